This design comes from an exercise in tuning for small area, a short achievable clock period and few clock cycles on the open sky130 flow, not from production work. Function was checked by simulation only, so behaviour that the tests miss may differ from the original. Order is by start time. A run may have started before the one above it ended, and the first run may already hold edits. Some runs may be left out. An edit can pass the tests and still lose a function that they never use. No activity file was given, so power comes from the tool's default toggle rates.

==> flow/design.v <==
module Replicacao (
    input  wire       clk,
    input  wire       rst,
    input  wire       enable,          
    input  wire [7:0] pixel_in,        
    input  wire [2:0] escala,          
    output reg  [7:0]  pixel_out,      
    output reg  [3:0]  offset_x,       
    output reg  [3:0]  offset_y,       
    output reg         done            
);
    reg [3:0] cont_x, cont_y;
    reg [7:0] pixel_hold;
    reg estado;   
    always @(posedge clk or posedge rst) begin
        if (rst) begin
            estado <= 0;
            cont_x <= 0;
            cont_y <= 0;
            pixel_out <= 0;
            pixel_hold <= 0;
            offset_x <= 0;
            offset_y <= 0;
            done <= 0;
        end else begin
            if (estado == 0) begin   
                done <= 0;
                if (enable) begin
                    pixel_hold <= pixel_in;
                    pixel_out <= pixel_in;
                    cont_x <= 0;
                    cont_y <= 0;
                    offset_x <= 0;
                    offset_y <= 0;
                    estado <= 1;
                end
            end else begin   
                pixel_out <= pixel_hold;
                offset_x <= cont_x;
                offset_y <= cont_y;
                if (cont_x == escala-1 && cont_y == escala-1) begin
                    done <= 1;
                    estado <= 0;
                end else begin
                    done <= 0;
                    if (cont_x < escala-1)
                        cont_x <= cont_x + 1;
                    else begin
                        cont_x <= 0;
                        cont_y <= cont_y + 1;
                    end
                end
            end
        end
    end
endmodule
module Decimacao (
    input  wire       clk,
    input  wire       rst,
    input  wire       enable,
    input  wire [7:0] pixel_in,
    input  wire [9:0] x_orig,          
    input  wire [9:0] y_orig,          
    input  wire [2:0] escala,
    output reg  [7:0] pixel_out,
    output reg        should_write,    
    output reg        ready
);
    wire amostravel = ((x_orig % escala) == 0) && ((y_orig % escala) == 0);
    always @(posedge clk or posedge rst) begin
        if (rst) begin
            pixel_out <= 0;
            should_write <= 0;
            ready <= 1;
        end else begin
            if (enable) begin
                pixel_out <= pixel_in;
                should_write <= amostravel;   
                ready <= 1;   
            end else begin
                should_write <= 0;
                ready <= 1;
            end
        end
    end
endmodule
module VizinhoMaisProximo #(
    parameter LARGURA_ORIG = 320   
)(
    input  wire       clk,
    input  wire       rst,
    input  wire       enable,
    input  wire [7:0] pixel_in,
    input  wire [9:0] x_dest,
    input  wire [9:0] y_dest,
    input  wire [2:0] escala,
    output reg  [7:0]  pixel_out,
    output wire [9:0]  x_orig,
    output wire [9:0]  y_orig,
    output wire [16:0] rom_addr_calc,   
    output reg         ready
);
    assign x_orig = x_dest / escala;
    assign y_orig = y_dest / escala;
    wire [21:0] y_mult = {12'b0, y_orig} * LARGURA_ORIG;   
    assign rom_addr_calc = y_mult + {12'b0, x_orig};       
    always @(posedge clk or posedge rst) begin
        if (rst) begin
            pixel_out <= 0;
            ready <= 1;
        end else begin
            if (enable) begin
                pixel_out <= pixel_in;
                ready <= 1;
            end else begin
                ready <= 1;
            end
        end
    end
endmodule
module MediaDeBlocos (
    input  wire       clk,
    input  wire       rst,
    input  wire       enable,          
    input  wire       new_block,       
    input  wire [7:0] pixel_in,
    input  wire [12:0] tamanho_bloco,  
    output reg  [7:0] pixel_out,       
    output reg        block_done       
);
    reg [18:0] acumulador;
    reg [12:0] contador;
    reg        processing;   
    always @(posedge clk or posedge rst) begin
        if (rst) begin
            acumulador <= 0;
            contador <= 0;
            pixel_out <= 0;
            block_done <= 0;
            processing <= 0;
        end else begin
            if (new_block) begin
                acumulador <= 0;
                contador <= 0;
                block_done <= 0;
                processing <= 1;   
            end 
            else if (enable && processing) begin
                acumulador <= acumulador + pixel_in;
                contador <= contador + 1;
                if (contador == tamanho_bloco - 1) begin
                    pixel_out <= (acumulador + pixel_in) / tamanho_bloco;
                    block_done <= 1;
                    processing <= 0;   
                end else begin
                    block_done <= 0;
                end
            end 
            else if (block_done && !new_block) begin
                block_done <= 1;   
            end
            else begin
                block_done <= 0;
            end
        end
    end
endmodule
module ControladorRedimensionamento #(
    parameter LARGURA_ORIG = 320,      
    parameter ALTURA_ORIG   = 240,
    parameter MAX_LARGURA   = 640,
    parameter MAX_ALTURA   = 480
)(
    input  wire        clk,
    input  wire        rst,
    input  wire        start,
    input  wire [1:0]  algoritmo,
    input  wire [1:0]  zoom_select,
    input  wire [7:0]  pixel_in, 
	 input wire [7:0]   red_pixel,
    input  wire [8:0]  janela_x_inicio,    
    input  wire [7:0]  janela_y_inicio,    
    input  wire [10:0]  janela_largura,     
    input  wire [9:0]  janela_altura,      
    output reg  [16:0] rom_addr,       
    output reg  [16:0] ram_addr, 
    output reg  [7:0]  pixel_out,
    output reg         wren,
    output reg         done
);
    localparam IDLE    = 3'b000;
    localparam LOAD    = 3'b001;
    localparam WAIT    = 3'b010;
    localparam PROCESS = 3'b011;
    localparam WRITE   = 3'b100;
    localparam FINAL   = 3'b101;
    reg [2:0] estado, prox_estado;
    reg [2:0] escala_reg;
    reg [1:0] wait_counter;
    reg [9:0] x_orig, y_orig;
    reg [9:0] x_dest, y_dest;
    reg [4:0] local_x, local_y;
    wire [10:0] largura_ampliada = janela_largura * escala_reg;
    wire [10:0] altura_ampliada = janela_altura * escala_reg;
    wire precisa_cortar_x = (largura_ampliada > MAX_LARGURA);
    wire precisa_cortar_y = (altura_ampliada > MAX_ALTURA);
    wire [9:0] offset_corte_x = precisa_cortar_x ? ((largura_ampliada - MAX_LARGURA) >> 1) : 10'd0;
    wire [9:0] offset_corte_y = precisa_cortar_y ? ((altura_ampliada - MAX_ALTURA) >> 1) : 10'd0;
    wire [9:0] largura_final = precisa_cortar_x ? MAX_LARGURA : largura_ampliada[9:0];
    wire [9:0] altura_final = precisa_cortar_y ? MAX_ALTURA : altura_ampliada[9:0];
    wire [10:0] largura_dest = (algoritmo == 2'b00 || algoritmo == 2'b10) ? 
                               {1'b0, largura_final} :
                               (janela_largura / escala_reg);
    wire [10:0] altura_dest = (algoritmo == 2'b00 || algoritmo == 2'b10) ? 
                              {1'b0, altura_final} :
                              (janela_altura / escala_reg);
    wire [12:0] tamanho_bloco = escala_reg * escala_reg;
    reg alg_enable, new_block;
    wire [9:0] x_absoluto = janela_x_inicio + x_orig;
    wire [9:0] y_absoluto = janela_y_inicio + y_orig;
    wire [16:0] rom_addr_absoluto = y_absoluto * LARGURA_ORIG + x_absoluto;
    wire [7:0] rep_pixel;
    wire [3:0] rep_offset_x, rep_offset_y;
    wire rep_done;
    Replicacao rep_inst (
        .clk(clk), 
        .rst(rst),
        .enable(alg_enable && algoritmo == 2'b00),
        .pixel_in(pixel_in),
        .escala(escala_reg),
        .pixel_out(rep_pixel),
        .offset_x(rep_offset_x),
        .offset_y(rep_offset_y),
        .done(rep_done)
    );
    wire [7:0] dcm_pixel;
    wire dcm_should_write, dcm_ready;
    Decimacao dcm_inst (
        .clk(clk), 
        .rst(rst),
        .enable(alg_enable && algoritmo == 2'b01),
        .pixel_in(red_pixel),
        .x_orig(x_orig),
        .y_orig(y_orig),
        .escala(escala_reg),
        .pixel_out(dcm_pixel),
        .should_write(dcm_should_write),
        .ready(dcm_ready)
    );
    wire [7:0] vmp_pixel;
    wire [9:0] vmp_x_orig, vmp_y_orig;
    wire [16:0] vmp_rom_calc_relativo;
    wire vmp_ready;
    VizinhoMaisProximo #(LARGURA_ORIG) vmp_inst (
        .clk(clk), 
        .rst(rst),
        .enable(alg_enable && algoritmo == 2'b10),
        .pixel_in(pixel_in),
        .x_dest(x_dest),
        .y_dest(y_dest),
        .escala(escala_reg),
        .pixel_out(vmp_pixel),
        .x_orig(vmp_x_orig),
        .y_orig(vmp_y_orig),
        .rom_addr_calc(vmp_rom_calc_relativo),
        .ready(vmp_ready)
    );
    wire [9:0] vmp_x_absoluto = janela_x_inicio + vmp_x_orig;
    wire [9:0] vmp_y_absoluto = janela_y_inicio + vmp_y_orig;
    wire [16:0] vmp_rom_addr_absoluto = vmp_y_absoluto * LARGURA_ORIG + vmp_x_absoluto;
    wire [7:0] mdb_pixel;
    wire mdb_block_done;
    MediaDeBlocos mdb_inst (
        .clk(clk),
        .rst(rst),
        .enable(alg_enable && algoritmo == 2'b11),
        .new_block(new_block),
        .pixel_in(red_pixel),
        .tamanho_bloco(tamanho_bloco),
        .pixel_out(mdb_pixel),
        .block_done(mdb_block_done)
    );
    reg [9:0] x_ampliada;
    reg [9:0] y_ampliada;
    reg [9:0] x_ram;
    reg [9:0] y_ram;
    reg dentro_janela_x;
    reg dentro_janela_y;                                    
    reg dentro_janela;
    reg [9:0] x_ampliada_vmp;
    reg [9:0] y_ampliada_vmp;
    reg dentro_janela_x_vmp;
    reg dentro_janela_y_vmp;
    reg dentro_janela_vmp;
    reg [9:0] x_ram_vmp;
    reg [9:0] y_ram_vmp;
    always @(posedge clk or posedge rst) begin
        if (rst)
            escala_reg <= 1;
        else if (start) begin
            case (zoom_select)
                2'b00: escala_reg <= 1;
                2'b01: escala_reg <= 2;
                2'b10: escala_reg <= 4;
                2'b11: escala_reg <= 8;
            endcase
        end
    end
    always @(posedge clk or posedge rst) begin
        if (rst) begin
            estado <= IDLE;
            prox_estado <= IDLE;
            x_orig <= 0;
            y_orig <= 0;
            x_dest <= 0;
            y_dest <= 0;
            local_x <= 0;
            local_y <= 0;
            rom_addr <= 0;
            ram_addr <= 0;
            pixel_out <= 0;
            wren <= 0;
            alg_enable <= 0;
            new_block <= 0;
            wait_counter <= 0;
            done <= 0;
            x_ampliada <= 0;
            y_ampliada <= 0;
            x_ram <= 0;
            y_ram <= 0;
            dentro_janela_x <= 0;
            dentro_janela_y <= 0;
            dentro_janela <= 0;
            x_ampliada_vmp <= 0;
            y_ampliada_vmp <= 0;
            dentro_janela_x_vmp <= 0;
            dentro_janela_y_vmp <= 0;
            dentro_janela_vmp <= 0;
            x_ram_vmp <= 0;
            y_ram_vmp <= 0;
        end else begin
            estado <= prox_estado;
            case (estado)
                IDLE: begin
                    alg_enable <= 0;
                    new_block <= 0;
                    wren <= 0;
                    done <= 0;
                    if (start) begin
                        x_orig <= 0;
                        y_orig <= 0;
                        x_dest <= 0;
                        y_dest <= 0;
                        local_x <= 0;
                        local_y <= 0;
                        prox_estado <= LOAD;
                    end else
                        prox_estado <= IDLE;
                end
               LOAD: begin
                    wren <= 0;
                    alg_enable <= 0;
                    wait_counter <= 0;
                    case (algoritmo)
                        2'b00: begin  
                           rom_addr <= rom_addr_absoluto;  
                        end
                        2'b01: begin  
                          rom_addr <= 17'b0;  
                            ram_addr <= {2'b00, y_orig} * {2'b00, largura_final} + {11'b0, x_orig};
                        end
                        2'b10: begin  
                            rom_addr <= vmp_rom_addr_absoluto;  
                        end
                        2'b11: begin  
                            rom_addr <= 17'b0;
                            ram_addr <= ({2'b00, y_dest} * escala_reg + {6'b0, local_y}) * {2'b00, largura_final} + 
                                        ({2'b00, x_dest} * escala_reg + {6'b0, local_x});
                            if (local_x == 0 && local_y == 0)
                                new_block <= 1;
                            else
                                new_block <= 0;
                        end
                    endcase
                    prox_estado <= WAIT;
                end
                WAIT: begin
                    new_block <= 0;
                    if (wait_counter < 2) begin
                        wait_counter <= wait_counter + 1;
                        prox_estado <= WAIT;
                    end else begin
                        wait_counter <= 0;
                        prox_estado <= PROCESS;
                    end
                end
                PROCESS: begin
                    alg_enable <= 1;
                    prox_estado <= WRITE;
                end
                WRITE: begin
                    alg_enable <= 0;
                    case (algoritmo)
                        2'b00: begin   
                            x_ampliada <= x_orig * escala_reg + rep_offset_x;
                            y_ampliada <= y_orig * escala_reg + rep_offset_y;
                            dentro_janela_x <= (x_ampliada >= offset_corte_x) && 
                                               (x_ampliada < offset_corte_x + largura_final);
                            dentro_janela_y <= (y_ampliada >= offset_corte_y) && 
                                               (y_ampliada < offset_corte_y + altura_final);
                            dentro_janela <= dentro_janela_x && dentro_janela_y;
                            if (dentro_janela) begin
                                x_ram <= x_ampliada - offset_corte_x;
                                y_ram <= y_ampliada - offset_corte_y;
                                ram_addr <= ({11'b0, y_ram} * largura_dest) + {11'b0, x_ram};
                                pixel_out <= rep_pixel;
                                wren <= 1;
                            end else begin
                                wren <= 0;
                            end
                            if (rep_done) begin
                                if (x_orig == janela_largura - 1) begin
                                    x_orig <= 0;
                                    if (y_orig == janela_altura - 1)
                                        prox_estado <= FINAL;
                                    else begin
                                        y_orig <= y_orig + 1;
                                        prox_estado <= LOAD;
                                    end
                                end else begin
                                    x_orig <= x_orig + 1;
                                    prox_estado <= LOAD;
                                end 
                            end else begin
                                prox_estado <= WRITE;
                            end    
                        end
                        2'b01: begin   
                            if (dcm_ready) begin
                                if (dcm_should_write) begin
                                    ram_addr <= ({12'b0, y_orig} / escala_reg) * largura_dest 
																	+ ({12'b0, x_orig} / escala_reg);
                                    pixel_out <= dcm_pixel;
                                    wren <= 1;
                                end else
                                    wren <= 0;
                                if (x_orig == janela_largura - 1) begin
                                    x_orig <= 0;
                                    if (y_orig == janela_altura - 1)
                                        prox_estado <= FINAL;
                                    else begin
                                        y_orig <= y_orig + 1;
                                        prox_estado <= LOAD;
                                    end
                                end else begin
                                    x_orig <= x_orig + 1;
                                    prox_estado <= LOAD;
                                end
                            end else
                                prox_estado <= WRITE;
                        end
                        2'b10: begin   
                            if (vmp_ready) begin
                                x_ampliada_vmp <= x_dest;
                                y_ampliada_vmp <= y_dest;
                                dentro_janela_x_vmp <= (x_ampliada_vmp >= offset_corte_x) && 
                                                       (x_ampliada_vmp < offset_corte_x + largura_final);
                                dentro_janela_y_vmp <= (y_ampliada_vmp >= offset_corte_y) && 
                                                       (y_ampliada_vmp < offset_corte_y + altura_final);
                                dentro_janela_vmp <= dentro_janela_x_vmp && dentro_janela_y_vmp;
                                if (dentro_janela_vmp) begin
                                    x_ram_vmp <= x_ampliada_vmp - offset_corte_x;
                                    y_ram_vmp <= y_ampliada_vmp - offset_corte_y;
                                    ram_addr <= ({12'b0, y_ram_vmp} * largura_dest) 
														+ {12'b0, x_ram_vmp};
                                    pixel_out <= vmp_pixel;
                                    wren <= 1;
                                end else begin
                                    wren <= 0;
                                end
                                if (x_dest == largura_ampliada[9:0] - 1) begin
                                    x_dest <= 0;
                                    if (y_dest == altura_ampliada[9:0] - 1)
                                        prox_estado <= FINAL;
                                    else begin
                                        y_dest <= y_dest + 1;
                                        prox_estado <= LOAD;
                                    end
                                end else begin
                                    x_dest <= x_dest + 1;
                                    prox_estado <= LOAD;
                                end
                            end else
                                prox_estado <= WRITE;
                        end
                        2'b11: begin   
                            if (mdb_block_done) begin
                                 ram_addr <= ({12'b0, y_dest} * largura_dest) + {12'b0, x_dest};
                                pixel_out <= mdb_pixel;
                                wren <= 1;
                                local_x <= 0;
                                local_y <= 0;
                                if (x_dest == largura_dest - 1) begin
                                    x_dest <= 0;
                                    if (y_dest == altura_dest - 1)
                                        prox_estado <= FINAL;
                                    else begin
                                        y_dest <= y_dest + 1;
                                        prox_estado <= LOAD;
                                    end
                                end else begin
                                    x_dest <= x_dest + 1;
                                    prox_estado <= LOAD;
                                end
                            end else begin
                                wren <= 0;
                                if (local_x < escala_reg - 1) begin
                                    local_x <= local_x + 1;
                                end else begin
                                    local_x <= 0;
                                    local_y <= local_y + 1;
                                end
                                prox_estado <= LOAD;
                            end
                        end
                    endcase
                end
                FINAL: begin
                    wren <= 0;
                    done <= 1;
                    prox_estado <= IDLE;
                end
                default: prox_estado <= IDLE;
            endcase
        end
    end
endmodule
==> flow/run.sh <==
#!/bin/bash
# synth_recipe.tcl (not shown) runs the flow's synth.tcl, then flattens the netlist and writes it again
# the make line also repeats each setting of config.mk as NAME=value (left out here)
make -C /OpenROAD-flow-scripts/flow DESIGN_CONFIG=/design/flow/config.mk WORK_HOME=/design/flow/orfs CLKGATE_MAP_FILE= SYNTH_SCRIPT=/design/flow/synth_recipe.tcl finish
==> flow/config.mk <==
export PLATFORM = sky130hd
export DESIGN_NAME = ControladorRedimensionamento
export DESIGN_NICKNAME = ControladorRedimensionamento
export VERILOG_FILES = /design/flow/design.v
export SDC_FILE = /design/flow/constraint.sdc
export NUM_CORES = 4
export LEC_CHECK = 0
export CAP_MARGIN = 20
export CORE_MARGIN = 2
export CORE_UTILIZATION = 40
export SLEW_MARGIN = 20
==> flow/constraint.sdc <==
create_clock -name core_clock -period 85.0 [get_ports {clk}]
set_input_delay 17.0000 -clock core_clock [delete_from_list [all_inputs] [get_ports {clk}]]
set_output_delay 17.0000 -clock core_clock [all_outputs]
set_load 0.01 [all_outputs]
==> results of run 1 <==
==> per-stage QoR <==
| step | cells | util (%) |
|---|---|---|
| 5_1_grt | 18900 | 42.7 |
| 4_1_cts | 18800 | 42.7 |
| 3_3_place_gp | 18800 | 42.1 |
| 2_1_floorplan | 15300 | - |
| 6_report | 18900 | 42.7 |
| 3_5_place_dp | 18800 | 42.1 |
==> layout make-up <==
class / count / area share (%)
Multi-Input combinational cell: 13300 / 82.7
Sequential cell: 286 / 6.08
Tap cell: 3705 / 3.93
Inverter: 1119 / 3.59
Timing Repair Buffer: 335 / 2.37
Clock buffer: 47 / 0.914
Clock inverter: 26 / 0.336
Antenna cell: 23 / 0.0488
==> cell families (layout without fill, tap and decap cells) <==
family | after synthesis | after routing | synth area share [%]
multiplexers | 307 | 307 | 3.19
adder cells (fa/ha/maj) | 1649 | 1649 | 22.4
flip-flops | 286 | 286 | 6.46
other | 1 | 89 | 0.00339
XOR/XNOR | 1089 | 1089 | 8.63
AND/OR/NAND/NOR | 6044 | 6044 | 27.5
buffers and inverters | 1695 | 1527 | 5.94
AO/OA/AOI/OAI | 4160 | 4160 | 25.9
==> placed cells by master, fill, tap and decap left out, types with 332 or more instances in the layout <==
| cell type | netlist | layout |
|---|---|---|
| nand2_1 | 1637 | 1636 |
| nor2_1 | 1320 | 1317 |
| inv_1 | 1106 | 1103 |
| ha_1 | 1069 | 1069 |
| a21oi_1 | 903 | 900 |
| o21ai_0 | 846 | 845 |
| xnor2_1 | 754 | 753 |
| fa_1 | 566 | 566 |
| nor3_1 | 509 | 501 |
| nand3_1 | 447 | 447 |
| and2_1 | 358 | 358 |
| xor2_1 | 333 | 332 |
==> final timing paths <==
check	startpoint	to	slack (ns)	cells after the start
max in group asynchronous	rst	escala_reg[1]	66.73	3
worst min-delay path	prox_estado[0]	estado[0]	0.35	0
worst min register to register	prox_estado[0]	estado[0]	0.35	0
worst max-delay path	escala_reg[1]	dcm_inst.should_write	11.04	257
worst max register to register	escala_reg[1]	dcm_inst.should_write	11.04	257
min in group asynchronous	rst	pixel_out[4]	16.85	2
==> layer usage <==
metal,global-route usage (%),share of wire (%),wire (um),up-vias
met1,39.9,46,189000,55200
met5,0,0.0022,9,-
met3,3.35,6.7,27300,508
li1,-,-,-,55100
met2,44.7,44,181000,3910
met4,8.00,3.1,12500,2
==> summary.txt, run 1 <==
Yosys
  – Most instantiated cells after synthesis: 1637 x nand2_1, 1320 x nor2_1, 1106 x inv_1
  – Top_reg_cell synth: dfrtp_1
  – Post-Syn Instances: 15200
  – Dominant cell type by area after synthesis: ha_1
  – Mapped Area: 0.111 mm^2
  – Syn avg cell area: 7.27 um^2
  – Synth top area share: 12.1%
  – Warnings, synthesis: 5
  – FF+latch count, synth: 286
  – Dominant cells by area after synthesis: ha_1 12%, fa_1 10%, dfrtp_1 6.4%, xnor2_1 6.0%, nand2_1 5.5%
  – Number of enable flip-flop cells after synthesis: 0
  – Seq/Total Area, Yosys: 6.46%
  – Synth cell types: 159
  – Async SR Flop Fraction: 100%
  – Top-count cell post-synth: nand2_1

Cells and area
  – Area grow syn2layout: 6.42%
  – Largest register FFs: 19
  – Regs by FF count: mdb_inst.acumulador (19), ram_addr (17), rom_addr (17)
  – Fillers: 28800
  – Area of the multi-input gates: 0.0975 mm^2
  – Share of layout cells above drive strength 1: 5.86%
  – Final instance area: 0.118 mm^2
  – Sequential cell area: 0.00717 mm^2
  – Largest Register: mdb_inst.acumulador
  – Final net count: 16800

Place
  – RD Place Congestion: 1.00
  – IO Port Bufs: 104
  – DP Area: 0.116 mm^2
  – DP Wirelength: 330000 um
  – Dpl ws: 12.76 ns

Clock tree
  – Clock Pin Slew Worst Setup and Hold Paths: 0.07 ns
  – H-tree Lvls: 2
  – CTS tree: done
  – Max clock buf depth: 3
  – Post-cts sizing count: 0
  – CTS buffer count: 40
  – CTS Hold Bufs: 0
  – Post-CTS Setup Bufs: 0
  – Clock root buffer: clkbuf_16
  – Clk Latency, worst-skew pair: 0.65 ns
  – Clock tree sinks: 286

Floorplanning
  – IO Pins: 105
  – Die ar.: 0.281 mm^2
  – Die Width: 530 um
  – Core Region: 0.276 mm^2
  – Site Rows: 193
  – Starting Density: 40.1%
  – Height of the chip: 530 um

Setup path
  – Crit-path most repeated cell: ha_1
  – Crit path buffers/inverters: 20
  – Slowest stage delay, CP: 0.87 ns
  – Data required time of the critical path: 85.54 ns
  – Crit Path Class: reg2reg
  – Crit-path slowest cell: nor2b_1
  – CP Capture Type: flip-flop
  – Critical Path Fanout Max: 35
  – CP delay by family, top: simple AND/OR/NAND/NOR gates
  – Signal arrival time at the worst endpoint: 74.50 ns
  – Startpoint Class: flip-flop

Global route
  – Global route overflow: 0
  – GRT Overall Usage: 28.2%
  – Largest net degree at the start of global routing: 150
  – Initial antenna violation count: 31
  – First-pass GRT wire length: 635000 um
  – Vias in the first global route: 107000

Timing
  – Slew Viols, Final: 0
  – Final setup fails: 0
  – Worst Max-Slew Pin Slew: 1.21 ns
  – Minimum clock period: 73.96 ns
  – Rel. slew slack: 18.8%
  – Setup_tns: 0 ns
  – Final WS setup: 11.04 ns
  – Fmax: 13.5 MHz
  – Final period utilization: 87.0%
  – RSZ-0062 raised after global routing: no
  – WHS: 0.349 ns
  – Worst clock skew: 0.0366 ns
  – Endpoints failing hold: 0

Status
  – Status: no timing/DRC/antenna violations

Hold path
  – Hold Crit Class: reg2reg

Drt
  – Final ANT Viol Nets: 0
  – DR vias: 115000
  – DR vias/cell: 6.08
  – WL/cell: 21.8 um
  – Initial drt markers: 10300
  – # DRC: 0
  – Routed WL: 410000 um
  – DR pass1 iterations: 8

Run
  – Max_cap viols: 0
Testbench counts, summed over its fixed seeds: cycles 3,155,936.
Power of run 1 is not shown: default switching activity piles up to over one toggle a cycle in this logic, so the estimate is an artifact.
==> run 2: changes to the inputs <==
==> flow/design.v (replaced) <==
module ControladorRedimensionamento #(
    parameter LARGURA_ORIG = 320,
    parameter ALTURA_ORIG  = 240,
    parameter MAX_LARGURA  = 640,
    parameter MAX_ALTURA   = 480
)(
    input  wire        clk,
    input  wire        rst,
    input  wire        start,
    input  wire [1:0]  algoritmo,
    input  wire [1:0]  zoom_select,
    input  wire [7:0]  pixel_in,
    input  wire [7:0]  red_pixel,
    input  wire [8:0]  janela_x_inicio,
    input  wire [7:0]  janela_y_inicio,
    input  wire [10:0] janela_largura,
    input  wire [9:0]  janela_altura,
    output reg  [16:0] rom_addr,
    output reg  [16:0] ram_addr,
    output reg  [7:0]  pixel_out,
    output reg         wren,
    output reg         done
);
    reg        st_r;
    reg [1:0]  p_alg, p_k;
    reg [8:0]  p_jx, p_w;
    reg [7:0]  p_jy, p_h;
    reg [7:0]  rp;
    always @(posedge clk) begin
        p_alg <= algoritmo;
        p_k   <= zoom_select;
        p_jx  <= janela_x_inicio;
        p_jy  <= janela_y_inicio;
        p_w   <= janela_largura[8:0];
        p_h   <= janela_altura[7:0];
        rp    <= red_pixel;
    end
    always @(posedge clk or posedge rst)
        if (rst) st_r <= 1'b0;
        else     st_r <= start;
    wire [1:0] k = p_k;
    wire [10:0] lax = {2'b00, p_w} << k;
    wire [9:0]  lay = {2'b00, p_h} << k;
    wire        cropx = lax > 11'd640;
    wire        cropy = lay > 10'd480;
    wire [10:0] lax_m = lax - 11'd640;
    wire [9:0]  lay_m = lay - 10'd480;
    wire [9:0]  offx = cropx ? lax_m[10:1] : 10'd0;
    wire [9:0]  offy = cropy ? {1'b0, lay_m[9:1]} : 10'd0;
    wire [9:0]  lfx  = cropx ? 10'd640 : lax[9:0];
    wire [9:0]  lfy  = cropy ? 10'd480 : lay;
    wire [9:0]  limx = offx + lfx;
    wire [9:0]  limy = offy + lfy;
    localparam S_IDLE = 2'd0, S_NR = 2'd1, S_DRAIN = 2'd2, S_DA = 2'd3;
    reg [1:0] estado;
    wire is_nr  = ~p_alg[0];           
    wire is_rep = ~p_alg[1];           
    wire is_avg = p_alg[1];            
    reg [9:0] r_xa, r_ya, r_xr, r_yr;
    reg       r_dx, r_dy, r_dj;
    reg [9:0] n_xa, n_ya, n_xr, n_yr;
    reg       n_dx, n_dy, n_dj;
    wire [9:0] c_xa = is_rep ? r_xa : n_xa;
    wire [9:0] c_ya = is_rep ? r_ya : n_ya;
    wire [9:0] c_xr = is_rep ? r_xr : n_xr;
    wire [9:0] c_yr = is_rep ? r_yr : n_yr;
    wire       c_dx = is_rep ? r_dx : n_dx;
    wire       c_dy = is_rep ? r_dy : n_dy;
    wire       c_dj = is_rep ? r_dj : n_dj;
    wire       s_dx = (c_xa >= offx) && (c_xa < limx);
    wire       s_dy = (c_ya >= offy) && (c_ya < limy);
    wire       s_dj = c_dx & c_dy;
    wire [9:0] s_xr = c_dj ? c_xa - offx : c_xr;
    wire [9:0] s_yr = c_dj ? c_ya - offy : c_yr;
    reg [9:0] gX, gY;
    reg [3:0] gJ;
    wire       j_last = is_rep ? (gJ == ((k == 2'd2) ? 4'd8 : 4'd2)) : 1'b1;
    wire [9:0] xlim   = is_rep ? {1'b0, p_w} - 10'd1 : lax[9:0] - 10'd1;
    wire [9:0] ylim   = is_rep ? {2'b00, p_h} - 10'd1 : lay - 10'd1;
    wire       x_last = (gX == xlim);
    wire       y_last = (gY == ylim);
    wire       g_last = j_last & x_last & y_last;
    wire [3:0] nJ = j_last ? 4'd0 : gJ + 4'd1;
    wire [9:0] nX = j_last ? (x_last ? 10'd0 : gX + 10'd1) : gX;
    wire [9:0] nY = (j_last & x_last) ? gY + 10'd1 : gY;
    reg [1:0] ox, oy;
    always @* begin
        if (k == 2'd2) begin
            ox = (gJ == 4'd0) ? 2'd0 : (gJ[0] ? 2'd1 : 2'd3);
            oy = (gJ == 4'd0) ? 2'd0 : ((gJ - 4'd1) >> 1);
        end else begin
            ox = (gJ == 4'd0) ? 2'd0 : 2'd1;
            oy = (gJ == 4'd2) ? 2'd1 : 2'd0;
        end
    end
    wire [9:0] ax = is_rep ? ((gX << k) | {8'd0, ox}) : gX;
    wire [9:0] ay = is_rep ? ((gY << k) | {8'd0, oy}) : gY;
    wire       g_init = (estado == S_IDLE);
    wire [9:0] nXs = g_init ? 10'd0 : nX;
    wire [9:0] nYs = g_init ? 10'd0 : nY;
    wire [9:0] sx  = is_rep ? nXs : (nXs >> k);
    wire [9:0] sy  = is_rep ? nYs : (nYs >> k);
    wire [9:0] xabs = {1'b0, p_jx} + sx;
    wire [9:0] yabs = {2'b00, p_jy} + sy;
    wire [16:0] rom_next = {yabs, 8'd0} + {yabs, 6'd0} + {7'd0, xabs};
    reg [7:0] bX, bY, wX, wY;
    reg [1:0] lX, lY;
    reg       rdone;
    reg       t1v, t1f, t1l, t2v, t2f, t2l, t3v, t3f, t3l;
    reg [11:0] acc;
    wire [1:0] smax   = (k == 2'd2) ? 2'd3 : 2'd1;
    wire       lx_last = ~is_avg | (lX == smax);
    wire       ly_last = ~is_avg | (lY == smax);
    wire [8:0] wsub = p_w - (is_avg ? ({7'd0, smax} + 9'd1) : 9'd1);
    wire [7:0] hsub = p_h - (is_avg ? ({6'd0, smax} + 8'd1) : 8'd1);
    wire [7:0] bxlim = wsub[8:0] >> k;
    wire [7:0] bylim = hsub >> k;
    wire       bx_last = (bX == bxlim);
    wire       by_last = (bY == bylim);
    wire       wx_last = (wX == bxlim);
    wire       r_first = (lX == 2'd0) && (lY == 2'd0);
    wire       r_lastb = lx_last & ly_last;
    wire       r_final = r_lastb & bx_last & by_last;
    wire [7:0] ldw  = p_w >> k;
    wire [9:0] yrow = ({2'b00, bY} << k) | {8'd0, lY};
    wire [9:0] xcol = ({2'b00, bX} << k) | {8'd0, lX};
    wire       slow   = p_h[7];
    wire       w_dec  = t3v & t3l;
    wire       r_ok   = ~rdone & ~(slow & (t1l | t2l));
    wire       w_lastop = rdone & ~t1v & ~t2v;
    wire [11:0] sum   = (t3f ? 12'd0 : acc) + {4'd0, rp};
    wire [7:0]  avg   = (k == 2'd2) ? sum[11:4] : sum[9:2];
    wire       da_w  = (estado == S_DA) & w_dec;
    wire [9:0] mul_a = (estado == S_DA) ? (w_dec ? {2'b00, wY} : yrow) : c_yr;
    wire [9:0] mul_b = da_w ? {2'b00, ldw} : lfx;
    wire [9:0] mul_c = (estado == S_DA) ? (w_dec ? {2'b00, wX} : xcol) : c_xr;
    wire [19:0] prod  = mul_a * mul_b;
    wire [16:0] maddr = prod[16:0] + {7'd0, mul_c};
    reg [16:0] dA;
    reg        dW;
    always @(posedge clk or posedge rst) begin
        if (rst) begin
            estado <= S_IDLE;
            done <= 1'b0;
            wren <= 1'b0;
            dW <= 1'b0;
            r_xa <= 0; r_ya <= 0; r_xr <= 0; r_yr <= 0;
            r_dx <= 0; r_dy <= 0; r_dj <= 0;
            n_xa <= 0; n_ya <= 0; n_xr <= 0; n_yr <= 0;
            n_dx <= 0; n_dy <= 0; n_dj <= 0;
            t1v <= 0; t2v <= 0; t3v <= 0;
            t1l <= 0; t2l <= 0; t3l <= 0;
        end else begin
            done <= 1'b0;
            case (estado)
                S_IDLE: begin
                    wren <= 1'b0;
                    dW <= 1'b0;
                    t1v <= 0; t2v <= 0; t3v <= 0;
                    t1l <= 0; t2l <= 0; t3l <= 0;
                    if (st_r) begin
                        if (is_nr) begin
                            estado <= S_NR;
                        end else if (k == 2'd0) begin
                            done <= 1'b1;           
                        end else begin
                            estado <= S_DA;
                        end
                    end
                end
                S_NR: begin
                    dW <= c_dj;
                    dA <= maddr;
                    if (is_rep) begin
                        r_xa <= ax; r_ya <= ay;
                        r_dx <= s_dx; r_dy <= s_dy; r_dj <= s_dj;
                        r_xr <= s_xr; r_yr <= s_yr;
                    end else begin
                        n_xa <= ax; n_ya <= ay;
                        n_dx <= s_dx; n_dy <= s_dy; n_dj <= s_dj;
                        n_xr <= s_xr; n_yr <= s_yr;
                    end
                    wren <= dW;
                    if (g_last) estado <= S_DRAIN;
                end
                S_DRAIN: begin
                    dW <= 1'b0;
                    wren <= dW;
                    done <= 1'b1;
                    estado <= S_IDLE;
                end
                S_DA: begin
                    t2v <= t1v; t2l <= t1l;
                    t3v <= t2v; t3l <= t2l;
                    if (w_dec) begin
                        wren <= 1'b1;
                        t1v <= 1'b0; t1l <= 1'b0;
                        if (w_lastop) begin
                            done <= 1'b1;
                            estado <= S_IDLE;
                        end
                    end else if (r_ok) begin
                        wren <= 1'b0;
                        t1v <= 1'b1; t1l <= r_lastb;
                    end else begin
                        wren <= 1'b0;
                        t1v <= 1'b0; t1l <= 1'b0;
                    end
                end
            endcase
        end
    end
    always @(posedge clk) begin
        case (estado)
            S_IDLE: begin
                gX <= 10'd0; gY <= 10'd0; gJ <= 4'd0;
                rom_addr <= rom_next;
                bX <= 0; bY <= 0; lX <= 0; lY <= 0;
                wX <= 0; wY <= 0;
                rdone <= 1'b0;
            end
            S_NR: begin
                gX <= nX; gY <= nY; gJ <= nJ;
                rom_addr <= rom_next;
                ram_addr <= dA;
                pixel_out <= pixel_in;
            end
            S_DRAIN: begin
                ram_addr <= dA;
                pixel_out <= pixel_in;
            end
            S_DA: begin
                t2f <= t1f; t3f <= t2f;
                if (t3v) acc <= sum;
                if (w_dec) begin
                    ram_addr <= maddr;
                    pixel_out <= is_avg ? avg : rp;
                    if (wx_last) begin wX <= 0; wY <= wY + 8'd1; end
                    else wX <= wX + 8'd1;
                end else if (r_ok) begin
                    ram_addr <= maddr;
                    t1f <= r_first;
                    if (r_final) rdone <= 1'b1;
                    if (!lx_last) lX <= lX + 2'd1;
                    else begin
                        lX <= 2'd0;
                        if (!ly_last) lY <= lY + 2'd1;
                        else begin
                            lY <= 2'd0;
                            if (bx_last) begin bX <= 0; bY <= bY + 8'd1; end
                            else bX <= bX + 8'd1;
                        end
                    end
                end
            end
        endcase
    end
endmodule
==> run 2 against run 1 <==
Core utilization grew 2.9 points. Die area shrank 79%. Final cell count shrank 82%.
==> summary.txt, run 2 <==
Status
  – Status: no timing/DRC/antenna violations

Yosys
  – Async SR Flop Fraction: 35.1%
  – Post-Syn Instances: 2490
  – Warnings, synthesis: 1
  – Dominant cells by area after synthesis: edfxtp_1 18%, dfrtp_1 11%, ha_1 8.9%, fa_1 7.1%, nand2_1 5.0%
  – Top-count cell post-synth: nand2_1
  – FF+latch count, synth: 279
  – Dominant cell type by area after synthesis: edfxtp_1
  – Seq/Total Area, Yosys: 32.3%
  – Synth cell types: 97
  – Most instantiated cells after synthesis: 307 x nand2_1, 192 x nor2_1, 181 x inv_1
  – Synth top area share: 17.6%
  – Mapped Area: 0.0230 mm^2
  – Syn avg cell area: 9.24 um^2
  – Number of enable flip-flop cells after synthesis: 135
  – Top_reg_cell synth: edfxtp_1

Timing
  – Worst Max-Slew Pin Slew: 1.01 ns
  – Rel. slew slack: 30.7%
  – Endpoints failing hold: 0
  – Minimum clock period: 18.42 ns
  – Final WS setup: 66.58 ns
  – Setup_tns: 0 ns
  – Fmax: 54.3 MHz
  – RSZ-0062 raised after global routing: no
  – Final setup fails: 0
  – Final period utilization: 21.7%
  – WHS: 0.419 ns
  – Worst clock skew: 0.0250 ns
  – Slew Viols, Final: 0

Hold path
  – Hold Crit Class: reg2reg

Setup path
  – Data required time of the critical path: 68.00 ns
  – Worst R2R Path Depth: 35
  – Reg2reg end: rom_addr[16]
  – Crit Path Class: reg2out
  – Setup crit end: rom_addr[0]
  – Reg2Reg Launch Point: p_k[1]
  – Worst R2R Setup Slack: 75.57 ns
  – Critical Path Fanout Max: 1
  – CP Capture Type: output port
  – Crit-path slowest cell: clkdlybuf4s50_1
  – WP depth: 1
  – Startpoint Class: flip-flop
  – Signal arrival time at the worst endpoint: 1.42 ns
  – Cells along the critical path: clkdlybuf4s50_1
  – CP delay by family, top: buffers and inverters
  – CP startpoint: rom_addr[0]
  – Slowest stage delay, CP: 0.53 ns
  – Crit path buffers/inverters: 1

Floorplanning
  – IO Pins: 105
  – Core Region: 0.0566 mm^2
  – Die ar.: 0.0595 mm^2
  – Height of the chip: 244 um
  – Site Rows: 87
  – Starting Density: 40.6%
  – Die Width: 244 um

Global route
  – Largest net degree at the start of global routing: 62
  – First-pass GRT wire length: 100000 um
  – Initial antenna violation count: 0
  – Vias in the first global route: 18200
  – GRT Overall Usage: 21.1%
  – Global route overflow: 0

Cells and area
  – Commonest non-fill, non-tap cell in the layout: nand2_1
  – Final net count: 2829
  – Final instance area: 0.0258 mm^2
  – Area of the multi-input gates: 0.0144 mm^2
  – Fillers: 5410
  – Sequential cell area: 0.00744 mm^2
  – Regs by FF count: dA (17), ram_addr (17), rom_addr (17)
  – Antenna cell count: 0
  – Area grow syn2layout: 12.2%
  – Share of layout cells above drive strength 1: 8.55%
  – Commonest non-fill, non-tap cells in the layout: 305 x nand2_1, 192 x nor2_1, 179 x inv_1

Clock tree
  – Post-CTS Setup Bufs: 0
  – Clock Pin Slew Worst Setup and Hold Paths: 0.06 ns
  – CTS Hold Bufs: 0
  – Max clock buf depth: 3
  – H-tree Lvls: 2
  – Clock root buffer: clkbuf_16
  – Clk Latency, worst-skew pair: 0.56 ns
  – Clock tree sinks: 279
  – CTS buffer count: 35
  – Post-cts sizing count: 0
  – CTS tree: done

Power and ir drop
  – Static leakage: 11.0 nW
  – Pwr/cell area: 36.8 mW/mm^2
  – Peak VDD IR: 48.3 uV

Place
  – RD Place Congestion: 0.880
  – DP Wirelength: 46500 um
  – DP Area: 0.0246 mm^2
  – Dpl ws: 66.26 ns
  – IO Port Bufs: 100

Drt
  – # DRC: 0
  – DR pass1 iterations: 5
  – WL/cell: 18.9 um
  – DR vias/cell: 5.52
  – Initial drt markers: 1195
  – DR vias: 18300
  – Routed WL: 62400 um
  – Final ANT Viol Nets: 0

Run
  – Max_cap viols: 0
run 2: worst min path at each step:
| stage | from | endpoint | slack (ns) | depth (start not counted) |
|---|---|---|---|---|
| 2_1_floorplan | t1f | t2f | 0.40 | 0 |
| 3_3_place_gp | t1f | t2f | 0.40 | 0 |
| 3_5_place_dp | t1f | t2f | 0.42 | 0 |
| 4_1_cts | t2f | t3f | 0.42 | 0 |
| 5_1_grt | t2f | t3f | 0.42 | 0 |
| 6_report | t2f | t3f | 0.42 | 0 |
run 2: per-layer routing:
metal | vias up | routed length (um) | track usage (%)
met1 | 8938 | 28500 | 28.6
li1 | 8757 | - | -
met3 | 90 | 3060 | 2.45
met5 | - | 0 | 0
met2 | 468 | 29400 | 35.5
met4 | 0 | 1530 | 6.01
run 2: cell type report:
| class | count | area share (%) |
|---|---|---|
| Sequential cell | 279 | 28.8 |
| Inverter | 183 | 2.67 |
| Clock buffer | 49 | 3.87 |
| Multi-Input combinational cell | 1896 | 55.7 |
| Timing Repair Buffer | 127 | 4.66 |
| Clock inverter | 15 | 0.616 |
| Tap cell | 756 | 3.66 |
run 2: kinds of logic (layout without fill, tap and decap cells):
family          after synthesis  count (layout)  synth area share, %
compound gates              514             514                 14.7
xor+xnor                    179             179                 6.93
fa+ha+maj                   246             246                 16.1
buf+inv                     315             374                 5.43
flops                       279             279                 32.3
mux                         163             163                 8.65
other cells                   2               2               0.0326
simple gates                792             792                 16.0
run 2: report_power, final:
part | switching [mW] | leakage (nW) | internal, mW
sequential | 0.0454 | 3.01 | 0.221
combinational | 0.307 | 7.44 | 0.226
clock | 0.0617 | 0.560 | 0.0891
total | 0.414 | 11.0 | 0.536
run 2: stage by stage:
stage / power [mW] / std cells / utilization, %
after floorplan: 0.650 / 2490 / -
final: 0.950 / 3305 / 45.6
after CTS: 0.955 / 3305 / 45.6
after global placement: 0.786 / 3241 / 43.5
after global routing: 1.03 / 3305 / 45.6
after detailed placement: 0.799 / 3241 / 43.5
Testbench counts for the RTL of run 2, summed over its fixed seeds: cycles 327,894.
==> run 3: changes to the inputs <==
==> flow/design.v (replaced) <==
module rc_add #(parameter N = 8) (
    input  wire [N-1:0] a,
    input  wire [N-1:0] b,
    input  wire         ci,
    output wire [N-1:0] s,
    output wire         co
);
    wire [N:0] c;
    assign c[0] = ci;
    genvar i;
    generate for (i = 0; i < N; i = i + 1) begin : g
        assign s[i]   = a[i] ^ b[i] ^ c[i];
        assign c[i+1] = (a[i] & b[i]) | (a[i] & c[i]) | (b[i] & c[i]);
    end endgenerate
    assign co = c[N];
endmodule
module rc_inc #(parameter N = 8) (
    input  wire [N-1:0] a,
    input  wire         ci,
    output wire [N-1:0] s,
    output wire         co
);
    wire [N:0] c;
    assign c[0] = ci;
    genvar i;
    generate for (i = 0; i < N; i = i + 1) begin : g
        assign s[i]   = a[i] ^ c[i];
        assign c[i+1] = a[i] & c[i];
    end endgenerate
    assign co = c[N];
endmodule
module rc_ge #(parameter N = 8) (
    input  wire [N-1:0] a,
    input  wire [N-1:0] b,
    output wire         ge
);
    wire [N:0] c;
    assign c[0] = 1'b1;
    genvar i;
    generate for (i = 0; i < N; i = i + 1) begin : g
        assign c[i+1] = (a[i] & ~b[i]) | (a[i] & c[i]) | (~b[i] & c[i]);
    end endgenerate
    assign ge = c[N];
endmodule
module mul_acc (
    input  wire [9:0]  a,
    input  wire [9:0]  b,
    input  wire [9:0]  c,
    output wire [16:0] y
);
    wire [16:0] acc [0:10];
    assign acc[0] = {7'd0, c};
    genvar i;
    generate for (i = 0; i < 10; i = i + 1) begin : row
        wire [16:0] pp = {7'd0, a & {10{b[i]}}} << i;
        wire        co;
        rc_add #(17) u_add (.a(acc[i]), .b(pp), .ci(1'b0), .s(acc[i+1]), .co(co));
    end endgenerate
    assign y = acc[10];
endmodule
module ControladorRedimensionamento #(
    parameter LARGURA_ORIG = 320,
    parameter ALTURA_ORIG  = 240,
    parameter MAX_LARGURA  = 640,
    parameter MAX_ALTURA   = 480
)(
    input  wire        clk,
    input  wire        rst,
    input  wire        start,
    input  wire [1:0]  algoritmo,
    input  wire [1:0]  zoom_select,
    input  wire [7:0]  pixel_in,
    input  wire [7:0]  red_pixel,
    input  wire [8:0]  janela_x_inicio,
    input  wire [7:0]  janela_y_inicio,
    input  wire [10:0] janela_largura,
    input  wire [9:0]  janela_altura,
    output reg  [16:0] rom_addr,
    output reg  [16:0] ram_addr,
    output reg  [7:0]  pixel_out,
    output reg         wren,
    output reg         done
);
    reg        st_r;
    reg [1:0]  p_alg, p_k;
    reg [8:0]  p_jx, p_w;
    reg [7:0]  p_jy, p_h;
    reg [7:0]  rp;
    always @(posedge clk) begin
        p_alg <= algoritmo;
        p_k   <= zoom_select;
        p_jx  <= janela_x_inicio;
        p_jy  <= janela_y_inicio;
        p_w   <= janela_largura[8:0];
        p_h   <= janela_altura[7:0];
        rp    <= red_pixel;
    end
    always @(posedge clk or posedge rst)
        if (rst) st_r <= 1'b0;
        else     st_r <= start;
    wire k2 = p_k[1];                  
    wire k1 = ~p_k[1] & p_k[0];        
    wire [10:0] lax = k2 ? {p_w, 2'b00} : k1 ? {1'b0, p_w, 1'b0} : {2'b00, p_w};
    wire [9:0]  lay = k2 ? {p_h, 2'b00} : k1 ? {1'b0, p_h, 1'b0} : {2'b00, p_h};
    wire        cropx = lax[10] | (lax[9] & (lax[8] | (lax[7] & (|lax[6:0]))));
    wire        cropy = lay[9] | ((&lay[8:5]) & (|lay[4:0]));
    wire [3:0]  uxm, uxp;
    wire [4:0]  uym;
    wire [5:0]  uyp;
    wire        nc0, nc1, nc2, nc3;
    rc_add #(4) u_uxm (.a(lax[10:7]), .b(4'b1011),  .ci(1'b0), .s(uxm), .co(nc0));
    rc_add #(4) u_uxp (.a(lax[10:7]), .b(4'b0101),  .ci(1'b0), .s(uxp), .co(nc1));
    rc_add #(5) u_uym (.a(lay[9:5]),  .b(5'b10001), .ci(1'b0), .s(uym), .co(nc2));
    rc_add #(6) u_uyp (.a({1'b0, lay[9:5]}), .b(6'b001111), .ci(1'b0), .s(uyp), .co(nc3));
    wire [9:0]  offx = cropx ? {uxm, lax[6:1]} : 10'd0;
    wire [9:0]  limx = cropx ? {uxp, lax[6:1]} : lax[9:0];
    wire [9:0]  lfx  = cropx ? 10'd640 : lax[9:0];
    wire [9:0]  offy = cropy ? {1'b0, uym, lay[4:1]} : 10'd0;
    wire [9:0]  limy = cropy ? {uyp, lay[4:1]} : lay;
    localparam S_IDLE = 2'd0, S_NR = 2'd1, S_DRAIN = 2'd2, S_DA = 2'd3;
    reg [1:0] estado;
    wire in_da = (estado == S_DA);
    wire is_nr  = ~p_alg[0];           
    wire is_rep = ~p_alg[1];           
    wire is_avg = p_alg[1];            
    reg [9:0] r_xa, r_ya, r_xr, r_yr;
    reg       r_dx, r_dy, r_dj;
    reg [9:0] n_xa, n_ya, n_xr, n_yr;
    reg       n_dx, n_dy, n_dj;
    wire [9:0] c_xa = is_rep ? r_xa : n_xa;
    wire [9:0] c_ya = is_rep ? r_ya : n_ya;
    wire [9:0] c_xr = is_rep ? r_xr : n_xr;
    wire [9:0] c_yr = is_rep ? r_yr : n_yr;
    wire       c_dx = is_rep ? r_dx : n_dx;
    wire       c_dy = is_rep ? r_dy : n_dy;
    wire       c_dj = is_rep ? r_dj : n_dj;
    wire [9:0] xa_off, ya_off;
    wire       ge_x, ge_y, lim_x, lim_y;
    rc_add #(10) u_xoff (.a(c_xa), .b(~offx), .ci(1'b1), .s(xa_off), .co(ge_x));
    rc_add #(10) u_yoff (.a(c_ya), .b(~offy), .ci(1'b1), .s(ya_off), .co(ge_y));
    rc_ge  #(10) u_xlim (.a(c_xa), .b(limx), .ge(lim_x));
    rc_ge  #(10) u_ylim (.a(c_ya), .b(limy), .ge(lim_y));
    wire       s_dx = ge_x & ~lim_x;
    wire       s_dy = ge_y & ~lim_y;
    wire       s_dj = c_dx & c_dy;
    wire [9:0] s_xr = c_dj ? xa_off : c_xr;
    wire [9:0] s_yr = c_dj ? ya_off : c_yr;
    reg [9:0] gX, gY;
    reg [3:0] gJ;
    wire [9:0] gX1, gY1;
    wire [3:0] gJ1;
    wire       nc4, nc5, nc6;
    rc_inc #(10) u_gx1 (.a(gX), .ci(1'b1), .s(gX1), .co(nc4));
    rc_inc #(10) u_gy1 (.a(gY), .ci(1'b1), .s(gY1), .co(nc5));
    rc_inc #(4)  u_gj1 (.a(gJ), .ci(1'b1), .s(gJ1), .co(nc6));
    wire       j_last = ~is_rep | (k2 ? (gJ == 4'd8) : (gJ == 4'd2));
    wire [9:0] xend   = is_rep ? {1'b0, p_w} : lax[9:0];
    wire [9:0] yend   = is_rep ? {2'b00, p_h} : lay;
    wire       x_last = (gX1 == xend);
    wire       y_last = (gY1 == yend);
    wire       g_last = j_last & x_last & y_last;
    wire [3:0] nJ = j_last ? 4'd0 : gJ1;
    wire [9:0] nX = j_last ? (x_last ? 10'd0 : gX1) : gX;
    wire [9:0] nY = (j_last & x_last) ? gY1 : gY;
    wire       j0 = (gJ == 4'd0);
    wire [1:0] ox = j0 ? 2'd0 : (k2 ? (gJ[0] ? 2'd1 : 2'd3) : 2'd1);
    wire [3:0] jm1 = gJ - 4'd1;
    wire [1:0] oy = j0 ? 2'd0 : (k2 ? jm1[2:1] : {1'b0, gJ[1]});
    wire [9:0] gXs = k2 ? {gX[7:0], 2'b00} : {gX[8:0], 1'b0};
    wire [9:0] gYs = k2 ? {gY[7:0], 2'b00} : {gY[8:0], 1'b0};
    wire [9:0] ax = is_rep ? {gXs[9:2], gXs[1:0] | ox} : gX;
    wire [9:0] ay = is_rep ? {gYs[9:2], gYs[1:0] | oy} : gY;
    wire       g_init = (estado == S_IDLE);
    wire [9:0] nXs = g_init ? 10'd0 : nX;
    wire [9:0] nYs = g_init ? 10'd0 : nY;
    wire [8:0] sx = is_rep ? nXs[8:0] : k2 ? {1'b0, nXs[9:2]} : k1 ? nXs[9:1] : nXs[8:0];
    wire [7:0] sy = is_rep ? nYs[7:0] : k2 ? nYs[9:2] : k1 ? nYs[8:1] : nYs[7:0];
    wire [8:0] xabs_l, yabs_l, tt_l, rh;
    wire       xabs_h, yabs_h, tt_h, nc7;
    rc_add #(9) u_xabs (.a(p_jx), .b(sx), .ci(1'b0), .s(xabs_l), .co(xabs_h));
    rc_add #(8) u_yabs (.a(p_jy), .b(sy), .ci(1'b0), .s(yabs_l[7:0]), .co(yabs_l[8]));
    wire [9:0] xabs = {xabs_h, xabs_l};
    wire [8:0] yabs = yabs_l;
    rc_add #(9) u_tt (.a(yabs), .b({5'd0, xabs[9:6]}), .ci(1'b0), .s(tt_l), .co(tt_h));
    rc_add #(9) u_rh (.a(yabs), .b({tt_h, tt_l[8:2]}), .ci(1'b0), .s(rh), .co(nc7));
    wire [16:0] rom_next = {rh, tt_l[1:0], xabs[5:0]};
    reg [16:0] dA;                     
    reg        dW;
    reg        rdone;
    reg        t1v, t1f, t1l, t2v, t2f, t2l, t3v, t3f, t3l;
    reg [11:0] acc;
    wire [7:0] wX = dA[7:0];
    wire [7:0] wY = dA[15:8];
    wire [1:0] lX = gJ[1:0];
    wire [1:0] lY = gJ[3:2];
    wire       lx_last = ~is_avg | (k2 ? (lX == 2'd3) : (lX == 2'd1));
    wire       ly_last = ~is_avg | (k2 ? (lY == 2'd3) : (lY == 2'd1));
    wire [1:0] rnd = is_avg ? 2'd0 : (k2 ? 2'd3 : 2'd1);
    wire [8:0] wr_l; wire wr_h;
    wire [7:0] hr_l; wire hr_h;
    rc_add #(9) u_wr (.a(p_w), .b({7'd0, rnd}), .ci(1'b0), .s(wr_l), .co(wr_h));
    rc_add #(8) u_hr (.a(p_h), .b({6'd0, rnd}), .ci(1'b0), .s(hr_l), .co(hr_h));
    wire [8:0] nbx = k2 ? {1'b0, wr_h, wr_l[8:2]} : {wr_h, wr_l[8:1]};
    wire [8:0] nby = k2 ? {2'b00, hr_h, hr_l[7:2]} : {1'b0, hr_h, hr_l[7:1]};
    wire       bx_last = (gX1[8:0] == nbx);
    wire       by_last = (gY1[8:0] == nby);
    wire [8:0] wX1; wire [7:0] wY1; wire nc8, nc9;
    rc_inc #(8) u_wx1 (.a(wX), .ci(1'b1), .s(wX1[7:0]), .co(wX1[8]));
    rc_inc #(8) u_wy1 (.a(wY), .ci(1'b1), .s(wY1), .co(nc9));
    wire       wx_last = (wX1 == nbx);
    wire       r_first = (gJ == 4'd0);
    wire       r_lastb = lx_last & ly_last;
    wire       r_final = r_lastb & bx_last & by_last;
    wire [7:0] ldw  = k2 ? {2'b00, p_w[8:2]} : {1'b0, p_w[8:1]};
    wire [9:0] yrow = k2 ? {gY[7:0], lY} : {gY[8:0], lY[0]};
    wire [9:0] xcol = k2 ? {gX[7:0], lX} : {gX[8:0], lX[0]};
    wire       slow   = p_h[7];
    wire       w_dec  = t3v & t3l;
    wire       r_ok   = ~rdone & ~(slow & (t1l | t2l));
    wire       w_lastop = rdone & ~t1v & ~t2v;
    wire [11:0] sum;
    wire        nc10;
    rc_add #(12) u_sum (.a(t3f ? 12'd0 : acc), .b({4'd0, rp}), .ci(1'b0), .s(sum), .co(nc10));
    wire [7:0]  avg = k2 ? sum[11:4] : sum[9:2];
    wire       da_w  = in_da & w_dec;
    wire [9:0] mul_a = in_da ? (w_dec ? {2'b00, wY} : yrow) : c_yr;
    wire [9:0] mul_b = da_w ? {2'b00, ldw} : lfx;
    wire [9:0] mul_c = in_da ? (w_dec ? {2'b00, wX} : xcol) : c_xr;
    wire [16:0] maddr;
    mul_acc u_mul (.a(mul_a), .b(mul_b), .c(mul_c), .y(maddr));
    always @(posedge clk or posedge rst) begin
        if (rst) begin
            estado <= S_IDLE;
            done <= 1'b0;
            wren <= 1'b0;
            r_xa <= 0; r_ya <= 0; r_xr <= 0; r_yr <= 0;
            r_dx <= 0; r_dy <= 0; r_dj <= 0;
            n_xa <= 0; n_ya <= 0; n_xr <= 0; n_yr <= 0;
            n_dx <= 0; n_dy <= 0; n_dj <= 0;
        end else begin
            done <= 1'b0;
            case (estado)
                S_IDLE: begin
                    wren <= 1'b0;
                    if (st_r) begin
                        if (is_nr)
                            estado <= S_NR;
                        else if (p_k == 2'd0)
                            done <= 1'b1;           
                        else
                            estado <= S_DA;
                    end
                end
                S_NR: begin
                    if (is_rep) begin
                        r_xa <= ax; r_ya <= ay;
                        r_dx <= s_dx; r_dy <= s_dy; r_dj <= s_dj;
                        r_xr <= s_xr; r_yr <= s_yr;
                    end else begin
                        n_xa <= ax; n_ya <= ay;
                        n_dx <= s_dx; n_dy <= s_dy; n_dj <= s_dj;
                        n_xr <= s_xr; n_yr <= s_yr;
                    end
                    wren <= dW;
                    if (g_last) estado <= S_DRAIN;
                end
                S_DRAIN: begin
                    wren <= dW;
                    done <= 1'b1;
                    estado <= S_IDLE;
                end
                S_DA: begin
                    wren <= w_dec;
                    if (w_dec & w_lastop) begin
                        done <= 1'b1;
                        estado <= S_IDLE;
                    end
                end
            endcase
        end
    end
    always @(posedge clk) begin
        rom_addr  <= rom_next;
        ram_addr  <= in_da ? maddr : dA;
        pixel_out <= in_da ? (is_avg ? avg : rp) : pixel_in;
        t2v <= t1v; t2l <= t1l; t2f <= t1f;
        t3v <= t2v; t3l <= t2l; t3f <= t2f;
        t1f <= r_first;
        t1v <= 1'b0; t1l <= 1'b0;
        dW  <= 1'b0;
        case (estado)
            S_IDLE: begin
                gX <= 10'd0; gY <= 10'd0; gJ <= 4'd0;
                dA <= 17'd0;
                rdone <= 1'b0;
                t2v <= 1'b0; t3v <= 1'b0;
            end
            S_NR: begin
                gX <= nX; gY <= nY; gJ <= nJ;
                dA <= maddr;
                dW <= c_dj;
            end
            S_DA: begin
                if (t3v) acc <= sum;
                if (w_dec) begin
                    if (wx_last) dA[15:0] <= {wY1, 8'd0};
                    else         dA[7:0]  <= wX1[7:0];
                end else if (r_ok) begin
                    t1v <= 1'b1; t1l <= r_lastb;
                    if (r_final) rdone <= 1'b1;
                    if (!lx_last) gJ[1:0] <= lX + 2'd1;
                    else begin
                        gJ[1:0] <= 2'd0;
                        if (!ly_last) gJ[3:2] <= lY + 2'd1;
                        else begin
                            gJ[3:2] <= 2'd0;
                            if (bx_last) begin gX <= 10'd0; gY <= gY1; end
                            else gX <= gX1;
                        end
                    end
                end
            end
            default: ;
        endcase
    end
endmodule
--- a/flow/config.mk
+++ b/flow/config.mk
@@ -5,6 +5,7 @@
 export SDC_FILE = /design/flow/constraint.sdc
 export NUM_CORES = 4
 export LEC_CHECK = 0
+export ABC_AREA = 1
 export CAP_MARGIN = 20
 export CORE_MARGIN = 2
 export CORE_UTILIZATION = 40
==> run 3 against run 2 <==
Register-to-register slack got worse by 5.8 ns. Worst setup slack worse by 0.11 ns. Wire length is 24% lower. Clock power shrank 14%. Final area is 25% lower. Global-route usage up 0.77 points. Core utilization rose by 0.81 points. Total power down 16%. Critical path type unchanged. Critical endpoint is now done. Largest power group unchanged.
==> summary.txt, run 3 <==
Yosys
  – Post-Syn Instances: 1992
  – Async SR Flop Fraction: 37.4%
  – Mapped Area: 0.0168 mm^2
  – Synth top area share: 16.0%
  – Number of enable flip-flop cells after synthesis: 54
  – Dominant cell type by area after synthesis: fa_1
  – Top_reg_cell synth: dfxtp_1
  – Warnings, synthesis: 3
  – Most instantiated cells after synthesis: 433 x nand2_1, 252 x inv_1, 190 x o21ai_0
  – Syn avg cell area: 8.46 um^2
  – Dominant cells by area after synthesis: fa_1 16%, dfrtp_1 14%, dfxtp_1 12%, nand2_1 9.6%, edfxtp_1 9.6%
  – Synth cell types: 53
  – Top-count cell post-synth: nand2_1
  – Seq/Total Area, Yosys: 34.8%
  – FF+latch count, synth: 243

Drt
  – DR vias: 13800
  – Final ANT Viol Nets: 0
  – Initial drt markers: 1076
  – Routed WL: 47500 um
  – DR vias/cell: 5.25
  – # DRC: 0
  – DR pass1 iterations: 6
  – WL/cell: 18.1 um

Setup path
  – CP delay by family, top: buffers and inverters
  – Worst R2R Setup Slack: 69.78 ns
  – Startpoint Class: flip-flop
  – Signal arrival time at the worst endpoint: 1.53 ns
  – Slowest stage delay, CP: 0.62 ns
  – Cells along the critical path: clkdlybuf4s50_1
  – Crit Path Class: reg2out
  – Crit path buffers/inverters: 1
  – Reg2reg end: dA[16]
  – Crit-path slowest cell: clkdlybuf4s50_1
  – CP Capture Type: output port
  – Reg2Reg Launch Point: p_k[1]
  – Worst R2R Path Depth: 43
  – Critical Path Fanout Max: 1
  – Data required time of the critical path: 68.00 ns

Cells and area
  – Commonest non-fill, non-tap cells in the layout: 432 x nand2_1, 250 x inv_1, 190 x o21ai_0
  – Fillers: 4043
  – Final instance area: 0.0194 mm^2
  – Area grow syn2layout: 15.0%
  – Regs by FF count: dA (17), ram_addr (17), rom_addr (17)
  – Post-route insts no fill: 2623
  – Final Util: 46.4%
  – Share of layout cells above drive strength 1: 6.58%
  – Commonest non-fill, non-tap cell in the layout: nand2_1
  – Final net count: 2344

Global route
  – Initial antenna violation count: 0
  – First-pass GRT wire length: 75100 um
  – GRT Overall Usage: 21.9%
  – Global route overflow: 0
  – Vias in the first global route: 13500
  – Largest net degree at the start of global routing: 72

Clock tree
  – CTS tree: done
  – Max clock buf depth: 3
  – CTS buffer count: 28
  – Post-cts sizing count: 0
  – Clock Pin Slew Worst Setup and Hold Paths: 0.07 ns
  – Clk Latency, worst-skew pair: 0.58 ns
  – Clock root buffer: clkbuf_16
  – Clock tree sinks: 243
  – Post-CTS Setup Bufs: 0
  – H-tree Lvls: 1
  – CTS Hold Bufs: 0

Hold path
  – Hold depth: 0
  – Hold Crit Start: t2f
  – Min-Delay Endpoint: t3f
  – Hold Crit Class: reg2reg

Timing
  – Worst Max-Slew Pin Slew: 1.09 ns
  – Final period utilization: 21.8%
  – Final WS setup: 66.47 ns
  – Minimum clock period: 18.53 ns
  – RSZ-0062 raised after global routing: no
  – Endpoints failing hold: 0
  – Fmax: 54.0 MHz
  – Final setup fails: 0
  – WHS: 0.339 ns
  – Worst clock skew: 0.0218 ns
  – Slew Viols, Final: 0
  – Rel. slew slack: 27.4%
  – Setup_tns: 0 ns

Place
  – IO Port Bufs: 100
  – DP Area: 0.0184 mm^2
  – RD Place Congestion: 0.886
  – DP Wirelength: 35800 um
  – Placed insts: 2570
  – Dpl ws: 66.23 ns

Floorplanning
  – Die ar.: 0.0438 mm^2
  – Starting Density: 40.4%
  – Core Region: 0.0418 mm^2
  – IO Pins: 105
  – Site Rows: 75
  – Height of the chip: 209 um
  – Die Width: 209 um

Power and ir drop
  – Register share of total power: 24.4%
  – Switch Pwr: 362 uW
  – Pwr/cell area: 41.2 mW/mm^2
  – P_int: 437 uW
  – Peak VDD IR: 25.4 uV
  – Share of total power in combinational logic: 59.3%
  – Tot Pwr: 800 uW
  – Clock share of power: 16.3%
  – Switching share of power: 45.3%
  – Static leakage: 9.30 nW

Run
  – Max_cap viols: 0

Status
  – Status: no timing/DRC/antenna violations
## run 3: power groups by stage
stage | registers [mW] | clock network, mW | logic [mW]
after floorplan | 0.192 | 0 | 0.332
after global placement | 0.196 | 0 | 0.470
after detailed placement | 0.197 | 0 | 0.479
after CTS | 0.195 | 0.133 | 0.481
after global routing | 0.199 | 0.137 | 0.545
final | 0.195 | 0.130 | 0.474
## run 3: logic make-up after synthesis
kind of cell	count (synthesis)	share of synthesized area, %
DFF	243	34.8
AOI/OAI and AO/OA	339	11.2
muxes	45	2.81
buffers and inverters	353	8.06
xor gates and xnor gates	52	2.70
adders and majority gates	222	22.5
and+or+nand+nor	738	17.9
## run 3: cell type report
class | count | area [um^2] | area share, %
well taps | 539 | 674 | 3.48
clock inverters | 17 | 181 | 0.936
inverters | 270 | 1010 | 5.24
diodes | 1 | 2.50 | 0.0129
multi-input cells | 1396 | 9650 | 49.8
repair buffers | 122 | 1170 | 6.02
clock buffers | 35 | 832 | 4.29
flip-flops and latches | 243 | 5870 | 30.3
## run 3: worst max-delay path by stage
stage          startpoint  cells past startpoint      end
6_report             done                      1     done
3_3_place_gp          rst                      3  n_xr[6]
3_5_place_dp          rst                      3  n_xr[5]
5_1_grt              done                      1     done
4_1_cts              done                      1     done
2_1_floorplan         rst                      1     done
## run 3: layer usage
layer	vias to the layer above	global-route usage (%)	share of wire (%)	routed length, um
met1	6686	29.7	44	21000
li1	6557	-	-	-
met4	0	7.86	3.7	1770
met5	-	0	0	0
met2	434	35.6	46	21800
met3	93	3.32	6.1	2880
Testbench counts for the RTL of run 3, summed over its fixed seeds: cycles 327,894.
==> run 4: changes to the inputs <==
--- a/flow/design.v
+++ b/flow/design.v
@@ -124,15 +124,14 @@
     wire is_rep = ~p_alg[1];           
     wire is_avg = p_alg[1];            
     reg [9:0] r_xa, r_ya, r_xr, r_yr;
-    reg       r_dx, r_dy, r_dj;
+    reg       r_dxy, r_dj;
     reg [9:0] n_xa, n_ya, n_xr, n_yr;
-    reg       n_dx, n_dy, n_dj;
+    reg       n_dxy, n_dj;
     wire [9:0] c_xa = is_rep ? r_xa : n_xa;
     wire [9:0] c_ya = is_rep ? r_ya : n_ya;
     wire [9:0] c_xr = is_rep ? r_xr : n_xr;
     wire [9:0] c_yr = is_rep ? r_yr : n_yr;
-    wire       c_dx = is_rep ? r_dx : n_dx;
-    wire       c_dy = is_rep ? r_dy : n_dy;
+    wire       c_dxy = is_rep ? r_dxy : n_dxy;
     wire       c_dj = is_rep ? r_dj : n_dj;
     wire [9:0] xa_off, ya_off;
     wire       ge_x, ge_y, lim_x, lim_y;
@@ -140,9 +139,8 @@
     rc_add #(10) u_yoff (.a(c_ya), .b(~offy), .ci(1'b1), .s(ya_off), .co(ge_y));
     rc_ge  #(10) u_xlim (.a(c_xa), .b(limx), .ge(lim_x));
     rc_ge  #(10) u_ylim (.a(c_ya), .b(limy), .ge(lim_y));
-    wire       s_dx = ge_x & ~lim_x;
-    wire       s_dy = ge_y & ~lim_y;
-    wire       s_dj = c_dx & c_dy;
+    wire       s_dxy = ge_x & ~lim_x & ge_y & ~lim_y;    
+    wire       s_dj  = c_dxy;
     wire [9:0] s_xr = c_dj ? xa_off : c_xr;
     wire [9:0] s_yr = c_dj ? ya_off : c_yr;
     reg [9:0] gX, gY;
@@ -153,7 +151,7 @@
     rc_inc #(10) u_gx1 (.a(gX), .ci(1'b1), .s(gX1), .co(nc4));
     rc_inc #(10) u_gy1 (.a(gY), .ci(1'b1), .s(gY1), .co(nc5));
     rc_inc #(4)  u_gj1 (.a(gJ), .ci(1'b1), .s(gJ1), .co(nc6));
-    wire       j_last = ~is_rep | (k2 ? (gJ == 4'd8) : (gJ == 4'd2));
+    wire       j_last = (estado != S_IDLE) & (~is_rep | (k2 ? (gJ == 4'd8) : (gJ == 4'd2)));
     wire [9:0] xend   = is_rep ? {1'b0, p_w} : lax[9:0];
     wire [9:0] yend   = is_rep ? {2'b00, p_h} : lay;
     wire       x_last = (gX1 == xend);
@@ -170,9 +168,8 @@
     wire [9:0] gYs = k2 ? {gY[7:0], 2'b00} : {gY[8:0], 1'b0};
     wire [9:0] ax = is_rep ? {gXs[9:2], gXs[1:0] | ox} : gX;
     wire [9:0] ay = is_rep ? {gYs[9:2], gYs[1:0] | oy} : gY;
-    wire       g_init = (estado == S_IDLE);
-    wire [9:0] nXs = g_init ? 10'd0 : nX;
-    wire [9:0] nYs = g_init ? 10'd0 : nY;
+    wire [9:0] nXs = nX;
+    wire [9:0] nYs = nY;
     wire [8:0] sx = is_rep ? nXs[8:0] : k2 ? {1'b0, nXs[9:2]} : k1 ? nXs[9:1] : nXs[8:0];
     wire [7:0] sy = is_rep ? nYs[7:0] : k2 ? nYs[9:2] : k1 ? nYs[8:1] : nYs[7:0];
     wire [8:0] xabs_l, yabs_l, tt_l, rh;
@@ -185,30 +182,32 @@
     rc_add #(9) u_rh (.a(yabs), .b({tt_h, tt_l[8:2]}), .ci(1'b0), .s(rh), .co(nc7));
     wire [16:0] rom_next = {rh, tt_l[1:0], xabs[5:0]};
     reg [16:0] dA;                     
-    reg        dW;
-    reg        rdone;
-    reg        t1v, t1f, t1l, t2v, t2f, t2l, t3v, t3f, t3l;
-    reg [11:0] acc;
+    reg        dW;                     
+    reg        t3l;
+    wire [11:0] acc   = rom_addr[11:0];
+    wire        rdone = rom_addr[12];
+    wire        t1v   = rom_addr[13];
+    wire        t1l   = rom_addr[14];
+    wire        t2v   = rom_addr[15];
+    wire        t2l   = rom_addr[16];
+    wire        t3v   = dW;
     wire [7:0] wX = dA[7:0];
     wire [7:0] wY = dA[15:8];
     wire [1:0] lX = gJ[1:0];
     wire [1:0] lY = gJ[3:2];
     wire       lx_last = ~is_avg | (k2 ? (lX == 2'd3) : (lX == 2'd1));
     wire       ly_last = ~is_avg | (k2 ? (lY == 2'd3) : (lY == 2'd1));
-    wire [1:0] rnd = is_avg ? 2'd0 : (k2 ? 2'd3 : 2'd1);
-    wire [8:0] wr_l; wire wr_h;
-    wire [7:0] hr_l; wire hr_h;
-    rc_add #(9) u_wr (.a(p_w), .b({7'd0, rnd}), .ci(1'b0), .s(wr_l), .co(wr_h));
-    rc_add #(8) u_hr (.a(p_h), .b({6'd0, rnd}), .ci(1'b0), .s(hr_l), .co(hr_h));
-    wire [8:0] nbx = k2 ? {1'b0, wr_h, wr_l[8:2]} : {wr_h, wr_l[8:1]};
-    wire [8:0] nby = k2 ? {2'b00, hr_h, hr_l[7:2]} : {1'b0, hr_h, hr_l[7:1]};
-    wire       bx_last = (gX1[8:0] == nbx);
-    wire       by_last = (gY1[8:0] == nby);
-    wire [8:0] wX1; wire [7:0] wY1; wire nc8, nc9;
+    wire [1:0]  sm  = is_avg ? (k2 ? 2'd3 : 2'd1) : 2'd0;
+    wire [10:0] qx  = k2 ? {gX1[8:0], sm} : {1'b0, gX1[8:0], sm[0]};
+    wire [10:0] qy  = k2 ? {gY1[8:0], sm} : {1'b0, gY1[8:0], sm[0]};
+    wire [8:0]  wX1; wire [7:0] wY1; wire nc9;
     rc_inc #(8) u_wx1 (.a(wX), .ci(1'b1), .s(wX1[7:0]), .co(wX1[8]));
     rc_inc #(8) u_wy1 (.a(wY), .ci(1'b1), .s(wY1), .co(nc9));
-    wire       wx_last = (wX1 == nbx);
-    wire       r_first = (gJ == 4'd0);
+    wire [10:0] qw  = k2 ? {wX1, sm} : {1'b0, wX1, sm[0]};
+    wire        bx_last, by_last, wx_last;
+    rc_ge #(11) u_bxl (.a(qx), .b({2'b00, p_w}), .ge(bx_last));
+    rc_ge #(11) u_byl (.a(qy), .b({3'b000, p_h}), .ge(by_last));
+    rc_ge #(11) u_wxl (.a(qw), .b({2'b00, p_w}), .ge(wx_last));
     wire       r_lastb = lx_last & ly_last;
     wire       r_final = r_lastb & bx_last & by_last;
     wire [7:0] ldw  = k2 ? {2'b00, p_w[8:2]} : {1'b0, p_w[8:1]};
@@ -220,7 +219,7 @@
     wire       w_lastop = rdone & ~t1v & ~t2v;
     wire [11:0] sum;
     wire        nc10;
-    rc_add #(12) u_sum (.a(t3f ? 12'd0 : acc), .b({4'd0, rp}), .ci(1'b0), .s(sum), .co(nc10));
+    rc_add #(12) u_sum (.a(acc), .b({4'd0, rp}), .ci(1'b0), .s(sum), .co(nc10));
     wire [7:0]  avg = k2 ? sum[11:4] : sum[9:2];
     wire       da_w  = in_da & w_dec;
     wire [9:0] mul_a = in_da ? (w_dec ? {2'b00, wY} : yrow) : c_yr;
@@ -234,9 +233,9 @@
             done <= 1'b0;
             wren <= 1'b0;
             r_xa <= 0; r_ya <= 0; r_xr <= 0; r_yr <= 0;
-            r_dx <= 0; r_dy <= 0; r_dj <= 0;
+            r_dxy <= 0; r_dj <= 0;
             n_xa <= 0; n_ya <= 0; n_xr <= 0; n_yr <= 0;
-            n_dx <= 0; n_dy <= 0; n_dj <= 0;
+            n_dxy <= 0; n_dj <= 0;
         end else begin
             done <= 1'b0;
             case (estado)
@@ -254,11 +253,11 @@
                 S_NR: begin
                     if (is_rep) begin
                         r_xa <= ax; r_ya <= ay;
-                        r_dx <= s_dx; r_dy <= s_dy; r_dj <= s_dj;
+                        r_dxy <= s_dxy; r_dj <= s_dj;
                         r_xr <= s_xr; r_yr <= s_yr;
                     end else begin
                         n_xa <= ax; n_ya <= ay;
-                        n_dx <= s_dx; n_dy <= s_dy; n_dj <= s_dj;
+                        n_dxy <= s_dxy; n_dj <= s_dj;
                         n_xr <= s_xr; n_yr <= s_yr;
                     end
                     wren <= dW;
@@ -279,21 +278,30 @@
             endcase
         end
     end
+    reg [11:0] acc_n;
+    reg        rdone_n, t1v_n, t1l_n;
+    always @* begin
+        acc_n   = t3v ? (t3l ? 12'd0 : sum) : acc;
+        rdone_n = rdone;
+        t1v_n   = 1'b0;
+        t1l_n   = 1'b0;
+        if (!w_dec && r_ok) begin
+            t1v_n = 1'b1;
+            t1l_n = r_lastb;
+            if (r_final) rdone_n = 1'b1;
+        end
+    end
     always @(posedge clk) begin
-        rom_addr  <= rom_next;
         ram_addr  <= in_da ? maddr : dA;
         pixel_out <= in_da ? (is_avg ? avg : rp) : pixel_in;
-        t2v <= t1v; t2l <= t1l; t2f <= t1f;
-        t3v <= t2v; t3l <= t2l; t3f <= t2f;
-        t1f <= r_first;
-        t1v <= 1'b0; t1l <= 1'b0;
         dW  <= 1'b0;
+        t3l <= 1'b0;
+        rom_addr <= rom_next;
         case (estado)
             S_IDLE: begin
                 gX <= 10'd0; gY <= 10'd0; gJ <= 4'd0;
                 dA <= 17'd0;
-                rdone <= 1'b0;
-                t2v <= 1'b0; t3v <= 1'b0;
+                if (!is_nr) rom_addr <= 17'd0;
             end
             S_NR: begin
                 gX <= nX; gY <= nY; gJ <= nJ;
@@ -301,13 +309,13 @@
                 dW <= c_dj;
             end
             S_DA: begin
-                if (t3v) acc <= sum;
+                rom_addr <= {t1l, t1v, t1l_n, t1v_n, rdone_n, acc_n};
+                dW  <= t2v;
+                t3l <= t2l;
                 if (w_dec) begin
                     if (wx_last) dA[15:0] <= {wY1, 8'd0};
                     else         dA[7:0]  <= wX1[7:0];
                 end else if (r_ok) begin
-                    t1v <= 1'b1; t1l <= r_lastb;
-                    if (r_final) rdone <= 1'b1;
                     if (!lx_last) gJ[1:0] <= lX + 2'd1;
                     else begin
                         gJ[1:0] <= 2'd0;
--- a/flow/config.mk
+++ b/flow/config.mk
@@ -9,4 +9,7 @@
 export CAP_MARGIN = 20
 export CORE_MARGIN = 2
 export CORE_UTILIZATION = 40
+export CTS_BUF_LIST = sky130_fd_sc_hd__clkbuf_16
+export CTS_CLUSTER_DIAMETER = 100
+export CTS_CLUSTER_SIZE = 20
 export SLEW_MARGIN = 20
==> run 4 against run 3 <==
Still clean. Sequential power down 6%. Final cell count down 4.0%. Wire length down 0.96%. Fmax up 0.20%. Combinational power down 6.8%. Clock-buffer cell count down 20. Critical path depth unchanged. Area after synthesis down 3.1%. First-iteration DRC count down 6.1%.
==> summary.txt, run 4 <==
Status
  – Status: no timing/DRC/antenna violations

Floorplanning
  – Height of the chip: 206 um
  – Die Width: 206 um
  – Starting Density: 40.8%
  – IO Pins: 105
  – Core Region: 0.0400 mm^2
  – Die ar.: 0.0424 mm^2
  – Site Rows: 73

Power and ir drop
  – Peak VDD IR: 32.2 uV
  – Clock share of power: 10.2%
  – Tot Pwr: 697 uW
  – Static leakage: 8.62 nW
  – Register share of total power: 26.3%
  – P_int: 359 uW
  – Switch Pwr: 338 uW
  – Share of total power in combinational logic: 63.5%
  – Pwr/cell area: 38.4 mW/mm^2
  – Switching share of power: 48.5%

Drt
  – Routed WL: 47000 um
  – # DRC: 0
  – DR vias/cell: 5.30
  – DR vias: 13300
  – Final ANT Viol Nets: 0
  – WL/cell: 18.7 um
  – DR pass1 iterations: 7
  – Initial drt markers: 1010

Hold path
  – Hold Crit Class: reg2reg
  – Hold Crit Start: dA[16]

Setup path
  – Critical Path Fanout Max: 2
  – Crit Path Class: reg2out
  – Crit-path slowest cell: clkdlybuf4s50_1
  – Cells along the critical path: clkdlybuf4s50_1
  – Data required time of the critical path: 68.00 ns
  – CP startpoint: rom_addr[6]
  – Reg2Reg Launch Point: estado[1]
  – CP Capture Type: output port
  – Slowest stage delay, CP: 0.60 ns
  – CP delay by family, top: buffers and inverters
  – Signal arrival time at the worst endpoint: 1.49 ns
  – Startpoint Class: flip-flop
  – Crit path buffers/inverters: 1

Timing
  – Final period utilization: 21.8%
  – Fmax: 54.1 MHz
  – Endpoints failing hold: 0
  – Rel. slew slack: 26.7%
  – Final setup fails: 0
  – Worst Max-Slew Pin Slew: 1.10 ns
  – RSZ-0062 raised after global routing: no
  – WHS: 0.469 ns
  – Worst clock skew: 0.0289 ns
  – Minimum clock period: 18.49 ns
  – Setup_tns: 0 ns
  – Slew Viols, Final: 0

Run
  – Max_cap viols: 0

Yosys
  – Syn avg cell area: 8.46 um^2
  – Top_reg_cell synth: dfrtp_1
  – Async SR Flop Fraction: 40.5%
  – Number of enable flip-flop cells after synthesis: 54
  – Seq/Total Area, Yosys: 33.0%
  – Dominant cell type by area after synthesis: fa_1
  – Dominant cells by area after synthesis: fa_1 16%, dfrtp_1 14%, edfxtp_1 9.9%, nand2_1 9.9%, dfxtp_1 9.4%
  – Top-count cell post-synth: nand2_1
  – Synth top area share: 16.3%
  – Post-Syn Instances: 1928
  – Most instantiated cells after synthesis: 430 x nand2_1, 237 x inv_1, 201 x o21ai_0
  – Warnings, synthesis: 3
  – Synth cell types: 62
  – FF+latch count, synth: 220
  – Mapped Area: 0.0163 mm^2

Clock tree
  – Post-cts sizing count: 0
  – Post-CTS Setup Bufs: 0
  – Clk Latency, worst-skew pair: 0.51 ns
  – H-tree Lvls: 1
  – CTS tree: done
  – CTS Hold Bufs: 0
  – Clock root buffer: clkbuf_16
  – Clock Pin Slew Worst Setup and Hold Paths: 0.08 ns
  – Clock tree sinks: 220
  – CTS buffer count: 15
  – Max clock buf depth: 3

Global route
  – Initial antenna violation count: 0
  – GRT Overall Usage: 23.1%
  – Vias in the first global route: 13300
  – First-pass GRT wire length: 75200 um
  – Largest net degree at the start of global routing: 75
  – Global route overflow: 0

Place
  – DP Area: 0.0177 mm^2
  – IO Port Bufs: 100
  – DP Wirelength: 36900 um
  – RD Place Congestion: 0.943

Cells and area
  – Commonest non-fill, non-tap cells in the layout: 429 x nand2_1, 242 x inv_1, 201 x o21ai_0
  – Share of layout cells above drive strength 1: 7.23%
  – Final instance area: 0.0181 mm^2
  – Area grow syn2layout: 11.1%
  – Final net count: 2252
  – Regs by FF count: dA (17), ram_addr (17), rom_addr (17)
  – Commonest non-fill, non-tap cell in the layout: nand2_1
  – Fillers: 3960
  – Antenna cell count: 0
-- run 4: metal layers --
layer / up-vias / GRT usage (%) / wire [um]
met3: 80 / 3.28 / 3040
li1: 6355 / - / -
met2: 462 / 38.1 / 21900
met1: 6440 / 30.9 / 20200
met5: - / 0 / 0
met4: 0 / 8.85 / 1900
-- run 4: per-stage QoR --
step,util [%],std cells,worst slack [ns]
2_1_floorplan,-,1928,65.69
3_3_place_gp,44.2,2492,66.37
3_5_place_dp,44.3,2492,66.36
4_1_cts,45.3,2517,66.48
5_1_grt,45.3,2517,66.46
6_report,45.3,2517,66.51
-- run 4: area by class of cell --
cell class | count | area (um^2) | share of cell area (%)
clock inverter | 10 | 53.8 | 0.297
clock buffer | 15 | 375 | 2.07
tap | 525 | 657 | 3.62
timing repair buffer | 117 | 1130 | 6.22
sequential | 220 | 5400 | 29.8
multi-input combinational | 1376 | 9560 | 52.7
inverter | 254 | 963 | 5.31
-- run 4: final timing paths --
kind	to	slack (ns)	depth (start not counted)
max	rom_addr[6]	66.51	1
min	ram_addr[16]	0.47	2
max reg2reg	dA[16]	69.88	39
min reg2reg	ram_addr[16]	0.47	2
max in group asynchronous	estado[0]	66.97	3
min in group asynchronous	r_yr[4]	16.82	2
-- run 4: logic make-up (layout without fill, tap and decap cells) --
kind of cell	after synthesis	after routing	synth area share (%)
buffers and inverters	332	396	8.47
flip-flops	220	220	33.0
XOR/XNOR	37	37	2.08
multiplexers	48	48	3.09
AND/OR/NAND/NOR	700	700	18.0
adder cells (fa/ha/maj)	207	207	22.0
AO/OA/AOI/OAI	384	384	13.3
-- run 4: power groups by stage --
| stage | sequential, mW | combinational, mW | clock, mW |
|---|---|---|---|
| 3_3_place_gp | 0.184 | 0.436 | 0 |
| 2_1_floorplan | 0.178 | 0.288 | 0 |
| 5_1_grt | 0.188 | 0.505 | 0.0768 |
| 3_5_place_dp | 0.185 | 0.443 | 0 |
| 6_report | 0.183 | 0.442 | 0.0708 |
| 4_1_cts | 0.183 | 0.446 | 0.0729 |
Testbench counts for the RTL of run 4, summed over its fixed seeds: cycles 327,894.
==> run 5: changes to the inputs <==
==> flow/flow/run.sh (new file) <==
#!/bin/bash
# Layout flow: the standard ORFS flow (standard.sh, all steps), except
# that the buffers buffer_ports puts on every input and output port are
# sky130_fd_sc_hd__buf_1 cells. The make output goes to standard_flow.log;
# ORFS keeps each step's own log under orfs/logs/.
set -euo pipefail
cd "$(dirname "${BASH_SOURCE[0]}")/.."
export BUFFER_PORTS_ARGS="-buffer_cell sky130_fd_sc_hd__buf_1"
bash standard.sh > standard_flow.log 2>&1
==> flow/standard.sh (new file) <==
#!/bin/bash
# synth_recipe.tcl (not shown) runs the flow's synth.tcl, then flattens the netlist and writes it again
# the make line also repeats each setting of config.mk as NAME=value (left out here)
make -C /OpenROAD-flow-scripts/flow DESIGN_CONFIG=/design/flow/config.mk WORK_HOME=/design/flow/orfs CLKGATE_MAP_FILE= SYNTH_SCRIPT=/design/flow/synth_recipe.tcl "${@:-finish}"
removed: flow/run.sh
==> run 5 against run 4 <==
Critical endpoint is now rom_addr[3]. Area after synthesis unchanged. Core utilization down 1.5 points. Critical path type unchanged. Critical path depth did not move. Non-clock buffer count increased by 2. Register-to-register slack gained 0.02 ns. Global-route usage is 0.51 points lower. Sequential share of layout area grew 1.0 points. Worst hold slack worse by 0.0040 ns.
==> summary.txt, run 5 <==
Timing
  – Endpoints failing hold: 0
  – Final period utilization: 21.3%
  – Worst Max-Slew Pin Slew: 1.10 ns
  – Rel. slew slack: 26.3%
  – Worst clock skew: 0.0290 ns
  – WHS: 0.465 ns
  – RSZ-0062 raised after global routing: no
  – Slew Viols, Final: 0
  – Fmax: 55.2 MHz
  – Minimum clock period: 18.12 ns
  – Setup_tns: 0 ns
  – Final setup fails: 0

Cells and area
  – Sequential cell area: 0.00540 mm^2
  – Fillers: 4089
  – Final net count: 2254
  – Commonest non-fill, non-tap cell in the layout: nand2_1
  – Area grow syn2layout: 7.37%
  – Commonest non-fill, non-tap cells in the layout: 429 x nand2_1, 243 x inv_1, 201 x o21ai_0
  – Antenna cell count: 0
  – Regs by FF count: dA (17), ram_addr (17), rom_addr (17)
  – Area of the multi-input gates: 0.00956 mm^2
  – Share of layout cells above drive strength 1: 7.27%

Setup path
  – Signal arrival time at the worst endpoint: 1.12 ns
  – Cells along the critical path: buf_1
  – CP delay by family, top: flip-flops
  – Crit-path slowest cell: edfxtp_1
  – Crit Path Class: reg2out
  – Startpoint Class: flip-flop
  – Crit path buffers/inverters: 1
  – Data required time of the critical path: 68.00 ns
  – CP Capture Type: output port
  – Slowest stage delay, CP: 0.46 ns
  – Critical Path Fanout Max: 2

Clock tree
  – Max clock buf depth: 3
  – Clock root buffer: clkbuf_16
  – Clock tree sinks: 220
  – Clk Latency, worst-skew pair: 0.51 ns
  – CTS buffer count: 15
  – Post-cts sizing count: 0
  – Post-CTS Setup Bufs: 0
  – CTS tree: done
  – H-tree Lvls: 1
  – CTS Hold Bufs: 0
  – Clock Pin Slew Worst Setup and Hold Paths: 0.09 ns

Global route
  – First-pass GRT wire length: 74200 um
  – Met3 Usage GRT: 2.16%
  – GRT Overall Usage: 22.6%
  – Met2 usage: 38.9%
  – Initial antenna violation count: 0
  – Met1 Resource Use GR: 30.1%
  – Vias in the first global route: 13200
  – Busiest grt layer: met2
  – Global route overflow: 0
  – Largest net degree at the start of global routing: 76

Yosys
  – Seq/Total Area, Yosys: 33.0%
  – Async SR Flop Fraction: 40.5%
  – Top_reg_cell synth: dfrtp_1
  – Mapped Area: 0.0163 mm^2
  – Most instantiated cells after synthesis: 430 x nand2_1, 237 x inv_1, 201 x o21ai_0
  – FF+latch count, synth: 220
  – Dominant cell type by area after synthesis: fa_1
  – Dominant cells by area after synthesis: fa_1 16%, dfrtp_1 14%, edfxtp_1 9.9%, nand2_1 9.9%, dfxtp_1 9.4%
  – Number of enable flip-flop cells after synthesis: 54
  – Post-Syn Instances: 1928
  – Synth top area share: 16.3%
  – Synth cell types: 62
  – Top-count cell post-synth: nand2_1
  – Syn avg cell area: 8.46 um^2
  – Warnings, synthesis: 3

Place
  – DP Wirelength: 36300 um
  – RD Place Congestion: 0.893
  – IO Port Bufs: 100

Status
  – Status: no timing/DRC/antenna violations

Drt
  – Routed WL: 46400 um
  – WL/cell: 18.4 um
  – Final ANT Viol Nets: 0
  – DR vias/cell: 5.24
  – DR vias: 13200
  – Initial drt markers: 1003
  – DR pass1 iterations: 7
  – # DRC: 0

Floorplanning
  – Die Width: 206 um
  – Height of the chip: 206 um
  – Site Rows: 73
  – Starting Density: 40.8%
  – Die ar.: 0.0424 mm^2
  – Core Region: 0.0400 mm^2
  – IO Pins: 105

Run
  – Max_cap viols: 0

Hold path
  – Hold Crit Class: reg2reg

Power and ir drop
  – Pwr/cell area: 39.0 mW/mm^2
  – Static leakage: 8.38 nW
  – Peak VDD IR: 36.4 uV
  – Tot Pwr: 683 uW
[run 5: cell count changes in the layout (fill, tap and decap cells not counted)]
cell / change
o221ai_2: -1
clkdlybuf4s50_1: -100
clkinvlp_4: -1
o221ai_1: +1
inv_6: +1
buf_4: +1
buf_1: +100
clkbuf_4: +1
clkinv_1: -1
inv_1: +1
[run 5: path summary, 6_finish.rpt]
| check | start | to | slack (ns) | cells past startpoint |
|---|---|---|---|---|
| min reg2reg | dA[16] | ram_addr[16] | 0.46 | 2 |
| min in group asynchronous | rst | r_yr[5] | 16.50 | 2 |
| max reg2reg | estado[1] | dA[16] | 69.90 | 38 |
| max | rom_addr[3] | rom_addr[3] | 66.88 | 1 |
| max in group asynchronous | rst | estado[0] | 67.33 | 3 |
| min | dA[16] | ram_addr[16] | 0.46 | 2 |
[run 5: cell type report]
cell class	instances	area share (%)
clock buffers	15	2.14
clock inverters	10	0.314
inverters	254	5.50
multi-input cells	1376	54.5
flip-flops and latches	220	30.8
well taps	525	3.75
repair buffers	119	2.96
[run 5: layer usage]
metal | vias up | part of all wire (%) | wire length (um)
met1 | 6425 | 44 | 20400
li1 | 6347 | - | -
met5 | - | 0 | 0
met4 | 0 | 3.1 | 1440
met3 | 69 | 4.6 | 2150
met2 | 352 | 48 | 22400
[run 5: report_power, final]
| group | total (mW) | internal [mW] | switching [mW] |
|---|---|---|---|
| Clock | 0.0710 | 0.0328 | 0.0382 |
| Combinational | 0.429 | 0.158 | 0.271 |
| Sequential | 0.183 | 0.156 | 0.0268 |
| Total | 0.683 | 0.347 | 0.336 |
[run 5: cell families (layout without fill, tap and decap cells)]
group,Yosys count,after routing,share of synthesized area (%)
simple gates,700,700,18.0
compound gates,384,384,13.3
buf+inv,332,398,8.47
flops,220,220,33.0
fa+ha+maj,207,207,22.0
mux,48,48,3.09
xor+xnor,37,37,2.08
[run 5: per-stage QoR]
stage	instances	setup slack, ns	utilization (%)	area (um^2)
after floorplan	1928	65.69	-	16300
after global placement	2493	66.77	42.7	17100
after detailed placement	2493	66.74	42.7	17100
after CTS	2518	66.86	43.8	17500
after global routing	2519	66.85	43.8	17500
final	2519	66.88	43.8	17500
==> run 6: changes to the inputs <==
--- a/flow/design.v
+++ b/flow/design.v
@@ -104,19 +104,15 @@
     wire [9:0]  lay = k2 ? {p_h, 2'b00} : k1 ? {1'b0, p_h, 1'b0} : {2'b00, p_h};
     wire        cropx = lax[10] | (lax[9] & (lax[8] | (lax[7] & (|lax[6:0]))));
     wire        cropy = lay[9] | ((&lay[8:5]) & (|lay[4:0]));
-    wire [3:0]  uxm, uxp;
+    wire [3:0]  uxm;
     wire [4:0]  uym;
-    wire [5:0]  uyp;
-    wire        nc0, nc1, nc2, nc3;
+    wire        nc0, nc2;
     rc_add #(4) u_uxm (.a(lax[10:7]), .b(4'b1011),  .ci(1'b0), .s(uxm), .co(nc0));
-    rc_add #(4) u_uxp (.a(lax[10:7]), .b(4'b0101),  .ci(1'b0), .s(uxp), .co(nc1));
     rc_add #(5) u_uym (.a(lay[9:5]),  .b(5'b10001), .ci(1'b0), .s(uym), .co(nc2));
-    rc_add #(6) u_uyp (.a({1'b0, lay[9:5]}), .b(6'b001111), .ci(1'b0), .s(uyp), .co(nc3));
     wire [9:0]  offx = cropx ? {uxm, lax[6:1]} : 10'd0;
-    wire [9:0]  limx = cropx ? {uxp, lax[6:1]} : lax[9:0];
     wire [9:0]  lfx  = cropx ? 10'd640 : lax[9:0];
     wire [9:0]  offy = cropy ? {1'b0, uym, lay[4:1]} : 10'd0;
-    wire [9:0]  limy = cropy ? {uyp, lay[4:1]} : lay;
+    wire [9:0]  lfy  = cropy ? 10'd480 : lay;
     localparam S_IDLE = 2'd0, S_NR = 2'd1, S_DRAIN = 2'd2, S_DA = 2'd3;
     reg [1:0] estado;
     wire in_da = (estado == S_DA);
@@ -137,45 +133,49 @@
     wire       ge_x, ge_y, lim_x, lim_y;
     rc_add #(10) u_xoff (.a(c_xa), .b(~offx), .ci(1'b1), .s(xa_off), .co(ge_x));
     rc_add #(10) u_yoff (.a(c_ya), .b(~offy), .ci(1'b1), .s(ya_off), .co(ge_y));
-    rc_ge  #(10) u_xlim (.a(c_xa), .b(limx), .ge(lim_x));
-    rc_ge  #(10) u_ylim (.a(c_ya), .b(limy), .ge(lim_y));
+    rc_ge  #(10) u_xlim (.a(xa_off), .b(lfx), .ge(lim_x));
+    rc_ge  #(10) u_ylim (.a(ya_off), .b(lfy), .ge(lim_y));
     wire       s_dxy = ge_x & ~lim_x & ge_y & ~lim_y;    
     wire       s_dj  = c_dxy;
     wire [9:0] s_xr = c_dj ? xa_off : c_xr;
     wire [9:0] s_yr = c_dj ? ya_off : c_yr;
-    reg [9:0] gX, gY;
+    reg [8:0] gX;
+    reg [7:0] gY;
     reg [3:0] gJ;
-    wire [9:0] gX1, gY1;
+    wire [8:0] gX1;
+    wire [7:0] gY1;
     wire [3:0] gJ1;
-    wire       nc4, nc5, nc6;
-    rc_inc #(10) u_gx1 (.a(gX), .ci(1'b1), .s(gX1), .co(nc4));
-    rc_inc #(10) u_gy1 (.a(gY), .ci(1'b1), .s(gY1), .co(nc5));
-    rc_inc #(4)  u_gj1 (.a(gJ), .ci(1'b1), .s(gJ1), .co(nc6));
-    wire       j_last = (estado != S_IDLE) & (~is_rep | (k2 ? (gJ == 4'd8) : (gJ == 4'd2)));
-    wire [9:0] xend   = is_rep ? {1'b0, p_w} : lax[9:0];
-    wire [9:0] yend   = is_rep ? {2'b00, p_h} : lay;
-    wire       x_last = (gX1 == xend);
-    wire       y_last = (gY1 == yend);
-    wire       g_last = j_last & x_last & y_last;
-    wire [3:0] nJ = j_last ? 4'd0 : gJ1;
-    wire [9:0] nX = j_last ? (x_last ? 10'd0 : gX1) : gX;
-    wire [9:0] nY = (j_last & x_last) ? gY1 : gY;
+    wire       gX1c, gY1c, nc6;
+    rc_inc #(9) u_gx1 (.a(gX), .ci(1'b1), .s(gX1), .co(gX1c));
+    rc_inc #(8) u_gy1 (.a(gY), .ci(1'b1), .s(gY1), .co(gY1c));
+    rc_inc #(4) u_gj1 (.a(gJ), .ci(1'b1), .s(gJ1), .co(nc6));
+    wire [1:0] smax   = k2 ? 2'd3 : {1'b0, k1};
+    wire       i_last = (estado != S_IDLE) &
+                        (is_rep ? (k2 ? (gJ == 4'd8) : (gJ == 4'd2)) : (gJ[1:0] == smax));
+    wire       r_last = is_rep | (gJ[3:2] == smax);
+    wire       x_last = (gX1 == p_w);
+    wire       y_last = (gY1 == p_h);
+    wire       g_last = i_last & x_last & r_last & y_last;
+    wire [1:0] sy1 = gJ[3:2] + 2'd1;
+    wire [3:0] nJ = ~i_last ? gJ1 :
+                    is_rep  ? 4'd0 :
+                    ~x_last ? {gJ[3:2], 2'b00} :        
+                    r_last  ? 4'd0 :                    
+                              {sy1, 2'b00};             
+    wire [8:0] nX = i_last ? (x_last ? 9'd0 : gX1) : gX;
+    wire [7:0] nY = (i_last & x_last & r_last) ? gY1 : gY;
     wire       j0 = (gJ == 4'd0);
-    wire [1:0] ox = j0 ? 2'd0 : (k2 ? (gJ[0] ? 2'd1 : 2'd3) : 2'd1);
     wire [3:0] jm1 = gJ - 4'd1;
-    wire [1:0] oy = j0 ? 2'd0 : (k2 ? jm1[2:1] : {1'b0, gJ[1]});
-    wire [9:0] gXs = k2 ? {gX[7:0], 2'b00} : {gX[8:0], 1'b0};
-    wire [9:0] gYs = k2 ? {gY[7:0], 2'b00} : {gY[8:0], 1'b0};
-    wire [9:0] ax = is_rep ? {gXs[9:2], gXs[1:0] | ox} : gX;
-    wire [9:0] ay = is_rep ? {gYs[9:2], gYs[1:0] | oy} : gY;
-    wire [9:0] nXs = nX;
-    wire [9:0] nYs = nY;
-    wire [8:0] sx = is_rep ? nXs[8:0] : k2 ? {1'b0, nXs[9:2]} : k1 ? nXs[9:1] : nXs[8:0];
-    wire [7:0] sy = is_rep ? nYs[7:0] : k2 ? nYs[9:2] : k1 ? nYs[8:1] : nYs[7:0];
+    wire [1:0] ox = is_rep ? (j0 ? 2'd0 : (k2 ? (gJ[0] ? 2'd1 : 2'd3) : 2'd1)) : gJ[1:0];
+    wire [1:0] oy = is_rep ? (j0 ? 2'd0 : (k2 ? jm1[2:1] : {1'b0, gJ[1]})) : gJ[3:2];
+    wire [9:0] gXs = k2 ? {gX[7:0], 2'b00} : k1 ? {gX, 1'b0} : {1'b0, gX};
+    wire [9:0] gYs = k2 ? {gY, 2'b00} : k1 ? {1'b0, gY, 1'b0} : {2'b00, gY};
+    wire [9:0] ax = {gXs[9:2], gXs[1:0] | ox};
+    wire [9:0] ay = {gYs[9:2], gYs[1:0] | oy};
     wire [8:0] xabs_l, yabs_l, tt_l, rh;
     wire       xabs_h, yabs_h, tt_h, nc7;
-    rc_add #(9) u_xabs (.a(p_jx), .b(sx), .ci(1'b0), .s(xabs_l), .co(xabs_h));
-    rc_add #(8) u_yabs (.a(p_jy), .b(sy), .ci(1'b0), .s(yabs_l[7:0]), .co(yabs_l[8]));
+    rc_add #(9) u_xabs (.a(p_jx), .b(nX), .ci(1'b0), .s(xabs_l), .co(xabs_h));
+    rc_add #(8) u_yabs (.a(p_jy), .b(nY), .ci(1'b0), .s(yabs_l[7:0]), .co(yabs_l[8]));
     wire [9:0] xabs = {xabs_h, xabs_l};
     wire [8:0] yabs = yabs_l;
     rc_add #(9) u_tt (.a(yabs), .b({5'd0, xabs[9:6]}), .ci(1'b0), .s(tt_l), .co(tt_h));
@@ -183,7 +183,7 @@
     wire [16:0] rom_next = {rh, tt_l[1:0], xabs[5:0]};
     reg [16:0] dA;                     
     reg        dW;                     
-    reg        t3l;
+    reg        t3l, t1e, t2e, t3e;
     wire [11:0] acc   = rom_addr[11:0];
     wire        rdone = rom_addr[12];
     wire        t1v   = rom_addr[13];
@@ -191,27 +191,24 @@
     wire        t2v   = rom_addr[15];
     wire        t2l   = rom_addr[16];
     wire        t3v   = dW;
-    wire [7:0] wX = dA[7:0];
-    wire [7:0] wY = dA[15:8];
     wire [1:0] lX = gJ[1:0];
     wire [1:0] lY = gJ[3:2];
     wire       lx_last = ~is_avg | (k2 ? (lX == 2'd3) : (lX == 2'd1));
     wire       ly_last = ~is_avg | (k2 ? (lY == 2'd3) : (lY == 2'd1));
     wire [1:0]  sm  = is_avg ? (k2 ? 2'd3 : 2'd1) : 2'd0;
     wire [10:0] qx  = k2 ? {gX1[8:0], sm} : {1'b0, gX1[8:0], sm[0]};
-    wire [10:0] qy  = k2 ? {gY1[8:0], sm} : {1'b0, gY1[8:0], sm[0]};
-    wire [8:0]  wX1; wire [7:0] wY1; wire nc9;
-    rc_inc #(8) u_wx1 (.a(wX), .ci(1'b1), .s(wX1[7:0]), .co(wX1[8]));
-    rc_inc #(8) u_wy1 (.a(wY), .ci(1'b1), .s(wY1), .co(nc9));
-    wire [10:0] qw  = k2 ? {wX1, sm} : {1'b0, wX1, sm[0]};
-    wire        bx_last, by_last, wx_last;
+    wire [10:0] qy  = k2 ? {1'b0, gY1c, gY1, sm} : {2'b00, gY1c, gY1, sm[0]};
+    wire        bx_last, by_last;
     rc_ge #(11) u_bxl (.a(qx), .b({2'b00, p_w}), .ge(bx_last));
     rc_ge #(11) u_byl (.a(qy), .b({3'b000, p_h}), .ge(by_last));
-    rc_ge #(11) u_wxl (.a(qw), .b({2'b00, p_w}), .ge(wx_last));
+    wire        w_ragged = k2 ? (|p_w[1:0]) : p_w[0];
+    wire        w_hold   = t3e & ~is_avg & w_ragged;
+    wire [16:0] wA1;
+    wire        nc9;
+    rc_inc #(17) u_wa1 (.a(dA), .ci(~w_hold), .s(wA1), .co(nc9));
     wire       r_lastb = lx_last & ly_last;
     wire       r_final = r_lastb & bx_last & by_last;
-    wire [7:0] ldw  = k2 ? {2'b00, p_w[8:2]} : {1'b0, p_w[8:1]};
-    wire [9:0] yrow = k2 ? {gY[7:0], lY} : {gY[8:0], lY[0]};
+    wire [9:0] yrow = k2 ? {gY, lY} : {1'b0, gY, lY[0]};
     wire [9:0] xcol = k2 ? {gX[7:0], lX} : {gX[8:0], lX[0]};
     wire       slow   = p_h[7];
     wire       w_dec  = t3v & t3l;
@@ -221,12 +218,10 @@
     wire        nc10;
     rc_add #(12) u_sum (.a(acc), .b({4'd0, rp}), .ci(1'b0), .s(sum), .co(nc10));
     wire [7:0]  avg = k2 ? sum[11:4] : sum[9:2];
-    wire       da_w  = in_da & w_dec;
-    wire [9:0] mul_a = in_da ? (w_dec ? {2'b00, wY} : yrow) : c_yr;
-    wire [9:0] mul_b = da_w ? {2'b00, ldw} : lfx;
-    wire [9:0] mul_c = in_da ? (w_dec ? {2'b00, wX} : xcol) : c_xr;
+    wire [9:0] mul_a = in_da ? yrow : c_yr;
+    wire [9:0] mul_c = in_da ? xcol : c_xr;
     wire [16:0] maddr;
-    mul_acc u_mul (.a(mul_a), .b(mul_b), .c(mul_c), .y(maddr));
+    mul_acc u_mul (.a(mul_a), .b(lfx), .c(mul_c), .y(maddr));
     always @(posedge clk or posedge rst) begin
         if (rst) begin
             estado <= S_IDLE;
@@ -292,14 +287,17 @@
         end
     end
     always @(posedge clk) begin
-        ram_addr  <= in_da ? maddr : dA;
+        ram_addr  <= (in_da & ~w_dec) ? maddr : dA;
         pixel_out <= in_da ? (is_avg ? avg : rp) : pixel_in;
         dW  <= 1'b0;
         t3l <= 1'b0;
+        t1e <= bx_last;
+        t2e <= t1e;
+        t3e <= t2e;
         rom_addr <= rom_next;
         case (estado)
             S_IDLE: begin
-                gX <= 10'd0; gY <= 10'd0; gJ <= 4'd0;
+                gX <= 9'd0; gY <= 8'd0; gJ <= 4'd0;
                 dA <= 17'd0;
                 if (!is_nr) rom_addr <= 17'd0;
             end
@@ -313,8 +311,7 @@
                 dW  <= t2v;
                 t3l <= t2l;
                 if (w_dec) begin
-                    if (wx_last) dA[15:0] <= {wY1, 8'd0};
-                    else         dA[7:0]  <= wX1[7:0];
+                    dA <= wA1;
                 end else if (r_ok) begin
                     if (!lx_last) gJ[1:0] <= lX + 2'd1;
                     else begin
@@ -322,7 +319,7 @@
                         if (!ly_last) gJ[3:2] <= lY + 2'd1;
                         else begin
                             gJ[3:2] <= 2'd0;
-                            if (bx_last) begin gX <= 10'd0; gY <= gY1; end
+                            if (bx_last) begin gX <= 9'd0; gY <= gY1; end
                             else gX <= gX1;
                         end
                     end
==> run 6 against run 5 <==
Clock skew is 0.011 ns lower. Worst hold slack worse by 0.13 ns. Area after synthesis down 7.5%. Synthesized cell count is 8.1% lower. Highest routed layer unchanged.
==> summary.txt, run 6 <==
Place
  – RD Place Congestion: 0.878
  – IO Port Bufs: 100
  – DP Wirelength: 30200 um
  – Dpl ws: 66.69 ns

Setup path
  – Crit Path Class: reg2out
  – Signal arrival time at the worst endpoint: 1.08 ns
  – Crit path buffers/inverters: 1
  – CP Capture Type: output port
  – Critical Path Fanout Max: 2
  – WP depth: 1
  – Worst R2R Path Depth: 35
  – Startpoint Class: flip-flop
  – CP delay by family, top: flip-flops
  – Data required time of the critical path: 68.00 ns
  – Cells along the critical path: buf_1
  – Crit-path slowest cell: edfxtp_1
  – Slowest stage delay, CP: 0.42 ns

Clock tree
  – Post-CTS Setup Bufs: 0
  – CTS buffer count: 15
  – Clock root buffer: clkbuf_16
  – Post-cts sizing count: 0
  – H-tree Lvls: 1
  – Clock tree sinks: 220
  – CTS tree: done
  – Max clock buf depth: 3
  – Clk Latency, worst-skew pair: 0.51 ns
  – Clock Pin Slew Worst Setup and Hold Paths: 0.09 ns
  – CTS Hold Bufs: 0

Global route
  – Met3 Usage GRT: 2.11%
  – Met2 usage: 36.5%
  – First-pass GRT wire length: 65500 um
  – Met1 Resource Use GR: 28.9%
  – Largest net degree at the start of global routing: 75
  – Vias in the first global route: 12100
  – Initial antenna violation count: 0
  – Busiest grt layer: met2
  – GRT Overall Usage: 21.4%
  – Global route overflow: 0

Yosys
  – Dominant cells by area after synthesis: fa_1 18%, dfrtp_1 15%, nand2_1 11%, dfxtp_1 11%, edfxtp_1 10%
  – Seq/Total Area, Yosys: 35.5%
  – Async SR Flop Fraction: 40.5%
  – Synth top area share: 17.6%
  – Most instantiated cells after synthesis: 429 x nand2_1, 209 x o21ai_0, 208 x inv_1
  – Dominant cell type by area after synthesis: fa_1
  – Post-Syn Instances: 1771
  – Syn avg cell area: 8.52 um^2
  – FF+latch count, synth: 220
  – Top-count cell post-synth: nand2_1
  – Mapped Area: 0.0151 mm^2
  – Synth cell types: 51
  – Number of enable flip-flop cells after synthesis: 51
  – Warnings, synthesis: 3
  – Top_reg_cell synth: dfrtp_1

Timing
  – Endpoints failing hold: 0
  – Final period utilization: 21.3%
  – Minimum clock period: 18.08 ns
  – Setup_tns: 0 ns
  – RSZ-0062 raised after global routing: no
  – Worst Max-Slew Pin Slew: 1.11 ns
  – Fmax: 55.3 MHz
  – Rel. slew slack: 25.4%
  – WHS: 0.333 ns
  – Slew Viols, Final: 0
  – Final WS setup: 66.92 ns
  – Final setup fails: 0
  – Worst clock skew: 0.0176 ns

Cells and area
  – Area grow syn2layout: 8.01%
  – Share of layout cells above drive strength 1: 3.66%
  – Regs by FF count: dA (17), ram_addr (17), rom_addr (17)
  – Antenna cell count: 0
  – Commonest non-fill, non-tap cell in the layout: nand2_1
  – Commonest non-fill, non-tap cells in the layout: 429 x nand2_1, 214 x inv_1, 209 x o21ai_0
  – Final net count: 2085

Floorplanning
  – Core Region: 0.0374 mm^2
  – Height of the chip: 198 um
  – Site Rows: 71
  – Die ar.: 0.0393 mm^2
  – Starting Density: 40.3%
  – IO Pins: 105
  – Die Width: 198 um

Drt
  – # DRC: 0
  – DR vias: 12100
  – DR pass1 iterations: 6
  – Final ANT Viol Nets: 0
  – WL/cell: 17.3 um
  – Initial drt markers: 1057
  – DR vias/cell: 5.18
  – Routed WL: 40500 um

Power and ir drop
  – Peak VDD IR: 22.5 uV
  – Tot Pwr: 626 uW
  – Static leakage: 7.82 nW
  – Pwr/cell area: 38.4 mW/mm^2

Status
  – Status: no timing/DRC/antenna violations

Hold path
  – Hold depth: 0
  – Hold Crit Class: reg2reg

Run
  – Max_cap viols: 0
-- run 6: cell count changes after synthesis, sizes merged, moves of 10 or more --
cell    delta
nand2     -14
o22ai     -37
clkbuf    +10
a21oi     -12
nor2      -12
or2       -11
mux2      -17
inv       -31
o21ai     -14
xor2      -11
-- run 6: final timing paths --
path                              from     endpoint  slack (ns)
min in group asynchronous          rst      r_ya[0]       16.43
max                        rom_addr[1]  rom_addr[1]       66.92
min reg2reg                        t2e          t3e        0.33
max in group asynchronous          rst      n_xr[2]       67.32
min                                t2e          t3e        0.33
max reg2reg                     p_k[1]       dA[16]       71.10
-- run 6: final cells by class --
cell class	count	area (um^2)
clock inverter	11	58.8
multi-input combinational	1250	8550
fill	3792	21100
sequential	220	5360
clock buffer	15	375
timing repair buffer	115	488
inverter	220	828
tap	511	639
-- run 6: where the power goes --
part           total [mW]  switching [mW]  internal [mW]
registers           0.174          0.0206          0.153
clock network      0.0722          0.0392         0.0330
logic               0.380           0.241          0.139
total               0.626           0.301          0.325
-- run 6: per-layer routing --
| metal | up-vias | wire, um |
|---|---|---|
| li1 | 5801 | - |
| met1 | 5977 | 17900 |
| met2 | 312 | 19600 |
| met3 | 47 | 1910 |
| met4 | 0 | 1060 |
| met5 | - | 0 |
-- run 6: stage by stage --
step | cells | utilization (%) | area (um^2)
floorplan | 1771 | - | 15100
CTS | 2341 | 43.6 | 16300
finish | 2342 | 43.6 | 16300
detailed placement | 2315 | 42.4 | 15900
global placement | 2315 | 42.4 | 15900
global route | 2342 | 43.6 | 16300
-- run 6: worst reg2reg max path: cells and delay by family (launching register included) --
family | cells | cell delay, ns
adder cells (fa/ha/maj) | 25 | 10.79
AO/OA/AOI/OAI | 1 | 0.13
XOR/XNOR | 3 | 0.75
AND/OR/NAND/NOR | 3 | 1.03
flip-flops | 1 | 0.41
buffers and inverters | 3 | 0.49
-- run 6: logic make-up (layout without fill, tap and decap cells) --
family	Yosys count	count (layout)	share of synthesized area [%]
simple gates	664	664	17.7
fa+ha+maj	202	202	23.4
xor+xnor	28	28	1.63
mux	23	23	1.54
compound gates	333	333	12.3
buf+inv	301	361	7.96
flops	220	220	35.5
Testbench counts for the RTL of run 6, summed over its fixed seeds: cycles 327,894.
==> run 7: changes to the inputs <==
--- a/flow/design.v
+++ b/flow/design.v
@@ -119,16 +119,18 @@
     wire is_nr  = ~p_alg[0];           
     wire is_rep = ~p_alg[1];           
     wire is_avg = p_alg[1];            
-    reg [9:0] r_xa, r_ya, r_xr, r_yr;
-    reg       r_dxy, r_dj;
-    reg [9:0] n_xa, n_ya, n_xr, n_yr;
-    reg       n_dxy, n_dj;
-    wire [9:0] c_xa = is_rep ? r_xa : n_xa;
-    wire [9:0] c_ya = is_rep ? r_ya : n_ya;
-    wire [9:0] c_xr = is_rep ? r_xr : n_xr;
-    wire [9:0] c_yr = is_rep ? r_yr : n_yr;
-    wire       c_dxy = is_rep ? r_dxy : n_dxy;
-    wire       c_dj = is_rep ? r_dj : n_dj;
+    reg [9:0] a_xa, a_ya, a_xr, a_yr;
+    reg       a_dxy, a_dj;
+    reg [9:0] b_xa, b_ya, b_xr, b_yr;
+    reg       b_dxy, b_dj;
+    reg       a_nn, b_v;
+    wire [9:0] c_xa = a_xa;
+    wire [9:0] c_ya = a_ya;
+    wire [9:0] c_xr = a_xr;
+    wire [9:0] c_yr = a_yr;
+    wire       c_dxy = a_dxy;
+    wire       c_dj = a_dj;
+    wire       swap = (estado == S_IDLE) & st_r & is_nr & (a_nn == is_rep);
     wire [9:0] xa_off, ya_off;
     wire       ge_x, ge_y, lim_x, lim_y;
     rc_add #(10) u_xoff (.a(c_xa), .b(~offx), .ci(1'b1), .s(xa_off), .co(ge_x));
@@ -227,15 +229,22 @@
             estado <= S_IDLE;
             done <= 1'b0;
             wren <= 1'b0;
-            r_xa <= 0; r_ya <= 0; r_xr <= 0; r_yr <= 0;
-            r_dxy <= 0; r_dj <= 0;
-            n_xa <= 0; n_ya <= 0; n_xr <= 0; n_yr <= 0;
-            n_dxy <= 0; n_dj <= 0;
+            a_xa <= 0; a_ya <= 0; a_xr <= 0; a_yr <= 0;
+            a_dxy <= 0; a_dj <= 0;
+            a_nn <= 1'b0;
+            b_v <= 1'b0;
         end else begin
             done <= 1'b0;
             case (estado)
                 S_IDLE: begin
                     wren <= 1'b0;
+                    if (swap) begin
+                        a_xa <= b_xa & {10{b_v}}; a_ya <= b_ya & {10{b_v}};
+                        a_xr <= b_xr & {10{b_v}}; a_yr <= b_yr & {10{b_v}};
+                        a_dxy <= b_dxy & b_v; a_dj <= b_dj & b_v;
+                        a_nn <= ~a_nn;
+                        b_v <= 1'b1;
+                    end
                     if (st_r) begin
                         if (is_nr)
                             estado <= S_NR;
@@ -246,15 +255,9 @@
                     end
                 end
                 S_NR: begin
-                    if (is_rep) begin
-                        r_xa <= ax; r_ya <= ay;
-                        r_dxy <= s_dxy; r_dj <= s_dj;
-                        r_xr <= s_xr; r_yr <= s_yr;
-                    end else begin
-                        n_xa <= ax; n_ya <= ay;
-                        n_dxy <= s_dxy; n_dj <= s_dj;
-                        n_xr <= s_xr; n_yr <= s_yr;
-                    end
+                    a_xa <= ax; a_ya <= ay;
+                    a_dxy <= s_dxy; a_dj <= s_dj;
+                    a_xr <= s_xr; a_yr <= s_yr;
                     wren <= dW;
                     if (g_last) estado <= S_DRAIN;
                 end
@@ -287,6 +290,10 @@
         end
     end
     always @(posedge clk) begin
+        if (swap) begin
+            b_xa <= a_xa; b_ya <= a_ya; b_xr <= a_xr; b_yr <= a_yr;
+            b_dxy <= a_dxy; b_dj <= a_dj;
+        end
         ram_addr  <= (in_da & ~w_dec) ? maddr : dA;
         pixel_out <= in_da ? (is_avg ? avg : rp) : pixel_in;
         dW  <= 1'b0;
==> run 7 against run 6 <==
Still clean. Die area down 3.1%. Fmax about the same. Core utilization up 0.069 points. First-iteration DRC count down 23%.
==> summary.txt, run 7 <==
Timing
  – Worst clock skew: 0.0266 ns
  – Final setup fails: 0
  – Slew Viols, Final: 0
  – Setup_tns: 0 ns
  – Worst Max-Slew Pin Slew: 1.09 ns
  – Final period utilization: 21.3%
  – Fmax: 55.3 MHz
  – Minimum clock period: 18.10 ns
  – Rel. slew slack: 26.7%
  – Endpoints failing hold: 0
  – Final WS setup: 66.90 ns
  – RSZ-0062 raised after global routing: no

Floorplanning
  – Core Region: 0.0363 mm^2
  – Site Rows: 70
  – Height of the chip: 195 um
  – Die ar.: 0.0381 mm^2
  – IO Pins: 105
  – Starting Density: 40.3%
  – Die Width: 195 um

Yosys
  – Async SR Flop Fraction: 22.1%
  – Synth top area share: 19.1%
  – Mapped Area: 0.0146 mm^2
  – Seq/Total Area, Yosys: 38.4%
  – Syn avg cell area: 9.12 um^2
  – Post-Syn Instances: 1603
  – Top_reg_cell synth: edfxtp_1
  – Dominant cells by area after synthesis: edfxtp_1 19%, fa_1 18%, dfxtp_1 11%, dfrtp_1 8.4%, nand2_1 6.9%
  – Number of enable flip-flop cells after synthesis: 93
  – Warnings, synthesis: 3
  – Synth cell types: 56
  – Top-count cell post-synth: nand2_1
  – Dominant cell type by area after synthesis: edfxtp_1
  – FF+latch count, synth: 222
  – Most instantiated cells after synthesis: 269 x nand2_1, 201 x inv_1, 188 x nor2_1

Hold path
  – Min-Delay Endpoint: t3e
  – Hold Crit Start: t2e
  – Hold depth: 0
  – Hold Crit Class: reg2reg

Global route
  – Vias in the first global route: 11200
  – First-pass GRT wire length: 60900 um
  – GRT Overall Usage: 20.4%
  – Initial antenna violation count: 0
  – Global route overflow: 0
  – Largest net degree at the start of global routing: 70

Clock tree
  – CTS buffer count: 15
  – Max clock buf depth: 3
  – Clock Pin Slew Worst Setup and Hold Paths: 0.10 ns
  – Clock tree sinks: 222
  – Clk Latency, worst-skew pair: 0.50 ns
  – Post-CTS Setup Bufs: 0
  – Clock root buffer: clkbuf_16
  – CTS tree: done
  – CTS Hold Bufs: 0
  – Post-cts sizing count: 0
  – H-tree Lvls: 1

Place
  – DP Wirelength: 28400 um
  – IO Port Bufs: 100
  – RD Place Congestion: 0.902
  – Dpl ws: 67.17 ns

Drt
  – DR pass1 iterations: 7
  – DR vias: 11300
  – Initial drt markers: 817
  – Routed WL: 38300 um
  – # DRC: 0
  – DR vias/cell: 5.26
  – Final ANT Viol Nets: 0
  – WL/cell: 17.9 um

Setup path
  – Crit-path slowest cell: edfxtp_1
  – Worst R2R Setup Slack: 70.88 ns
  – CP Capture Type: output port
  – Crit Path Class: reg2out
  – Crit path buffers/inverters: 1
  – CP startpoint: rom_addr[1]
  – Slowest stage delay, CP: 0.44 ns
  – CP delay by family, top: flip-flops
  – Startpoint Class: flip-flop
  – Worst R2R Path Depth: 36
  – Reg2Reg Launch Point: estado[0]
  – Data required time of the critical path: 68.00 ns
  – Signal arrival time at the worst endpoint: 1.10 ns
  – Cells along the critical path: buf_1
  – WP depth: 1
  – Reg2reg end: dA[16]
  – Critical Path Fanout Max: 2

Cells and area
  – Area grow syn2layout: 8.27%
  – Final Util: 43.7%
  – Commonest non-fill, non-tap cells in the layout: 269 x nand2_1, 208 x inv_1, 187 x nor2_1
  – Area of the multi-input gates: 0.00789 mm^2
  – Final net count: 1927
  – Sequential cell area: 0.00562 mm^2
  – Commonest non-fill, non-tap cell in the layout: nand2_1
  – Fillers: 3616
  – Antenna cell count: 0
  – Share of layout cells above drive strength 1: 4.67%
  – Regs by FF count: dA (17), ram_addr (17), rom_addr (17)

Run
  – Max_cap viols: 0

Status
  – Status: no timing/DRC/antenna violations
[run 7: cell count changes after synthesis, moves of 23 or more]
cell	change
a22oi_1	+23
edfxtp_1	+42
a21oi_1	+50
o21ai_0	-89
nand2_1	-160
dfrtp_1	-40
nor2_1	+32
[run 7: per-stage QoR]
stage               cell area [um^2]  instances  hold WS (ns)
finish                         15800       2140         0.331
global route                   15800       2140         0.341
CTS                            15800       2139         0.334
detailed placement             15400       2114         0.314
global placement               15400       2114         0.313
floorplan                      14600       1603         0.310
[run 7: worst max-delay path by stage]
stage,to
detailed placement,a_nn
finish,rom_addr[1]
CTS,rom_addr[1]
global route,rom_addr[1]
floorplan,a_dj
global placement,a_nn
[run 7: logic make-up (layout without fill, tap and decap cells)]
logic type,after synthesis,after routing,synth area share (%)
buf+inv,285,354,7.81
xor+xnor,29,29,1.74
flops,222,222,38.4
simple gates,547,547,15.4
fa+ha+maj,206,206,24.4
compound gates,314,314,12.2
[run 7: layout make-up]
| type | instances | share of cell area [%] |
|---|---|---|
| timing repair buffer | 115 | 3.13 |
| sequential | 222 | 35.5 |
| multi-input combinational | 1096 | 49.8 |
| clock buffer | 15 | 2.37 |
| inverter | 214 | 5.09 |
| clock inverter | 10 | 0.348 |
| tap | 468 | 3.70 |
[run 7: layer usage]
layer | part of all wire [%] | up-vias | global-route usage (%)
met4 | 2.1 | 0 | 5.15
met1 | 44 | 5503 | 27.7
met2 | 47 | 370 | 34.6
li1 | - | 5343 | -
met3 | 6.9 | 43 | 2.69
met5 | 0 | - | 0
Testbench counts for the RTL of run 7, summed over its fixed seeds: cycles 327,894.
Power of run 7 is not shown: default switching activity piles up to over one toggle a cycle in this logic, so the estimate is an artifact.
==> run 8: changes to the inputs <==
--- a/flow/design.v
+++ b/flow/design.v
@@ -124,6 +124,7 @@
     reg [9:0] b_xa, b_ya, b_xr, b_yr;
     reg       b_dxy, b_dj;
     reg       a_nn, b_v;
+    reg       fresh;                   
     wire [9:0] c_xa = a_xa;
     wire [9:0] c_ya = a_ya;
     wire [9:0] c_xr = a_xr;
@@ -131,6 +132,7 @@
     wire       c_dxy = a_dxy;
     wire       c_dj = a_dj;
     wire       swap = (estado == S_IDLE) & st_r & is_nr & (a_nn == is_rep);
+    wire       a_ld = (estado == S_IDLE) & (swap | fresh);    
     wire [9:0] xa_off, ya_off;
     wire       ge_x, ge_y, lim_x, lim_y;
     rc_add #(10) u_xoff (.a(c_xa), .b(~offx), .ci(1'b1), .s(xa_off), .co(ge_x));
@@ -229,8 +231,7 @@
             estado <= S_IDLE;
             done <= 1'b0;
             wren <= 1'b0;
-            a_xa <= 0; a_ya <= 0; a_xr <= 0; a_yr <= 0;
-            a_dxy <= 0; a_dj <= 0;
+            fresh <= 1'b1;
             a_nn <= 1'b0;
             b_v <= 1'b0;
         end else begin
@@ -238,10 +239,8 @@
             case (estado)
                 S_IDLE: begin
                     wren <= 1'b0;
+                    fresh <= 1'b0;
                     if (swap) begin
-                        a_xa <= b_xa & {10{b_v}}; a_ya <= b_ya & {10{b_v}};
-                        a_xr <= b_xr & {10{b_v}}; a_yr <= b_yr & {10{b_v}};
-                        a_dxy <= b_dxy & b_v; a_dj <= b_dj & b_v;
                         a_nn <= ~a_nn;
                         b_v <= 1'b1;
                     end
@@ -255,9 +254,6 @@
                     end
                 end
                 S_NR: begin
-                    a_xa <= ax; a_ya <= ay;
-                    a_dxy <= s_dxy; a_dj <= s_dj;
-                    a_xr <= s_xr; a_yr <= s_yr;
                     wren <= dW;
                     if (g_last) estado <= S_DRAIN;
                 end
@@ -294,6 +290,15 @@
             b_xa <= a_xa; b_ya <= a_ya; b_xr <= a_xr; b_yr <= a_yr;
             b_dxy <= a_dxy; b_dj <= a_dj;
         end
+        if (a_ld) begin
+            a_xa <= b_xa & {10{b_v}}; a_ya <= b_ya & {10{b_v}};
+            a_xr <= b_xr & {10{b_v}}; a_yr <= b_yr & {10{b_v}};
+            a_dxy <= b_dxy & b_v; a_dj <= b_dj & b_v;
+        end else if (estado == S_NR) begin
+            a_xa <= ax; a_ya <= ay;
+            a_dxy <= s_dxy; a_dj <= s_dj;
+            a_xr <= s_xr; a_yr <= s_yr;
+        end
         ram_addr  <= (in_da & ~w_dec) ? maddr : dA;
         pixel_out <= in_da ? (is_avg ? avg : rp) : pixel_in;
         dW  <= 1'b0;
==> run 8 against run 7 <==
Core utilization is 0.44 points higher. Via count is 2.8% lower. Non-clock buffer count is 2 lower. First-iteration DRC count is 7.5% higher. Final cell count is 3.1% lower. Flip-flop and latch count is 1 higher. Sequential share of layout area is 1.7 points higher. Final area is 0.67% lower. Die area is 0.65% lower. Fmax is 0.12% lower.
==> summary.txt, run 8 <==
Setup path
  – Crit-path slowest cell: edfxtp_1
  – CP delay by family, top: flip-flops
  – Signal arrival time at the worst endpoint: 1.12 ns
  – Reg2Reg Launch Point: p_k[1]
  – Cells along the critical path: buf_1
  – Crit Path Class: reg2out
  – Worst R2R Setup Slack: 70.36 ns
  – Worst R2R Path Depth: 35
  – Slowest stage delay, CP: 0.45 ns
  – Reg2reg end: dA[16]
  – CP startpoint: rom_addr[1]
  – CP Capture Type: output port
  – Crit path buffers/inverters: 1
  – Data required time of the critical path: 68.00 ns
  – Startpoint Class: flip-flop
  – Critical Path Fanout Max: 2

Cells and area
  – Commonest non-fill, non-tap cell in the layout: nand2_1
  – Area grow syn2layout: 8.26%
  – Final instance area: 0.0157 mm^2
  – Regs by FF count: dA (17), ram_addr (17), rom_addr (17)
  – Final net count: 1868
  – Commonest non-fill, non-tap cells in the layout: 281 x nand2_1, 202 x inv_1, 179 x nor2_1
  – Share of layout cells above drive strength 1: 4.46%
  – Antenna cell count: 0

Yosys
  – Top-count cell post-synth: nand2_1
  – Syn avg cell area: 9.44 um^2
  – Async SR Flop Fraction: 3.59%
  – Post-Syn Instances: 1538
  – Dominant cell type by area after synthesis: edfxtp_1
  – FF+latch count, synth: 223
  – Number of enable flip-flop cells after synthesis: 135
  – Synth top area share: 27.9%
  – Most instantiated cells after synthesis: 281 x nand2_1, 195 x inv_1, 180 x nor2_1
  – Synth cell types: 52
  – Seq/Total Area, Yosys: 40.3%
  – Warnings, synthesis: 3
  – Mapped Area: 0.0145 mm^2
  – Top_reg_cell synth: edfxtp_1
  – Dominant cells by area after synthesis: edfxtp_1 28%, fa_1 18%, dfxtp_1 11%, nand2_1 7.3%, ha_1 5.9%

Timing
  – Minimum clock period: 18.12 ns
  – Final setup fails: 0
  – Final period utilization: 21.3%
  – Fmax: 55.2 MHz
  – Worst clock skew: 0.0248 ns
  – Rel. slew slack: 28.2%
  – Worst Max-Slew Pin Slew: 1.07 ns
  – RSZ-0062 raised after global routing: no
  – Endpoints failing hold: 0
  – Setup_tns: 0 ns
  – Slew Viols, Final: 0

Clock tree
  – Clock Pin Slew Worst Setup and Hold Paths: 0.10 ns
  – Post-cts sizing count: 0
  – H-tree Lvls: 1
  – Max clock buf depth: 3
  – Clk Latency, worst-skew pair: 0.50 ns
  – CTS tree: done
  – Clock root buffer: clkbuf_16
  – Post-CTS Setup Bufs: 0
  – Clock tree sinks: 223
  – CTS Hold Bufs: 0
  – CTS buffer count: 15

Global route
  – Vias in the first global route: 11100
  – GRT Overall Usage: 20.5%
  – Initial antenna violation count: 0
  – Largest net degree at the start of global routing: 55
  – Global route overflow: 0
  – First-pass GRT wire length: 60600 um

Place
  – DP Area: 0.0153 mm^2
  – DP Wirelength: 28700 um
  – IO Port Bufs: 100
  – RD Place Congestion: 0.913

Floorplanning
  – Site Rows: 69
  – Core Region: 0.0357 mm^2
  – Die ar.: 0.0378 mm^2
  – Height of the chip: 195 um
  – Die Width: 195 um
  – IO Pins: 105
  – Starting Density: 40.7%

Run
  – Max_cap viols: 0

Drt
  – DR vias/cell: 5.28
  – DR pass1 iterations: 5
  – Routed WL: 38300 um
  – Initial drt markers: 878
  – # DRC: 0
  – WL/cell: 18.5 um
  – Final ANT Viol Nets: 0
  – DR vias: 10900

Hold path
  – Hold Crit Start: t2e
  – Min-Delay Endpoint: t3e
  – Hold Crit Class: reg2reg
  – Hold depth: 0

Status
  – Status: no timing/DRC/antenna violations
run 8: stage by stage:
step,util (%),hold WS [ns],setup slack (ns),instances
global placement,42.8,0.313,67.43,2049
detailed placement,42.8,0.321,67.42,2049
global route,44.1,0.346,66.86,2074
finish,44.1,0.337,66.88,2074
CTS,44.1,0.335,66.87,2074
floorplan,-,0.310,67.50,1538
run 8: kinds of logic (layout without fill, tap and decap cells):
family | Yosys count | count (layout) | share of synthesized area (%)
buf+inv | 269 | 344 | 7.55
simple gates | 537 | 537 | 15.0
fa+ha+maj | 202 | 202 | 24.3
flops | 223 | 223 | 40.3
xor+xnor | 32 | 32 | 1.93
compound gates | 275 | 275 | 10.9
run 8: worst max path at each step:
stage	to	slack [ns]	cells after the start
6_report	rom_addr[1]	66.88	1
4_1_cts	rom_addr[1]	66.87	1
3_5_place_dp	rom_addr[1]	67.42	1
3_3_place_gp	rom_addr[1]	67.43	1
5_1_grt	rom_addr[1]	66.86	1
2_1_floorplan	rom_addr[12]	67.50	1
run 8: final cells by class:
class	instances	area (um^2)
Clock inverter	9	46.3
Fill cell	3510	19900
Clock buffer	16	400
Sequential cell	223	5860
Inverter	206	778
Tap cell	461	577
Multi-Input combinational cell	1046	7590
Timing Repair Buffer	113	473
run 8: layer usage:
layer / GRT usage [%] / routed length, um / vias to the layer above
met5: 0 / 0 / -
met1: 27.9 / 16500 / 5327
met3: 3.47 / 3090 / 50
li1: - / - / 5154
met4: 5.10 / 857 / 0
met2: 34.1 / 17900 / 418
run 8: worst reg2reg max path: cells and delay by family (launching register included):
| family | cells | cell delay (ns) |
|---|---|---|
| adders and majority gates | 24 | 10.83 |
| buffers and inverters | 3 | 1.13 |
| xor gates and xnor gates | 3 | 0.70 |
| DFF | 1 | 0.69 |
| AOI/OAI and AO/OA | 2 | 0.66 |
| and+or+nand+nor | 3 | 0.51 |
Testbench counts for the RTL of run 8, summed over its fixed seeds: cycles 327,894.
Power of run 8 is left out for the same reason.
==> run 9: changes to the inputs <==
--- a/flow/design.v
+++ b/flow/design.v
@@ -220,7 +220,7 @@
     wire       w_lastop = rdone & ~t1v & ~t2v;
     wire [11:0] sum;
     wire        nc10;
-    rc_add #(12) u_sum (.a(acc), .b({4'd0, rp}), .ci(1'b0), .s(sum), .co(nc10));
+    rc_add #(12) u_sum (.a(acc), .b({4'd0, rp & {8{t3v}}}), .ci(1'b0), .s(sum), .co(nc10));
     wire [7:0]  avg = k2 ? sum[11:4] : sum[9:2];
     wire [9:0] mul_a = in_da ? yrow : c_yr;
     wire [9:0] mul_c = in_da ? xcol : c_xr;
@@ -275,14 +275,13 @@
     reg [11:0] acc_n;
     reg        rdone_n, t1v_n, t1l_n;
     always @* begin
-        acc_n   = t3v ? (t3l ? 12'd0 : sum) : acc;
-        rdone_n = rdone;
+        acc_n   = t3l ? 12'd0 : sum;
+        rdone_n = rdone | (~w_dec & r_ok & r_final);
         t1v_n   = 1'b0;
         t1l_n   = 1'b0;
         if (!w_dec && r_ok) begin
             t1v_n = 1'b1;
             t1l_n = r_lastb;
-            if (r_final) rdone_n = 1'b1;
         end
     end
     always @(posedge clk) begin
==> run 9 against run 8 <==
Wire length decreased by 2.4%. Die area decreased by 0.79%. Non-clock buffer count decreased by 2. First-iteration DRC count decreased by 11%. Core utilization decreased by 0.11 points. Highest routed layer unchanged. Critical path depth unchanged. Fmax increased by 0.31%.
==> summary.txt, run 9 <==
Global route
  – Largest net degree at the start of global routing: 60
  – First-pass GRT wire length: 59400 um
  – Vias in the first global route: 10900
  – Initial antenna violation count: 0
  – Global route overflow: 0
  – GRT Overall Usage: 19.9%

Drt
  – Initial drt markers: 785
  – DR vias: 10800
  – Routed WL: 37400 um
  – WL/cell: 18.1 um
  – # DRC: 0
  – Final ANT Viol Nets: 0
  – DR vias/cell: 5.23
  – DR pass1 iterations: 5

Yosys
  – Dominant cells by area after synthesis: edfxtp_1 25%, fa_1 18%, dfxtp_1 13%, nand2_1 7.4%, ha_1 6.0%
  – Number of enable flip-flop cells after synthesis: 122
  – Top_reg_cell synth: edfxtp_1
  – Synth top area share: 25.4%
  – Async SR Flop Fraction: 3.59%
  – FF+latch count, synth: 223
  – Top-count cell post-synth: nand2_1
  – Synth cell types: 59
  – Warnings, synthesis: 3
  – Mapped Area: 0.0144 mm^2
  – Post-Syn Instances: 1533
  – Dominant cell type by area after synthesis: edfxtp_1
  – Seq/Total Area, Yosys: 39.8%
  – Most instantiated cells after synthesis: 285 x nand2_1, 190 x inv_1, 168 x nor2_1
  – Syn avg cell area: 9.40 um^2

Floorplanning
  – Height of the chip: 194 um
  – Die ar.: 0.0375 mm^2
  – Site Rows: 69
  – Die Width: 194 um
  – Core Region: 0.0355 mm^2
  – IO Pins: 105
  – Starting Density: 40.6%

Cells and area
  – Commonest non-fill, non-tap cell in the layout: nand2_1
  – Fillers: 3478
  – Area grow syn2layout: 8.33%
  – Final net count: 1864
  – Antenna cell count: 0
  – Commonest non-fill, non-tap cells in the layout: 285 x nand2_1, 198 x inv_1, 168 x nor2_1
  – Regs by FF count: dA (17), ram_addr (17), rom_addr (17)
  – Share of layout cells above drive strength 1: 4.66%

Timing
  – Endpoints failing hold: 0
  – Rel. slew slack: 29.8%
  – Worst clock skew: 0.0508 ns
  – RSZ-0062 raised after global routing: no
  – Worst Max-Slew Pin Slew: 1.05 ns
  – Setup_tns: 0 ns
  – Final period utilization: 21.2%
  – Final setup fails: 0
  – Fmax: 55.4 MHz
  – Minimum clock period: 18.06 ns
  – Slew Viols, Final: 0

Setup path
  – Crit-path slowest cell: dfxtp_1
  – Startpoint Class: flip-flop
  – Crit Path Class: reg2out
  – Slowest stage delay, CP: 0.38 ns
  – CP Capture Type: output port
  – CP delay by family, top: flip-flops
  – Crit path buffers/inverters: 1
  – Signal arrival time at the worst endpoint: 1.06 ns
  – Critical Path Fanout Max: 3
  – Cells along the critical path: buf_1
  – Data required time of the critical path: 68.00 ns

Clock tree
  – Clk Latency, worst-skew pair: 0.51 ns
  – Max clock buf depth: 3
  – H-tree Lvls: 1
  – Post-cts sizing count: 0
  – CTS Hold Bufs: 0
  – Clock root buffer: clkbuf_16
  – Clock tree sinks: 223
  – CTS buffer count: 15
  – Clock Pin Slew Worst Setup and Hold Paths: 0.08 ns
  – Post-CTS Setup Bufs: 0
  – CTS tree: done

Hold path
  – Hold Crit Class: reg2reg

Place
  – RD Place Congestion: 0.874
  – DP Wirelength: 28100 um
  – IO Port Bufs: 100

Status
  – Status: no timing/DRC/antenna violations

Run
  – Max_cap viols: 0
[run 9: changes by cell type in the layout (fill, tap and decap cells not counted), sizes merged, moves of 3 or more]
cell,before,now
edfxtp,135,122
o211ai,10,6
nor2,182,173
a31oi,9,12
a22o,5,9
o21ai,155,150
o221ai,7,2
nand3,41,44
dfxtp,80,93
nand2,287,292
o22ai,19,23
[run 9: area by class of cell]
cell class                 instances  area (um^2)  share of cell area, %
inverter                         205          771                   4.94
timing repair buffer             111          478                   3.06
clock inverter                    10         55.1                  0.353
tap                              461          577                   3.70
clock buffer                      15          375                   2.41
sequential                       223         5730                   36.7
multi-input combinational       1045         7620                   48.8
[run 9: metrics by stage]
| step | hold WS (ns) | instances | utilization, % | cell area [um^2] | setup slack [ns] |
|---|---|---|---|---|---|
| after floorplan | 0.310 | 1533 | - | 14400 | 67.56 |
| after global placement | 0.311 | 2044 | 42.7 | 15100 | 67.46 |
| after detailed placement | 0.318 | 2045 | 42.8 | 15200 | 67.46 |
| after CTS | 0.341 | 2070 | 44.0 | 15600 | 66.92 |
| after global routing | 0.347 | 2070 | 44.0 | 15600 | 66.89 |
| final | 0.337 | 2070 | 44.0 | 15600 | 66.94 |
[run 9: logic make-up after synthesis]
family | Yosys count | share of synthesized area, %
and+or+nand+nor | 537 | 15.3
AOI/OAI and AO/OA | 275 | 11.1
buffers and inverters | 265 | 7.46
DFF | 223 | 39.8
adders and majority gates | 203 | 24.5
xor gates and xnor gates | 30 | 1.82
[run 9: worst paths after layout]
| path | depth (start not counted) | start | end | slack [ns] |
|---|---|---|---|---|
| max in group asynchronous | 2 | rst | fresh | 68.30 |
| worst max-delay path | 1 | rom_addr[14] | rom_addr[14] | 66.94 |
| worst max register to register | 34 | p_k[1] | dA[16] | 70.18 |
| min in group asynchronous | 2 | rst | estado[1] | 16.39 |
| worst min register to register | 0 | t1e | t2e | 0.34 |
| worst min-delay path | 0 | t1e | t2e | 0.34 |
[run 9: metal layers]
metal | vias to the layer above | share of wire [%] | track usage, %
li1 | 5131 | - | -
met1 | 5315 | 44 | 27.5
met2 | 327 | 47 | 33.0
met3 | 48 | 6.3 | 2.90
met4 | 0 | 2.3 | 4.89
met5 | - | 0 | 0
Testbench counts for the RTL of run 9, summed over its fixed seeds: cycles 327,894.
Power of run 9 is left out for the same reason.
==> run 10: changes to the inputs <==
--- a/flow/design.v
+++ b/flow/design.v
@@ -85,15 +85,11 @@
     reg [1:0]  p_alg, p_k;
     reg [8:0]  p_jx, p_w;
     reg [7:0]  p_jy, p_h;
-    reg [7:0]  rp;
     always @(posedge clk) begin
         p_alg <= algoritmo;
         p_k   <= zoom_select;
-        p_jx  <= janela_x_inicio;
-        p_jy  <= janela_y_inicio;
         p_w   <= janela_largura[8:0];
         p_h   <= janela_altura[7:0];
-        rp    <= red_pixel;
     end
     always @(posedge clk or posedge rst)
         if (rst) st_r <= 1'b0;
@@ -187,7 +183,11 @@
     wire [16:0] rom_next = {rh, tt_l[1:0], xabs[5:0]};
     reg [16:0] dA;                     
     reg        dW;                     
-    reg        t3l, t1e, t2e, t3e;
+    wire [7:0] rp  = p_jx[7:0];
+    wire       t3l = p_jx[8];
+    wire       t1e = p_jy[0];
+    wire       t2e = p_jy[1];
+    wire       t3e = p_jy[2];
     wire [11:0] acc   = rom_addr[11:0];
     wire        rdone = rom_addr[12];
     wire        t1v   = rom_addr[13];
@@ -301,10 +301,8 @@
         ram_addr  <= (in_da & ~w_dec) ? maddr : dA;
         pixel_out <= in_da ? (is_avg ? avg : rp) : pixel_in;
         dW  <= 1'b0;
-        t3l <= 1'b0;
-        t1e <= bx_last;
-        t2e <= t1e;
-        t3e <= t2e;
+        p_jx <= janela_x_inicio;
+        p_jy <= janela_y_inicio;
         rom_addr <= rom_next;
         case (estado)
             S_IDLE: begin
@@ -320,7 +318,8 @@
             S_DA: begin
                 rom_addr <= {t1l, t1v, t1l_n, t1v_n, rdone_n, acc_n};
                 dW  <= t2v;
-                t3l <= t2l;
+                p_jx <= {t2l, red_pixel};
+                p_jy <= {p_jy[7:3], t2e, t1e, bx_last};
                 if (w_dec) begin
                     dA <= wA1;
                 end else if (r_ok) begin
--- a/flow/config.mk
+++ b/flow/config.mk
@@ -8,7 +8,7 @@
 export ABC_AREA = 1
 export CAP_MARGIN = 20
 export CORE_MARGIN = 2
-export CORE_UTILIZATION = 40
+export CORE_UTILIZATION = 65
 export CTS_BUF_LIST = sky130_fd_sc_hd__clkbuf_16
 export CTS_CLUSTER_DIAMETER = 100
 export CTS_CLUSTER_SIZE = 20
==> run 10 against run 9 <==
Still clean. Sequential share of layout area down 0.45 points. Register-to-register slack better by 0.26 ns. Fmax up 0.17%. Wire length down 6.3%. Synthesized cell count up 1.4%. Clock-buffer cell count unchanged. Worst hold slack better by 0.12 ns. Final area down 2.1%. Critical endpoint is now rom_addr[13]. Highest routed layer unchanged.
==> summary.txt, run 10 <==
Clock tree
  – H-tree Lvls: 1
  – CTS buffer count: 14
  – Post-CTS Setup Bufs: 0
  – Max clock buf depth: 3
  – CTS Hold Bufs: 0
  – Clk Latency, worst-skew pair: 0.50 ns
  – Clock root buffer: clkbuf_16
  – CTS tree: done
  – Clock tree sinks: 211
  – Post-cts sizing count: 0
  – Clock Pin Slew Worst Setup and Hold Paths: 0.08 ns

Setup path
  – Signal arrival time at the worst endpoint: 1.03 ns
  – Crit Path Class: reg2out
  – Data required time of the critical path: 68.00 ns
  – Crit-path slowest cell: dfxtp_1
  – CP startpoint: rom_addr[13]
  – CP Capture Type: output port
  – Cells along the critical path: buf_1
  – Reg2reg end: dA[16]
  – Crit path buffers/inverters: 1
  – Setup crit end: rom_addr[13]
  – Worst R2R Setup Slack: 70.44 ns
  – Reg2Reg Launch Point: estado[0]
  – CP delay by family, top: flip-flops
  – WP depth: 1
  – Worst R2R Path Depth: 33
  – Critical Path Fanout Max: 3
  – Startpoint Class: flip-flop
  – Slowest stage delay, CP: 0.37 ns

Timing
  – RSZ-0062 raised after global routing: no
  – Final period utilization: 21.2%
  – Rel. slew slack: 29.0%
  – Setup_tns: 0 ns
  – Fmax: 55.5 MHz
  – Worst Max-Slew Pin Slew: 1.06 ns
  – Worst clock skew: 0.0300 ns
  – Slew Viols, Final: 0
  – Endpoints failing hold: 0
  – Minimum clock period: 18.03 ns
  – Final WS setup: 66.97 ns
  – Final setup fails: 0

Floorplanning
  – IO Pins: 105
  – Core Region: 0.0217 mm^2
  – Starting Density: 65.9%
  – Die Width: 152 um
  – Site Rows: 54
  – Height of the chip: 152 um
  – Die ar.: 0.0232 mm^2

Drt
  – WL/cell: 18.3 um
  – Routed WL: 35000 um
  – DR pass1 iterations: 5
  – Initial drt markers: 694
  – DR vias: 10900
  – DR vias/cell: 5.73
  – # DRC: 0
  – Final ANT Viol Nets: 0

Global route
  – Vias in the first global route: 11100
  – Initial antenna violation count: 0
  – GRT Overall Usage: 31.1%
  – Global route overflow: 0
  – Largest net degree at the start of global routing: 53
  – First-pass GRT wire length: 57400 um

Yosys
  – Post-Syn Instances: 1554
  – Synth top area share: 26.7%
  – Number of enable flip-flop cells after synthesis: 127
  – Syn avg cell area: 9.20 um^2
  – Most instantiated cells after synthesis: 315 x nand2_1, 195 x inv_1, 174 x nor2_1
  – Top_reg_cell synth: edfxtp_1
  – Dominant cell type by area after synthesis: edfxtp_1
  – Seq/Total Area, Yosys: 38.7%
  – Synth cell types: 56
  – Warnings, synthesis: 3
  – Top-count cell post-synth: nand2_1
  – Mapped Area: 0.0143 mm^2
  – Async SR Flop Fraction: 3.79%
  – FF+latch count, synth: 211
  – Dominant cells by area after synthesis: edfxtp_1 27%, fa_1 19%, dfxtp_1 11%, nand2_1 8.3%, ha_1 6.0%

Cells and area
  – Share of layout cells above drive strength 1: 4.84%
  – Commonest non-fill, non-tap cells in the layout: 315 x nand2_1, 202 x inv_1, 173 x nor2_1
  – Final net count: 1886
  – Area grow syn2layout: 6.86%
  – Antenna cell count: 0
  – Post-route insts no fill: 1911
  – Commonest non-fill, non-tap cell in the layout: nand2_1
  – Regs by FF count: dA (17), ram_addr (17), rom_addr (17)
  – Final Util: 70.4%

Place
  – RD Place Congestion: 0.938
  – Placed insts: 1887
  – DP Wirelength: 26600 um
  – IO Port Bufs: 100
  – Dpl ws: 67.49 ns

Run
  – Max_cap viols: 0

Status
  – Status: no timing/DRC/antenna violations

Hold path
  – Hold Crit Class: reg2reg
[run 10: worst min path at each step]
stage	slack, ns	from	depth (start not counted)	endpoint
after detailed placement	0.43	a_ya[0]	0	b_ya[0]
after global placement	0.43	a_yr[2]	0	b_yr[2]
final	0.46	a_yr[6]	0	b_yr[6]
after global routing	0.46	a_xr[9]	0	b_xr[9]
after floorplan	0.43	a_dj	0	b_dj
after CTS	0.46	a_yr[6]	0	b_yr[6]
[run 10: per-stage QoR]
step	hold slack, ns	cell area (um^2)
finish	0.455	15300
global route	0.462	15300
CTS	0.455	15300
detailed placement	0.433	14900
global placement	0.432	14900
floorplan	0.426	14300
[run 10: cell families (layout without fill, tap and decap cells)]
logic type,count (synthesis),in the layout,share of synthesized area [%]
and+or+nand+nor,557,557,15.7
AOI/OAI and AO/OA,280,280,11.4
DFF,211,211,38.7
buffers and inverters,276,353,7.75
adders and majority gates,204,204,24.8
xor gates and xnor gates,26,26,1.59
[run 10: final cells by class]
| type | instances | area [um^2] |
|---|---|---|
| Clock buffer | 15 | 375 |
| Clock inverter | 9 | 38.8 |
| Fill cell | 1771 | 6410 |
| Inverter | 213 | 800 |
| Multi-Input combinational cell | 1067 | 7680 |
| Sequential cell | 211 | 5540 |
| Tap cell | 280 | 350 |
| Timing Repair Buffer | 116 | 495 |
[run 10: per-layer routing]
| layer | track usage (%) | up-vias | part of all wire, % |
|---|---|---|---|
| met3 | 2.90 | 61 | 6.5 |
| met1 | 42.7 | 5271 | 43 |
| met4 | 9.03 | 0 | 2.6 |
| met2 | 53.4 | 410 | 48 |
| li1 | - | 5199 | - |
| met5 | 0 | - | 0 |
Testbench counts for the RTL of run 10, summed over its fixed seeds: cycles 327,894.
Power of run 10 is left out for the same reason.
==> run 11: changes to the inputs <==
--- a/flow/config.mk
+++ b/flow/config.mk
@@ -10,6 +10,6 @@
 export CORE_MARGIN = 2
 export CORE_UTILIZATION = 65
 export CTS_BUF_LIST = sky130_fd_sc_hd__clkbuf_16
-export CTS_CLUSTER_DIAMETER = 100
-export CTS_CLUSTER_SIZE = 20
+export CTS_CLUSTER_DIAMETER = 120
+export CTS_CLUSTER_SIZE = 22
 export SLEW_MARGIN = 20
==> run 11 against run 10 <==
Still clean. Fmax hardly changed. Sequential share of layout area rose by 0.13 points. First-iteration DRC count grew 6.5%. Global-route usage decreased by 0.24 points. Area after synthesis unchanged. Core utilization is 0.24 points lower. Critical endpoint is now rom_addr[15]. Largest cell class unchanged. Highest routed layer unchanged.
==> summary.txt, run 11 <==
Floorplanning
  – Height of the chip: 152 um
  – Core Region: 0.0217 mm^2
  – Die ar.: 0.0232 mm^2
  – Starting Density: 65.9%
  – IO Pins: 105
  – Site Rows: 54
  – Die Width: 152 um

Yosys
  – Seq/Total Area, Yosys: 38.7%
  – Most instantiated cells after synthesis: 315 x nand2_1, 195 x inv_1, 174 x nor2_1
  – FF+latch count, synth: 211
  – Mapped Area: 0.0143 mm^2
  – Post-Syn Instances: 1554
  – Top-count cell post-synth: nand2_1
  – Number of enable flip-flop cells after synthesis: 127
  – Syn avg cell area: 9.20 um^2
  – Top_reg_cell synth: edfxtp_1
  – Synth top area share: 26.7%
  – Dominant cell type by area after synthesis: edfxtp_1
  – Warnings, synthesis: 3
  – Async SR Flop Fraction: 3.79%
  – Synth cell types: 56
  – Dominant cells by area after synthesis: edfxtp_1 27%, fa_1 19%, dfxtp_1 11%, nand2_1 8.3%, ha_1 6.0%

Clock tree
  – CTS Hold Bufs: 0
  – Clk Latency, worst-skew pair: 0.47 ns
  – CTS tree: done
  – H-tree Lvls: 1
  – CTS buffer count: 13
  – Clock tree sinks: 211
  – Post-cts sizing count: 0
  – Clock root buffer: clkbuf_16
  – Post-CTS Setup Bufs: 0
  – Clock Pin Slew Worst Setup and Hold Paths: 0.09 ns
  – Max clock buf depth: 3

Cells and area
  – Share of layout cells above drive strength 1: 4.73%
  – Fillers: 1785
  – Commonest non-fill, non-tap cell in the layout: nand2_1
  – Antenna cell count: 0
  – Area grow syn2layout: 6.50%
  – Final net count: 1885
  – Commonest non-fill, non-tap cells in the layout: 315 x nand2_1, 201 x inv_1, 173 x nor2_1
  – Regs by FF count: dA (17), ram_addr (17), rom_addr (17)

Drt
  – Routed WL: 34700 um
  – # DRC: 0
  – WL/cell: 18.2 um
  – Initial drt markers: 739
  – DR vias: 11000
  – DR vias/cell: 5.75
  – Final ANT Viol Nets: 0
  – DR pass1 iterations: 5

Timing
  – Slew Viols, Final: 0
  – Worst Max-Slew Pin Slew: 1.06 ns
  – Fmax: 55.5 MHz
  – RSZ-0062 raised after global routing: no
  – Rel. slew slack: 28.8%
  – Final setup fails: 0
  – Minimum clock period: 18.01 ns
  – Final period utilization: 21.2%
  – Worst clock skew: 0.0174 ns
  – Setup_tns: 0 ns
  – Endpoints failing hold: 0

Global route
  – Vias in the first global route: 11100
  – First-pass GRT wire length: 57100 um
  – Initial antenna violation count: 0
  – Global route overflow: 0
  – Largest net degree at the start of global routing: 53
  – GRT Overall Usage: 30.9%

Setup path
  – Crit path buffers/inverters: 1
  – Cells along the critical path: buf_1
  – CP Capture Type: output port
  – Data required time of the critical path: 68.00 ns
  – Crit-path slowest cell: dfxtp_1
  – Signal arrival time at the worst endpoint: 1.01 ns
  – Worst R2R Path Depth: 33
  – WP depth: 1
  – Critical Path Fanout Max: 3
  – Slowest stage delay, CP: 0.38 ns
  – Startpoint Class: flip-flop
  – Crit Path Class: reg2out
  – CP delay by family, top: flip-flops

Hold path
  – Hold depth: 0
  – Hold Crit Class: reg2reg

Place
  – DP Wirelength: 26600 um
  – IO Port Bufs: 100
  – RD Place Congestion: 0.938

Status
  – Status: no timing/DRC/antenna violations

Run
  – Max_cap viols: 0
## run 11: cell count changes in the layout (fill, tap and decap cells not counted), sizes merged
| cell | delta |
|---|---|
| inv | -3 |
| clkbuf | -2 |
| clkinv | +2 |
## run 11: routing by layer
metal | track usage (%) | vias up | share of wire [%]
li1 | - | 5198 | -
met1 | 42.7 | 5263 | 43
met2 | 53.0 | 445 | 49
met3 | 2.70 | 58 | 6.6
met4 | 8.46 | 0 | 2.3
met5 | 0 | - | 0
## run 11: metrics by stage
step | area [um^2] | utilization [%] | worst slack, ns | hold slack, ns | instances
2_1_floorplan | 14300 | - | 67.56 | 0.426 | 1554
3_3_place_gp | 14900 | 68.5 | 67.49 | 0.432 | 1887
3_5_place_dp | 14900 | 68.5 | 67.49 | 0.433 | 1887
4_1_cts | 15200 | 70.2 | 66.98 | 0.456 | 1908
5_1_grt | 15200 | 70.2 | 66.93 | 0.464 | 1908
6_report | 15200 | 70.2 | 66.99 | 0.457 | 1908
## run 11: path summary, 6_finish.rpt
| path | startpoint | end | slack, ns |
|---|---|---|---|
| min reg2reg | a_yr[6] | b_yr[6] | 0.46 |
| min | a_yr[6] | b_yr[6] | 0.46 |
| max in group asynchronous | rst | fresh | 68.22 |
| max | rom_addr[15] | rom_addr[15] | 66.99 |
| min in group asynchronous | rst | b_v | 16.47 |
| max reg2reg | estado[0] | dA[16] | 70.48 |
## run 11: layout make-up
cell class / instances / area, um^2 / area share, %
Sequential cell: 211 / 5540 / 36.4
Timing Repair Buffer: 116 / 495 / 3.25
Clock inverter: 8 / 36.3 / 0.238
Tap cell: 280 / 350 / 2.30
Multi-Input combinational cell: 1067 / 7680 / 50.4
Clock buffer: 13 / 325 / 2.14
Inverter: 213 / 800 / 5.25
## run 11: cells by family (layout without fill, tap and decap cells)
kind of cell    count (synthesis)  after routing  synth area share, %
xor+xnor                       26             26                 1.59
buf+inv                       276            350                 7.75
simple gates                  557            557                 15.7
compound gates                280            280                 11.4
fa+ha+maj                     204            204                 24.8
flops                         211            211                 38.7
Power of run 11 is left out for the same reason.
==> run 12: changes to the inputs <==
==> flow/flow/run.sh (replaced) <==
#!/bin/bash
# Layout flow: the standard ORFS flow (standard.sh, all steps), except
#  - the buffers buffer_ports puts on every input and output port are
#    sky130_fd_sc_hd__buf_1 cells;
#  - clock tree synthesis runs with the settings of config.mk and without
#    dummy loads.
# The make output goes to standard_flow.log; ORFS keeps each step's own log
# under orfs/logs/.
set -euo pipefail
cd "$(dirname "${BASH_SOURCE[0]}")/.."
export BUFFER_PORTS_ARGS="-buffer_cell sky130_fd_sc_hd__buf_1"
export CTS_ARGS="-sink_clustering_enable -repair_clock_nets -sink_clustering_size 22 -sink_clustering_max_diameter 120 -buf_list sky130_fd_sc_hd__clkbuf_16 -dont_use_dummy_load"
bash standard.sh > standard_flow.log 2>&1
==> run 12 against run 11 <==
Still clean on timing, DRC and antenna. Worst setup slack better by 0.0080 ns. Critical path depth unchanged. Via count about the same. Largest cell class unchanged.
==> summary.txt, run 12 <==
Status
  – Status: no timing/DRC/antenna violations

Drt
  – DR pass1 iterations: 5
  – Routed WL: 34800 um
  – DR vias: 11000
  – # DRC: 0
  – Initial drt markers: 734
  – WL/cell: 18.3 um
  – DR vias/cell: 5.77
  – Final ANT Viol Nets: 0

Timing
  – Slew Viols, Final: 0
  – Rel. slew slack: 29.7%
  – Setup_tns: 0 ns
  – Minimum clock period: 18.01 ns
  – RSZ-0062 raised after global routing: no
  – Final period utilization: 21.2%
  – Worst clock skew: 0.0191 ns
  – Final setup fails: 0
  – Endpoints failing hold: 0
  – Worst Max-Slew Pin Slew: 1.05 ns
  – Fmax: 55.5 MHz

Setup path
  – Critical Path Fanout Max: 2
  – WP depth: 1
  – Crit Path Class: reg2out
  – Slowest stage delay, CP: 0.37 ns
  – Data required time of the critical path: 68.00 ns
  – Crit path buffers/inverters: 1
  – Startpoint Class: flip-flop
  – Worst R2R Path Depth: 33
  – Crit-path slowest cell: dfxtp_1
  – Signal arrival time at the worst endpoint: 1.01 ns
  – Cells along the critical path: buf_1
  – CP delay by family, top: flip-flops
  – CP Capture Type: output port

Run
  – Max_cap viols: 0

Place
  – IO Port Bufs: 100
  – Placed insts: 1887
  – RD Place Congestion: 0.938
  – DP Wirelength: 26600 um

Yosys
  – Top-count cell post-synth: nand2_1
  – Multiplexer share of the synthesized area: 0%
  – Dominant cells by area after synthesis: edfxtp_1 27%, fa_1 19%, dfxtp_1 11%, nand2_1 8.3%, ha_1 6.0%
  – Mapped Area: 0.0143 mm^2
  – FF+latch count, synth: 211
  – Warnings, synthesis: 3
  – Synth Area in Compound Gates: 11.4%
  – Top_reg_cell synth: edfxtp_1
  – Number of enable flip-flop cells after synthesis: 127
  – Dominant cell type by area after synthesis: edfxtp_1
  – Post-Synth Adder-Cell Area: 24.8%
  – Post-Syn Instances: 1554
  – Post-synthesis simple-gate area fraction: 15.7%
  – Syn avg cell area: 9.20 um^2
  – Seq/Total Area, Yosys: 38.7%
  – Synth top area share: 26.7%
  – Largest family of logic cells by synthesized area: adder cells
  – Async SR Flop Fraction: 3.79%
  – Most instantiated cells after synthesis: 315 x nand2_1, 195 x inv_1, 174 x nor2_1
  – Post-synthesis xor/xnor area fraction: 1.59%
  – Synth cell types: 56

Cells and area
  – Antenna cell count: 0
  – Commonest non-fill, non-tap cell in the layout: nand2_1
  – Share of layout cells above drive strength 1: 4.63%
  – Final net count: 1885
  – Commonest non-fill, non-tap cells in the layout: 315 x nand2_1, 195 x inv_1, 173 x nor2_1
  – Fillers: 1787
  – Regs by FF count: dA (17), ram_addr (17), rom_addr (17)
  – Area of the multi-input gates: 0.00768 mm^2
  – Sequential cell area: 0.00554 mm^2
  – Post-route insts no fill: 1900
  – Area grow syn2layout: 6.24%

Global route
  – Initial antenna violation count: 0
  – Largest net degree at the start of global routing: 53
  – GRT Overall Usage: 30.8%
  – First-pass GRT wire length: 56900 um
  – Global route overflow: 0
  – Vias in the first global route: 11100

Floorplanning
  – Core Region: 0.0217 mm^2
  – Height of the chip: 152 um
  – Starting Density: 65.9%
  – Die Width: 152 um
  – IO Pins: 105
  – Die ar.: 0.0232 mm^2
  – Site Rows: 54

Hold path
  – Hold Crit Class: reg2reg
  – Hold depth: 0

Clock tree
  – CTS buffer count: 13
  – Post-CTS Setup Bufs: 0
  – Clock Pin Slew Worst Setup and Hold Paths: 0.09 ns
  – Post-cts sizing count: 0
  – H-tree Lvls: 1
  – CTS tree: done
  – Max clock buf depth: 3
  – CTS Hold Bufs: 0
  – Clock root buffer: clkbuf_16
  – Clock tree sinks: 211
  – Clk Latency, worst-skew pair: 0.47 ns
## run 12: cell counts after synthesis
Identical to the previous run, type by type.
## run 12: final timing paths
| check | start | end | slack [ns] |
|---|---|---|---|
| hold reg to reg | a_xr[9] | b_xr[9] | 0.45 |
| setup / recovery | rom_addr[11] | rom_addr[11] | 66.99 |
| min in group asynchronous | rst | b_v | 16.47 |
| setup reg to reg | estado[0] | dA[16] | 70.47 |
| hold / removal | a_xr[9] | b_xr[9] | 0.45 |
| max in group asynchronous | rst | fresh | 68.22 |
## run 12: final cells by class
class | instances | share of cell area, %
multi-input combinational | 1067 | 50.6
timing repair buffer | 116 | 3.26
tap | 280 | 2.31
inverter | 213 | 5.26
sequential | 211 | 36.5
clock buffer | 13 | 2.14
## run 12: through the flow
stage | instance area [um^2] | hold slack [ns] | utilization (%) | worst slack, ns
after detailed placement | 14900 | 0.433 | 68.5 | 67.49
after floorplan | 14300 | 0.426 | - | 67.56
after global placement | 14900 | 0.432 | 68.5 | 67.49
after CTS | 15200 | 0.453 | 70.0 | 66.98
final | 15200 | 0.453 | 70.0 | 66.99
after global routing | 15200 | 0.452 | 70.0 | 66.93
## run 12: cells by family (layout without fill, tap and decap cells)
| kind of cell | after synthesis | count (layout) |
|---|---|---|
| compound gates | 280 | 280 |
| xor+xnor | 26 | 26 |
| fa+ha+maj | 204 | 204 |
| buf+inv | 276 | 342 |
| flops | 211 | 211 |
| simple gates | 557 | 557 |
## run 12: per-layer routing
metal / part of all wire, % / track usage, % / up-vias
met5: 0 / 0 / -
met4: 2.3 / 8.50 / 0
met3: 6.4 / 2.53 / 57
met2: 49 / 53.0 / 443
met1: 43 / 42.7 / 5273
li1: - / - / 5184
Power of run 12 is left out for the same reason.

## what the ideal ports hide
The results above use ideal ports. As a check the final layouts listed here were re-extracted and re-timed, cells and wires unchanged.
Step 1, drivers: a clkbuf_16 drives clk and a buf_2 each remaining input, both assumed.
Step 2 also shifts input and output timing later by t, the mid clock arrival at the registers, as if the neighbouring blocks saw the same clock.
Three values: ideal, step 1, step 2; two values: the first two.
| run | t, ns | setup slack, ns | worst setup path at the end | worst slew at a driven data input, ns |
|---|---|---|---|---|
| run 1 | 0.708 | 11.042 / 11.042 / 11.042 | register to register | 0.26 |
| run 2 | 0.600 | 66.577 / 66.520 / 66.322 | input, reset recovery | 0.04 |
| run 3 | 0.621 | 66.470 / 66.415 / 66.330 | input, reset recovery | 0.06 |
| run 4 | 0.546 | 66.508 / 66.456 / 66.454 | input, reset recovery | 0.05 |
| run 5 | 0.545 | 66.881 / 66.830 / 66.811 | input, reset recovery | 0.05 |
| run 6 | 0.551 | 66.918 / 66.866 / 66.804 | input, reset recovery | 0.04 |
| run 7 | 0.540 | 66.904 / 66.853 / 67.234 | input, reset recovery | 0.05 |
| run 8 | 0.542 | 66.883 / 66.833 / 67.376 | register to output | 0.05 |
| run 9 | 0.536 | 66.939 / 66.890 / 67.426 | register to output | 0.04 |
| run 10 | 0.530 | 66.970 / 66.921 / 67.452 | register to output | 0.05 |
| run 11 | 0.512 | 66.987 / 66.938 / 67.449 | register to output | 0.05 |
| run 12 | 0.510 | 66.995 / 66.945 / 67.455 | register to output | 0.05 |
After both steps every run listed still meets setup and hold. For run 2, which loses most, drivers alone change the setup slack by -0.057 ns; drivers and shift together by -0.255 ns. Setup slack includes reset recovery checks.
